What follows belongs to an exercise in optimizing a design on an open flow for small area; a production flow would make more cautious choices.
Function was checked by simulation only, so behaviour that the tests miss may differ from the original.
Order is by start time. A run may have started before the one above it ended, and the first run may already hold edits.
Some runs may be left out. An edit can pass the tests and still lose a function that they never use. The clock port is modelled as an ideal driver; clocking choices that lean on that would not hold on a real chip.

[flow/run.sh]
#!/bin/bash
# synth_recipe.tcl (not shown) runs the flow's synth.tcl, then flattens the netlist and writes it again
# the make line also repeats each setting of config.mk as NAME=value (left out here)
make -C /OpenROAD-flow-scripts/flow DESIGN_CONFIG=/design/flow/config.mk WORK_HOME=/design/flow/orfs CLKGATE_MAP_FILE= SYNTH_SCRIPT=/design/flow/synth_recipe.tcl finish
[flow/config.mk]
export PLATFORM = sky130hd
export DESIGN_NAME = decryption_top
export DESIGN_NICKNAME = decryption_top
export VERILOG_FILES = /design/flow/design.v
export SDC_FILE = /design/flow/constraint.sdc
export NUM_CORES = 4
export LEC_CHECK = 0
export CAP_MARGIN = 20
export CORE_MARGIN = 2
export CORE_UTILIZATION = 40
export PLACE_DENSITY = 0.6
export SLEW_MARGIN = 20
[flow/constraint.sdc]
create_clock -name core_clock -period 7.5 [get_ports {clk_sys}]
set_input_delay 1.5000 -clock core_clock [delete_from_list [all_inputs] [get_ports {clk_sys}]]
set_output_delay 1.5000 -clock core_clock [all_outputs]
set_load 0.01 [all_outputs]
[flow/design.v]
`timescale 1ns / 1ps
module decryption_regfile #(
            parameter addr_witdth    = 8,
            parameter reg_width      = 16
        )(
            input clk,         
            input rst_n,       
            input [addr_witdth - 1 : 0]    addr,   
            input                          read,   
            input                          write,  
            input [reg_width - 1 : 0]      wdata,  
            output reg [reg_width - 1 : 0] rdata,  
            output reg                     done,   
            output reg                     error,  
            output reg [reg_width - 1 : 0] select,     
            output reg [reg_width - 1 : 0] caesar_key,
            output reg [reg_width - 1 : 0] scytale_key,
            output reg [reg_width - 1 : 0] zigzag_key
    );
    always @(posedge clk) begin
        if (rst_n) begin
            done <= (read || write);  
            error <= (addr == 8'd0 || addr == 8'd16 || addr == 8'd18 || addr == 8'd20) ? 0 : 1;
            case (addr)
                8'd0: begin  
                    rdata <= (read)  ? select : 0;
                    select <= (write) ? {14'b0, wdata[1:0]} : select;
                end
                8'd16: begin  
                    rdata <= (read) ? caesar_key : 0;
                    caesar_key <= (write) ? wdata : caesar_key;
                end
                8'd18: begin  
                    rdata <= (read) ? scytale_key : 0;
                    scytale_key <= (write) ? wdata : scytale_key;
                end
                8'd20: begin  
                    rdata <= (read) ? zigzag_key : 0;
                    zigzag_key <= (write) ? wdata : zigzag_key;
                end
            endcase
        end
        else begin
            rdata <= 0;
            done <= 1;
            error <= 0;
            select <= 0;
            caesar_key <= 0;
            scytale_key <= 16'hFFFF;
            zigzag_key <= 16'h2;
        end
    end
endmodule
`timescale 1ns / 1ps
module demux #(
        parameter MST_DWIDTH = 32,
        parameter SYS_DWIDTH = 8
    )(
        input clk_sys,       
        input rst_n,         
        input[1:0] select,
        input [MST_DWIDTH - 1 : 0]          data_i,      
        input                               valid_i,     
        output reg [SYS_DWIDTH - 1 : 0]     data0_o,     
        output reg                          valid0_o,    
        output reg [SYS_DWIDTH - 1 : 0]     data1_o,     
        output reg                          valid1_o,    
        output reg [SYS_DWIDTH - 1 : 0]     data2_o,     
        output reg                          valid2_o     
    );
    reg [MST_DWIDTH - 1 : 0] stored_data;
    reg [1:0] state;
    always @(posedge clk_sys) begin
        if (rst_n) begin  
            case (state)  
                2'b00: begin  
                    data0_o <= (select == 2'b00 && stored_data != 0) ? stored_data[23:16] : 0;
                    valid0_o <= (select == 2'b00 && stored_data != 0) ? 1 : 0;
                    data1_o <= (select == 2'b01 && stored_data != 0) ? stored_data[23:16] : 0;
                    valid1_o <= (select == 2'b01 && stored_data != 0) ? 1 : 0;
                    data2_o <= (select == 2'b10 && stored_data != 0) ? stored_data[23:16] : 0;
                    valid2_o <= (select == 2'b10 && stored_data != 0) ? 1 : 0;
                    if (valid_i || stored_data != 0)
                        state <= state + 2'b01;  
                end
                2'b01: begin  
                    data0_o <= (select == 2'b00 && stored_data != 0) ? stored_data[15:8] : 0;
                    valid0_o <= (select == 2'b00 && stored_data != 0) ? 1 : 0;
                    data1_o <= (select == 2'b01 && stored_data != 0) ? stored_data[15:8] : 0;
                    valid1_o <= (select == 2'b01 && stored_data != 0) ? 1 : 0;
                    data2_o <= (select == 2'b10 && stored_data != 0) ? stored_data[15:8] : 0;
                    valid2_o <= (select == 2'b10 && stored_data != 0) ? 1 : 0;
                    state <= state + 2'b01;  
                end
                2'b10: begin  
                    data0_o <= (select == 2'b00 && stored_data != 0) ? stored_data[7:0] : 0;
                    valid0_o <= (select == 2'b00 && stored_data != 0) ? 1 : 0;
                    data1_o <= (select == 2'b01 && stored_data != 0) ? stored_data[7:0] : 0;
                    valid1_o <= (select == 2'b01 && stored_data != 0) ? 1 : 0;
                    data2_o <= (select == 2'b10 && stored_data != 0) ? stored_data[7:0] : 0;
                    valid2_o <= (select == 2'b10 && stored_data != 0) ? 1 : 0;
                    stored_data <= (valid_i) ? data_i : 0;  
                    state <= state + 2'b01;  
                end
                2'b11: begin  
                    data0_o <= (select == 2'b00 && stored_data != 0) ? stored_data[31:24] : 0;
                    valid0_o <= (select == 2'b00 && stored_data != 0) ? 1 : 0;
                    data1_o <= (select == 2'b01 && stored_data != 0) ? stored_data[31:24] : 0;
                    valid1_o <= (select == 2'b01 && stored_data != 0) ? 1 : 0;
                    data2_o <= (select == 2'b10 && stored_data != 0) ? stored_data[31:24] : 0;
                    valid2_o <= (select == 2'b10 && stored_data != 0) ? 1 : 0;
                    state <= state + 2'b01;  
                end
            endcase
        end else begin  
            data0_o <= 0; valid0_o <= 0;
            data1_o <= 0; valid1_o <= 0;
            data2_o <= 0; valid2_o <= 0;
            state <= 0; stored_data <= 0;
        end
    end
endmodule
`timescale 1ns / 1ps
module mux #(
        parameter D_WIDTH = 8
    )(
        input clk,       
        input rst_n,     
        input[1:0] select,
        output reg[D_WIDTH - 1 : 0] data_o,      
        output reg                  valid_o,     
        input [D_WIDTH - 1 : 0]     data0_i,     
        input                       valid0_i,    
        input [D_WIDTH - 1 : 0]     data1_i,      
        input                       valid1_i,     
        input [D_WIDTH - 1 : 0]     data2_i,     
        input                       valid2_i     
    );
    always @(posedge clk) begin
        if (!rst_n || select == 2'b11) begin
            data_o <= 0;
            valid_o <= 0;
        end else begin  
            case (select)
                2'b00: begin
                    data_o <= (valid0_i) ? data0_i : 0;
                    valid_o <= (valid0_i);
                end
                2'b01: begin  
                    data_o <= (valid1_i) ? data1_i : 0;
                    valid_o <= (valid1_i);
                end
                2'b10: begin  
                    data_o <= (valid2_i) ? data2_i : 0;
                    valid_o <= (valid2_i);
                end
            endcase
        end
    end
endmodule
`timescale 1ns / 1ps
module caesar_decryption #(
                parameter D_WIDTH = 8,
                parameter KEY_WIDTH = 16
            )(
            input clk,         
            input rst_n,       
            input[D_WIDTH - 1:0] data_i,     
            input valid_i,                   
            input[KEY_WIDTH - 1 : 0] key,    
            output reg busy,
            output reg[D_WIDTH - 1:0] data_o,    
            output reg valid_o                   
    );
    always @(posedge clk) begin
        busy <= 0;
        if (rst_n) begin
            valid_o <= valid_i;
            data_o <= (valid_i) ? data_i - key : 0;
        end 
        if (!rst_n) begin
            valid_o <= 0;
            data_o <= 0;
        end
    end
endmodule
`timescale 1ns / 1ps
module scytale_decryption#(
            parameter D_WIDTH = 8, 
            parameter KEY_WIDTH = 8, 
            parameter MAX_NOF_CHARS = 50,
            parameter START_DECRYPTION_TOKEN = 8'hFA
        )(
            input clk,       
            input rst_n,     
            input[D_WIDTH - 1:0] data_i,     
            input valid_i,                   
            input[KEY_WIDTH - 1 : 0] key_N,      
            input[KEY_WIDTH - 1 : 0] key_M,      
            output reg busy,                     
            output reg[D_WIDTH - 1:0] data_o,    
            output reg valid_o                   
    );
    reg [D_WIDTH * MAX_NOF_CHARS - 1 : 0] message;   
    reg [KEY_WIDTH - 1 : 0] n;   
    reg [KEY_WIDTH - 1 : 0] i;
    reg [KEY_WIDTH - 1 : 0] j;
    always @(posedge clk) begin
        if (rst_n && valid_i) begin  
            if (data_i != START_DECRYPTION_TOKEN && !busy) begin
                message[D_WIDTH * n +: D_WIDTH ] <= data_i;
                n <= n + 1;  
            end else begin
                i <= 0; j <= 0;
                busy <= 1;   
            end
        end
        if (busy) begin  
            if (j < n) begin
                valid_o <= 1;    
                data_o <= message[D_WIDTH * j +: D_WIDTH ];
                j <= j + key_N;
            end else begin
                valid_o <= 1;    
                i <= i + 1;  
                j <= i + 1 + key_N;
                if (i + 1 < key_N) begin
                    data_o <= message[D_WIDTH * (i+1) +: D_WIDTH ];
                end
            end
        end
        if ( rst_n == 0 || (i+1 >= key_N && j >= n)) begin
            n <= 0; i <= 0; j <= 0;
            message <= 0;
            valid_o <= 0;
            data_o <= 0;
            busy <= 0;
        end
    end
endmodule
`timescale 1ns / 1ps
module zigzag_decryption #(
                parameter D_WIDTH = 8,
                parameter KEY_WIDTH = 8,
                parameter MAX_NOF_CHARS = 50,
                parameter START_DECRYPTION_TOKEN = 8'hFA
            )(
            input clk,       
            input rst_n,     
            input[D_WIDTH - 1:0] data_i,     
            input valid_i,                   
            input[KEY_WIDTH - 1 : 0] key,
            output reg busy,                   
            output reg[D_WIDTH - 1:0] data_o,  
            output reg valid_o                 
    );
    reg [D_WIDTH * MAX_NOF_CHARS - 1 : 0] message;  
    reg [KEY_WIDTH - 1 : 0] n;  
    reg [KEY_WIDTH - 1 : 0] index_o;  
    reg [KEY_WIDTH - 1 : 0] i;
    reg [KEY_WIDTH - 1 : 0] j;
    reg [KEY_WIDTH - 1 : 0] k;
    reg [KEY_WIDTH - 1 : 0] state;  
    reg [KEY_WIDTH - 1 : 0] aux1;
    reg [KEY_WIDTH - 1 : 0] aux2;
    always @(posedge clk) begin
        if (rst_n && valid_i) begin  
            if (data_i != START_DECRYPTION_TOKEN && !busy) begin
                message[D_WIDTH * n +: D_WIDTH] <= data_i;
                n <= n + 1'b1;  
            end else begin  
                index_o <= 0;    
                busy <= 1;   
                case (key)
                    2: begin
                        aux1 <= (n>>1) + (n&1);  
                    end
                    3: begin
                        aux1 <= (n>>2) + ( ((n&3) > 0) ? 1 : 0 );
                        aux2 <= (n>>2) * 2 + ( ((n&3) > 1) ? 1 : 0 );
                    end
                endcase
            end
        end
        if (busy && index_o < n) begin  
            case (key)
                2: begin
                    valid_o <= 1;    
                    index_o <= index_o + 1;
                    case (state)
                        0: begin
                            data_o <= message[D_WIDTH * i +: D_WIDTH];
                            state <= 1;  
                        end
                        1: begin
                            data_o <= message[D_WIDTH * ( i + aux1 ) +: D_WIDTH];
                            i <= i + 1; 
                            state <= 0;  
                        end
                    endcase
                end
                3: begin
                    valid_o <= 1;    
                    index_o <= index_o + 1;
                    case (state)
                        0: begin  
                            data_o <= message[D_WIDTH * i +: D_WIDTH];
                            i <= i + 1;
                            state <= 1;
                        end
                        1: begin  
                            data_o <= message[D_WIDTH * ( j + aux1 ) +: D_WIDTH];
                            j <= j + 1;
                            state <= 2;
                        end
                        2: begin  
                            data_o <= message[D_WIDTH * ( k + aux1 + aux2 ) +: D_WIDTH];
                            k <= k + 1;
                            state <= 3;
                        end
                        3: begin 
                            data_o <= message[D_WIDTH * ( j + aux1 ) +: D_WIDTH];
                            j <= j + 1;
                            state <= 0;
                        end
                    endcase
                end
                default: begin
                    valid_o <= 1;
                    data_o <= message[D_WIDTH * index_o +: D_WIDTH];
                    index_o <= index_o + 1;
                end
            endcase
        end
        if ( (busy && index_o >= n) || rst_n == 0) begin
            valid_o <= 0;
            data_o <= 0;
            busy <= 0;
            message <= 0;
            n <= 0;
            index_o <= 0;
            i <= 0; j <= 0; k <= 0;
            state <= 0;
            aux1 <= 0;
            aux2 <= 0;
        end
    end
endmodule
`timescale 1ns / 1ps
module decryption_top#(
            parameter addr_witdth   = 8,
            parameter reg_width     = 16,
            parameter MST_DWIDTH    = 32,
            parameter SYS_DWIDTH    = 8
        )(
        input clk_sys,       
        input rst_n,         
        input [MST_DWIDTH -1 : 0]   data_i,      
        input                       valid_i,     
        output                      busy,        
        output [SYS_DWIDTH - 1 : 0] data_o,      
        output                      valid_o,     
        input[addr_witdth - 1:0]    addr,    
        input                       read,    
        input                       write,   
        input [reg_width - 1 : 0]   wdata,   
        output[reg_width - 1 : 0]   rdata,   
        output                      done,    
        output                      error    
    );
    wire                        caesar_busy;
    wire [reg_width - 1 : 0]    caesar_key;
    wire                        caesar_valid_o;
    wire [SYS_DWIDTH - 1 : 0]   caesar_data_o;
    wire                        caesar_valid_i;
    wire [SYS_DWIDTH - 1 : 0]   caesar_data_i;
    wire                        scytale_busy;
    wire [reg_width - 1 : 0]    scytale_key;
    wire                        scytale_valid_o;
    wire [SYS_DWIDTH - 1 : 0]   scytale_data_o;
    wire                        scytale_valid_i;
    wire [SYS_DWIDTH - 1 : 0]   scytale_data_i;
    wire                        zigzag_busy;
    wire [reg_width - 1 : 0]    zigzag_key;
    wire                        zigzag_valid_o;
    wire [SYS_DWIDTH - 1 : 0]   zigzag_data_o;
    wire                        zigzag_valid_i;
    wire [SYS_DWIDTH - 1 : 0]   zigzag_data_i;
    wire [reg_width - 1 : 0] mux_select;
    decryption_regfile regfile(
        .clk(clk_sys),
        .rst_n(rst_n),
        .addr(addr),
        .read(read),
        .write(write),
        .rdata(rdata),
        .wdata(wdata),
        .done(done),
        .error(error),
        .select(mux_select),
        .caesar_key(caesar_key),
        .scytale_key(scytale_key),
        .zigzag_key(zigzag_key)
    );
    demux dmx(
        .clk_sys(clk_sys),
        .rst_n(rst_n),
        .select(mux_select[1:0]),
        .data_i(data_i),
        .valid_i(valid_i),
        .data0_o(caesar_data_i),
        .valid0_o(caesar_valid_i),
        .data1_o(scytale_data_i),
        .valid1_o(scytale_valid_i),
        .data2_o(zigzag_data_i),
        .valid2_o(zigzag_valid_i)
    );
    mux mx(
        .clk(clk_sys),
        .rst_n(rst_n),
        .select(mux_select[1:0]),
        .data_o(data_o),
        .valid_o(valid_o),
        .data0_i(caesar_data_o),
        .valid0_i(caesar_valid_o),
        .data1_i(scytale_data_o),
        .valid1_i(scytale_valid_o),
        .data2_i(zigzag_data_o),
        .valid2_i(zigzag_valid_o)
    );
    caesar_decryption cd(
        .clk(clk_sys),
        .rst_n(rst_n),
        .data_i(caesar_data_i),
        .valid_i(caesar_valid_i),
        .key(caesar_key),
        .busy(caesar_busy),
        .data_o(caesar_data_o),
        .valid_o(caesar_valid_o)
    );
    scytale_decryption sd(
        .clk(clk_sys),
        .rst_n(rst_n),
        .data_i(scytale_data_i),
        .valid_i(scytale_valid_i),
        .key_M(scytale_key[7:0]),
        .key_N(scytale_key[15:8]),
        .busy(scytale_busy),
        .data_o(scytale_data_o),
        .valid_o(scytale_valid_o)
    );
    zigzag_decryption zd(
        .clk(clk_sys),
        .rst_n(rst_n),
        .data_i(zigzag_data_i),
        .valid_i(zigzag_valid_i),
        .key(zigzag_key[7:0]),
        .busy(zigzag_busy),
        .data_o(zigzag_data_o),
        .valid_o(zigzag_valid_o)
    );
    assign busy = (caesar_busy || scytale_busy || zigzag_busy);
endmodule
==> results of run 1 <==
## flip-flops by register name, summed over array words and instances, names as in the netlist, 16 cells and up
signal / cells
dmx.stored_data: 32
regfile.caesar_key: 16
regfile.rdata: 16
regfile.scytale_key: 16
regfile.zigzag_key: 16
sd.message: 400
zd.message: 400
## cells by family (layout without fill, tap and decap cells)
logic type | Yosys count | after routing | share of synthesized area, %
other | 0 | 3 | 0
and+or+nand+nor | 2086 | 2086 | 14.9
muxes | 1416 | 1416 | 32.3
DFF | 1048 | 1048 | 33.5
buffers and inverters | 664 | 499 | 4.47
AOI/OAI and AO/OA | 1147 | 1147 | 11.6
xor gates and xnor gates | 84 | 84 | 1.19
adders and majority gates | 101 | 101 | 2.09
## cell usage in the layout (no fill, tap or decap), drive strengths merged, types with 65 or more instances in the layout
cell type / netlist / final
dfxtp: 1048 / 1048
nor2: 973 / 973
mux2i: 901 / 901
nand2: 584 / 584
mux4: 477 / 477
a21oi: 378 / 378
o21ai: 257 / 257
clkbuf: 384 / 174
nand3: 130 / 130
buf: 215 / 128
a211oi: 102 / 102
ha: 95 / 95
clkdlybuf4s50: 0 / 87
nor3: 79 / 79
and3: 65 / 65
inv: 62 / 65
## cell type report
cell class	count	area (µm²)	area share, %
multi-input combinational	4834	39000	56.5
sequential	1048	21000	30.5
clock buffer	174	3460	5.02
tap	2058	2570	3.73
timing repair buffer	215	1920	2.78
clock inverter	45	766	1.11
inverter	65	244	0.354
antenna	3	7.51	0.0109
## metrics by stage
| stage | util (%) | hold slack [ps] | std cells | setup WS, ps | cell area, µm² |
|---|---|---|---|---|---|
| floorplan | - | 427 | 6546 | 3120 | 62600 |
| global placement | 41.5 | 438 | 8219 | 2310 | 64700 |
| detailed placement | 41.6 | 443 | 8220 | 2220 | 64800 |
| CTS | 44.3 | 455 | 8439 | 2300 | 69000 |
| global route | 44.3 | 471 | 8439 | 2130 | 69000 |
| finish | 44.3 | 452 | 8442 | 2170 | 69000 |
## worst register-to-register path, delay by kind of cell (launching register included)
family	cells	cell delay, ps
simple gates	3	2280
compound gates	5	1400
buf+inv	1	560
fa+ha+maj	2	550
flops	1	460
## per-layer routing
| layer | vias up | GRT usage, % |
|---|---|---|
| met5 | - | 0 |
| met4 | 8 | 15.4 |
| met3 | 739 | 5.77 |
| met2 | 2888 | 44.4 |
| met1 | 26700 | 36.4 |
| li1 | 23500 | - |
## path summary, 6_finish.rpt
check | start | end | slack (ps)
setup / recovery | zd.aux1[0] | zd.data_o[1] | 2170
hold / removal | regfile.rdata[13] | regfile.rdata[13] | 450
setup reg to reg | zd.aux1[0] | zd.data_o[1] | 2170
hold reg to reg | regfile.rdata[13] | regfile.rdata[13] | 450
==> reports/summary.txt, run 1 <==
CP top delay family = simple AND/OR/NAND/NOR gates
First-pass GRT wire length = 343 mm
Core area = 156000 µm²
Buffers on Ports = 88
Status = complete, no violations
Setup Crit Path Kind = flop to flop
Most frequent cell after synthesis = dfxtp_1
Top-area cell type share of the netlist area = 33.5%
CTS tree = yes
Vias in the first global route = 50.8k
Top_reg_cell synth = dfxtp_1
DIE HEIGHT = 400 µm
Initial core utilization = 40.2%
Cell Area, Synth = 62600 µm²
Post-CTS Setup Bufs = 0
Max_cap viols = 0
Layout Nets = 6444
Layout cell share with drive strength beyond 1 = 15.7%
Die width = 400 µm
H-tree depth = 3
Fin Setup TNS = 0 ps
Worst-path clk slew = 70 ps
Slowest Stage Delay on Critical Path = 810 ps
CP max FO = 54
Root buf cell = clkbuf_16
DR vias/cell = 6.37
Die ar. = 160000 µm²
Initial antenna violation count = 8
Register bit count reported by yosys = 1048
CP required = 8180 ps
Post-DP HPWL = 154 mm
CTS buffer count = 118
Relative slew slack = 7.20%
DRC errors left = 0
Boundary Pins = 89
Critical path, cell by cell = ha_1 -> ha_1 -> or3b_2 -> nand2_4 -> buf_4 -> a211oi_1 -> nor4_1 -> a211oi_1 -> o21ai_0 -> o311ai_0 -> o22ai_1
M1 WL = 91.0 mm
Final Cycle Share = 71.1%
Post-CTS sizing = 0
Via Count = 53.8k
Cells on worst reg2reg path = 11
Fin. max-slew vios = 0
Mapped Nets = 6708
Worst hold-check path type = flop to flop
TritonRoute pass-1 iters = 6
Total grt overflow = 0
Sequential share of the synthesized area = 33.5%
Fill cells = 14.8k
Final Setup Violations = 0
YS warnings = 6
Hold Vio Cnt, Final = 0
CP bufs+invs = 1
Gr usage total = 28.3%
Post-synthesis area per instance = 9.56 µm²
Slowest CP cell = nand2_4
Clk buf depth = 3
Synth Instances = 6546
Met3 wire length = 20.8 mm
Asr flop ratio synth = 0%
CTS sink count = 1048
Slew @ Worst Pin = 1390 ps
Post-synth top cells = dfxtp_1, nor2_1, mux2i_1
Wire length on met2 = 105 mm
Synth area leader = dfxtp_1
Hold-fix buffers, CTS = 0
Clock Latency Late Sink = 800 ps
Critical Path Stages = 11
Highest metal used = met5
Worst setup EP type = flop
Routed len/inst = 27.4 µm
Final wirelength = 231 mm
Core Rows = 145
Skew final = 61.4 ps
Synth unique cells = 96
Starting DRT DRC Count = 6550
Post-synth EDFFs = 0
Startpoint types = flop
Dominant cells by area after synthesis = dfxtp_1, mux4_2, mux2i_1
Area growth from synthesis to layout = 10.2%
F_max = 188 MHz
Largest net degree at the start of global routing = 230
RSZ-0062 raised after global routing = no
Worst endpoint data arrival time = 6010 ps
Gpl congestion = 1.00
Worst hold stages = 2
Period minus WS final = 5330 ps
Antenna-violating nets left = 0
Power of run 1 is not shown: the default activity estimate is doubtful for this run.
==> run 2, diff against run 1 <==
==> flow/design.v (replaced) <==
`timescale 1ns / 1ps
module decryption_top #(
            parameter addr_witdth   = 8,
            parameter reg_width     = 16,
            parameter MST_DWIDTH    = 32,
            parameter SYS_DWIDTH    = 8
        )(
        input clk_sys,
        input rst_n,
        input [MST_DWIDTH -1 : 0]   data_i,
        input                       valid_i,
        output                      busy,
        output reg [SYS_DWIDTH - 1 : 0] data_o,
        output reg                      valid_o,
        input [addr_witdth - 1:0]   addr,
        input                       read,
        input                       write,
        input [reg_width - 1 : 0]   wdata,
        output reg [reg_width - 1 : 0] rdata,
        output reg                  done,
        output reg                  error
    );
    localparam [7:0] TOKEN = 8'hFA;
    reg [1:0]  sel;
    reg [15:0] ckey, skey, zkey;
    wire a0  = (addr == 8'd0);
    wire a16 = (addr == 8'd16);
    wire a18 = (addr == 8'd18);
    wire a20 = (addr == 8'd20);
    wire hit = a0 | a16 | a18 | a20;
    always @(posedge clk_sys) begin
        if (!rst_n) begin
            rdata <= 0; done <= 1; error <= 0;
            sel <= 0; ckey <= 0; skey <= 16'hFFFF; zkey <= 16'h0002;
        end else begin
            done  <= read | write;
            error <= ~hit;
            if (hit)
                rdata <= read ? (({16{a0}}  & {14'b0, sel}) |
                                 ({16{a16}} & ckey) |
                                 ({16{a18}} & skey) |
                                 ({16{a20}} & zkey)) : 16'd0;
            if (write & a0)  sel  <= wdata[1:0];
            if (write & a16) ckey <= wdata;
            if (write & a18) skey <= wdata;
            if (write & a20) zkey <= wdata;
        end
    end
    reg [1:0]  st;
    reg        nz;
    reg [31:0] sh;
    always @(posedge clk_sys) begin
        if (!rst_n) begin
            st <= 0; nz <= 0;
        end else begin
            if (st != 2'd0 || valid_i || nz) st <= st + 2'd1;
            if (st == 2'd3) nz <= valid_i & (|data_i);
        end
        sh[31:8] <= (st == 2'd3) ? data_i[31:8] : sh[23:0];
        sh[7:0]  <= data_i[7:0];
    end
    wire [7:0] db = sh[31:24];
    wire vc  = nz & (sel == 2'd0);
    wire scy = (sel == 2'd1);
    wire zig = (sel == 2'd2);
    wire vp  = nz & (scy | zig);           
    reg        bsy;
    reg [5:0]  ns, nzz;                    
    reg [5:0]  ci;                         
    reg [6:0]  cp;                         
    reg [7:0]  xd;                         
    reg        xv;
    wire [7:0] kn   = skey[15:8];
    wire [7:0] zk   = zkey[7:0];
    wire [5:0] nact = scy ? ns : nzz;
    wire wr  = vp & (db != TOKEN) & ~bsy;
    wire tok = vp & ~wr;
    wire [6:0] ci1 = {1'b0, ci} + 7'd1;
    wire cp_lt_n   = (cp < {1'b0, nact});
    wire clr_s = ({1'b0, ci1} >= {1'b0, kn}) & ~cp_lt_n;
    wire clr   = scy ? clr_s : (zig & bsy & ~cp_lt_n);
    wire act   = bsy & ~clr;
    wire [5:0] m   = cp[5:0];
    wire [5:0] h2  = nzz[5:1] + {5'd0, nzz[0]};                
    wire [5:0] a31 = {2'd0, nzz[5:2]} + {5'd0, |nzz[1:0]};      
    wire [5:0] a32 = {1'b0, nzz[5:2], 1'b0} + {5'd0, (nzz[1:0] > 2'd1)};
    wire [5:0] q   = {2'd0, m[5:2]};
    reg  [6:0] za;
    always @(*) begin
        if (zk == 8'd2)
            za = {2'd0, m[5:1]} + (m[0] ? {1'b0, h2} : 7'd0);
        else if (zk == 8'd3)
            case (m[1:0])
                2'd0: za = {1'b0, q};
                2'd1: za = {q, 1'b0} + {1'b0, a31};
                2'd2: za = {1'b0, q} + {1'b0, a31} + {1'b0, a32};
                default: za = {q, 1'b1} + {1'b0, a31};
            endcase
        else
            za = {1'b0, m};
    end
    wire [6:0] sa = cp_lt_n ? cp : ci1;
    wire [6:0] ra = scy ? sa : za;
    wire       rin = (ra < {1'b0, nact});
    reg [7:0] mem [0:54];
    function [5:0] phys(input z, input [5:0] p);
        phys = (z && p < 6'd3) ? (6'd52 + p) : p;
    endfunction
    wire [5:0] wa = phys(zig, nact);
    wire [5:0] pa = phys(zig, ra[5:0]);
    wire [7:0] rd = rin ? mem[pa] : 8'd0;
    always @(posedge clk_sys) begin
        if (wr) mem[wa] <= db;
    end
    always @(posedge clk_sys) begin
        if (!rst_n) begin
            bsy <= 0; ns <= 0; nzz <= 0; ci <= 0; cp <= 0;
            xd <= 0; xv <= 0; data_o <= 0; valid_o <= 0;
        end else begin
            data_o  <= xd;
            valid_o <= xv;
            xd <= act ? rd : (vc ? db - ckey[7:0] : 8'd0);
            xv <= act | vc;
            if (clr) begin
                bsy <= 0; ci <= 0; cp <= 0;
                if (scy) ns <= 0; else nzz <= 0;
            end else begin
                if (tok) bsy <= 1;
                if (wr) begin
                    if (scy) ns <= ns + 6'd1; else nzz <= nzz + 6'd1;
                end
                if (bsy) begin
                    if (scy) begin
                        if (cp_lt_n) begin
                            cp <= cp + kn[6:0];
                            if (tok) ci <= 0;
                        end else begin
                            ci <= ci1[5:0];
                            cp <= ci1 + kn[6:0];
                        end
                    end else begin
                        cp <= cp + 7'd1;
                    end
                end else if (tok) begin
                    ci <= 0; cp <= 0;
                end
            end
        end
    end
    assign busy = bsy;
endmodule
==> reports/summary.txt, run 2 <==
CTS sink count = 587
CP required = 7980 ps
Finished Layout Cells = 3088
Worst setup endpoint = xd[0]
Cells after DPL = 2970
Fill cells = 5749
Critical path, cell by cell = inv_1 -> ha_1 -> inv_1 -> ha_1 -> ha_1 -> xor2_1 -> fa_1 -> fa_1 -> xor2_1 -> a22o_1 -> o221ai_1 -> a31oi_1 -> mux2i_1 -> ha_1 -> nand2_1 -> a41o_2 -> or4_4 -> nand2_2 -> buf_4 -> mux4_2 -> mux2i_1 -> a221oi_1 -> a2111o_1
RSZ-0062 raised after global routing = no
Register bit count reported by yosys = 587
Clock Latency Late Sink = 610 ps
Hold Vio Cnt, Final = 0
GRT met2 Usage = 34.1%
Register area = 16200 µm²
Synth Instances = 2100
GR peak layer = met2
Multi-input logic area = 9380 µm²
Total grt overflow = 0
Crit Reg-Reg Startpoint = nzz[0]
Status = complete, no violations
Period minus WS final = 6510 ps
RR Endpoint = xd[0]
Relative slew slack = 29.8%
Max FFs per register = 440
Vias in the first global route = 16.8k
Post-synth EDFFs = 440
Sequential share of the synthesized area = 61.8%
Area growth from synthesis to layout = 15.1%
Setup Crit Path Kind = flop to flop
Die width = 260 µm
Antenna-violating nets left = 0
DRC errors left = 0
H-tree depth = 3
Cells on worst reg2reg path = 23
Final wirelength = 69.3 mm
Slowest CP cell = fa_1
Worst hold-check path type = flop to flop
Mapped Nets = 2237
CP dominant cell by count = ha_1
CTS tree = yes
Worst setup EP type = flop
Critical Path Stages = 23
Post-CTS sizing = 0
Reg-to-reg slack, setup = 990 ps
Buffers on Ports = 88
CTS buffer count = 66
Layout cell share with drive strength beyond 1 = 10.6%
Top-area cell type share of the netlist area = 50.6%
Routed len/inst = 22.4 µm
Dpl ws = 1090 ps
Worst-path clk slew = 60 ps
Largest net degree at the start of global routing = 79
Boundary Pins = 89
CP bufs+invs = 3
Die ar. = 67400 µm²
Final Setup Violations = 0
Met1 Usage GRT = 28.2%
Commonest non-fill, non-tap cells in the layout = edfxtp_1, nand2_1, mux2i_1, nand3_1, dfxtp_1
Most common cell after layout, fill and taps aside = edfxtp_1
Dominant cells by area after synthesis = edfxtp_1, dfxtp_1, mux2i_1
Starting DRT DRC Count = 1717
Post-synthesis area per instance = 12.4 µm²
Layout Nets = 2321
Clk buf depth = 3
Core Rows = 93
Final worst setup slack = 985 ps
Synth unique cells = 87
Post-synth top cells = edfxtp_1, nand2_1, mux2i_1
Fin. max-slew vios = 0
Most frequent cell after synthesis = edfxtp_1
CP max FO = 18
Biggest register = mem
Skew final = 25.9 ps
Root buf cell = clkbuf_16
Synth area leader = edfxtp_1
TritonRoute pass-1 iters = 6
Post-DP HPWL = 46.0 mm
Startpoint types = flop
Fin Setup TNS = 0 ps
First-pass GRT wire length = 105 mm
Gr usage total = 20.6%
Gpl congestion = 0.893
Max_cap viols = 0
Asr flop ratio synth = 0%
Hold-fix buffers, CTS = 0
F_max = 154 MHz
Final Cycle Share = 86.9%
CP top delay family = adder cells
Post-CTS Setup Bufs = 0
DR vias/cell = 5.54
Core area = 64500 µm²
Initial core utilization = 40.5%
Met3 GRT Util = 3.09%
Worst endpoint data arrival time = 7000 ps
Largest regs = mem x440, sh x32
Worst setup startpoint = nzz[0]
Cell Area, Synth = 26100 µm²
Via Count = 17.1k
Slew @ Worst Pin = 1050 ps
YS warnings = 1
Top_reg_cell synth = edfxtp_1
Ant. Diodes = 0
Initial antenna violation count = 1
DIE HEIGHT = 260 µm
Slowest Stage Delay on Critical Path = 520 ps
==> run 2: cell count changes in the layout (fill, tap and decap cells not counted), sizes merged, moves of 97 or more <==
cell    before  now
dfxtp     1048  147
nor2       973  132
mux2i      901  148
mux4       477   32
edfxtp       0  440
a21oi      378   59
nand2      584  344
o21ai      257   51
a211oi     102    4
buf        128   31
==> run 2: how the worst min path moves through the flow <==
| stage | endpoint | from | slack [ps] | cells past startpoint |
|---|---|---|---|---|
| floorplan | data_o[0] | xd[0] | 410 | 1 |
| global placement | sh[19] | sh[11] | 440 | 1 |
| detailed placement | data_o[7] | xd[7] | 430 | 1 |
| CTS | data_o[7] | xd[7] | 450 | 1 |
| global route | sh[13] | sh[5] | 450 | 1 |
| finish | sh[29] | sh[21] | 440 | 1 |
==> run 2: cell families (layout without fill, tap and decap cells) <==
group           count (synthesis)  after routing  share of synthesized area (%)
xor+xnor                       39             39                           1.31
compound gates                294            294                           7.85
mux                           212            212                           9.85
flops                         587            587                           61.8
fa+ha+maj                      77             77                           3.96
simple gates                  742            742                           12.8
buf+inv                       149            282                           2.44
==> run 2: stage by stage <==
step / hold slack (ps) / instance area, µm² / utilization (%)
after floorplan: 412 / 26100 / -
after global placement: 440 / 27900 / 43.3
after detailed placement: 435 / 27900 / 43.3
after CTS: 448 / 30100 / 46.6
after global routing: 454 / 30100 / 46.6
final: 445 / 30100 / 46.6
==> run 2: cell type report <==
class | instances | area share (%)
clock buffers | 86 | 6.07
multi-input cells | 1364 | 31.2
flip-flops and latches | 587 | 53.8
inverters | 47 | 0.587
well taps | 855 | 3.56
clock inverters | 31 | 1.07
repair buffers | 118 | 3.74
==> run 2: routing by layer <==
layer	vias up	share of wire, %
met5	-	0
met3	128	5.5
met1	8513	43
met4	0	2.7
met2	559	48
li1	7918	-
Power of run 2 is not shown: the default activity estimate is doubtful for this run.
==> run 3, diff against run 2 <==
--- a/flow/config.mk
+++ b/flow/config.mk
@@ -8,5 +8,7 @@
 export CAP_MARGIN = 20
 export CORE_MARGIN = 2
 export CORE_UTILIZATION = 40
+export CTS_BUF_LIST = sky130_fd_sc_hd__clkbuf_4 sky130_fd_sc_hd__clkbuf_8
+export CTS_CLUSTER_SIZE = 24
 export PLACE_DENSITY = 0.6
 export SLEW_MARGIN = 20
==> reports/summary.txt, run 3 <==
Worst hold-check path type = flop to flop
Hold Vio Cnt, Final = 0
Most frequent cell after synthesis = edfxtp_1
Area growth from synthesis to layout = 14.7%
Period minus WS final = 6490 ps
CP required = 8080 ps
Antenna-violating nets left = 0
Post-synth EDFFs = 440
CP top delay family = adder cells
DRC errors left = 0
CP max FO = 18
Final Cycle Share = 86.5%
YS warnings = 1
Gr usage total = 20.7%
Core area = 64500 µm²
Starting DRT DRC Count = 1614
Die width = 260 µm
Post-CTS Setup Bufs = 0
Post-synthesis area per instance = 12.4 µm²
Critical path, cell by cell = inv_1 -> ha_1 -> inv_1 -> ha_1 -> ha_1 -> xor2_1 -> fa_1 -> fa_1 -> xor2_1 -> a22o_1 -> o221ai_1 -> a31oi_1 -> mux2i_1 -> ha_1 -> nand2_1 -> a41o_2 -> or4_4 -> nand2_2 -> buf_4 -> mux4_2 -> mux2i_1 -> a221oi_1 -> a2111o_1
Final wirelength = 70.1 mm
Core Rows = 93
Top-area cell type share of the netlist area = 50.6%
Total grt overflow = 0
Clock Latency Late Sink = 700 ps
Final Setup Violations = 0
Cell Area, Synth = 26100 µm²
Layout cell share with drive strength beyond 1 = 13.0%
Initial antenna violation count = 1
RSZ-0062 raised after global routing = no
Slowest Stage Delay on Critical Path = 520 ps
Worst-path clk slew = 60 ps
Largest regs = mem x440, sh x32
Boundary Pins = 89
Crit Reg-Reg Startpoint = nzz[0]
Synth area leader = edfxtp_1
Biggest register = mem
Clk buf depth = 3
Synth Instances = 2100
Status = complete, no violations
Post-DP HPWL = 46.0 mm
Max FFs per register = 440
Vias in the first global route = 17.2k
Via Count = 17.4k
Buffers on Ports = 88
Initial core utilization = 40.5%
H-tree depth = 3
Gpl congestion = 0.893
Relative slew slack = 30.2%
DR vias/cell = 5.52
Ant. Diodes = 0
Commonest non-fill, non-tap cells in the layout = edfxtp_1, nand2_1, mux2i_1, nand3_1, dfxtp_1
Post-CTS sizing = 0
Setup Crit Path Kind = flop to flop
Routed len/inst = 22.3 µm
Register bit count reported by yosys = 587
CP dominant cell by count = ha_1
Post-synth top cells = edfxtp_1, nand2_1, mux2i_1
Fin. max-slew vios = 0
Sequential share of the synthesized area = 61.8%
Die ar. = 67400 µm²
CTS buffer count = 98
Worst setup startpoint = nzz[0]
Startpoint types = flop
Fin Setup TNS = 0 ps
TritonRoute pass-1 iters = 5
Synth unique cells = 87
Dominant cells by area after synthesis = edfxtp_1, dfxtp_1, mux2i_1
CP bufs+invs = 3
Asr flop ratio synth = 0%
First-pass GRT wire length = 106 mm
Fin util = 46.5%
Finished Layout Cells = 3149
Top_reg_cell synth = edfxtp_1
Slowest CP cell = fa_1
Most common cell after layout, fill and taps aside = edfxtp_1
Cells after DPL = 2970
Hold Startpoint = sh[21]
Skew final = 45.8 ps
CTS tree = yes
Worst setup EP type = flop
Hold-fix buffers, CTS = 0
CTS sink count = 587
Layout Nets = 2352
Worst hold margin = 446 ps
Largest net degree at the start of global routing = 79
Worst endpoint data arrival time = 7070 ps
Mapped Nets = 2237
Slew @ Worst Pin = 1040 ps
F_max = 154 MHz
Root buf cell = clkbuf_8
Max_cap viols = 0
DIE HEIGHT = 260 µm
[run 3: cell type report]
class	instances	area (µm²)
clock buffer	137	1700
clock inverter	42	337
fill	5798	34500
inverter	47	176
multi-input combinational	1364	9380
sequential	587	16200
tap	855	1070
timing repair buffer	117	1120
[run 3: cell families (layout without fill, tap and decap cells)]
logic type / after synthesis / after routing / synth area share [%]
flops: 587 / 587 / 61.8
fa+ha+maj: 77 / 77 / 3.96
mux: 212 / 212 / 9.85
simple gates: 742 / 742 / 12.8
xor+xnor: 39 / 39 / 1.31
buf+inv: 149 / 343 / 2.44
compound gates: 294 / 294 / 7.85
[run 3: stage by stage]
step / worst slack, ps / cell area, µm²
2_1_floorplan: 1810 / 26100
3_3_place_gp: 1300 / 27900
3_5_place_dp: 1090 / 27900
4_1_cts: 1080 / 29900
5_1_grt: 774 / 30000
6_report: 1010 / 30000
[run 3: metal layers]
metal	wire length [µm]	part of all wire (%)	global-route usage (%)
met4	1940	2.8	6.98
met3	4460	6.4	3.42
met5	0	0	0
met2	33700	48	34.3
met1	30100	43	27.8
[run 3: final timing paths]
kind | endpoint | slack (ps) | cells after the start
worst max register to register | xd[0] | 1010 | 23
worst min-delay path | sh[29] | 450 | 1
worst min register to register | sh[29] | 450 | 1
worst max-delay path | xd[0] | 1010 | 23
[run 3: worst reg2reg max path, cell delays in order, from the launching register on]
cell and delay (ps):
dfxtp_1 420, inv_1 110, ha_1 220, inv_1 60
ha_1 160, ha_1 180, xor2_1 320, fa_1 520
fa_1 430, xor2_1 190, a22o_1 210, o221ai_1 160
a31oi_1 110, mux2i_1 480, ha_1 250, nand2_1 60
a41o_2 280, or4_4 440, nand2_2 370, buf_4 360
mux4_2 340, mux2i_1 150, a221oi_1 130, a2111o_1 430
Power of run 3 is not shown: the default activity estimate is doubtful for this run.
==> run 4, diff against run 3 <==
--- a/flow/design.v
+++ b/flow/design.v
@@ -81,34 +81,49 @@
     wire clr   = scy ? clr_s : (zig & bsy & ~cp_lt_n);
     wire act   = bsy & ~clr;
     wire [5:0] m   = cp[5:0];
-    wire [5:0] h2  = nzz[5:1] + {5'd0, nzz[0]};                
-    wire [5:0] a31 = {2'd0, nzz[5:2]} + {5'd0, |nzz[1:0]};      
-    wire [5:0] a32 = {1'b0, nzz[5:2], 1'b0} + {5'd0, (nzz[1:0] > 2'd1)};
     wire [5:0] q   = {2'd0, m[5:2]};
-    reg  [6:0] za;
+    wire [5:0] h2  = nzz[5:1] + {5'd0, nzz[0]};                 
+    wire [5:0] a31 = {2'd0, nzz[5:2]} + {5'd0, |nzz[1:0]};       
+    wire [5:0] a3s = {2'd0, nzz[5:2]} + {1'b0, nzz[5:2], 1'b0}
+                   + {4'd0, nzz[1], ~nzz[1] & nzz[0]};        
+    reg  [5:0] zb, zo;
     always @(*) begin
-        if (zk == 8'd2)
-            za = {2'd0, m[5:1]} + (m[0] ? {1'b0, h2} : 7'd0);
-        else if (zk == 8'd3)
+        zb = m; zo = 6'd0;
+        if (zk == 8'd2) begin
+            zb = {1'b0, m[5:1]};
+            zo = m[0] ? h2 : 6'd0;
+        end else if (zk == 8'd3) begin
             case (m[1:0])
-                2'd0: za = {1'b0, q};
-                2'd1: za = {q, 1'b0} + {1'b0, a31};
-                2'd2: za = {1'b0, q} + {1'b0, a31} + {1'b0, a32};
-                default: za = {q, 1'b1} + {1'b0, a31};
+                2'd0: begin zb = q;                  zo = 6'd0; end
+                2'd1: begin zb = {q[4:0], 1'b0};     zo = a31;  end
+                2'd2: begin zb = q;                  zo = a3s;  end
+                default: begin zb = {q[4:0], 1'b1};  zo = a31;  end
             endcase
-        else
-            za = {1'b0, m};
+        end
     end
-    wire [6:0] sa = cp_lt_n ? cp : ci1;
-    wire [6:0] ra = scy ? sa : za;
-    wire       rin = (ra < {1'b0, nact});
-    reg [7:0] mem [0:54];
+    wire [5:0] za = zb + zo;
+    wire [6:0] sa  = cp_lt_n ? cp : ci1;
+    wire [5:0] ra  = scy ? sa[5:0] : za;
+    wire       rin = ~scy | cp_lt_n | (ci1 < {1'b0, ns});
+    reg [7:0] mem [0:53];
     function [5:0] phys(input z, input [5:0] p);
-        phys = (z && p < 6'd3) ? (6'd52 + p) : p;
+        phys = (z && p < 6'd2) ? {4'b1101, p[1:0]} : p;
     endfunction
     wire [5:0] wa = phys(zig, nact);
-    wire [5:0] pa = phys(zig, ra[5:0]);
-    wire [7:0] rd = rin ? mem[pa] : 8'd0;
+    wire [5:0] pa = phys(zig, ra);
+    wire [7:0] rlo = 8'd1 << pa[2:0];
+    wire [7:0] rhi = {7'd0, rin} << pa[5:3];
+    reg  [7:0] rgrp [0:6];
+    reg  [7:0] rd;
+    integer k;
+    always @(*) begin
+        for (k = 0; k < 7; k = k + 1) rgrp[k] = 8'd0;
+        for (k = 0; k < 54; k = k + 1)
+            if (k < 49 || k > 51)
+                rgrp[k / 8] = rgrp[k / 8] | (mem[k] & {8{rlo[k % 8]}});
+        rd = 8'd0;
+        for (k = 0; k < 7; k = k + 1) rd = rd | (rgrp[k] & {8{rhi[k]}});
+    end
     always @(posedge clk_sys) begin
         if (wr) mem[wa] <= db;
     end
@@ -131,12 +146,11 @@
                 end
                 if (bsy) begin
                     if (scy) begin
+                        cp <= sa + kn[6:0];
                         if (cp_lt_n) begin
-                            cp <= cp + kn[6:0];
                             if (tok) ci <= 0;
                         end else begin
                             ci <= ci1[5:0];
-                            cp <= ci1 + kn[6:0];
                         end
                     end else begin
                         cp <= cp + 7'd1;
--- a/flow/config.mk
+++ b/flow/config.mk
@@ -8,7 +8,5 @@
 export CAP_MARGIN = 20
 export CORE_MARGIN = 2
 export CORE_UTILIZATION = 40
-export CTS_BUF_LIST = sky130_fd_sc_hd__clkbuf_4 sky130_fd_sc_hd__clkbuf_8
-export CTS_CLUSTER_SIZE = 24
 export PLACE_DENSITY = 0.6
 export SLEW_MARGIN = 20
==> reports/summary.txt, run 4 <==
Worst hold-check path type = flop to flop
Worst-path clk slew = 60 ps
Synth Instances = 1941
Antenna-violating nets left = 0
Setup Crit Path Kind = flop to flop
Period minus WS final = 6160 ps
Most common cell after layout, fill and taps aside = edfxtp_1
DR vias/cell = 5.74
Total grt overflow = 0
Core Rows = 90
Gpl congestion = 0.953
H-tree depth = 2
Synth area leader = edfxtp_1
Fin util = 46.3%
Ant. Diodes = 0
Fin Setup TNS = 0 ps
CTS tree = yes
TritonRoute pass-1 iters = 7
RSZ-0062 raised after global routing = no
Worst hold margin = 451 ps
Core area = 60000 µm²
Final Cycle Share = 82.1%
Most frequent cell after synthesis = edfxtp_1
Worst hold stages = 1
CTS buffer count = 57
CP max FO = 20
Gr usage total = 21.0%
Dominant cells by area after synthesis = edfxtp_1, dfxtp_1, mux2i_1
Max FFs per register = 408
Post-synth top cells = edfxtp_1, nand2_1, dfxtp_1
Max_cap viols = 0
Initial antenna violation count = 2
Skew final = 11.9 ps
Die ar. = 62300 µm²
Post-CTS Setup Bufs = 0
Vias in the first global route = 15.8k
Top-area cell type share of the netlist area = 50.8%
Worst endpoint data arrival time = 6640 ps
Commonest non-fill, non-tap cells in the layout = edfxtp_1, nand2_1, dfxtp_1, a21oi_1, nor2_1
Mapped Nets = 2067
Worst setup EP type = flop
Starting DRT DRC Count = 1713
Post-synth EDFFs = 408
Slew @ Worst Pin = 1210 ps
Cell Area, Synth = 24100 µm²
Startpoint types = flop
Top_reg_cell synth = edfxtp_1
Root buf cell = clkbuf_16
Relative slew slack = 19.6%
Fin. max-slew vios = 0
First-pass GRT wire length = 99.9 mm
Synth unique cells = 79
Final Setup Violations = 0
Biggest register = mem
DRC errors left = 0
Post-CTS sizing = 0
Die width = 250 µm
Via Count = 16.4k
Buffers on Ports = 88
Clock Latency Late Sink = 620 ps
Final wirelength = 66.6 mm
Post-synthesis area per instance = 12.4 µm²
Register bit count reported by yosys = 555
Routed len/inst = 23.3 µm
CP required = 7980 ps
Asr flop ratio synth = 0%
Post-DP HPWL = 44.1 mm
YS warnings = 2
Status = complete, no violations
DIE HEIGHT = 250 µm
Cells on worst reg2reg path = 15
Layout Nets = 2155
Boundary Pins = 89
Area growth from synthesis to layout = 15.2%
Largest regs = mem x408, sh x32
Largest net degree at the start of global routing = 55
F_max = 162 MHz
CTS sink count = 555
Hold Vio Cnt, Final = 0
Sequential share of the synthesized area = 63.0%
Clk buf depth = 3
Layout cell share with drive strength beyond 1 = 10.0%
Hold-fix buffers, CTS = 0
Initial core utilization = 40.2%
run 4: kinds of logic (layout without fill, tap and decap cells):
kind of cell	after synthesis	count (layout)	share of synthesized area (%)
xor+xnor	35	35	1.27
simple gates	536	536	9.73
flops	555	555	63.0
fa+ha+maj	65	65	3.53
compound gates	435	435	12.1
buf+inv	155	291	3.01
mux	160	160	7.39
run 4: layout make-up:
type / count / area [µm²]
multi-input cells: 1231 / 8260
clock buffers: 88 / 1660
flip-flops and latches: 555 / 15200
clock inverters: 19 / 225
inverters: 52 / 195
fillers: 5370 / 32200
repair buffers: 132 / 1270
well taps: 782 / 978
run 4: per-stage QoR:
stage,worst slack [ps],cells,instance area (µm²)
after detailed placement,1560,2752,25900
after floorplan,2660,1941,24100
final,1340,2859,27800
after global placement,1600,2751,25900
after CTS,1550,2859,27800
after global routing,1150,2859,27800
run 4: path summary, 6_finish.rpt:
path                            slack, ps      end  startpoint
worst max-delay path                 1340    xd[3]      sel[1]
worst min-delay path                  450  valid_o          xv
worst max register to register       1340    xd[3]      sel[1]
worst min register to register        450  valid_o          xv
run 4: critical path, cell delays in order, from the launching register on:
cell and delay, ps:
dfxtp_1 410, inv_1 90, ha_2 320, o21ai_0 750, inv_1 300, ha_1 350, and4b_1 260, o2111ai_2 120
nand3_1 540, a311oi_4 1070, buf_4 390, mux2_2 350, o21ai_0 250, a21oi_1 180, a211oi_1 470, a31oi_1 160
run 4: metal layers:
metal	share of wire, %	vias up	global-route usage (%)
li1	-	7462	-
met4	2.4	4	5.99
met2	46	676	32.8
met5	0.053	-	0
met3	7.9	123	4.58
met1	44	8151	29.6
Power of run 4 is not shown: the default activity estimate is doubtful for this run.
==> run 5, diff against run 4 <==
==> flow/flow/run.sh (new file) <==
#!/bin/bash
# Standard ORFS layout (standard.sh) with two changes:
#  - clock tree synthesis without dummy loads, built from small clock buffers
#  - port buffers use the smallest buffer cell
set -euo pipefail
export CTS_ARGS="-sink_clustering_enable -repair_clock_nets -dont_use_dummy_load -buf_list {sky130_fd_sc_hd__clkbuf_4 sky130_fd_sc_hd__clkbuf_8}"
export BUFFER_PORTS_ARGS="-buffer_cell sky130_fd_sc_hd__buf_1"
bash standard.sh > standard.log 2>&1
==> flow/standard.sh (new file) <==
#!/bin/bash
# synth_recipe.tcl (not shown) runs the flow's synth.tcl, then flattens the netlist and writes it again
# the make line also repeats each setting of config.mk as NAME=value (left out here)
make -C /OpenROAD-flow-scripts/flow DESIGN_CONFIG=/design/flow/config.mk WORK_HOME=/design/flow/orfs CLKGATE_MAP_FILE= SYNTH_SCRIPT=/design/flow/synth_recipe.tcl "${@:-finish}"
removed: flow/run.sh
==> reports/summary.txt, run 5 <==
Status = complete, no violations
Antenna-violating nets left = 0
Most common cell after layout, fill and taps aside = edfxtp_1
RSZ-0062 raised after global routing = no
Dpl ws = 1780 ps
Startpoint types = flop
Final worst setup slack = 1860 ps
Post-synth EDFFs = 408
Routed len/inst = 23.2 µm
Max FFs per register = 408
First-pass GRT wire length = 99.8 mm
Ant. Diodes = 0
Worst hold-check path type = flop to flop
Vias in the first global route = 16.0k
Synth area leader = edfxtp_1
Commonest non-fill, non-tap cells in the layout = edfxtp_1, nand2_1, dfxtp_1, a21oi_1, nor2_1
Clock Latency Late Sink = 690 ps
Initial antenna violation count = 1
Synth Instances = 1941
Post-CTS sizing = 0
Die width = 250 µm
Hold Vio Cnt, Final = 0
Boundary Pins = 89
Root buf cell = clkbuf_8
CTS tree = yes
Buffers on Ports = 88
Die ar. = 62300 µm²
CTS sink count = 555
Fin. max-slew vios = 0
Initial core utilization = 40.2%
Max_cap viols = 0
Total grt overflow = 0
Dominant cells by area after synthesis = edfxtp_1, dfxtp_1, mux2i_1
Mapped Nets = 2067
Post-synth top cells = edfxtp_1, nand2_1, dfxtp_1
Synth unique cells = 79
Most frequent cell after synthesis = edfxtp_1
Post-CTS Setup Bufs = 0
Biggest register = mem
Largest regs = mem x408, sh x32
Via Count = 16.3k
Layout Nets = 2177
Starting DRT DRC Count = 1731
Top_reg_cell synth = edfxtp_1
Skew final = 85.0 ps
Post-DP HPWL = 43.4 mm
CTS buffer count = 95
DIE HEIGHT = 250 µm
Setup Crit Path Kind = flop to flop
Final Cycle Share = 75.2%
DRC errors left = 0
Slew @ Worst Pin = 982 ps
Layout cell share with drive strength beyond 1 = 10.0%
Top-area cell type share of the netlist area = 50.8%
Post-synthesis area per instance = 12.4 µm²
Worst endpoint data arrival time = 6240 ps
Asr flop ratio synth = 0%
F_max = 177 MHz
Fin Setup TNS = 0 ps
Relative slew slack = 34.5%
Worst setup startpoint = nzz[2]
Clk buf depth = 3
Fin util = 44.2%
Register bit count reported by yosys = 555
Hold-fix buffers, CTS = 0
H-tree depth = 3
Final wirelength = 65.7 mm
Gr usage total = 20.9%
CP max FO = 9
Cell Area, Synth = 24100 µm²
Area growth from synthesis to layout = 9.97%
Final Setup Violations = 0
Largest net degree at the start of global routing = 89
Sequential share of the synthesized area = 63.0%
Core Rows = 90
CP required = 8110 ps
Worst setup EP type = flop
Period minus WS final = 5640 ps
Core area = 60000 µm²
YS warnings = 2
DR vias/cell = 5.75
Gpl congestion = 0.913
Hold Startpoint = xv
TritonRoute pass-1 iters = 5
Crit Reg-Reg Startpoint = nzz[2]
Worst-path clk slew = 60 ps
-- run 5: cell counts after synthesis --
Identical to the previous run, type by type.
-- run 5: metal layers --
metal  vias to the layer above  track usage, %  wire length, µm
li1                       7418               -                -
met1                      8094            29.3            29300
met2                       646            33.2            30000
met3                       111            3.75             4840
met4                         0            6.21             1510
met5                         -               0                0
-- run 5: kinds of logic after synthesis --
| logic type | after synthesis | share of synthesized area, % |
|---|---|---|
| buffers and inverters | 155 | 3.01 |
| AND/OR/NAND/NOR | 536 | 9.73 |
| flip-flops | 555 | 63.0 |
| AO/OA/AOI/OAI | 435 | 12.1 |
| multiplexers | 160 | 7.39 |
| XOR/XNOR | 35 | 1.27 |
| adder cells (fa/ha/maj) | 65 | 3.53 |
-- run 5: metrics by stage --
stage               std cells  area, µm²  hold WS [ps]
finish                   2831      26500           440
global route             2831      26500           459
CTS                      2831      26500           448
detailed placement       2736      25200           434
global placement         2736      25200           426
floorplan                1941      24100           412
-- run 5: layout make-up --
cell class              count  area, µm²
clock buffers              95       1310
fillers                  5460      33500
well taps                 782        978
flip-flops and latches    555      15200
repair buffers            116        591
inverters                  52        195
multi-input cells        1231       8260
-- run 5: worst paths after layout --
check / to / slack, ps / cells after the start
worst max-delay path: xd[1] / 1860 / 19
worst min-delay path: valid_o / 440 / 1
worst max register to register: xd[1] / 1860 / 19
worst min register to register: valid_o / 440 / 1
-- run 5: critical path, stage by stage, from the launching register on --
cell and delay (ps):
dfxtp_1 470, inv_1 100, fa_1 520, inv_1 50, ha_1 210, fa_1 460, xor2_1 180, a22o_1 180
a22oi_1 180, nor2_1 60, ha_1 340, nor3b_1 300, o22ai_1 160, or3_1 340, a31oi_1 530, nor2b_1 300
nand3_1 450, a21oi_1 430, nor4b_1 110, a211oi_1 240
Power of run 5 is not shown: the default activity estimate is doubtful for this run.
==> run 6, diff against run 5 <==
--- a/flow/design.v
+++ b/flow/design.v
@@ -105,27 +105,23 @@
     wire [6:0] sa  = cp_lt_n ? cp : ci1;
     wire [5:0] ra  = scy ? sa[5:0] : za;
     wire       rin = ~scy | cp_lt_n | (ci1 < {1'b0, ns});
-    reg [7:0] mem [0:53];
-    function [5:0] phys(input z, input [5:0] p);
-        phys = (z && p < 6'd2) ? {4'b1101, p[1:0]} : p;
-    endfunction
-    wire [5:0] wa = phys(zig, nact);
-    wire [5:0] pa = phys(zig, ra);
-    wire [7:0] rlo = 8'd1 << pa[2:0];
-    wire [7:0] rhi = {7'd0, rin} << pa[5:3];
+    reg [7:0] mems [0:48];
+    reg [7:0] memz [0:48];
+    wire [7:0] rlo = 8'd1 << ra[2:0];
+    wire [7:0] rhi = {7'd0, rin} << ra[5:3];
     reg  [7:0] rgrp [0:6];
     reg  [7:0] rd;
     integer k;
     always @(*) begin
         for (k = 0; k < 7; k = k + 1) rgrp[k] = 8'd0;
-        for (k = 0; k < 54; k = k + 1)
-            if (k < 49 || k > 51)
-                rgrp[k / 8] = rgrp[k / 8] | (mem[k] & {8{rlo[k % 8]}});
+        for (k = 0; k < 49; k = k + 1)
+            rgrp[k / 8] = rgrp[k / 8] | ((scy ? mems[k] : memz[k]) & {8{rlo[k % 8]}});
         rd = 8'd0;
         for (k = 0; k < 7; k = k + 1) rd = rd | (rgrp[k] & {8{rhi[k]}});
     end
     always @(posedge clk_sys) begin
-        if (wr) mem[wa] <= db;
+        if (wr & scy) mems[ns] <= db;
+        if (wr & zig) memz[nzz] <= db;
     end
     always @(posedge clk_sys) begin
         if (!rst_n) begin
==> flow/run.sh (new file) <==
#!/bin/bash
# synth_recipe.tcl (not shown) runs the flow's synth.tcl, then flattens the netlist and writes it again
# the make line also repeats each setting of config.mk as NAME=value (left out here)
make -C /OpenROAD-flow-scripts/flow DESIGN_CONFIG=/design/flow/config.mk WORK_HOME=/design/flow/orfs CLKGATE_MAP_FILE= SYNTH_SCRIPT=/design/flow/synth_recipe.tcl finish
removed: flow/flow/run.sh
removed: flow/standard.sh
==> reports/summary.txt, run 6 <==
Status = complete, no violations
Dominant cells by area after synthesis = edfxtp_1, dfxtp_1, mux4_2
CP required = 8110 ps
Post-Place Cell Area = 41000 µm²
Sequential share of the synthesized area = 68.6%
Period minus WS final = 6200 ps
CTS buffer count = 95
Gr usage total = 24.3%
Initial core utilization = 40.5%
First-pass GRT wire length = 174 mm
Buffers on Ports = 88
Worst-path clk slew = 70 ps
Post-CTS Setup Bufs = 0
Asr flop ratio synth = 0%
Die width = 315 µm
Cell Area, Synth = 38600 µm²
Post-synthesis area per instance = 14.7 µm²
Most frequent cell after synthesis = edfxtp_1
Largest regs = mems x392, memz x392, sh x32
Antenna-violating nets left = 0
Slew @ Worst Pin = 1140 ps
Initial antenna violation count = 4
Via Count = 24.6k
Fin. max-slew vios = 0
Top_reg_cell synth = edfxtp_1
Slowest CP cell = nor2_1
CP max FO = 10
Post-DP HPWL = 81.9 mm
Routed len/inst = 29.8 µm
Hold-fix buffers, CTS = 0
TritonRoute pass-1 iters = 8
Slowest Stage Delay on Critical Path = 760 ps
Startpoint types = flop
Mapped Nets = 2765
CTS tree = yes
Worst hold-check path type = flop to flop
Root buf cell = clkbuf_16
Final Cycle Share = 82.6%
H-tree depth = 3
Post-CTS sizing = 0
Core Rows = 113
Post-synth top cells = edfxtp_1, nand2_1, nor2_1
Top-area cell type share of the netlist area = 61.0%
Total grt overflow = 0
CTS sink count = 931
Final Setup Violations = 0
Setup Crit Path Kind = flop to flop
Clock Latency Late Sink = 690 ps
Post-synth EDFFs = 784
Final wirelength = 121 mm
YS warnings = 2
DR vias/cell = 6.04
Most common cell after layout, fill and taps aside = edfxtp_1
Starting DRT DRC Count = 3090
Hold Vio Cnt, Final = 0
Worst endpoint data arrival time = 6800 ps
Synth unique cells = 95
Synth Instances = 2633
Worst hold margin = 438 ps
Boundary Pins = 89
CP dominant cell by count = o21ai_0
Max_cap viols = 0
Worst setup EP type = flop
DIE HEIGHT = 315 µm
Layout Nets = 2865
Vias in the first global route = 24.2k
Largest net degree at the start of global routing = 102
Core area = 95300 µm²
Fin util = 46.4%
Register bit count reported by yosys = 931
Clk buf depth = 3
Critical path, cell by cell = inv_1 -> fa_1 -> inv_1 -> ha_1 -> fa_1 -> xor2_1 -> a22o_1 -> a22oi_1 -> nor2_1 -> ha_1 -> o21ai_0 -> o21ai_0 -> a21o_1 -> mux2i_1 -> nor2_1 -> and2_0 -> o21ai_0 -> o2111a_1 -> a31oi_1
Gpl congestion = 0.996
Ant. Diodes = 0
Commonest non-fill, non-tap cells in the layout = edfxtp_1, nand2_1, nor2_1, dfxtp_1, mux2i_1
F_max = 161 MHz
Post-route cell area = 44200 µm²
Fin Setup TNS = 0 ps
Area growth from synthesis to layout = 14.4%
Layout cell share with drive strength beyond 1 = 12.7%
Relative slew slack = 23.9%
Skew final = 41.3 ps
DRC errors left = 0
RSZ-0062 raised after global routing = no
Die ar. = 99000 µm²
Synth area leader = edfxtp_1
## run 6: cell types whose count changed after synthesis, moves of 24 or more
cell and delta:
edfxtp_1 +376, a21oi_1 -63, a22oi_1 +26, nor2_1 +89, buf_2 +24, nand2_1 -26, mux4_2 +66
## run 6: layer usage
metal | up-vias | share of wire [%] | wire (µm) | track usage [%]
met2 | 1341 | 46 | 55900 | 38.4
met1 | 12500 | 40 | 48600 | 32.4
met3 | 266 | 9.0 | 11000 | 5.30
met5 | - | 0.011 | 13 | 0
met4 | 2 | 4.8 | 5850 | 10.6
li1 | 10500 | - | - | -
## run 6: final timing paths
path         slack, ps    from       to  depth (start not counted)
max               1300  nzz[3]    xd[3]                         19
min reg2reg        440      xv  valid_o                          1
min                440      xv  valid_o                          1
max reg2reg       1300  nzz[3]    xd[3]                         19
## run 6: through the flow
stage | setup WS [ps] | std cells
after floorplan | 1990 | 2633
after global placement | 1580 | 3899
after detailed placement | 1420 | 3900
after CTS | 1420 | 4075
after global routing | 1090 | 4076
final | 1300 | 4076
## run 6: worst max-delay path, delay by kind of cell (launching register included)
family / cells / cell delay, ps
DFF: 1 / 560
AOI/OAI and AO/OA: 8 / 1870
xor gates and xnor gates: 1 / 160
and+or+nand+nor: 3 / 1570
muxes: 1 / 110
adders and majority gates: 4 / 1590
buffers and inverters: 2 / 240
## run 6: logic make-up (layout without fill, tap and decap cells)
| logic type | after synthesis | count (layout) | synth area share, % |
|---|---|---|---|
| flops | 931 | 931 | 68.6 |
| simple gates | 679 | 679 | 8.08 |
| compound gates | 490 | 490 | 9.49 |
| mux | 230 | 230 | 8.51 |
| buf+inv | 197 | 375 | 2.14 |
| fa+ha+maj | 71 | 71 | 2.40 |
| xor+xnor | 35 | 35 | 0.794 |
## run 6: final cells by class
class,count,area [µm²]
clock buffer,113,2500
clock inverter,62,662
fill,8289,51100
inverter,58,218
multi-input combinational,1505,11400
sequential,931,26500
tap,1265,1580
timing repair buffer,142,1330
Power of run 6 is not shown: the default activity estimate is doubtful for this run.
==> run 7, diff against run 6 <==
--- a/flow/design.v
+++ b/flow/design.v
@@ -105,23 +105,27 @@
     wire [6:0] sa  = cp_lt_n ? cp : ci1;
     wire [5:0] ra  = scy ? sa[5:0] : za;
     wire       rin = ~scy | cp_lt_n | (ci1 < {1'b0, ns});
-    reg [7:0] mems [0:48];
-    reg [7:0] memz [0:48];
-    wire [7:0] rlo = 8'd1 << ra[2:0];
-    wire [7:0] rhi = {7'd0, rin} << ra[5:3];
+    reg [7:0] mem [0:53];
+    function [5:0] phys(input z, input [5:0] p);
+        phys = (z && p < 6'd2) ? {4'b1101, p[1:0]} : p;
+    endfunction
+    wire [5:0] wa = phys(zig, nact);
+    wire [5:0] pa = phys(zig, ra);
+    wire [7:0] rlo = 8'd1 << pa[2:0];
+    wire [7:0] rhi = {7'd0, rin} << pa[5:3];
     reg  [7:0] rgrp [0:6];
     reg  [7:0] rd;
     integer k;
     always @(*) begin
         for (k = 0; k < 7; k = k + 1) rgrp[k] = 8'd0;
-        for (k = 0; k < 49; k = k + 1)
-            rgrp[k / 8] = rgrp[k / 8] | ((scy ? mems[k] : memz[k]) & {8{rlo[k % 8]}});
+        for (k = 0; k < 54; k = k + 1)
+            if (k < 49 || k > 51)
+                rgrp[k / 8] = rgrp[k / 8] | (mem[k] & {8{rlo[k % 8]}});
         rd = 8'd0;
         for (k = 0; k < 7; k = k + 1) rd = rd | (rgrp[k] & {8{rhi[k]}});
     end
     always @(posedge clk_sys) begin
-        if (wr & scy) mems[ns] <= db;
-        if (wr & zig) memz[nzz] <= db;
+        if (wr) mem[wa] <= db;
     end
     always @(posedge clk_sys) begin
         if (!rst_n) begin
==> flow/flow/run.sh (new file) <==
#!/bin/bash
# Standard ORFS layout (standard.sh) with two changes:
#  - clock tree synthesis without dummy loads, built from one small clock buffer type in larger clusters
#  - port buffers use the smallest buffer cell
set -euo pipefail
export CTS_ARGS="-sink_clustering_enable -repair_clock_nets -dont_use_dummy_load -buf_list {sky130_fd_sc_hd__clkbuf_8} -sink_clustering_size 16 -sink_clustering_max_diameter 60"
export BUFFER_PORTS_ARGS="-buffer_cell sky130_fd_sc_hd__buf_1"
bash standard.sh > standard.log 2>&1
==> flow/standard.sh (new file) <==
#!/bin/bash
# synth_recipe.tcl (not shown) runs the flow's synth.tcl, then flattens the netlist and writes it again
# the make line also repeats each setting of config.mk as NAME=value (left out here)
make -C /OpenROAD-flow-scripts/flow DESIGN_CONFIG=/design/flow/config.mk WORK_HOME=/design/flow/orfs CLKGATE_MAP_FILE= SYNTH_SCRIPT=/design/flow/synth_recipe.tcl "${@:-finish}"
removed: flow/run.sh
==> reports/summary.txt, run 7 <==
Biggest register = mem
Slowest Stage Delay on Critical Path = 930 ps
Relative slew slack = 29.6%
DRC errors left = 0
GRT met2 Usage = 32.7%
Area growth from synthesis to layout = 7.06%
YS warnings = 2
Sequential share of the synthesized area = 63.0%
Dpl ws = 1780 ps
Finished Layout Cells = 2780
Skew final = 82.6 ps
Post-synth top cells = edfxtp_1, nand2_1, dfxtp_1
Period minus WS final = 5860 ps
Fill cells = 5502
Post-CTS sizing = 0
Core area = 60000 µm²
Slew @ Worst Pin = 1030 ps
Max_cap viols = 0
Most frequent cell after synthesis = edfxtp_1
CTS buffer count = 44
Worst hold-check path type = flop to flop
Worst-path clk slew = 100 ps
Layout Nets = 2126
Fin. max-slew vios = 0
F_max = 171 MHz
Most common cell after layout, fill and taps aside = edfxtp_1
CTS sink count = 555
CP bufs+invs = 3
Worst hold margin = 452 ps
Post-DP HPWL = 43.4 mm
Status = complete, no violations
Asr flop ratio synth = 0%
Cells after DPL = 2736
Via Count = 15.9k
Hold Vio Cnt, Final = 0
H-tree depth = 2
RSZ-0062 raised after global routing = no
Clk buf depth = 3
Post-synth EDFFs = 408
CP max FO = 18
Mapped Nets = 2067
Cell Area, Synth = 24100 µm²
Met3 GRT Util = 4.39%
Gpl congestion = 0.913
Ant. Diodes = 0
Worst endpoint data arrival time = 6390 ps
Layout cell share with drive strength beyond 1 = 7.71%
Initial core utilization = 40.2%
Post-synthesis area per instance = 12.4 µm²
Max FFs per register = 408
Die width = 250 µm
Met1 Usage GRT = 28.5%
Final Cycle Share = 78.2%
First-pass GRT wire length = 97.7 mm
Gr usage total = 20.5%
Fin Setup TNS = 0 ps
Final worst setup slack = 1640 ps
Largest regs = mem x408, sh x32
Starting DRT DRC Count = 1580
Boundary Pins = 89
Slowest CP cell = a2111oi_0
Synth Instances = 1941
Total grt overflow = 0
CP top delay family = compound AO/OA/AOI/OAI gates
Dominant cells by area after synthesis = edfxtp_1, dfxtp_1, mux2i_1
Post-CTS Setup Bufs = 0
CTS tree = yes
Critical path, cell by cell = inv_1 -> ha_2 -> o21ai_0 -> inv_1 -> ha_1 -> and4b_1 -> o2111ai_2 -> nand3_1 -> o21a_1 -> a2111oi_0 -> buf_4 -> nor2b_1 -> nand3_1 -> a21oi_1 -> nor3_1 -> a31oi_1
Top-area cell type share of the netlist area = 50.8%
TritonRoute pass-1 iters = 6
CP required = 8030 ps
Hold-fix buffers, CTS = 0
Initial antenna violation count = 2
Antenna-violating nets left = 0
DR vias/cell = 5.72
Clock Latency Late Sink = 660 ps
Buffers on Ports = 88
Vias in the first global route = 15.6k
GR peak layer = met2
Startpoint types = flop
Die ar. = 62300 µm²
Core Rows = 90
DIE HEIGHT = 250 µm
Root buf cell = clkbuf_8
Commonest non-fill, non-tap cells in the layout = edfxtp_1, nand2_1, dfxtp_1, a21oi_1, nor2_1
Synth area leader = edfxtp_1
Routed len/inst = 23.4 µm
Top_reg_cell synth = edfxtp_1
Final wirelength = 64.9 mm
Register bit count reported by yosys = 555
Final Setup Violations = 0
Setup Crit Path Kind = flop to flop
Synth unique cells = 79
Largest net degree at the start of global routing = 89
Worst setup EP type = flop
-- run 7: per-stage QoR --
stage / utilization (%) / area, µm²
after floorplan: - / 24100
after global routing: 43.0 / 25800
after CTS: 43.0 / 25800
final: 43.0 / 25800
after global placement: 42.0 / 25200
after detailed placement: 42.0 / 25200
-- run 7: kinds of logic after synthesis --
kind of cell	share of synthesized area, %
AO/OA/AOI/OAI	12.1
XOR/XNOR	1.27
adder cells (fa/ha/maj)	3.53
buffers and inverters	3.01
flip-flops	63.0
multiplexers	7.39
AND/OR/NAND/NOR	9.73
-- run 7: final timing paths --
path                             start       to  slack (ps)  cells after the start
worst max-delay path            sel[1]    xd[6]        1640                     16
worst min-delay path                xv  valid_o         450                      1
worst max register to register  sel[1]    xd[6]        1640                     16
worst min register to register      xv  valid_o         450                      1
-- run 7: layout make-up --
cell class                 instances  area [µm²]  share of cell area [%]
clock buffer                      44         606                    2.34
inverter                          52         195                   0.755
multi-input combinational       1231        8260                    32.0
sequential                       555       15200                    58.8
tap                              782         978                    3.79
timing repair buffer             116         591                    2.29
-- run 7: per-layer routing --
metal / vias up / part of all wire, %
met5: - / 0
met2: 621 / 46
met1: 7902 / 44
li1: 7303 / -
met3: 87 / 7.7
met4: 0 / 2.2
-- run 7: worst reg2reg max path, cell delays in order (launching register included) --
cell and delay, ps:
dfxtp_1 410, inv_1 90, ha_2 320, o21ai_0 620, inv_1 210, ha_1 330, and4b_1 260, o2111ai_2 120
nand3_1 530, o21a_1 430, a2111oi_0 930, buf_4 250, nor2b_1 70, nand3_1 410, a21oi_1 100, nor3_1 530
a31oi_1 170
Power of run 7 is not shown: the default activity estimate is doubtful for this run.
==> run 8, diff against run 7 <==
==> flow/flow/run.sh (replaced) <==
#!/bin/bash
# Standard ORFS layout (standard.sh) with three changes:
#  - synthesis maps the logic with an area-oriented ABC script (abc_area.script)
#    instead of ORFS's delay-oriented one; everything else in the standard flow's synthesis
#    script (registers, flattening, renaming) is unchanged
#  - clock tree synthesis without dummy loads, built from clkbuf_8 in clusters
#    of up to 16 sinks
#  - port buffers use the smallest buffer cell
set -euo pipefail
cd "$(dirname "$0")/.."
here=$(pwd)
{
  echo 'proc abc {args} {'
  echo '  set i [lsearch $args -script]'
  echo "  if {\$i >= 0} { lset args [expr {\$i + 1}] $here/flow/abc_area.script }"
  echo '  yosys abc {*}$args'
  echo '}'
  cat synth_recipe.tcl
} > flow_synth.tcl
grep -q "$here/synth_recipe.tcl" standard.sh
sed "s#$here/synth_recipe.tcl#$here/flow_synth.tcl#" standard.sh > flow_standard.sh
export CTS_ARGS="-sink_clustering_enable -repair_clock_nets -dont_use_dummy_load -buf_list {sky130_fd_sc_hd__clkbuf_8} -sink_clustering_size 16 -sink_clustering_max_diameter 60"
export BUFFER_PORTS_ARGS="-buffer_cell sky130_fd_sc_hd__buf_1"
bash flow_standard.sh > standard.log 2>&1
==> flow/flow/abc_area.script (new file) <==
strash
&get -n
&st
&syn2
&dch -f
&nf -R 1000 -p
&put
strash
dch -f
amap
--- a/flow/config.mk
+++ b/flow/config.mk
@@ -7,6 +7,6 @@
 export LEC_CHECK = 0
 export CAP_MARGIN = 20
 export CORE_MARGIN = 2
-export CORE_UTILIZATION = 40
-export PLACE_DENSITY = 0.6
+export CORE_UTILIZATION = 55
+export PLACE_DENSITY = 0.7
 export SLEW_MARGIN = 20
==> reports/summary.txt, run 8 <==
First-pass GRT wire length = 87.8 mm
Core area = 38900 µm²
Total grt overflow = 0
Final wirelength = 58.1 mm
Setup Crit Path Kind = flop to flop
Area growth from synthesis to layout = 9.17%
Status = complete, no violations
Gr usage total = 28.2%
Commonest non-fill, non-tap cells in the layout = edfxtp_1, nor2_1, dfxtp_1, clkinv_1, a222oi_1
Slowest CP cell = a2111oi_1
Synth unique cells = 46
Fin. max-slew vios = 0
Post-DP HPWL = 38.4 mm
Top-area cell type share of the netlist area = 56.1%
Hold-fix buffers, CTS = 0
Most common cell after layout, fill and taps aside = edfxtp_1
Register bit count reported by yosys = 555
DR vias/cell = 6.68
Fin Setup TNS = 0 ps
Slew @ Worst Pin = 1160 ps
Worst setup startpoint = sel[1]
YS warnings = 2
Clock Latency Late Sink = 640 ps
Starting DRT DRC Count = 2355
Gpl congestion = 0.924
Cell Area, Synth = 21800 µm²
Buffers on Ports = 88
Die ar. = 41300 µm²
DIE HEIGHT = 203 µm
Biggest register = mem
CTS sink count = 555
Post-synth EDFFs = 408
RSZ-0062 raised after global routing = no
Period minus WS final = 7100 ps
Largest net degree at the start of global routing = 61
Dominant cells by area after synthesis = edfxtp_1, dfxtp_1, a222oi_1
CTS buffer count = 43
Antenna-violating nets left = 0
CTS tree = yes
Skew final = 55.4 ps
Die width = 203 µm
CP required = 7970 ps
Relative slew slack = 22.6%
Cells after DPL = 2256
Hold Vio Cnt, Final = 0
Max FFs per register = 408
DRC errors left = 0
TritonRoute pass-1 iters = 7
Final Cycle Share = 94.7%
Worst hold-check path type = flop to flop
Crit Reg-Reg Startpoint = sel[1]
Slowest Stage Delay on Critical Path = 770 ps
CP max FO = 37
Post-synthesis area per instance = 13.6 µm²
Worst setup EP type = flop
Post-CTS sizing = 0
H-tree depth = 2
Finished Layout Cells = 2299
RR Endpoint = xd[5]
Synth area leader = edfxtp_1
Via Count = 15.4k
Worst hold stages = 1
Layout cell share with drive strength beyond 1 = 5.90%
Routed len/inst = 25.3 µm
Layout Nets = 1909
Asr flop ratio synth = 0%
Worst endpoint data arrival time = 7570 ps
Post-synth top cells = edfxtp_1, nor2_1, dfxtp_1
Root buf cell = clkbuf_8
Worst setup endpoint = xd[5]
Boundary Pins = 89
Max_cap viols = 0
Ant. Diodes = 0
Reg-to-reg slack, setup = 400 ps
Startpoint types = flop
Post-CTS Setup Bufs = 0
Top_reg_cell synth = edfxtp_1
Mapped Nets = 1735
Most frequent cell after synthesis = edfxtp_1
Cells on worst reg2reg path = 27
Synth Instances = 1609
Largest regs = mem x408, sh x32
Initial core utilization = 56.1%
Final Setup Violations = 0
Core Rows = 72
Sequential share of the synthesized area = 69.6%
Worst-path clk slew = 100 ps
Clk buf depth = 3
Vias in the first global route = 14.3k
F_max = 141 MHz
Initial antenna violation count = 0
## run 8: metal layers
metal | part of all wire [%] | up-vias | track usage (%)
met5 | 0 | - | 0
met4 | 3.2 | 0 | 8.37
met3 | 10 | 125 | 4.01
met2 | 47 | 973 | 45.6
met1 | 40 | 7487 | 40.1
li1 | - | 6779 | -
## run 8: cells by family (layout without fill, tap and decap cells)
| kind of cell | Yosys count | in the layout | synth area share [%] |
|---|---|---|---|
| flip-flops | 555 | 555 | 69.6 |
| AO/OA/AOI/OAI | 463 | 463 | 16.2 |
| AND/OR/NAND/NOR | 402 | 402 | 8.17 |
| buffers and inverters | 124 | 296 | 2.13 |
| adder cells (fa/ha/maj) | 65 | 65 | 3.90 |
## run 8: worst min-delay path by stage
stage,start,slack (ps),endpoint
detailed placement,xv,430,valid_o
global route,sh[13],460,sh[21]
floorplan,xd[0],410,data_o[0]
global placement,sh[0],430,sh[8]
CTS,xv,450,valid_o
finish,sh[23],450,sh[31]
## run 8: cell type report
class,instances,area (µm²)
clock buffers,43,592
fillers,3045,15100
inverters,124,467
multi-input cells,930,6250
flip-flops and latches,555,15200
well taps,518,648
repair buffers,129,663
## run 8: critical path: cells and delay by family (launching register included)
| family | cells | cell delay [ps] |
|---|---|---|
| DFF | 1 | 320 |
| adders and majority gates | 2 | 500 |
| buffers and inverters | 10 | 1960 |
| and+or+nand+nor | 7 | 1580 |
| AOI/OAI and AO/OA | 8 | 2550 |
## run 8: metrics by stage
step                utilization, %  setup slack, ps  hold slack, ps  instance area, µm²
global placement              59.7              507             428               23200
detailed placement            59.7              485             425               23200
global route                  61.2             21.0             464               23800
CTS                           61.2              461             453               23800
finish                        61.2              399             450               23800
floorplan                        -              182             414               21900
Power of run 8 is not shown: the default activity estimate is doubtful for this run.
==> run 9, diff against run 8 <==
--- a/flow/design.v
+++ b/flow/design.v
@@ -70,6 +70,7 @@
     reg [6:0]  cp;                         
     reg [7:0]  xd;                         
     reg        xv;
+    reg        xa;                         
     wire [7:0] kn   = skey[15:8];
     wire [7:0] zk   = zkey[7:0];
     wire [5:0] nact = scy ? ns : nzz;
@@ -111,8 +112,8 @@
     endfunction
     wire [5:0] wa = phys(zig, nact);
     wire [5:0] pa = phys(zig, ra);
-    wire [7:0] rlo = 8'd1 << pa[2:0];
-    wire [7:0] rhi = {7'd0, rin} << pa[5:3];
+    wire [7:0] rlo = 8'd1 << xd[2:0];
+    wire [7:0] rhi = {7'd0, xd[6]} << xd[5:3];
     reg  [7:0] rgrp [0:6];
     reg  [7:0] rd;
     integer k;
@@ -130,12 +131,13 @@
     always @(posedge clk_sys) begin
         if (!rst_n) begin
             bsy <= 0; ns <= 0; nzz <= 0; ci <= 0; cp <= 0;
-            xd <= 0; xv <= 0; data_o <= 0; valid_o <= 0;
+            xd <= 0; xv <= 0; xa <= 0; data_o <= 0; valid_o <= 0;
         end else begin
-            data_o  <= xd;
+            data_o  <= xa ? rd : xd;
             valid_o <= xv;
-            xd <= act ? rd : (vc ? db - ckey[7:0] : 8'd0);
+            xd <= act ? {1'b0, rin, pa} : (vc ? db - ckey[7:0] : 8'd0);
             xv <= act | vc;
+            xa <= act;
             if (clr) begin
                 bsy <= 0; ci <= 0; cp <= 0;
                 if (scy) ns <= 0; else nzz <= 0;
==> reports/summary.txt, run 9 <==
Status = complete, no violations
Boundary Pins = 89
Synth area leader = edfxtp_1
Slowest Stage Delay on Critical Path = 420 ps
Post-DP HPWL = 36.5 mm
CP required = 7960 ps
Largest regs = mem x408, sh x32
Worst setup EP type = flop
Commonest non-fill, non-tap cells in the layout = edfxtp_1, nor2_1, dfxtp_1, clkinv_1
Hold Vio Cnt, Final = 0
YS warnings = 2
RSZ-0062 raised after global routing = no
Worst hold-check path type = flop to flop
H-tree depth = 2
Die width = 203 µm
Clk buf depth = 3
Asr flop ratio synth = 0%
Sequential share of the synthesized area = 69.6%
CTS tree = yes
Area growth from synthesis to layout = 8.70%
Initial core utilization = 55.4%
Slowest CP cell = clkinv_1
Post-synth EDFFs = 408
Biggest register = mem
Starting DRT DRC Count = 2092
Post-synth top cells = edfxtp_1, nor2_1, dfxtp_1
DRC errors left = 0
Clock Latency Late Sink = 610 ps
Slew @ Worst Pin = 899 ps
Buffers on Ports = 88
Mapped Nets = 1732
Ant. Diodes = 0
Dominant cells by area after synthesis = edfxtp_1, dfxtp_1, a222oi_1
RR Endpoint = cp[6]
Top_reg_cell synth = edfxtp_1
Hold Crit Endpoint = sh[23]
First-pass GRT wire length = 86.4 mm
F_max = 157 MHz
Fin. max-slew vios = 0
Max_cap viols = 0
Core Rows = 73
Max FFs per register = 408
CTS buffer count = 42
Relative slew slack = 40.1%
Worst endpoint data arrival time = 6830 ps
Die ar. = 41400 µm²
Worst-path clk slew = 100 ps
Final wirelength = 56.4 mm
Top-area cell type share of the netlist area = 56.0%
Fin Setup TNS = 0 ps
DR vias/cell = 6.51
Most frequent cell after synthesis = edfxtp_1
Routed len/inst = 24.6 µm
CTS sink count = 556
Post-synthesis area per instance = 13.6 µm²
Final Setup Violations = 0
Setup Crit Path Kind = flop to flop
Core area = 39500 µm²
Synth unique cells = 45
Layout cell share with drive strength beyond 1 = 5.54%
Post-CTS Setup Bufs = 0
Skew final = 62.8 ps
Cells on worst reg2reg path = 30
Period minus WS final = 6370 ps
Hold Startpoint = sh[15]
Total grt overflow = 0
Synth Instances = 1606
Via Count = 14.9k
CP max FO = 27
Worst hold stages = 1
Vias in the first global route = 14.3k
Most common cell after layout, fill and taps aside = edfxtp_1
Gpl congestion = 0.928
Hold-fix buffers, CTS = 0
Gr usage total = 27.4%
Startpoint types = flop
Final Cycle Share = 84.9%
Initial antenna violation count = 0
TritonRoute pass-1 iters = 6
Fill cells = 3123
Layout Nets = 1897
DIE HEIGHT = 203 µm
Root buf cell = clkbuf_8
Register bit count reported by yosys = 556
Post-CTS sizing = 0
Crit Reg-Reg Startpoint = sel[1]
Cell Area, Synth = 21900 µm²
Largest net degree at the start of global routing = 55
Antenna-violating nets left = 0
Reg-to-reg slack, setup = 1130 ps
==> run 9: cell count changes in the layout (fill, tap and decap cells not counted), moves of 11 or more <==
cell / delta
nor2_1: +11
a22o_1: +12
o21ai_0: -11
o22ai_1: +19
nor3_1: -13
a22oi_1: +20
==> run 9: how the worst max path moves through the flow <==
stage            from  endpoint  slack, ps
3_5_place_dp   sel[1]     cp[6]       1240
4_1_cts        sel[1]     cp[6]       1190
3_3_place_gp   sel[1]     cp[6]       1390
5_1_grt        sel[1]     cp[6]        440
6_report       sel[1]     cp[6]       1130
2_1_floorplan  sel[1]     cp[6]        250
==> run 9: stage by stage <==
| stage | util (%) | hold WS (ps) | worst slack (ps) | instance area [µm²] | instances |
|---|---|---|---|---|---|
| global placement | 58.7 | 429 | 1390 | 23200 | 2252 |
| detailed placement | 58.7 | 431 | 1240 | 23200 | 2252 |
| finish | 60.2 | 450 | 1130 | 23800 | 2294 |
| global route | 60.2 | 461 | 444 | 23800 | 2294 |
| floorplan | - | 414 | 248 | 21900 | 1606 |
| CTS | 60.2 | 455 | 1190 | 23800 | 2294 |
==> run 9: metal layers <==
| metal | global-route usage [%] | vias up | wire (µm) |
|---|---|---|---|
| met5 | 0 | - | 0 |
| met4 | 9.41 | 0 | 1840 |
| met3 | 4.14 | 89 | 5240 |
| met2 | 42.7 | 781 | 26100 |
| met1 | 39.7 | 7274 | 23300 |
| li1 | - | 6784 | - |
==> run 9: critical path: cells and delay by family, from the launching register on <==
kind / cells / cell delay [ps]
AOI/OAI and AO/OA: 10 / 2130
adders and majority gates: 4 / 1110
and+or+nand+nor: 7 / 610
buffers and inverters: 9 / 2050
DFF: 1 / 340
==> run 9: final cells by class <==
cell class	instances	area, µm²	area share (%)
flip-flops and latches	556	15200	64.1
inverters	118	443	1.86
well taps	525	657	2.76
multi-input cells	932	6280	26.4
repair buffers	121	578	2.43
clock buffers	42	578	2.43
==> run 9: logic make-up (layout without fill, tap and decap cells) <==
group	Yosys count	count (layout)	share of synthesized area, %
DFF	556	556	69.6
xor gates and xnor gates	1	1	0.0401
buffers and inverters	118	281	2.03
and+or+nand+nor	380	380	7.61
adders and majority gates	65	65	3.89
AOI/OAI and AO/OA	486	486	16.8
Power of run 9 is not shown: the default activity estimate is doubtful for this run.
==> run 10, diff against run 9 <==
==> flow/flow/run.sh (replaced) <==
#!/bin/bash
# Standard ORFS layout (standard.sh) with these changes:
#  - synthesis maps the logic with an area-oriented ABC script (abc_area.script)
#    instead of ORFS's delay-oriented one, leaves adders and comparators to ABC
#    (no extract_fa, no Kogge-Stone carry lookahead); everything else in
#    the standard flow's synthesis script (registers, flattening, renaming) is unchanged
#  - clock tree synthesis without dummy loads, built from clkbuf_8 in clusters
#    of up to 16 sinks
#  - port buffers use the smallest buffer cell
set -euo pipefail
cd "$(dirname "$0")/.."
here=$(pwd)
{
  echo 'proc abc {args} {'
  echo '  set i [lsearch $args -script]'
  echo "  if {\$i >= 0} { lset args [expr {\$i + 1}] $here/flow/abc_area.script }"
  echo '  yosys abc {*}$args'
  echo '}'
  echo 'proc extract_fa {args} { puts "extract_fa skipped" }'
  cat synth_recipe.tcl
} > flow_synth.tcl
grep -q "$here/synth_recipe.tcl" standard.sh
sed "s#$here/synth_recipe.tcl#$here/flow_synth.tcl#" standard.sh > flow_standard.sh
export SYNTH_OPERATIONS_ARGS=" "
export CTS_ARGS="-sink_clustering_enable -repair_clock_nets -dont_use_dummy_load -buf_list {sky130_fd_sc_hd__clkbuf_8} -sink_clustering_size 16 -sink_clustering_max_diameter 60"
export BUFFER_PORTS_ARGS="-buffer_cell sky130_fd_sc_hd__buf_1"
bash flow_standard.sh > standard.log 2>&1
==> flow/flow/abc_area.script (replaced) <==
strash
&get -n
&st
&syn2
&dch -f
&nf -R 1000 -p
&put
strash
dch -f
amap -F 3 -A 8
==> reports/summary.txt, run 10 <==
Status = complete, no violations
Total grt overflow = 0
Fill cells = 2994
Most frequent cell after synthesis = edfxtp_1
Worst hold-check path type = flop to flop
Cell Area, Synth = 21100 µm²
Synth Instances = 1567
Post-synth top cells = edfxtp_1, nor2_1, dfxtp_1
Root buf cell = clkbuf_8
Synth Area in Simple Gates = 7.94%
CTS buffer count = 43
Xor/xnor share of the synthesized area = 0.0415%
Setup Crit Path Kind = flop to flop
Clk buf depth = 3
Post-CTS sizing = 0
Startpoint types = flop
Skew final = 84.7 ps
Sequential share of the synthesized area = 72.1%
Starting DRT DRC Count = 1933
Die ar. = 40000 µm²
CP required = 7990 ps
Synth area leader = edfxtp_1
Initial antenna violation count = 0
Hold-fix buffers, CTS = 0
Max FFs per register = 408
Register bit count reported by yosys = 556
Clock Latency Late Sink = 650 ps
Ant. Diodes = 0
Mapped Nets = 1628
Mux cell area share after synthesis = 0%
Worst-path clk slew = 100 ps
Fin. max-slew vios = 0
Via Count = 14.9k
CP max FO = 20
Post-synthesis area per instance = 13.5 µm²
Layout cell share with drive strength beyond 1 = 5.55%
Routed len/inst = 25.5 µm
Worst hold margin = 457 ps
Biggest register = mem
RSZ-0062 raised after global routing = no
First-pass GRT wire length = 85.9 mm
Dominant cells by area after synthesis = edfxtp_1, dfxtp_1, a222oi_1
Largest net degree at the start of global routing = 58
Commonest non-fill, non-tap cells in the layout = edfxtp_1, nor2_1, dfxtp_1, a222oi_1, clkinv_1
Hold Vio Cnt, Final = 0
Buffers on Ports = 88
Post-DP HPWL = 36.5 mm
Most common cell after layout, fill and taps aside = edfxtp_1
Boundary Pins = 89
Post-Synth Adder-Cell Area = 0%
Final Cycle Share = 77.0%
CTS tree = yes
Largest regs = mem x408, sh x32
Slowest Stage Delay on Critical Path = 540 ps
Post-CTS Setup Bufs = 0
DRC errors left = 0
Largest family of logic cells by synthesized area = compound AO/OA/AOI/OAI gates
YS warnings = 2
F_max = 173 MHz
Slowest CP cell = o21ai_0
Final Setup Violations = 0
Core area = 37800 µm²
Area growth from synthesis to layout = 8.94%
Max_cap viols = 0
Worst setup EP type = flop
Worst endpoint data arrival time = 6260 ps
Asr flop ratio synth = 0%
CTS sink count = 556
Vias in the first global route = 14.3k
Die width = 200 µm
Gr usage total = 29.0%
Gpl congestion = 0.950
Fin Setup TNS = 0 ps
Top-area cell type share of the netlist area = 58.1%
Initial core utilization = 55.9%
Synth unique cells = 43
Period minus WS final = 5770 ps
Compound-Gate Fraction of Synth Area = 18.2%
Layout Nets = 1794
Slew @ Worst Pin = 1040 ps
Antenna-violating nets left = 0
DIE HEIGHT = 200 µm
Top_reg_cell synth = edfxtp_1
Relative slew slack = 30.6%
DR vias/cell = 6.63
Post-synth EDFFs = 408
H-tree depth = 2
Core Rows = 71
Final wirelength = 57.1 mm
TritonRoute pass-1 iters = 9
## run 10: changes by cell type after synthesis, moves of 7 or more
cell and delta:
ha_1 -60, o21ai_0 +39, nor2_1 +25, clkinv_1 -21, a21oi_1 +20, o21a_1 -18
a22oi_1 +17, nand2_1 -15, o22ai_1 -14, a22o_1 -12, a221oi_1 -9, a222oi_1 +7
## run 10: worst paths after layout
check / start / slack [ps] / end / cells after the start
max: sel[0] / 1730 / cp[6] / 27
min: sh[3] / 460 / sh[11] / 1
max reg2reg: sel[0] / 1730 / cp[6] / 27
min reg2reg: sh[3] / 460 / sh[11] / 1
## run 10: cell type report
type	count	area (µm²)	area share, %
Clock buffer	43	592	2.57
Inverter	97	364	1.58
Tap cell	511	639	2.78
Multi-Input combinational cell	914	5590	24.3
Timing Repair Buffer	121	578	2.51
Sequential cell	556	15200	66.2
## run 10: critical path: cells and delay by family (launching register included)
kind,cells,cell delay [ps]
AO/OA/AOI/OAI,15,3410
buffers and inverters,5,1220
flip-flops,1,340
AND/OR/NAND/NOR,7,680
## run 10: layer usage
metal	wire length [µm]	up-vias	GRT usage, %
met1	22100	7242	37.7
met4	1940	0	11.3
li1	-	6707	-
met5	0	-	0
met2	27900	780	49.0
met3	5130	134	4.77
## run 10: per-stage QoR
step	worst slack, ps	cells	utilization [%]	area (µm²)
finish	1730	2242	60.9	23000
global route	977	2242	60.9	23000
CTS	1860	2242	60.9	23000
global placement	2000	2199	59.3	22400
detailed placement	1830	2199	59.3	22400
floorplan	2000	1567	-	21100
## run 10: cell families (layout without fill, tap and decap cells)
kind of cell / after synthesis / after routing
buffers and inverters: 97 / 261
flip-flops: 556 / 556
XOR/XNOR: 1 / 1
AO/OA/AOI/OAI: 527 / 527
AND/OR/NAND/NOR: 386 / 386
Power of run 10 is not shown: the default activity estimate is doubtful for this run.
==> run 11, diff against run 10 <==
--- a/flow/design.v
+++ b/flow/design.v
@@ -106,12 +106,8 @@
     wire [6:0] sa  = cp_lt_n ? cp : ci1;
     wire [5:0] ra  = scy ? sa[5:0] : za;
     wire       rin = ~scy | cp_lt_n | (ci1 < {1'b0, ns});
-    reg [7:0] mem [0:53];
-    function [5:0] phys(input z, input [5:0] p);
-        phys = (z && p < 6'd2) ? {4'b1101, p[1:0]} : p;
-    endfunction
-    wire [5:0] wa = phys(zig, nact);
-    wire [5:0] pa = phys(zig, ra);
+    reg [7:0] mems [0:48];
+    reg [7:0] memz [0:48];
     wire [7:0] rlo = 8'd1 << xd[2:0];
     wire [7:0] rhi = {7'd0, xd[6]} << xd[5:3];
     reg  [7:0] rgrp [0:6];
@@ -119,14 +115,14 @@
     integer k;
     always @(*) begin
         for (k = 0; k < 7; k = k + 1) rgrp[k] = 8'd0;
-        for (k = 0; k < 54; k = k + 1)
-            if (k < 49 || k > 51)
-                rgrp[k / 8] = rgrp[k / 8] | (mem[k] & {8{rlo[k % 8]}});
+        for (k = 0; k < 49; k = k + 1)
+            rgrp[k / 8] = rgrp[k / 8] | ((scy ? mems[k] : memz[k]) & {8{rlo[k % 8]}});
         rd = 8'd0;
         for (k = 0; k < 7; k = k + 1) rd = rd | (rgrp[k] & {8{rhi[k]}});
     end
     always @(posedge clk_sys) begin
-        if (wr) mem[wa] <= db;
+        if (wr & scy) mems[ns] <= db;
+        if (wr & zig) memz[nzz] <= db;
     end
     always @(posedge clk_sys) begin
         if (!rst_n) begin
@@ -135,7 +131,7 @@
         end else begin
             data_o  <= xa ? rd : xd;
             valid_o <= xv;
-            xd <= act ? {1'b0, rin, pa} : (vc ? db - ckey[7:0] : 8'd0);
+            xd <= act ? {1'b0, rin, ra} : (vc ? db - ckey[7:0] : 8'd0);
             xv <= act | vc;
             xa <= act;
             if (clr) begin
==> reports/summary.txt, run 11 <==
Area growth from synthesis to layout = 9.64%
RSZ-0062 raised after global routing = no
H-tree depth = 3
Fin. max-slew vios = 0
Skew final = 58.8 ps
CP bufs+invs = 5
Worst hold-check path type = flop to flop
Starting DRT DRC Count = 3055
Sequential share of the synthesized area = 74.3%
Asr flop ratio synth = 0%
Post-route cell area = 39100 µm²
Reg-to-reg slack, setup = 1560 ps
Root buf cell = clkbuf_8
Post-synth EDFFs = 784
Relative slew slack = 21.2%
Initial antenna violation count = 2
Gr usage total = 29.0%
CTS tree = yes
Hold Vio Cnt, Final = 0
Post-CTS Setup Bufs = 0
Cell Area, Synth = 35700 µm²
Post-DP HPWL = 60.8 mm
Core area = 64300 µm²
Total grt overflow = 0
CP top delay family = simple AND/OR/NAND/NOR gates
Synth area leader = edfxtp_1
Clk buf depth = 3
Startpoint types = flop
Worst-path clk slew = 100 ps
Post-CTS sizing = 0
Post-synth top cells = edfxtp_1, nor2_1, a22oi_1
Core Rows = 93
Die ar. = 67000 µm²
Mapped Nets = 2592
DR vias/cell = 6.74
Fill cells = 4902
CP required = 8070 ps
Gpl congestion = 0.923
Hold-fix buffers, CTS = 0
Top-area cell type share of the netlist area = 66.0%
Worst hold margin = 457 ps
CP max FO = 154
Largest net degree at the start of global routing = 179
Final wirelength = 97.9 mm
Register bit count reported by yosys = 932
DRC errors left = 0
Synth unique cells = 40
Final Cycle Share = 79.3%
First-pass GRT wire length = 145 mm
Period minus WS final = 5940 ps
F_max = 168 MHz
Setup Crit Path Kind = flop to flop
Slew @ Worst Pin = 1170 ps
Vias in the first global route = 22.9k
Slowest Stage Delay on Critical Path = 860 ps
Most frequent cell after synthesis = edfxtp_1
Post-synthesis area per instance = 14.1 µm²
Worst setup EP type = flop
Initial core utilization = 55.5%
Die width = 259 µm
Hold Startpoint = st[0]
Critical path, cell by cell = nand2_8 -> inv_8 -> o22ai_1 -> nand2_1 -> o21ai_0 -> nor3_1 -> o211ai_1 -> o211ai_1 -> clkinv_2 -> nor4_1 -> nor2_1 -> clkinv_1 -> nor2_1 -> clkinv_1 -> nor2_2 -> clkinv_1 -> o21ai_0 -> a21oi_1 -> nor2_1
TritonRoute pass-1 iters = 8
Routed len/inst = 27.3 µm
Commonest non-fill, non-tap cells in the layout = edfxtp_1, nor2_1, a22oi_1, o21ai_0, o22ai_1
CTS buffer count = 70
Worst endpoint data arrival time = 6510 ps
Slowest CP cell = inv_8
DIE HEIGHT = 259 µm
Max_cap viols = 0
Final Setup Violations = 0
Layout Nets = 2794
Status = complete, no violations
YS warnings = 2
Synth Instances = 2531
Layout cell share with drive strength beyond 1 = 8.13%
CTS sink count = 932
Clock Latency Late Sink = 710 ps
Crit Reg-Reg Startpoint = sel[0]
Largest regs = mems x392, memz x392, sh x32
Via Count = 24.2k
Post-Place Cell Area = 38100 µm²
Top_reg_cell synth = edfxtp_1
Dominant cells by area after synthesis = edfxtp_1, dfxtp_1, a22oi_1
Most common cell after layout, fill and taps aside = edfxtp_1
Boundary Pins = 89
Worst setup startpoint = sel[0]
Buffers on Ports = 88
Antenna-violating nets left = 0
==> run 11: cell count changes after synthesis, sizes merged, moves of 8 or more <==
cell,before,now
a222oi,102,19
or3,16,3
a41oi,9,0
o221ai,6,19
nand4,4,12
o21ai,86,219
o221a,0,17
edfxtp,408,784
o41a,0,48
a31oi,55,7
nor2,199,361
a22oi,80,260
o22ai,39,214
a221oi,19,8
==> run 11: cells by family (layout without fill, tap and decap cells) <==
| kind of cell | Yosys count | in the layout | synth area share (%) |
|---|---|---|---|
| compound gates | 945 | 945 | 18.3 |
| other cells | 0 | 1 | 0 |
| simple gates | 550 | 550 | 6.38 |
| xor+xnor | 1 | 1 | 0.0245 |
| flops | 932 | 932 | 74.3 |
| buf+inv | 103 | 303 | 1.08 |
==> run 11: worst paths after layout <==
check,cells past startpoint,endpoint
worst max-delay path,19,xd[6]
worst min-delay path,1,st[0]
worst max register to register,19,xd[6]
worst min register to register,1,st[0]
==> run 11: metrics by stage <==
stage | TNS, ps | util [%] | worst slack (ps) | cells
floorplan | -2620810 | - | -4170 | 2531
global placement | 0 | 59.2 | 1790 | 3515
detailed placement | 0 | 59.3 | 1690 | 3515
CTS | 0 | 60.8 | 1660 | 3585
global route | 0 | 60.8 | 1010 | 3587
finish | 0 | 60.8 | 1560 | 3587
==> run 11: per-layer routing <==
layer  GRT usage, %  share of wire [%]  up-vias
li1               -                  -    10700
met1           41.0                 40    12000
met2           46.3                 48     1321
met3           4.96                9.1      198
met4           9.55                3.6        0
met5              0                  0        -
==> run 11: area by class of cell <==
class / instances / area (µm²) / share of cell area (%)
Timing Repair Buffer: 130 / 662 / 1.69
Clock buffer: 70 / 963 / 2.46
Inverter: 103 / 400 / 1.02
Antenna cell: 1 / 2.50 / 0.00639
Sequential cell: 932 / 26500 / 67.8
Multi-Input combinational cell: 1496 / 9500 / 24.3
Tap cell: 855 / 1070 / 2.73
==> run 11: worst reg2reg max path, stage by stage (launching register included) <==
cell and delay [ps]:
dfxtp_1 530, nand2_8 530, inv_8 900, o22ai_1 280, nand2_1 130, o21ai_0 80, nor3_1 200, o211ai_1 110
o211ai_1 760, clkinv_2 310, nor4_1 840, nor2_1 250, clkinv_1 130, nor2_1 100, clkinv_1 90, nor2_2 80
clkinv_1 160, o21ai_0 110, a21oi_1 160, nor2_1 80
Power of run 11 is not shown: the default activity estimate is doubtful for this run.
==> run 12, diff against run 11 <==
--- a/flow/design.v
+++ b/flow/design.v
@@ -106,8 +106,12 @@
     wire [6:0] sa  = cp_lt_n ? cp : ci1;
     wire [5:0] ra  = scy ? sa[5:0] : za;
     wire       rin = ~scy | cp_lt_n | (ci1 < {1'b0, ns});
-    reg [7:0] mems [0:48];
-    reg [7:0] memz [0:48];
+    reg [7:0] mem [0:53];
+    function [5:0] phys(input z, input [5:0] p);
+        phys = (z && p < 6'd2) ? {4'b1101, p[1:0]} : p;
+    endfunction
+    wire [5:0] wa = phys(zig, nact);
+    wire [5:0] pa = phys(zig, ra);
     wire [7:0] rlo = 8'd1 << xd[2:0];
     wire [7:0] rhi = {7'd0, xd[6]} << xd[5:3];
     reg  [7:0] rgrp [0:6];
@@ -115,14 +119,14 @@
     integer k;
     always @(*) begin
         for (k = 0; k < 7; k = k + 1) rgrp[k] = 8'd0;
-        for (k = 0; k < 49; k = k + 1)
-            rgrp[k / 8] = rgrp[k / 8] | ((scy ? mems[k] : memz[k]) & {8{rlo[k % 8]}});
+        for (k = 0; k < 54; k = k + 1)
+            if (k < 49 || k > 51)
+                rgrp[k / 8] = rgrp[k / 8] | (mem[k] & {8{rlo[k % 8]}});
         rd = 8'd0;
         for (k = 0; k < 7; k = k + 1) rd = rd | (rgrp[k] & {8{rhi[k]}});
     end
     always @(posedge clk_sys) begin
-        if (wr & scy) mems[ns] <= db;
-        if (wr & zig) memz[nzz] <= db;
+        if (wr) mem[wa] <= db;
     end
     always @(posedge clk_sys) begin
         if (!rst_n) begin
@@ -131,7 +135,7 @@
         end else begin
             data_o  <= xa ? rd : xd;
             valid_o <= xv;
-            xd <= act ? {1'b0, rin, ra} : (vc ? db - ckey[7:0] : 8'd0);
+            xd <= act ? {1'b0, rin, pa} : (vc ? db - ckey[7:0] : 8'd0);
             xv <= act | vc;
             xa <= act;
             if (clr) begin
--- a/flow/config.mk
+++ b/flow/config.mk
@@ -7,6 +7,6 @@
 export LEC_CHECK = 0
 export CAP_MARGIN = 20
 export CORE_MARGIN = 2
-export CORE_UTILIZATION = 55
-export PLACE_DENSITY = 0.7
+export CORE_UTILIZATION = 72
+export PLACE_DENSITY = 0.85
 export SLEW_MARGIN = 20
==> reports/summary.txt, run 12 <==
Status = complete, no violations
Worst hold margin = 450 ps
Worst setup EP type = flop
Mapped Nets = 1628
Post-synth EDFFs = 408
Layout Nets = 1788
Layout cell share with drive strength beyond 1 = 5.22%
Via Count = 15.3k
Synth Instances = 1567
Core Rows = 62
Boundary Pins = 89
Post-CTS sizing = 0
Hold Vio Cnt, Final = 0
CP max FO = 20
Top_reg_cell synth = edfxtp_1
TritonRoute pass-1 iters = 19
Post-synthesis area per instance = 13.5 µm²
Sequential share of the synthesized area = 72.1%
Worst hold-check path type = flop to flop
CTS sink count = 556
Post-synth top cells = edfxtp_1, nor2_1, dfxtp_1
Startpoint types = flop
Clk buf depth = 3
Dominant cells by area after synthesis = edfxtp_1, dfxtp_1, a222oi_1
Final Setup Violations = 0
Setup Crit Path Kind = flop to flop
Slowest Stage Delay on Critical Path = 590 ps
Largest net degree at the start of global routing = 56
Worst endpoint data arrival time = 6350 ps
Slew @ Worst Pin = 1080 ps
First-pass GRT wire length = 84.1 mm
Skew final = 50.3 ps
CP required = 7890 ps
Area growth from synthesis to layout = 7.93%
DRC errors left = 0
Cells on worst reg2reg path = 27
Total grt overflow = 0
Slowest CP cell = o22ai_1
RR Endpoint = cp[6]
Final wirelength = 55.7 mm
Gpl congestion = 0.947
CTS buffer count = 42
Hold-fix buffers, CTS = 0
Gr usage total = 36.3%
Hold Startpoint = sh[21]
Hold Crit Endpoint = sh[29]
Relative slew slack = 28.1%
Biggest register = mem
DR vias/cell = 7.25
CTS tree = yes
Initial antenna violation count = 0
Clock Latency Late Sink = 580 ps
Starting DRT DRC Count = 2688
Post-route cell area = 22800 µm²
Max FFs per register = 408
F_max = 168 MHz
Most common cell after layout, fill and taps aside = edfxtp_1
Most frequent cell after synthesis = edfxtp_1
DIE HEIGHT = 175 µm
Cell Area, Synth = 21100 µm²
Post-CTS Setup Bufs = 0
Worst-path clk slew = 100 ps
Routed len/inst = 26.4 µm
Reg-to-reg slack, setup = 1540 ps
Die ar. = 30700 µm²
Asr flop ratio synth = 0%
Antenna-violating nets left = 0
H-tree depth = 2
RSZ-0062 raised after global routing = no
Synth area leader = edfxtp_1
Post-Place Cell Area = 22200 µm²
Buffers on Ports = 88
Max_cap viols = 0
Core area = 28800 µm²
Largest regs = mem x408, sh x32
Register bit count reported by yosys = 556
Fin Setup TNS = 0 ps
Ant. Diodes = 0
Fill cells = 1618
Vias in the first global route = 14.6k
Root buf cell = clkbuf_8
Initial core utilization = 73.3%
Crit Reg-Reg Startpoint = sel[0]
YS warnings = 2
Die width = 175 µm
Worst hold stages = 1
Post-DP HPWL = 35.6 mm
Commonest non-fill, non-tap cells in the layout = edfxtp_1, nor2_1, dfxtp_1, a222oi_1, clkinv_1
Synth unique cells = 43
Fin. max-slew vios = 0
Final Cycle Share = 79.5%
Period minus WS final = 5960 ps
Top-area cell type share of the netlist area = 58.1%
==> run 12: cell type report <==
type | instances | area [µm²] | share of cell area [%]
repair buffers | 116 | 541 | 2.37
inverters | 97 | 364 | 1.60
well taps | 384 | 480 | 2.11
multi-input cells | 914 | 5590 | 24.5
clock buffers | 42 | 578 | 2.54
flip-flops and latches | 556 | 15200 | 66.8
==> run 12: critical path, delay by kind of cell (launching register included) <==
kind | cells | cell delay (ps)
buffers and inverters | 5 | 1290
AND/OR/NAND/NOR | 7 | 720
flip-flops | 1 | 350
AO/OA/AOI/OAI | 15 | 3420
==> run 12: how the worst max path moves through the flow <==
stage            start       end  slack [ps]  cells past startpoint
6_report        sel[0]     cp[6]        1540                     27
5_1_grt         sel[0]     cp[6]         890                     27
4_1_cts         sel[0]     cp[6]        1690                     27
3_5_place_dp    sel[0]     cp[6]        1740                     27
3_3_place_gp    sel[0]     cp[6]        1950                     27
2_1_floorplan  addr[5]  skey[10]        2000                      9
==> run 12: metal layers <==
layer	GRT usage [%]	routed length [µm]	part of all wire, %	up-vias
met4	17.4	2960	5.3	0
met3	6.33	7010	13	200
li1	-	-	-	6690
met2	59.4	26600	48	1252
met1	47.8	19200	34	7150
met5	0	0	0	-
==> run 12: logic make-up after synthesis <==
group           share of synthesized area, %
buf+inv                                 1.73
compound gates                          18.2
flops                                   72.1
simple gates                            7.94
xor+xnor                              0.0415
==> run 12: per-stage QoR <==
step           instances  utilization (%)  setup WS [ps]
2_1_floorplan       1567                -           2000
3_3_place_gp        2067             77.1           1950
3_5_place_dp        2067             77.1           1740
4_1_cts             2109             79.1           1690
5_1_grt             2109             79.1            895
6_report            2109             79.1           1540
Power of run 12 is not shown: the default activity estimate is doubtful for this run.
==> run 13, diff against run 12 <==
--- a/flow/config.mk
+++ b/flow/config.mk
@@ -7,6 +7,6 @@
 export LEC_CHECK = 0
 export CAP_MARGIN = 20
 export CORE_MARGIN = 2
-export CORE_UTILIZATION = 72
-export PLACE_DENSITY = 0.85
+export CORE_UTILIZATION = 65
+export PLACE_DENSITY = 0.78
 export SLEW_MARGIN = 20
==> reports/summary.txt, run 13 <==
Setup Crit Path Kind = flop to flop
Dominant cells by area after synthesis = edfxtp_1, dfxtp_1, a222oi_1
Initial antenna violation count = 1
Antenna-violating nets left = 0
Boundary Pins = 89
Mapped Nets = 1628
Fin Setup TNS = 0 ps
Initial core utilization = 66.4%
Period minus WS final = 5860 ps
Multi-input logic area = 5590 µm²
CTS sink count = 556
RSZ-0062 raised after global routing = no
Post-Synth Adder-Cell Area = 0%
Biggest register = mem
Asr flop ratio synth = 0%
Top_reg_cell synth = edfxtp_1
Core area = 31800 µm²
Status = complete, no violations
CP max FO = 20
Gpl congestion = 0.965
Most frequent cell after synthesis = edfxtp_1
Clock Latency Late Sink = 610 ps
Startpoint types = flop
Total grt overflow = 0
Max FFs per register = 408
Top-area cell type share of the netlist area = 58.1%
Register bit count reported by yosys = 556
Synth area leader = edfxtp_1
Commonest non-fill, non-tap cells in the layout = edfxtp_1, nor2_1, dfxtp_1, a222oi_1, clkinv_1
Worst setup EP type = flop
Post-synth EDFFs = 408
Worst endpoint data arrival time = 6280 ps
Routed len/inst = 25.5 µm
Worst hold margin = 454 ps
Max_cap viols = 0
Layout cell share with drive strength beyond 1 = 5.16%
YS warnings = 2
Worst hold-check path type = flop to flop
Buffers on Ports = 88
Sequential share of the synthesized area = 72.1%
TritonRoute pass-1 iters = 7
Starting DRT DRC Count = 2323
Worst-path clk slew = 100 ps
Register area = 15200 µm²
Hold Vio Cnt, Final = 0
Via Count = 15.0k
Xor/xnor share of the synthesized area = 0.0415%
Slew @ Worst Pin = 1080 ps
Mux cell area share after synthesis = 0%
Largest regs = mem x408, sh x32
Vias in the first global route = 14.3k
Synth Area in Simple Gates = 7.94%
Layout Nets = 1787
Synth unique cells = 43
Gr usage total = 32.7%
DIE HEIGHT = 184 µm
Final Cycle Share = 78.1%
Fin. max-slew vios = 0
CTS tree = yes
Largest net degree at the start of global routing = 59
Post-CTS Setup Bufs = 0
Skew final = 97.9 ps
CP bufs+invs = 5
Fill cells = 2198
CTS buffer count = 41
Post-DP HPWL = 35.3 mm
CP required = 7920 ps
Relative slew slack = 27.4%
Cell Area, Synth = 21100 µm²
Area growth from synthesis to layout = 8.19%
CP top delay family = compound AO/OA/AOI/OAI gates
Synth Instances = 1567
Post-synth top cells = edfxtp_1, nor2_1, dfxtp_1
Hold-fix buffers, CTS = 0
Die ar. = 33900 µm²
Core Rows = 65
DR vias/cell = 6.96
Root buf cell = clkbuf_8
Slowest CP cell = o22ai_1
Clk buf depth = 3
Post-CTS sizing = 0
Final Setup Violations = 0
F_max = 171 MHz
Largest family of logic cells by synthesized area = compound AO/OA/AOI/OAI gates
First-pass GRT wire length = 83.5 mm
H-tree depth = 2
Most common cell after layout, fill and taps aside = edfxtp_1
Slowest Stage Delay on Critical Path = 590 ps
Post-synthesis area per instance = 13.5 µm²
DRC errors left = 0
Reg-to-reg slack, setup = 1640 ps
Die width = 184 µm
Final wirelength = 55.1 mm
Compound-Gate Fraction of Synth Area = 18.2%
-- run 13: final timing paths --
check / start / to / cells after the start
worst min register to register: st[0] / st[0] / 1
worst max-delay path: sel[0] / cp[6] / 27
worst max register to register: sel[0] / cp[6] / 27
worst min-delay path: st[0] / st[0] / 1
-- run 13: kinds of logic (layout without fill, tap and decap cells) --
kind of cell / count (synthesis) / count (layout)
buf+inv: 97 / 254
other cells: 0 / 1
xor+xnor: 1 / 1
flops: 556 / 556
simple gates: 386 / 386
compound gates: 527 / 527
-- run 13: metal layers --
layer	part of all wire, %	vias up	GRT usage, %
met2	47	968	53.3
met1	38	7238	44.8
met5	0	-	0
li1	-	6677	-
met3	10	142	4.98
met4	4.1	0	13.5
-- run 13: cell type report --
class	instances	area share (%)
inverter	97	1.59
sequential	556	66.7
multi-input combinational	914	24.5
tap	435	2.38
timing repair buffer	116	2.37
clock buffer	41	2.47
antenna	1	0.0110
-- run 13: stage by stage --
step	utilization, %	setup slack, ps	cells	cell area (µm²)
after floorplan	-	2000	1567	21100
after global placement	70.0	1920	2118	22300
after CTS	71.8	1680	2159	22800
after global routing	71.8	751	2159	22800
after detailed placement	70.0	1700	2118	22300
final	71.8	1640	2160	22800
Power of run 13 is not shown: the default activity estimate is doubtful for this run.
==> run 14, diff against run 13 <==
--- a/flow/design.v
+++ b/flow/design.v
@@ -65,7 +65,9 @@
     wire zig = (sel == 2'd2);
     wire vp  = nz & (scy | zig);           
     reg        bsy;
-    reg [5:0]  ns, nzz;                    
+    reg [5:0]  na;                         
+    reg        nown;                       
+    reg [1:0]  nlo;                        
     reg [5:0]  ci;                         
     reg [6:0]  cp;                         
     reg [7:0]  xd;                         
@@ -73,7 +75,8 @@
     reg        xa;                         
     wire [7:0] kn   = skey[15:8];
     wire [7:0] zk   = zkey[7:0];
-    wire [5:0] nact = scy ? ns : nzz;
+    wire [5:0] nact = na;
+    wire       nswap = (scy & nown) | (zig & ~nown);
     wire wr  = vp & (db != TOKEN) & ~bsy;
     wire tok = vp & ~wr;
     wire [6:0] ci1 = {1'b0, ci} + 7'd1;
@@ -83,10 +86,10 @@
     wire act   = bsy & ~clr;
     wire [5:0] m   = cp[5:0];
     wire [5:0] q   = {2'd0, m[5:2]};
-    wire [5:0] h2  = nzz[5:1] + {5'd0, nzz[0]};                 
-    wire [5:0] a31 = {2'd0, nzz[5:2]} + {5'd0, |nzz[1:0]};       
-    wire [5:0] a3s = {2'd0, nzz[5:2]} + {1'b0, nzz[5:2], 1'b0}
-                   + {4'd0, nzz[1], ~nzz[1] & nzz[0]};        
+    wire [5:0] h2  = na[5:1] + {5'd0, na[0]};                 
+    wire [5:0] a31 = {2'd0, na[5:2]} + {5'd0, |na[1:0]};       
+    wire [5:0] a3s = {2'd0, na[5:2]} + {1'b0, na[5:2], 1'b0}
+                   + {4'd0, na[1], ~na[1] & na[0]};        
     reg  [5:0] zb, zo;
     always @(*) begin
         zb = m; zo = 6'd0;
@@ -105,7 +108,7 @@
     wire [5:0] za = zb + zo;
     wire [6:0] sa  = cp_lt_n ? cp : ci1;
     wire [5:0] ra  = scy ? sa[5:0] : za;
-    wire       rin = ~scy | cp_lt_n | (ci1 < {1'b0, ns});
+    wire       rin = ~scy | cp_lt_n | (ci1 < {1'b0, na});
     reg [7:0] mem [0:53];
     function [5:0] phys(input z, input [5:0] p);
         phys = (z && p < 6'd2) ? {4'b1101, p[1:0]} : p;
@@ -130,7 +133,7 @@
     end
     always @(posedge clk_sys) begin
         if (!rst_n) begin
-            bsy <= 0; ns <= 0; nzz <= 0; ci <= 0; cp <= 0;
+            bsy <= 0; na <= 0; nown <= 0; nlo <= 0; ci <= 0; cp <= 0;
             xd <= 0; xv <= 0; xa <= 0; data_o <= 0; valid_o <= 0;
         end else begin
             data_o  <= xa ? rd : xd;
@@ -138,14 +141,14 @@
             xd <= act ? {1'b0, rin, pa} : (vc ? db - ckey[7:0] : 8'd0);
             xv <= act | vc;
             xa <= act;
-            if (clr) begin
+            if (nswap) begin
+                na <= {4'd0, nlo}; nlo <= na[1:0]; nown <= ~nown;
+            end else if (clr) begin
                 bsy <= 0; ci <= 0; cp <= 0;
-                if (scy) ns <= 0; else nzz <= 0;
+                na <= 0;
             end else begin
                 if (tok) bsy <= 1;
-                if (wr) begin
-                    if (scy) ns <= ns + 6'd1; else nzz <= nzz + 6'd1;
-                end
+                if (wr) na <= na + 6'd1;
                 if (bsy) begin
                     if (scy) begin
                         cp <= sa + kn[6:0];
==> reports/summary.txt, run 14 <==
Status = complete, no violations
CTS tree = yes
Fill cells = 2154
Initial antenna violation count = 0
Routed len/inst = 26.2 µm
CTS sink count = 553
Fin Setup TNS = 0 ps
Worst hold margin = 456 ps
Register bit count reported by yosys = 553
Worst hold stages = 1
Ant. Diodes = 0
Finished Layout Cells = 2107
Core Rows = 65
Post-synth top cells = edfxtp_1, nor2_1, dfxtp_1
Most frequent cell after synthesis = edfxtp_1
H-tree depth = 2
RR Endpoint = cp[5]
Worst endpoint data arrival time = 5840 ps
Area growth from synthesis to layout = 8.12%
Relative slew slack = 23.2%
Crit Reg-Reg Startpoint = na[1]
Fin. max-slew vios = 0
Post-Place Cell Area = 22100 µm²
Layout cell share with drive strength beyond 1 = 5.40%
Dominant cells by area after synthesis = edfxtp_1, dfxtp_1, a222oi_1
TritonRoute pass-1 iters = 7
Reg-to-reg slack, setup = 2070 ps
Initial core utilization = 66.2%
Post-DP HPWL = 34.8 mm
Slowest CP cell = nor3_1
Post-CTS sizing = 0
Startpoint types = flop
Hold Vio Cnt, Final = 0
Post-synthesis area per instance = 13.6 µm²
Starting DRT DRC Count = 2429
Mapped Nets = 1606
Commonest non-fill, non-tap cells in the layout = edfxtp_1, nor2_1, dfxtp_1, nand2_1, a222oi_1
Hold-fix buffers, CTS = 0
Worst setup EP type = flop
Die ar. = 33800 µm²
Final Setup Violations = 0
Root buf cell = clkbuf_8
Biggest register = mem
Top_reg_cell synth = edfxtp_1
Worst hold-check path type = flop to flop
Sequential share of the synthesized area = 72.1%
First-pass GRT wire length = 82.9 mm
DRC errors left = 0
Gr usage total = 32.7%
Layout Nets = 1768
CP top delay family = compound AO/OA/AOI/OAI gates
Max_cap viols = 0
Via Count = 15.0k
Buffers on Ports = 88
Final Cycle Share = 72.3%
YS warnings = 2
Post-route cell area = 22700 µm²
Post-CTS Setup Bufs = 0
Die width = 184 µm
Antenna-violating nets left = 0
CP dominant cell by count = nor2_1
CP max FO = 11
Slew @ Worst Pin = 1140 ps
Post-synth EDFFs = 408
Vias in the first global route = 14.2k
Largest net degree at the start of global routing = 56
DIE HEIGHT = 184 µm
Cell Area, Synth = 21000 µm²
Top-area cell type share of the netlist area = 58.3%
CP required = 7910 ps
Max FFs per register = 408
Worst-path clk slew = 90 ps
Hold Startpoint = sh[14]
Period minus WS final = 5430 ps
Total grt overflow = 0
Slowest Stage Delay on Critical Path = 830 ps
Synth area leader = edfxtp_1
Synth unique cells = 39
F_max = 184 MHz
Boundary Pins = 89
Gpl congestion = 0.989
Most common cell after layout, fill and taps aside = edfxtp_1
Final wirelength = 55.2 mm
Skew final = 78.2 ps
DR vias/cell = 7.12
Critical path, cell by cell = clkinv_1 -> nor2_1 -> nand2_1 -> a222oi_1 -> a2111oi_0 -> nor3_1 -> clkinv_1 -> o22ai_1 -> clkinv_1 -> o22ai_1 -> nor2_1 -> a21oi_1 -> nor2_1 -> o21ai_0 -> o22ai_1 -> nor2_1 -> a21oi_1 -> o21ai_0 -> a21oi_1 -> a31oi_1 -> o22a_1 -> nor2_1
Clk buf depth = 3
Asr flop ratio synth = 0%
Clock Latency Late Sink = 600 ps
Synth Instances = 1545
CTS buffer count = 42
Hold Crit Endpoint = sh[22]
Core area = 31700 µm²
Largest regs = mem x408, sh x32
Cells after DPL = 2065
CP bufs+invs = 3
RSZ-0062 raised after global routing = no
Cells on worst reg2reg path = 22
Setup Crit Path Kind = flop to flop
## run 14: final cells by class
cell class | instances | area, µm² | share of cell area (%)
timing repair buffer | 118 | 557 | 2.45
inverter | 90 | 338 | 1.49
clock buffer | 42 | 578 | 2.54
multi-input combinational | 902 | 5580 | 24.6
tap | 402 | 503 | 2.21
sequential | 553 | 15200 | 66.8
## run 14: how the worst max path moves through the flow
| stage | cells past startpoint | end | start |
|---|---|---|---|
| floorplan | 7 | skey[14] | addr[5] |
| global placement | 22 | cp[6] | na[1] |
| detailed placement | 22 | cp[5] | na[1] |
| CTS | 22 | cp[5] | na[1] |
| global route | 22 | cp[5] | na[1] |
| finish | 22 | cp[5] | na[1] |
## run 14: through the flow
step                worst slack [ps]  util (%)
finish                          2070      71.6
global route                    1390      71.6
CTS                             2230      71.6
detailed placement              2290      69.8
global placement                2440      69.8
floorplan                       2470         -
## run 14: per-layer routing
metal	track usage, %	routed length (µm)
met5	0	0
met4	12.5	2100
met3	5.51	5870
met2	53.3	26400
met1	44.8	20800
## run 14: kinds of logic (layout without fill, tap and decap cells)
group,count (synthesis),after routing,synth area share [%]
flip-flops,553,553,72.1
AO/OA/AOI/OAI,525,525,18.5
AND/OR/NAND/NOR,375,375,7.63
buffers and inverters,90,250,1.61
XOR/XNOR,2,2,0.0834
Power of run 14 is not shown: the default activity estimate is doubtful for this run.
==> run 15, diff against run 14 <==
==> flow/design.v: back to that of run 9 <==
--- a/flow/flow/run.sh
+++ b/flow/flow/run.sh
@@ -7,6 +7,7 @@
 #  - clock tree synthesis without dummy loads, built from clkbuf_8 in clusters
 #    of up to 16 sinks
 #  - port buffers use the smallest buffer cell
+#  - after global routing, cells off the critical paths are downsized (RECOVER_POWER)
 set -euo pipefail
 cd "$(dirname "$0")/.."
 here=$(pwd)
@@ -24,4 +25,5 @@
 export SYNTH_OPERATIONS_ARGS=" "
 export CTS_ARGS="-sink_clustering_enable -repair_clock_nets -dont_use_dummy_load -buf_list {sky130_fd_sc_hd__clkbuf_8} -sink_clustering_size 16 -sink_clustering_max_diameter 60"
 export BUFFER_PORTS_ARGS="-buffer_cell sky130_fd_sc_hd__buf_1"
+export RECOVER_POWER=100
 bash flow_standard.sh > standard.log 2>&1
==> reports/summary.txt, run 15 <==
CP bufs+invs = 5
CP top delay family = compound AO/OA/AOI/OAI gates
Hold Vio Cnt, Final = 0
Finished Layout Cells = 2159
RSZ-0062 raised after global routing = no
Top_reg_cell synth = edfxtp_1
Boundary Pins = 89
Post-CTS sizing = 0
Initial antenna violation count = 1
Most frequent cell after synthesis = edfxtp_1
Post-CTS Setup Bufs = 0
Startpoint types = flop
DRC errors left = 0
Worst endpoint data arrival time = 6330 ps
Area growth from synthesis to layout = 7.78%
Skew final = 98.9 ps
SO Viols = capacitance limit, slew limit
H-tree depth = 2
Gpl congestion = 0.965
Slew @ Worst Pin = 2790 ps
Synth area leader = edfxtp_1
Die width = 184 µm
Gr usage total = 32.7%
CP required = 7920 ps
Buffers on Ports = 88
Core Rows = 65
Worst-path clk slew = 90 ps
Status = finished with violations
Clock Latency Late Sink = 620 ps
Post-DP HPWL = 35.3 mm
Max FFs per register = 408
Sequential share of the synthesized area = 72.1%
Register bit count reported by yosys = 556
Vias in the first global route = 14.3k
Starting DRT DRC Count = 2378
Biggest register = mem
Final Setup Violations = 0
Post-Place Cell Area = 22300 µm²
Fin. max-slew vios = 553
Ant. Diodes = 0
DR vias/cell = 7.00
Relative slew slack = -85.7%
CTS buffer count = 41
Post-synth top cells = edfxtp_1, nor2_1, dfxtp_1
CTS tree = yes
Most common cell after layout, fill and taps aside = edfxtp_1
Worst hold-check path type = flop to flop
Register area = 15200 µm²
Worst setup EP type = flop
Max_cap viols = 11
Die ar. = 33900 µm²
Core area = 31800 µm²
Via Count = 15.1k
Multi-input logic area = 5570 µm²
F_max = 169 MHz
YS warnings = 2
Root buf cell = clkbuf_8
Synth unique cells = 43
Layout cell share with drive strength beyond 1 = 3.71%
Post-synthesis area per instance = 13.5 µm²
Post-synth EDFFs = 408
Asr flop ratio synth = 0%
First-pass GRT wire length = 83.5 mm
Post-route cell area = 22700 µm²
Cell Area, Synth = 21100 µm²
CP max FO = 20
Hold-fix buffers, CTS = 0
CTS sink count = 556
Layout Nets = 1787
Slowest CP cell = o22ai_1
Fill cells = 2217
TritonRoute pass-1 iters = 7
Initial core utilization = 66.4%
Routed len/inst = 25.5 µm
Antenna-violating nets left = 0
Mapped Nets = 1628
Cells after DPL = 2118
Final wirelength = 55.0 mm
Top-area cell type share of the netlist area = 58.1%
Largest regs = mem x408, sh x32
Largest net degree at the start of global routing = 59
Period minus WS final = 5900 ps
Final Cycle Share = 78.7%
Slowest Stage Delay on Critical Path = 600 ps
Dominant cells by area after synthesis = edfxtp_1, dfxtp_1, a222oi_1
Synth Instances = 1567
Setup Crit Path Kind = flop to flop
Fin Setup TNS = 0 ps
Total grt overflow = 0
DIE HEIGHT = 184 µm
Commonest non-fill, non-tap cells in the layout = edfxtp_1, nor2_1, dfxtp_1, a222oi_1, clkinv_1
Clk buf depth = 3
[run 15: cell types whose count changed after synthesis, moves of 7 or more]
cell and change:
a31oi_1 +12, o221a_1 -16, o21ai_0 +17, clkinv_1 +7, a22oi_1 +9, o22ai_1 -16, nor2_1 +23, a222oi_1 +11
nor4_1 +10, nand2_1 -19
[run 15: path summary, 6_finish.rpt]
path | from | end | slack (ps) | cells after the start
max | sel[0] | cp[6] | 1600 | 27
min reg2reg | st[0] | st[0] | 450 | 1
min | st[0] | st[0] | 450 | 1
max reg2reg | sel[0] | cp[6] | 1600 | 27
[run 15: stage by stage]
step           util (%)  setup WS, ps  hold slack (ps)
4_1_cts            71.8          1680              458
5_1_grt            71.5           751              481
2_1_floorplan         -          2000              414
3_5_place_dp       70.0          1700              442
3_3_place_gp       70.0          1920              437
6_report           71.5          1600              454
[run 15: cell type report]
cell class                 instances  share of cell area, %
clock buffer                      41                   2.48
inverter                          97                   1.60
multi-input combinational        914                   24.5
sequential                       556                   66.9
tap                              435                   2.39
timing repair buffer             116                   2.16
[run 15: cells by family (layout without fill, tap and decap cells)]
kind of cell    Yosys count  count (layout)  share of synthesized area, %
simple gates            386             386                          7.94
xor+xnor                  1               1                        0.0415
buf+inv                  97             254                          1.73
compound gates          527             527                          18.2
flops                   556             556                          72.1
[run 15: routing by layer]
| layer | track usage (%) | up-vias | wire [µm] | part of all wire, % |
|---|---|---|---|---|
| met5 | 0 | - | 0 | 0 |
| met4 | 13.5 | 0 | 2210 | 4.0 |
| met3 | 4.98 | 147 | 5520 | 10 |
| met2 | 53.3 | 969 | 26200 | 48 |
| met1 | 44.8 | 7309 | 21100 | 38 |
| li1 | - | 6681 | - | - |
Power of run 15 is not shown: the default activity estimate is doubtful for this run.
==> run 16, diff against run 15 <==
==> flow/design.v: back to that of run 14 <==
--- a/flow/flow/run.sh
+++ b/flow/flow/run.sh
@@ -7,7 +7,6 @@
 #  - clock tree synthesis without dummy loads, built from clkbuf_8 in clusters
 #    of up to 16 sinks
 #  - port buffers use the smallest buffer cell
-#  - after global routing, cells off the critical paths are downsized (RECOVER_POWER)
 set -euo pipefail
 cd "$(dirname "$0")/.."
 here=$(pwd)
@@ -25,5 +24,4 @@
 export SYNTH_OPERATIONS_ARGS=" "
 export CTS_ARGS="-sink_clustering_enable -repair_clock_nets -dont_use_dummy_load -buf_list {sky130_fd_sc_hd__clkbuf_8} -sink_clustering_size 16 -sink_clustering_max_diameter 60"
 export BUFFER_PORTS_ARGS="-buffer_cell sky130_fd_sc_hd__buf_1"
-export RECOVER_POWER=100
 bash flow_standard.sh > standard.log 2>&1
--- a/flow/config.mk
+++ b/flow/config.mk
@@ -8,5 +8,5 @@
 export CAP_MARGIN = 20
 export CORE_MARGIN = 2
 export CORE_UTILIZATION = 65
-export PLACE_DENSITY = 0.78
+export PLACE_DENSITY = 0.9
 export SLEW_MARGIN = 20
==> reports/summary.txt, run 16 <==
Cell Area, Synth = 21000 µm²
Final Setup Violations = 0
Max FFs per register = 408
Setup Crit Path Kind = flop to flop
Post-Synth Adder-Cell Area = 0%
Worst hold-check path type = flop to flop
Clk buf depth = 3
Post-CTS sizing = 0
Synth area leader = edfxtp_1
CTS tree = yes
Core area = 31700 µm²
Die width = 184 µm
Clock Latency Late Sink = 610 ps
RSZ-0062 raised after global routing = no
Routed len/inst = 26.9 µm
Status = complete, no violations
Post-synth EDFFs = 408
Register bit count reported by yosys = 553
Total grt overflow = 0
Commonest non-fill, non-tap cells in the layout = edfxtp_1, nor2_1, dfxtp_1, nand2_1, a222oi_1
Initial core utilization = 66.2%
Most frequent cell after synthesis = edfxtp_1
Asr flop ratio synth = 0%
Gpl congestion = 0.965
CP required = 7930 ps
Initial antenna violation count = 1
DIE HEIGHT = 184 µm
First-pass GRT wire length = 85.2 mm
Final wirelength = 56.7 mm
Crit Reg-Reg Startpoint = na[3]
Hold Vio Cnt, Final = 0
Worst-path clk slew = 90 ps
Biggest register = mem
Layout cell share with drive strength beyond 1 = 5.45%
RR Endpoint = cp[5]
CP dominant cell by count = nor2_1
Mapped Nets = 1606
Final Cycle Share = 63.1%
Hold-fix buffers, CTS = 0
H-tree depth = 2
Dominant cells by area after synthesis = edfxtp_1, dfxtp_1, a222oi_1
Dpl ws = 2900 ps
Compound-Gate Fraction of Synth Area = 18.5%
Worst setup EP type = flop
Critical path, cell by cell = clkinv_1 -> a222oi_1 -> a2111oi_0 -> nor3_1 -> buf_4 -> clkinv_1 -> o22ai_1 -> clkinv_1 -> o22ai_1 -> nor2_1 -> a21oi_1 -> nor2_1 -> o21ai_0 -> o22ai_1 -> nor2_1 -> a21oi_1 -> o21ai_0 -> a21oi_1 -> a31oi_1 -> o22a_1 -> nor2_1
Synth Instances = 1545
Largest net degree at the start of global routing = 56
Skew final = 101 ps
Max_cap viols = 0
Top_reg_cell synth = edfxtp_1
Final worst setup slack = 2770 ps
M1 WL = 20.1 mm
Worst setup endpoint = cp[5]
CP max FO = 14
Met3 wire length = 7.11 mm
DRC errors left = 0
Top-area cell type share of the netlist area = 58.3%
Synth Area in Simple Gates = 7.63%
Worst setup startpoint = na[3]
YS warnings = 2
Slew @ Worst Pin = 1220 ps
Reg-to-reg slack, setup = 2770 ps
Synth unique cells = 39
Slowest Stage Delay on Critical Path = 660 ps
Fin Setup TNS = 0 ps
Fin. max-slew vios = 0
Boundary Pins = 89
CTS sink count = 553
Largest family of logic cells by synthesized area = compound AO/OA/AOI/OAI gates
Sequential share of the synthesized area = 72.1%
Cells on worst reg2reg path = 21
Ant. Diodes = 0
Via Count = 15.4k
Finished Layout Cells = 2109
F_max = 211 MHz
Root buf cell = clkbuf_8
Startpoint types = flop
Post-CTS Setup Bufs = 0
DR vias/cell = 7.29
Core Rows = 65
Layout Nets = 1770
Xor/xnor share of the synthesized area = 0.0834%
Gr usage total = 33.6%
Buffers on Ports = 88
CTS buffer count = 42
Relative slew slack = 17.8%
Area growth from synthesis to layout = 8.19%
Slowest CP cell = dfxtp_1
Period minus WS final = 4730 ps
Fin util = 71.7%
Wire length on met2 = 26.9 mm
Starting DRT DRC Count = 2652
Die ar. = 33800 µm²
Post-synth top cells = edfxtp_1, nor2_1, dfxtp_1
Antenna-violating nets left = 0
Vias in the first global route = 14.9k
Mux cell area share after synthesis = 0%
Highest metal used = met4
Worst endpoint data arrival time = 5160 ps
Most common cell after layout, fill and taps aside = edfxtp_1
Cells after DPL = 2067
Post-synthesis area per instance = 13.6 µm²
Largest regs = mem x408, sh x32
TritonRoute pass-1 iters = 9
Post-DP HPWL = 35.6 mm
==> run 16: routing by layer <==
layer | GRT usage (%) | up-vias
li1 | - | 6625
met1 | 43.7 | 7341
met2 | 55.3 | 1209
met3 | 7.09 | 210
met4 | 14.7 | 0
met5 | 0 | -
==> run 16: per-stage QoR <==
stage	hold WS, ps	instance area [µm²]
after global routing	480	22700
final	455	22700
after detailed placement	441	22200
after floorplan	414	21000
after global placement	437	22100
after CTS	457	22700
==> run 16: worst min-delay path by stage <==
stage | to | startpoint | cells past startpoint
floorplan | valid_o | xv | 1
global placement | st[0] | st[0] | 1
detailed placement | sh[11] | sh[3] | 1
CTS | st[0] | st[0] | 1
global route | sh[25] | sh[17] | 1
finish | st[0] | st[0] | 1
==> run 16: logic make-up after synthesis <==
| kind of cell | count (synthesis) |
|---|---|
| simple gates | 375 |
| buf+inv | 90 |
| compound gates | 525 |
| flops | 553 |
| xor+xnor | 2 |
==> run 16: area by class of cell <==
type / instances / area (µm²)
Multi-Input combinational cell: 902 / 5580
Clock buffer: 42 / 578
Fill cell: 2042 / 8990
Inverter: 90 / 338
Sequential cell: 553 / 15200
Tap cell: 402 / 503
Timing Repair Buffer: 120 / 572
==> run 16: critical path, delay by kind of cell, from the launching register on <==
kind | cells | cell delay [ps]
simple gates | 5 | 570
buf+inv | 4 | 1030
flops | 1 | 660
compound gates | 12 | 2280
Power of run 16 is not shown: the default activity estimate is doubtful for this run.
==> run 17, diff against run 16 <==
--- a/flow/config.mk
+++ b/flow/config.mk
@@ -8,5 +8,7 @@
 export CAP_MARGIN = 20
 export CORE_MARGIN = 2
 export CORE_UTILIZATION = 65
-export PLACE_DENSITY = 0.9
+export GPL_ROUTABILITY_DRIVEN = 0
+export GPL_TIMING_DRIVEN = 0
+export PLACE_DENSITY = 0.78
 export SLEW_MARGIN = 20
==> reports/summary.txt, run 17 <==
Status = complete, no violations
Hold Startpoint = st[0]
Top-area cell type share of the netlist area = 58.3%
CTS tree = yes
Fin. max-slew vios = 0
CTS sink count = 553
Initial antenna violation count = 0
Boundary Pins = 89
Clock Latency Late Sink = 580 ps
CP max FO = 11
Post-synth EDFFs = 408
Top_reg_cell synth = edfxtp_1
Max_cap viols = 0
Cells after DPL = 2082
Most common cell after layout, fill and taps aside = edfxtp_1
Slew @ Worst Pin = 1120 ps
Slowest Stage Delay on Critical Path = 920 ps
Clk buf depth = 3
Sequential share of the synthesized area = 72.1%
Total grt overflow = 0
Worst setup EP type = flop
Critical path, cell by cell = clkinv_1 -> nor2_1 -> nand2_1 -> a222oi_1 -> a2111oi_0 -> nor3_1 -> clkinv_1 -> o22ai_1 -> clkinv_1 -> o22ai_1 -> nor2_1 -> a21oi_1 -> nor2_1 -> o21ai_0 -> o22ai_1 -> nor2_1 -> a21oi_1 -> o21ai_0 -> a21oi_1 -> a31oi_1 -> o22a_1 -> nor2_1
Ant. Diodes = 0
Routed len/inst = 25.8 µm
Die ar. = 33800 µm²
Largest net degree at the start of global routing = 47
DRC errors left = 0
Final Setup Violations = 0
Buffers on Ports = 88
Antenna-violating nets left = 0
Dominant cells by area after synthesis = edfxtp_1, dfxtp_1, a222oi_1
Final wirelength = 54.9 mm
CP required = 7930 ps
Startpoint types = flop
CP bufs+invs = 3
Initial core utilization = 66.2%
Synth area leader = edfxtp_1
YS warnings = 2
RSZ-0062 raised after global routing = no
Post-synth top cells = edfxtp_1, nor2_1, dfxtp_1
Biggest register = mem
Fill cells = 2075
Max FFs per register = 408
Mapped Nets = 1606
Synth Instances = 1545
Register area = 15200 µm²
Worst endpoint data arrival time = 6190 ps
Hold Vio Cnt, Final = 0
Post-DP HPWL = 36.4 mm
CP top delay family = compound AO/OA/AOI/OAI gates
Commonest non-fill, non-tap cells in the layout = edfxtp_1, nor2_1, dfxtp_1, nand2_1, a222oi_1
Core Rows = 65
Starting DRT DRC Count = 2755
Core area = 31700 µm²
DR vias/cell = 7.13
Most frequent cell after synthesis = edfxtp_1
Die width = 184 µm
First-pass GRT wire length = 83.0 mm
Area growth from synthesis to layout = 10.0%
Post-synthesis area per instance = 13.6 µm²
Synth unique cells = 39
Worst-path clk slew = 100 ps
Root buf cell = clkbuf_8
Period minus WS final = 5760 ps
Finished Layout Cells = 2123
Register bit count reported by yosys = 553
Layout Nets = 1784
Via Count = 15.1k
CP dominant cell by count = nor2_1
TritonRoute pass-1 iters = 9
Final Cycle Share = 76.9%
Post-CTS Setup Bufs = 0
Asr flop ratio synth = 0%
DIE HEIGHT = 184 µm
Worst setup startpoint = na[1]
Hold-fix buffers, CTS = 0
Layout cell share with drive strength beyond 1 = 6.57%
Relative slew slack = 24.7%
F_max = 173 MHz
Post-CTS sizing = 0
Largest regs = mem x408, sh x32
Worst hold-check path type = flop to flop
Slowest CP cell = nor3_1
Cell Area, Synth = 21000 µm²
Vias in the first global route = 14.4k
Setup Crit Path Kind = flop to flop
CTS buffer count = 41
H-tree depth = 2
Gr usage total = 32.6%
Multi-input logic area = 5590 µm²
Skew final = 39.7 ps
Crit Reg-Reg Startpoint = na[1]
==> run 17: cell types whose count changed in the layout (fill, tap and decap cells not counted), moves of 2 or more <==
cell and delta:
buf_12 +6, buf_16 +7, buf_2 +2, buf_4 -15, buf_6 +16, nor2_1 -3
nor2_2 +3
==> run 17: logic make-up (layout without fill, tap and decap cells) <==
kind of cell,after synthesis,in the layout,share of synthesized area [%]
AO/OA/AOI/OAI,525,525,18.5
buffers and inverters,90,266,1.61
AND/OR/NAND/NOR,375,375,7.63
flip-flops,553,553,72.1
XOR/XNOR,2,2,0.0834
==> run 17: final timing paths <==
check	to	slack, ps	cells after the start
max	cp[5]	1740	22
min	st[0]	450	1
max reg2reg	cp[5]	1740	22
min reg2reg	st[0]	450	1
==> run 17: area by class of cell <==
class,count,share of cell area (%)
sequential,553,65.6
multi-input combinational,902,24.2
timing repair buffer,135,4.14
clock buffer,41,2.44
tap,402,2.18
inverter,90,1.47
==> run 17: stage by stage <==
step / TNS [ps] / setup slack (ps) / hold slack [ps] / area (µm²) / util (%)
2_1_floorplan: 0 / 2470 / 414 / 21000 / -
3_3_place_gp: -8410 / -1400 / 436 / 21800 / 68.9
3_5_place_dp: 0 / 1980 / 442 / 22600 / 71.1
4_1_cts: 0 / 1990 / 458 / 23100 / 72.9
5_1_grt: 0 / 1190 / 468 / 23100 / 72.9
6_report: 0 / 1740 / 454 / 23100 / 72.9
==> run 17: metal layers <==
metal / routed length, µm / up-vias / global-route usage [%]
li1: - / 6663 / -
met2: 25700 / 1067 / 51.7
met4: 2240 / 0 / 13.9
met1: 20600 / 7251 / 45.3
met3: 6380 / 158 / 5.41
met5: 0 / - / 0
Power of run 17 is not shown: the default activity estimate is doubtful for this run.
==> run 18, diff against run 17 <==
--- a/flow/flow/run.sh
+++ b/flow/flow/run.sh
@@ -4,8 +4,8 @@
 #    instead of ORFS's delay-oriented one, leaves adders and comparators to ABC
 #    (no extract_fa, no Kogge-Stone carry lookahead); everything else in
 #    the standard flow's synthesis script (registers, flattening, renaming) is unchanged
-#  - clock tree synthesis without dummy loads, built from clkbuf_8 in clusters
-#    of up to 16 sinks
+#  - clock tree synthesis without dummy loads, built from clkbuf_16 in clusters
+#    of up to 30 sinks
 #  - port buffers use the smallest buffer cell
 set -euo pipefail
 cd "$(dirname "$0")/.."
@@ -22,6 +22,6 @@
 grep -q "$here/synth_recipe.tcl" standard.sh
 sed "s#$here/synth_recipe.tcl#$here/flow_synth.tcl#" standard.sh > flow_standard.sh
 export SYNTH_OPERATIONS_ARGS=" "
-export CTS_ARGS="-sink_clustering_enable -repair_clock_nets -dont_use_dummy_load -buf_list {sky130_fd_sc_hd__clkbuf_8} -sink_clustering_size 16 -sink_clustering_max_diameter 60"
+export CTS_ARGS="-sink_clustering_enable -repair_clock_nets -dont_use_dummy_load -buf_list {sky130_fd_sc_hd__clkbuf_16} -sink_clustering_size 30 -sink_clustering_max_diameter 100"
 export BUFFER_PORTS_ARGS="-buffer_cell sky130_fd_sc_hd__buf_1"
 bash flow_standard.sh > standard.log 2>&1
==> flow/flow/abc_area.script (replaced) <==
strash
&get -n
&st
&syn2
&dch -f
&nf -R 1000 -p
&put
strash
&get -n
&st
&syn2
&dch -f
&nf -R 1000 -p
&put
strash
dch -f
amap -F 3 -A 8
--- a/flow/config.mk
+++ b/flow/config.mk
@@ -8,7 +8,5 @@
 export CAP_MARGIN = 20
 export CORE_MARGIN = 2
 export CORE_UTILIZATION = 65
-export GPL_ROUTABILITY_DRIVEN = 0
-export GPL_TIMING_DRIVEN = 0
 export PLACE_DENSITY = 0.78
 export SLEW_MARGIN = 20
==> reports/summary.txt, run 18 <==
Reg-to-reg slack, setup = 2640 ps
Max_cap viols = 0
Core area = 31600 µm²
Met1 Usage GRT = 46.6%
RR Endpoint = ci[1]
Slowest CP cell = o21ai_0
Status = complete, no violations
Final wirelength = 55.6 mm
CTS sink count = 553
Startpoint types = flop
Biggest register = mem
Layout Nets = 1741
Relative slew slack = 21.9%
CP max FO = 8
Post-CTS Setup Bufs = 0
Worst hold margin = 393 ps
Final worst setup slack = 2640 ps
Die ar. = 33700 µm²
Met3 GRT Util = 4.71%
Die width = 184 µm
Post-synth EDFFs = 408
CTS tree = yes
Worst hold stages = 2
H-tree depth = 1
Fin Setup TNS = 0 ps
TritonRoute pass-1 iters = 10
Boundary Pins = 89
Post-synthesis area per instance = 13.6 µm²
Gpl congestion = 0.904
Initial core utilization = 66.3%
Dpl ws = 2500 ps
DR vias/cell = 7.20
CP required = 7870 ps
Synth Instances = 1544
Cell Area, Synth = 21000 µm²
Starting DRT DRC Count = 2525
Finished Layout Cells = 2080
Register bit count reported by yosys = 553
Total grt overflow = 0
Clock Latency Late Sink = 580 ps
Most frequent cell after synthesis = edfxtp_1
CP dominant cell by count = nor2_1
Final Cycle Share = 64.8%
Max FFs per register = 408
Crit Reg-Reg Startpoint = ci[0]
Area growth from synthesis to layout = 7.82%
Cells after DPL = 2057
Mapped Nets = 1605
Fin. max-slew vios = 0
Core Rows = 65
Gr usage total = 32.9%
Top-area cell type share of the netlist area = 58.4%
Cells on worst reg2reg path = 25
Clk buf depth = 3
DRC errors left = 0
RSZ-0062 raised after global routing = no
Post-DP HPWL = 34.2 mm
Dominant cells by area after synthesis = edfxtp_1, dfxtp_1, a222oi_1
Slew @ Worst Pin = 1160 ps
CP bufs+invs = 6
Worst hold-check path type = flop to flop
CTS buffer count = 22
CP top delay family = simple AND/OR/NAND/NOR gates
Top_reg_cell synth = edfxtp_1
Asr flop ratio synth = 0%
Final Setup Violations = 0
Post-CTS sizing = 0
Ant. Diodes = 0
Largest regs = mem x408, sh x32
DIE HEIGHT = 184 µm
Synth area leader = edfxtp_1
Critical Path Stages = 25
Skew final = 72.3 ps
Worst endpoint data arrival time = 5230 ps
Commonest non-fill, non-tap cells in the layout = edfxtp_1, nor2_1, dfxtp_1, a222oi_1, clkinv_1
Worst-path clk slew = 120 ps
Vias in the first global route = 14.0k
Period minus WS final = 4860 ps
Worst setup EP type = flop
Layout cell share with drive strength beyond 1 = 3.87%
Setup Crit Path Kind = flop to flop
Synth unique cells = 42
YS warnings = 2
Post-synth top cells = edfxtp_1, nor2_1, dfxtp_1
Via Count = 15.0k
Routed len/inst = 26.7 µm
GRT met2 Usage = 52.3%
F_max = 206 MHz
Slowest Stage Delay on Critical Path = 540 ps
Most common cell after layout, fill and taps aside = edfxtp_1
Hold Crit Endpoint = na[0]
GR peak layer = met2
Buffers on Ports = 88
Hold Startpoint = nlo[0]
Initial antenna violation count = 0
Root buf cell = clkbuf_16
Largest net degree at the start of global routing = 58
Sequential share of the synthesized area = 72.3%
Antenna-violating nets left = 0
First-pass GRT wire length = 83.5 mm
Hold Vio Cnt, Final = 0
Hold-fix buffers, CTS = 0
Fill cells = 2094
## run 18: cell count changes after synthesis, moves of 5 or more
cell,before,now
o21ai_0,69,91
o221a_1,16,4
o22a_1,31,26
a31oi_1,43,38
a21oi_1,64,59
nor2_1,176,190
nand2_1,99,76
a222oi_1,91,101
o22ai_1,55,49
a22oi_1,71,79
clkinv_1,90,96
## run 18: cell families after synthesis
group	after synthesis	synth area share (%)
XOR/XNOR	4	0.167
flip-flops	553	72.3
AND/OR/NAND/NOR	365	7.52
AO/OA/AOI/OAI	526	18.3
buffers and inverters	96	1.72
## run 18: worst max path at each step
stage | to | startpoint | slack [ps]
3_5_place_dp | zkey[13] | addr[5] | 2500
3_3_place_gp | zkey[9] | addr[5] | 2700
6_report | ci[1] | ci[0] | 2640
2_1_floorplan | cp[6] | na[2] | 2660
4_1_cts | ci[1] | ci[0] | 2760
5_1_grt | ci[1] | ci[0] | 2040
## run 18: worst reg2reg max path, stage by stage, from the launching register on
cell and delay (ps):
dfxtp_1 430, clkinv_1 140, nor2_1 170, clkinv_1 150, nor2_1 210, nand2_1 100, clkinv_1 60, nand2_1 70
nor2_1 140, clkinv_1 140, nand2_1 180, nor2_1 60, a21oi_1 140, a222oi_1 90, a21oi_1 120, or3_1 110
nor2_1 40, a21oi_1 200, clkinv_1 200, nor2_1 530, clkinv_1 280, o21ai_0 540, or2_0 370, nor2_1 90
a21oi_1 120, nor2_1 50
## run 18: layout make-up
type | instances | area (µm²) | share of cell area (%)
Sequential cell | 553 | 15200 | 67.1
Multi-Input combinational cell | 895 | 5520 | 24.4
Clock buffer | 22 | 551 | 2.43
Timing Repair Buffer | 112 | 510 | 2.26
Tap cell | 402 | 503 | 2.22
Inverter | 96 | 360 | 1.59
## run 18: stage by stage
stage | util (%) | instance area, µm²
floorplan | - | 21000
global placement | 69.7 | 22000
detailed placement | 69.7 | 22000
CTS | 71.4 | 22600
global route | 71.5 | 22600
finish | 71.5 | 22600
## run 18: metal layers
metal / wire length (µm) / vias up
met3: 6210 / 161
met1: 20800 / 7143
li1: - / 6560
met5: 0 / -
met4: 2580 / 0
met2: 26000 / 1115
Power of run 18 is not shown: the default activity estimate is doubtful for this run.
==> run 19, diff against run 18 <==
--- a/flow/flow/run.sh
+++ b/flow/flow/run.sh
@@ -4,8 +4,8 @@
 #    instead of ORFS's delay-oriented one, leaves adders and comparators to ABC
 #    (no extract_fa, no Kogge-Stone carry lookahead); everything else in
 #    the standard flow's synthesis script (registers, flattening, renaming) is unchanged
-#  - clock tree synthesis without dummy loads, built from clkbuf_16 in clusters
-#    of up to 30 sinks
+#  - clock tree synthesis without dummy loads, built from clkbuf_8 in clusters
+#    of up to 16 sinks
 #  - port buffers use the smallest buffer cell
 set -euo pipefail
 cd "$(dirname "$0")/.."
@@ -22,6 +22,6 @@
 grep -q "$here/synth_recipe.tcl" standard.sh
 sed "s#$here/synth_recipe.tcl#$here/flow_synth.tcl#" standard.sh > flow_standard.sh
 export SYNTH_OPERATIONS_ARGS=" "
-export CTS_ARGS="-sink_clustering_enable -repair_clock_nets -dont_use_dummy_load -buf_list {sky130_fd_sc_hd__clkbuf_16} -sink_clustering_size 30 -sink_clustering_max_diameter 100"
+export CTS_ARGS="-sink_clustering_enable -repair_clock_nets -dont_use_dummy_load -buf_list {sky130_fd_sc_hd__clkbuf_8} -sink_clustering_size 16 -sink_clustering_max_diameter 60"
 export BUFFER_PORTS_ARGS="-buffer_cell sky130_fd_sc_hd__buf_1"
 bash flow_standard.sh > standard.log 2>&1
==> reports/summary.txt, run 19 <==
Clk buf depth = 3
CP max FO = 8
CTS buffer count = 42
DIE HEIGHT = 184 µm
Final Cycle Share = 64.3%
CTS sink count = 553
Worst hold stages = 1
DR vias/cell = 7.16
Fin Setup TNS = 0 ps
Xor/xnor share of the synthesized area = 0.167%
Worst-path clk slew = 60 ps
Worst hold-check path type = flop to flop
Top_reg_cell synth = edfxtp_1
Worst endpoint data arrival time = 5220 ps
Dpl ws = 2500 ps
Mapped Nets = 1605
Root buf cell = clkbuf_8
Hold-fix buffers, CTS = 0
CP top delay family = simple AND/OR/NAND/NOR gates
Layout cell share with drive strength beyond 1 = 4.95%
Sequential share of the synthesized area = 72.3%
Skew final = 71.0 ps
Core area = 31600 µm²
Post-synth top cells = edfxtp_1, nor2_1, dfxtp_1
CTS tree = yes
Setup Crit Path Kind = flop to flop
Startpoint types = flop
Dominant cells by area after synthesis = edfxtp_1, dfxtp_1, a222oi_1
Most common cell after layout, fill and taps aside = edfxtp_1
Gr usage total = 33.0%
Largest net degree at the start of global routing = 58
Area growth from synthesis to layout = 7.93%
Slew @ Worst Pin = 1120 ps
Via Count = 15.0k
DRC errors left = 0
Hold Vio Cnt, Final = 0
Boundary Pins = 89
F_max = 207 MHz
RSZ-0062 raised after global routing = no
Post-DP HPWL = 34.2 mm
Die ar. = 33700 µm²
Wire length on met2 = 26.0 mm
Starting DRT DRC Count = 2628
Post-synthesis area per instance = 13.6 µm²
Mux cell area share after synthesis = 0%
Die width = 184 µm
Final worst setup slack = 2680 ps
Hold Startpoint = st[0]
Post-CTS sizing = 0
Synth Area in Simple Gates = 7.52%
Final Setup Violations = 0
Initial core utilization = 66.3%
Buffers on Ports = 88
H-tree depth = 2
Post-Synth Adder-Cell Area = 0%
Highest metal used = met4
Period minus WS final = 4820 ps
Fin. max-slew vios = 0
Layout Nets = 1760
Clock Latency Late Sink = 590 ps
Vias in the first global route = 14.1k
Largest regs = mem x408, sh x32
Cells on worst reg2reg path = 25
CP required = 7890 ps
CP bufs+invs = 6
Register bit count reported by yosys = 553
Synth Instances = 1544
Slowest Stage Delay on Critical Path = 520 ps
TritonRoute pass-1 iters = 8
Met3 wire length = 6.25 mm
Synth unique cells = 42
Top-area cell type share of the netlist area = 58.4%
Gpl congestion = 0.904
Core Rows = 65
Asr flop ratio synth = 0%
Critical Path Stages = 25
Worst setup EP type = flop
Biggest register = mem
Slowest CP cell = o21ai_0
Relative slew slack = 24.7%
Post-synth EDFFs = 408
Max_cap viols = 0
Status = complete, no violations
Cells after DPL = 2057
Max FFs per register = 408
Total grt overflow = 0
Compound-Gate Fraction of Synth Area = 18.3%
M1 WL = 21.1 mm
Cell Area, Synth = 21000 µm²
Antenna-violating nets left = 0
YS warnings = 2
First-pass GRT wire length = 83.5 mm
CP dominant cell by count = nor2_1
Routed len/inst = 26.5 µm
Worst setup startpoint = ci[0]
Post-CTS Setup Bufs = 0
Most frequent cell after synthesis = edfxtp_1
Finished Layout Cells = 2101
Commonest non-fill, non-tap cells in the layout = edfxtp_1, nor2_1, dfxtp_1, a222oi_1, clkinv_1
Synth area leader = edfxtp_1
Crit Reg-Reg Startpoint = ci[0]
Largest family of logic cells by synthesized area = compound AO/OA/AOI/OAI gates
Initial antenna violation count = 1
Final wirelength = 55.6 mm
-- run 19: cell counts after synthesis --
Identical to the previous run, type by type.
-- run 19: metal layers --
layer	vias to the layer above	track usage, %
met2	1087	52.1
li1	6588	-
met4	0	13.2
met5	-	0
met3	145	5.11
met1	7218	46.7
-- run 19: cell families (layout without fill, tap and decap cells) --
kind of cell / after synthesis / after routing
and+or+nand+nor: 365 / 365
buffers and inverters: 96 / 249
AOI/OAI and AO/OA: 526 / 526
other: 0 / 2
xor gates and xnor gates: 4 / 4
DFF: 553 / 553
-- run 19: worst paths after layout --
| kind | endpoint | slack [ps] |
|---|---|---|
| worst max-delay path | ci[4] | 2680 |
| worst min-delay path | st[0] | 450 |
| worst max register to register | ci[4] | 2680 |
| worst min register to register | st[0] | 450 |
-- run 19: metrics by stage --
step | hold slack [ps] | cell area [µm²] | utilization, %
4_1_cts | 449 | 22600 | 71.5
3_3_place_gp | 436 | 22000 | 69.7
3_5_place_dp | 440 | 22000 | 69.7
6_report | 450 | 22600 | 71.6
5_1_grt | 477 | 22600 | 71.5
2_1_floorplan | 414 | 21000 | -
-- run 19: layout make-up --
class,instances,area (µm²)
clock buffer,42,578
timing repair buffer,111,503
fill,2101,9000
multi-input combinational,895,5520
inverter,96,360
tap,402,503
antenna,2,5.00
sequential,553,15200
-- run 19: worst register-to-register path, cell delays in order (launching register included) --
cell and delay, ps:
dfxtp_1 420, clkinv_1 140, nor2_1 170, clkinv_1 160, nor2_1 220, nand2_1 100
clkinv_1 60, nand2_1 70, nor2_1 140, clkinv_1 140, nand2_1 180, nor2_1 60
a21oi_1 140, a222oi_1 90, a21oi_1 120, or3_1 110, nor2_1 40, a21oi_1 190
clkinv_1 200, nor2_1 510, clkinv_1 270, o21ai_0 520, or2_0 370, nor3_1 90
a21oi_1 130, nor2_1 50
Power of run 19 is not shown: the default activity estimate is doubtful for this run.
==> run 20, diff against run 19 <==
--- a/flow/flow/run.sh
+++ b/flow/flow/run.sh
@@ -4,8 +4,8 @@
 #    instead of ORFS's delay-oriented one, leaves adders and comparators to ABC
 #    (no extract_fa, no Kogge-Stone carry lookahead); everything else in
 #    the standard flow's synthesis script (registers, flattening, renaming) is unchanged
-#  - clock tree synthesis without dummy loads, built from clkbuf_8 in clusters
-#    of up to 16 sinks
+#  - clock tree synthesis without dummy loads, built from clkbuf_16 in clusters
+#    of up to 30 sinks
 #  - port buffers use the smallest buffer cell
 set -euo pipefail
 cd "$(dirname "$0")/.."
@@ -22,6 +22,6 @@
 grep -q "$here/synth_recipe.tcl" standard.sh
 sed "s#$here/synth_recipe.tcl#$here/flow_synth.tcl#" standard.sh > flow_standard.sh
 export SYNTH_OPERATIONS_ARGS=" "
-export CTS_ARGS="-sink_clustering_enable -repair_clock_nets -dont_use_dummy_load -buf_list {sky130_fd_sc_hd__clkbuf_8} -sink_clustering_size 16 -sink_clustering_max_diameter 60"
+export CTS_ARGS="-sink_clustering_enable -repair_clock_nets -dont_use_dummy_load -buf_list {sky130_fd_sc_hd__clkbuf_16} -sink_clustering_size 30 -sink_clustering_max_diameter 80"
 export BUFFER_PORTS_ARGS="-buffer_cell sky130_fd_sc_hd__buf_1"
 bash flow_standard.sh > standard.log 2>&1
==> reports/summary.txt, run 20 <==
F_max = 206 MHz
Clk buf depth = 3
Skew final = 34.0 ps
Status = complete, no violations
Post-synth EDFFs = 408
Largest family of logic cells by synthesized area = compound AO/OA/AOI/OAI gates
Sequential share of the synthesized area = 72.3%
Die width = 184 µm
CP required = 7920 ps
Root buf cell = clkbuf_16
Most common cell after layout, fill and taps aside = edfxtp_1
Biggest register = mem
Hold Vio Cnt, Final = 0
Antenna-violating nets left = 0
Most frequent cell after synthesis = edfxtp_1
CTS tree = yes
Commonest non-fill, non-tap cells in the layout = edfxtp_1, nor2_1, dfxtp_1, a222oi_1, clkinv_1
Met1 Usage GRT = 46.4%
Synth Instances = 1544
First-pass GRT wire length = 83.5 mm
Hold-fix buffers, CTS = 0
RSZ-0062 raised after global routing = no
Worst setup EP type = flop
DRC errors left = 0
Setup Crit Path Kind = flop to flop
Final Setup Violations = 0
Final Cycle Share = 64.9%
Worst-path clk slew = 100 ps
Dominant cells by area after synthesis = edfxtp_1, dfxtp_1, a222oi_1
Register bit count reported by yosys = 553
Period minus WS final = 4870 ps
Largest regs = mem x408, sh x32
Largest net degree at the start of global routing = 58
Worst endpoint data arrival time = 5290 ps
Synth area leader = edfxtp_1
Post-CTS Setup Bufs = 0
DIE HEIGHT = 184 µm
Fin util = 71.4%
GRT met2 Usage = 52.1%
Startpoint types = flop
Register area = 15200 µm²
Synth Area in Simple Gates = 7.52%
Layout cell share with drive strength beyond 1 = 3.82%
CTS sink count = 553
YS warnings = 2
Max FFs per register = 408
Cells after DPL = 2057
Relative slew slack = 23.3%
Starting DRT DRC Count = 2450
Post-synthesis area per instance = 13.6 µm²
Synth unique cells = 42
Compound-Gate Fraction of Synth Area = 18.3%
Die ar. = 33700 µm²
Via Count = 14.9k
CTS buffer count = 22
TritonRoute pass-1 iters = 6
Cell Area, Synth = 21000 µm²
Post-DP HPWL = 34.2 mm
DR vias/cell = 7.18
Final worst setup slack = 2630 ps
Fin Setup TNS = 0 ps
Top-area cell type share of the netlist area = 58.4%
Vias in the first global route = 13.9k
Core Rows = 65
Layout Nets = 1740
Clock Latency Late Sink = 570 ps
Buffers on Ports = 88
Ant. Diodes = 0
Total grt overflow = 0
Initial antenna violation count = 0
Slew @ Worst Pin = 1140 ps
CP max FO = 8
Worst hold-check path type = flop to flop
Mux cell area share after synthesis = 0%
Dpl ws = 2500 ps
Core area = 31600 µm²
Routed len/inst = 26.7 µm
Xor/xnor share of the synthesized area = 0.167%
Fill cells = 2106
GR peak layer = met2
H-tree depth = 1
Fin. max-slew vios = 0
Top_reg_cell synth = edfxtp_1
Area growth from synthesis to layout = 7.78%
Multi-input logic area = 5520 µm²
Mapped Nets = 1605
Gpl congestion = 0.904
Initial core utilization = 66.3%
Final wirelength = 55.4 mm
Asr flop ratio synth = 0%
Met3 GRT Util = 4.95%
Post-synth top cells = edfxtp_1, nor2_1, dfxtp_1
Boundary Pins = 89
Post-CTS sizing = 0
Finished Layout Cells = 2079
Post-Synth Adder-Cell Area = 0%
Gr usage total = 32.9%
Max_cap viols = 0
## run 20: cell types whose count changed in the layout (fill, tap and decap cells not counted), sizes merged
| cell | before | now |
|---|---|---|
| diode | 2 | 0 |
| clkbuf | 42 | 22 |
## run 20: worst paths after layout
kind	start	to	slack, ps	cells past startpoint
hold reg to reg	st[0]	st[0]	460	1
setup reg to reg	ci[0]	ci[4]	2630	25
hold / removal	st[0]	st[0]	460	1
setup / recovery	ci[0]	ci[4]	2630	25
## run 20: critical path: stages, from the launching register on
cell      delay, ps
dfxtp_1         450
clkinv_1        140
nor2_1          170
clkinv_1        160
nor2_1          220
nand2_1         100
clkinv_1         60
nand2_1          70
nor2_1          140
clkinv_1        140
nand2_1         180
nor2_1           60
a21oi_1         140
a222oi_1         90
a21oi_1         120
or3_1           110
nor2_1           40
a21oi_1         190
clkinv_1        200
nor2_1          530
clkinv_1        270
o21ai_0         530
or2_0           370
nor3_1           90
a21oi_1         130
nor2_1           50
## run 20: metrics by stage
stage | cell area, µm² | hold WS, ps
finish | 22600 | 456
global route | 22600 | 477
CTS | 22600 | 456
detailed placement | 22000 | 440
global placement | 22000 | 436
floorplan | 21000 | 414
## run 20: final cells by class
cell class                      count  area share [%]
Clock buffer                       22            2.44
Inverter                           96            1.59
Multi-Input combinational cell    895            24.4
Sequential cell                   553            67.1
Tap cell                          402            2.23
Timing Repair Buffer              111            2.23
## run 20: kinds of logic (layout without fill, tap and decap cells)
| family | count (synthesis) | after routing |
|---|---|---|
| DFF | 553 | 553 |
| AOI/OAI and AO/OA | 526 | 526 |
| and+or+nand+nor | 365 | 365 |
| buffers and inverters | 96 | 229 |
| xor gates and xnor gates | 4 | 4 |
## run 20: per-layer routing
metal	wire, µm	part of all wire (%)
met5	0	0
met4	2400	4.3
met3	6140	11
met2	26000	47
met1	20900	38
Power of run 20 is not shown: the default activity estimate is doubtful for this run.

[re-timing with driven ports]
The flow's constraints put no driver on any port. The routed layouts listed below were extracted and timed again, unchanged, in two steps.
Step 1: set_driving_cell puts a clkbuf_16 on clk_sys and a buf_2 on each other input, an assumption about the parent block.
Step 2 times the ports against the registers' clock, not the clock port: input delays grow and output delays shrink by t, the midpoint of the rising clock arrivals with the driver on.
a / b / c = no drivers / after step 1 / after step 2; a / b = the first two.
run	t (ns)	setup WS [ns]	worst slew at a driven data input, ns
run 1	0.847	2.169 / 2.169 / 2.107	0.05
run 2	0.653	0.985 / 0.985 / 0.985	0.07
run 3	0.735	1.010 / 1.010 / 1.010	0.07
run 4	0.672	1.341 / 1.341 / 1.341	0.06
run 5	0.702	1.863 / 1.863 / 1.863	0.05
run 6	0.750	1.302 / 1.302 / 1.302	0.07
run 7	0.671	1.636 / 1.636 / 1.636	0.05
run 8	0.664	0.399 / 0.399 / 0.399	0.05
run 9	0.630	1.129 / 1.129 / 1.129	0.05
run 10	0.665	1.726 / 1.726 / 1.726	0.05
run 11	0.738	1.555 / 1.555 / 1.555	0.05
run 12	0.605	1.536 / 1.536 / 1.536	0.04
run 13	0.611	1.642 / 1.642 / 1.642	0.04
run 14	0.612	2.074 / 2.074 / 2.074	0.04
run 15	0.615	1.597 / 1.597 / 1.525	0.04
run 16	0.606	2.766 / 2.766 / 2.766	0.04
run 17	0.607	1.736 / 1.736 / 1.736	0.04
run 18	0.596	2.639 / 2.639 / 2.639	0.04
run 19	0.611	2.678 / 2.678 / 2.488	0.04
run 20	0.607	2.635 / 2.635 / 2.485	0.04
The setup slack of run 19, which loses most, moves by 0.000 ns with the drivers and by -0.190 ns with both steps.
